What follows belongs to an exercise in optimizing a design on an open flow for small area; a production flow would make more cautious choices. RTL that was checked went through simulation tests only; none was proved equivalent to the original. The runs stand in the order in which they began. Some may have run side by side, so a run need not build on the results above it, and the first need not be the original design. Some runs may be left out. An edit can pass the tests and still lose a function that they never use. Only the layout flow was run in runs 2 to 6, 13, 15, 16, 18, 20 and 23; the RTL was not checked for function there. The clock port is modelled as an ideal driver; clocking choices that lean on that would not hold on a real chip.

==> design.v <==
`timescale 1ns / 1ps
module uart (
    input clk,
    input reset,
    input start,
    input [7:0] tx_data,
    output tx,
    output tx_done,
    input rx,
    output [7:0] rx_data,
    output rx_done
);
    wire w_br_tick;
    baudrate_generator U_BAUDRATE_GEN (
        .clk(clk),
        .reset(reset),
        .br_tick(w_br_tick)
    );
    transmitter U_Trnasmitter (
        .clk(clk),
        .reset(reset),
        .br_tick(w_br_tick),
        .start(start),
        .tx_data(tx_data),
        .tx(tx),
        .tx_done(tx_done)
    );
    receiver U_Receiver (
        .clk(clk),
        .reset(reset),
        .br_tick(w_br_tick),
        .rx(rx),
        .rx_data(rx_data),
        .rx_done(rx_done)
    );
endmodule
module baudrate_generator (
    input  clk,
    input  reset,
    output br_tick
);
    reg [$clog2(100_000_000 / 9600 / 16) - 1:0] counter_reg, counter_next;
    reg tick_reg, tick_next;
    assign br_tick = tick_reg;
    always @(posedge clk, posedge reset) begin
        if (reset) begin
            counter_reg <= 0;
            tick_reg <= 1'b0;
        end else begin
            counter_reg <= counter_next;
            tick_reg <= tick_next;
        end
    end
    always @(*) begin
        counter_next = counter_reg;
            if(counter_reg == 100_000_000 / 9600 / 16 - 1) begin  
            counter_next = 0;
            tick_next = 1'b1;
        end else begin
            counter_next = counter_reg + 1;
            tick_next = 1'b0;
        end
    end
endmodule
module transmitter (
    input clk,
    input reset,
    input br_tick,
    input start,
    input [7:0] tx_data,
    output tx,
    output tx_done
);
    localparam IDLE = 0, START = 1, DATA = 2, STOP = 3;
    reg [1:0] state, state_next;
    reg tx_reg, tx_next;
    reg [7:0] data_tmp_reg, data_tmp_next;
    reg [3:0] br_cnt_reg, br_cnt_next;
    reg [2:0] data_bit_cnt_reg, data_bit_cnt_next;
    assign tx = tx_reg;
    assign tx_done = (state == STOP) && br_tick && (br_cnt_reg == 15);
    always @(posedge clk, posedge reset) begin
        if (reset) begin
            state            <= IDLE;
            tx_reg           <= 1'b1;
            br_cnt_reg       <= 0;
            data_bit_cnt_reg <= 0;
            data_tmp_reg     <= 0;
        end else begin
            state            <= state_next;
            tx_reg           <= tx_next;
            br_cnt_reg       <= br_cnt_next;
            data_bit_cnt_reg <= data_bit_cnt_next;
            data_tmp_reg     <= data_tmp_next;
        end
    end
    always @(*) begin
        state_next        = state;
        data_tmp_next     = data_tmp_reg;
        tx_next           = tx_reg;
        br_cnt_next       = br_cnt_reg;
        data_bit_cnt_next = data_bit_cnt_reg;
        case (state)
            IDLE: begin
                tx_next      = 1'b1;
                if (start) begin
                    state_next        = START;
                    data_tmp_next     = tx_data;
                    br_cnt_next       = 0;
                    data_bit_cnt_next = 0;
                end
            end
            START: begin
                tx_next = 1'b0;
                if (br_tick) begin
                    if (br_cnt_reg == 15) begin
                        state_next  = DATA;
                        br_cnt_next = 0;
                    end else begin
                        br_cnt_next = br_cnt_reg + 1;
                    end
                end
            end
            DATA: begin
                tx_next = data_tmp_reg[0];
                if (br_tick) begin
                    if (br_cnt_reg == 15) begin
                        if (data_bit_cnt_reg == 7) begin
                            state_next  = STOP;
                            br_cnt_next = 0;
                        end else begin
                            data_bit_cnt_next = data_bit_cnt_reg + 1;
                            data_tmp_next = {
                                1'b0, data_tmp_reg[7:1]
                            };   
                            br_cnt_next = 0;
                        end
                    end else begin
                        br_cnt_next = br_cnt_reg + 1;
                    end
                end
            end
            STOP: begin
                tx_next = 1'b1;
                if (br_tick) begin
                    if (br_cnt_reg == 15) begin 
                        state_next   = IDLE;
                    end else begin
                        br_cnt_next = br_cnt_reg + 1;
                    end
                end
            end
        endcase
    end
endmodule
module receiver (
    input clk,
    input reset,
    input br_tick,
    input rx,
    output [7:0] rx_data,
    output rx_done
);
    localparam IDLE = 0, START = 1, DATA = 2, STOP = 3;
    reg [1:0] state, state_next;
    reg [7:0] rx_data_reg, rx_data_next;
    reg rx_done_reg, rx_done_next;
    reg [3:0] br_cnt_reg, br_cnt_next; 
    reg [2:0] data_bit_cnt_reg, data_bit_cnt_next;
    assign rx_data = rx_data_reg;
    assign rx_done = rx_done_reg;
    always @(posedge clk, posedge reset) begin
        if (reset) begin
            state            <= IDLE;
            rx_data_reg      <= 0;
            rx_done_reg      <= 1'b0;
            br_cnt_reg       <= 0;
            data_bit_cnt_reg <= 0;
        end else begin
            state            <= state_next;
            rx_data_reg      <= rx_data_next;
            rx_done_reg      <= rx_done_next;
            br_cnt_reg       <= br_cnt_next;
            data_bit_cnt_reg <= data_bit_cnt_next;
        end
    end
    always @(*) begin
        state_next        = state;
        br_cnt_next       = br_cnt_reg;
        data_bit_cnt_next = data_bit_cnt_reg;
        rx_data_next      = rx_data_reg;
        rx_done_next      = rx_done_reg;
        case (state)
            IDLE: begin
                rx_done_next = 1'b0;
                if (rx == 1'b0) begin
                    br_cnt_next       = 0;
                    data_bit_cnt_next = 0;
                    rx_data_next      = 0;
                    state_next        = START;
                end
            end
            START: begin
                if (br_tick) begin
                    if (br_cnt_reg == 7) begin
                        br_cnt_next = 0;
                        state_next  = DATA;
                    end else begin
                        br_cnt_next = br_cnt_reg + 1;
                    end
                end
            end
            DATA: begin
                if (br_tick) begin
                    if (br_cnt_reg == 15) begin
                        br_cnt_next  = 0;
                        rx_data_next = {rx, rx_data_reg[7:1]};   
                        if (data_bit_cnt_reg == 7) begin
                            state_next  = STOP;
                            br_cnt_next = 0;
                        end else begin
                            data_bit_cnt_next = data_bit_cnt_reg + 1;
                        end
                    end else begin
                        br_cnt_next = br_cnt_reg + 1;
                    end
                end
            end
            STOP: begin
                if (br_tick) begin
                    if (br_cnt_reg == 15) begin
                        br_cnt_next  = 0;
                        rx_done_next = 1'b1;
                        state_next   = IDLE;
                    end else begin
                        br_cnt_next = br_cnt_reg + 1;
                    end
                end
            end
        endcase
    end
endmodule
`timescale 1ns / 1ps
module fifo #(
    parameter ADDR_WIDTH = 3,
    DATA_WIDTH = 8
) (
    input clk,
    input reset,
    input                   wr_en,
    output                  full,
    input  [DATA_WIDTH-1:0] wdata,
    input                   rd_en,
    output                  empty,
    output [DATA_WIDTH-1:0] rdata
);
    wire [ADDR_WIDTH-1:0] w_waddr, w_raddr;
    register_file #(
        .ADDR_WIDTH(ADDR_WIDTH),
        .DATA_WIDTH (DATA_WIDTH)   
    ) U_RegFile (
        .clk  (clk),
        .reset(reset),
        .wr_en(wr_en & ~full),
        .waddr(w_waddr),
        .wdata(wdata),
        .raddr(w_raddr),
        .rdata(rdata)
    );
    fifo_control_unit #(
        .ADDR_WIDTH(ADDR_WIDTH)
    ) U_FIFO_CU (
        .clk  (clk),
        .reset(reset),
        .wr_en(wr_en),
        .full (full),
        .waddr(w_waddr),
        .rd_en(rd_en),
        .empty(empty),
        .raddr(w_raddr)
    );
endmodule
module register_file #(
    parameter ADDR_WIDTH = 3,
    DATA_WIDTH = 8
) (
    input                  clk,
    input                  reset,
    input                  wr_en,
    input [ADDR_WIDTH-1:0] waddr,
    input [DATA_WIDTH-1:0] wdata,
    input [ADDR_WIDTH-1:0] raddr,
    output [DATA_WIDTH-1:0] rdata
);
    reg [DATA_WIDTH-1:0] mem[0:2**ADDR_WIDTH-1];
    integer i;
    always @(posedge clk, posedge reset) begin
        if (reset) begin
            for (i = 0; i < 2**ADDR_WIDTH; i = i + 1) mem[i] <= 0;
        end else begin
            if (wr_en) mem[waddr] <= wdata;
        end
    end
    assign rdata = mem[raddr];
endmodule
module fifo_control_unit #(
    parameter ADDR_WIDTH = 3
) (
    input clk,
    input reset,
    input                   wr_en,
    output                  full,
    output [ADDR_WIDTH-1:0] waddr,
    input rd_en,
    output empty,
    output [ADDR_WIDTH-1:0] raddr
);
    reg [ADDR_WIDTH-1:0] wr_ptr_reg, wr_ptr_next;
    reg [ADDR_WIDTH-1:0] rd_ptr_reg, rd_ptr_next;
    reg full_reg, full_next, empty_reg, empty_next;
    assign waddr = wr_ptr_reg;
    assign raddr = rd_ptr_reg;
    assign full  = full_reg;
    assign empty = empty_reg;
    always @(posedge clk, posedge reset) begin
        if (reset) begin
            wr_ptr_reg <= 0;
            rd_ptr_reg <= 0;
            full_reg   <= 1'b0;
            empty_reg  <= 1'b1;
        end else begin
            wr_ptr_reg <= wr_ptr_next;
            rd_ptr_reg <= rd_ptr_next;
            full_reg   <= full_next;
            empty_reg  <= empty_next;
        end
    end
    always @(*) begin
        wr_ptr_next = wr_ptr_reg;
        rd_ptr_next = rd_ptr_reg;
        full_next   = full_reg;
        empty_next  = empty_reg;
        case ({
            wr_en, rd_en
        })
            2'b01: begin   
                if (!empty_reg) begin
                    full_next   = 1'b0;
                    rd_ptr_next = rd_ptr_reg + 1;
                    if (rd_ptr_next == wr_ptr_reg) begin
                        empty_next = 1'b1;
                    end
                end
            end
            2'b10: begin   
                if (!full_reg) begin
                    empty_next  = 1'b0;
                    wr_ptr_next = wr_ptr_reg + 1;
                    if (wr_ptr_next == rd_ptr_reg) begin
                        full_next = 1'b1;
                    end
                end
            end
            2'b11: begin   
                if (empty_reg) begin   
                    empty_next  = 1'b0;
                    wr_ptr_next = wr_ptr_reg + 1;
                end else if (full_reg) begin   
                    full_next   = 1'b0;
                    rd_ptr_next = rd_ptr_reg + 1;
                end else begin   
                    wr_ptr_next = wr_ptr_reg + 1;
                    rd_ptr_next = rd_ptr_reg + 1;
                end
            end
        endcase
    end
endmodule
`timescale 1ns / 1ps
module uart_fifo (
    input clk,
    input reset,
    output tx,
    input tx_en,
    input [7:0] tx_data,
    output tx_full,
    input rx,
    input rx_en,
    output [7:0] rx_data,
    output rx_empty
);
    wire w_tx_fifo_empty, w_tx_done, w_rx_done;
    wire [7:0] w_tx_fifo_rdata, w_rx_data;
    uart U_UART (
        .clk(clk),
        .reset(reset),
        .tx(tx),
        .start(~w_tx_fifo_empty),
        .tx_data(w_tx_fifo_rdata),
        .tx_done(w_tx_done),
        .rx(rx),
        .rx_data(w_rx_data),
        .rx_done(w_rx_done)
    );
    fifo #(
        .ADDR_WIDTH(3),
        .DATA_WIDTH(8)
    ) U_Rx_Fifo (
        .clk  (clk),
        .reset(reset),
        .wr_en(w_rx_done),
        .full (),
        .wdata(w_rx_data),
        .rd_en (rx_en),
        .empty(rx_empty),
        .rdata(rx_data)
    );
    fifo #(
        .ADDR_WIDTH(3),
        .DATA_WIDTH(8)
    ) U_Tx_Fifo (
        .clk  (clk),
        .reset(reset),
        .wr_en(tx_en),
        .full (tx_full),
        .wdata(tx_data),
        .rd_en (w_tx_done),
        .empty(w_tx_fifo_empty),
        .rdata(w_tx_fifo_rdata)
    );
endmodule
==> run.sh <==
#!/bin/bash
# synth_recipe.tcl (not shown) runs the flow's synth.tcl, then flattens the netlist and writes it again
# the make line also repeats each setting of config.mk as NAME=value (left out here)
make -C /OpenROAD-flow-scripts/flow DESIGN_CONFIG=/design/flow/config.mk WORK_HOME=/design/flow/orfs CLKGATE_MAP_FILE= SYNTH_SCRIPT=/design/flow/synth_recipe.tcl finish
==> config.mk <==
export PLATFORM = sky130hd
export DESIGN_NAME = uart_fifo
export DESIGN_NICKNAME = uart_fifo
export VERILOG_FILES = /design/flow/design.v
export SDC_FILE = /design/flow/constraint.sdc
export NUM_CORES = 4
export LEC_CHECK = 0
export CAP_MARGIN = 20
export CORE_MARGIN = 2
export CORE_UTILIZATION = 40
export PLACE_DENSITY = 0.6
export SLEW_MARGIN = 20
==> constraint.sdc <==
create_clock -name core_clock -period 10.0 [get_ports {clk}]
set_input_delay 2.0000 -clock core_clock [delete_from_list [all_inputs] [get_ports {clk}]]
set_output_delay 2.0000 -clock core_clock [all_outputs]
set_load 0.01 [all_outputs]
==> flow_summary.yaml, run 1 <==
detailed_routing:
  drt_iter0_markers: 386
  post_drt_wl_per_cell_um: 18.2
  drc: 0
  antenna_left: 0
  first_pass_iters: 5
  vias_per_cell: 5.51
  routed-via-count: 5755
  wirelength_um: 19000
floorplanning:
  fp.dieW_um: 156
  coreArea_mm2: 0.0227
  io-pin-count: 24
  initial_core_util_pct: 40.8
  die_height_um: 156
  die_area_mm2: 0.0244
  rows: 55
timing:
  slew_headroom_pct: 36.4
  worst_pin_slew_ns: 0.954
  slew_viol_final: 0
  layout_setup_ws_ns: 4.82
  hold_viol: 0
  finalSetupTns_ns: 0
  fin_crit_sh_pct: 51.8
  max_freq_mhz: 193
  layout_min_cycle_time_ns: 5.18
  setup_violations: 0
  finalClockSkew_ns: 0.0149
  rsz0062_at_grt: "no"
synthesis:
  yosys.area.top_type_share_pct: 50.8
  ys_async_sr_fraction_pct: 100
  ys.flop_type: "dfrtp_1"
  ys_types: 65
  synth_edf_count: 0
  synth_area_mm2: 0.00926
  ys_warn_count: 6
  synth_cells: 736
  ys_seq_area_share_pct: 51.7
  post-synth-top-area-cell: "dfrtp_1"
  ys_ff_latch: 191
  yosys-top-cells-area: "dfrtp_1 (51%), mux2_2 (18%), ha_1 (5.8%)"
  synth_area_per_cell_um2: 12.6
global_routing:
  grt_pass1_wl_um: 31700
  grt_pass1_vias: 6066
  grt_usage_pct: 16.6
  grt_overflow_total: 0
  grt_max_degree: 108
  antenna_found_initial: 0
final_layout:
  area_delta_synth_final_pct: 11.5
  antenna_cells: 0
  seq_area_mm2: 0.00478
  multi_input_area_mm2: 0.00419
  drive_above_1_share_pct: 27.0
  finalNonFillerCells: 1044
  final_nets: 802
  num-fill-cells: 2033
placed_design:
  dp_cells: 1011
  dp_slack_ns: 5.30
  io_buffers: 23
  dp.final_hpwl_um: 13100
  gp_congestion: 0.816
critical_path:
  reg2reg_to: "U_UART.U_Trnasmitter.data_tmp_reg[4]"
  reg2reg_setup_slack_ns: 7.60
  startpoint_type: "flip-flop"
  arrival_ns: 3.18
  r2r_cells: 6
  timing.rr.start: "U_Tx_Fifo.U_FIFO_CU.rd_ptr_reg[1]"
  end_kind: "output port"
  path_class: "flip-flop to output port"
  cp.required_ns: 8.00
  startpoint: "U_Rx_Fifo.U_FIFO_CU.rd_ptr_reg[2]"
  endpoint: "rx_data[6]"
  crit_path_max_fanout: 19
clocking:
  numCtsBuffers: 17
  cts_resized: 0
  clock_sinks: 191
  clk_latency_ns: 0.44
  cts_hold_repair.buffers: 0
  clockBufferDepth: 2
  tritoncts: "built"
  cts.clk_slew.worst_paths_ns: 0.08
  postCtsSetupBuffers: 0
  h-tree-depth: 4
  clockRootBuffer: "clkbuf_16"
outcome:
  status: "timing/DRC/antenna clean"
min_path:
  min-delay-path-class: "flip-flop to flip-flop"
flow_run:
  maxCapViolCount: 0
==> how the worst min path moves through the flow <==
stage,depth (start not counted),slack (ns),startpoint,endpoint
finish,2,0.48,U_UART.U_Trnasmitter.data_tmp_reg[7],U_UART.U_Trnasmitter.data_tmp_reg[7]
global route,2,0.51,U_UART.U_Trnasmitter.data_tmp_reg[7],U_UART.U_Trnasmitter.data_tmp_reg[7]
CTS,2,0.48,U_UART.U_Trnasmitter.data_tmp_reg[7],U_UART.U_Trnasmitter.data_tmp_reg[7]
floorplan,2,0.44,U_UART.U_Trnasmitter.data_tmp_reg[7],U_UART.U_Trnasmitter.data_tmp_reg[7]
global placement,2,0.46,U_UART.U_Trnasmitter.data_tmp_reg[7],U_UART.U_Trnasmitter.data_tmp_reg[7]
detailed placement,2,0.47,U_UART.U_Trnasmitter.data_tmp_reg[7],U_UART.U_Trnasmitter.data_tmp_reg[7]
==> layer usage <==
layer	GRT usage, %	vias up	share of wire, %	wire length [um]
met5	0	-	0	0
li1	-	2727	-	-
met4	4.46	0	1.6	295
met2	28.7	86	50	9400
met1	21.0	2917	46	8720
met3	3.56	25	2.8	530
==> critical path, stage by stage (launching register included) <==
cell             delay (ns)
dfrtp_1                0.74
inv_1                  0.27
ha_1                   0.38
nor4_1                 0.29
nand2b_2               0.24
mux2_2                 0.29
clkdlybuf4s50_1        0.52
==> stage by stage <==
stage	utilization (%)	instance area (um2)	hold WS, ns
final	45.5	10300	0.476
after global routing	45.5	10300	0.508
after CTS	45.4	10300	0.484
after detailed placement	42.6	9680	0.468
after global placement	42.6	9680	0.457
after floorplan	-	9260	0.440
==> logic make-up after synthesis <==
kind of cell | synth area share, %
buffers and inverters | 3.11
multiplexers | 18.6
AND/OR/NAND/NOR | 8.63
AO/OA/AOI/OAI | 10.1
adder cells (fa/ha/maj) | 5.81
XOR/XNOR | 2.18
flip-flops | 51.7
==> layout make-up <==
class                   count  share of cell area, %
flip-flops and latches    191                   46.3
multi-input cells         483                   40.6
clock buffers              17                   4.12
well taps                 285                   3.45
repair buffers             25                   2.41
clock inverters            15                   2.05
inverters                  28                   1.07
==> synth_stat cells (3+ instances only) <==
library cell / n
a21oi_1: 9
a221o_1: 7
a221oi_1: 7
a222oi_1: 13
a22o_1: 5
a22oi_1: 12
a31oi_1: 9
a41oi_1: 6
and2_1: 3
and3_1: 9
buf_1: 4
buf_2: 14
buf_4: 8
clkbuf_1: 7
dfrtp_1: 188
dfstp_2: 3
ha_1: 43
inv_1: 27
mux2_2: 149
mux2i_1: 4
nand2_1: 48
nand3_1: 18
nand4_1: 7
nor2_1: 23
nor3_1: 6
nor3b_1: 3
nor3b_4: 3
o211ai_1: 3
o21ai_0: 26
o21ai_1: 4
xnor2_1: 17
xor2_1: 6
==> layout by cell type (no fill, tap or decap), types with 5 or more instances in the layout <==
cell             synthesis  routed
clkdlybuf4s50_1          0      23
o21ai_0                 26      26
a21oi_1                  9       9
a221o_1                  7       7
mux2_2                 149     149
and3_1                   9       9
nor2_1                  23      23
dfrtp_1                188     188
a221oi_1                 7       7
a22o_1                   5       5
inv_1                   27      26
nand2_1                 48      48
xor2_1                   6       6
clkinv_8                 0       8
nor3_1                   6       6
a22oi_1                 12      12
nand4_1                  7       7
xnor2_1                 17      17
nand3_1                 18      18
clkbuf_16                0      17
ha_1                    43      43
a31oi_1                  9       9
a222oi_1                13      13
a41oi_1                  6       6
Power of run 1 is not shown: the default activity estimate is doubtful for this run.
==> run 2, diff against run 1 <==
==> design.v (replaced) <==
`timescale 1ns / 1ps
module baud_gen (
    input  clk,
    input  reset,
    output tick
);
    reg [1:0] a;
    reg [2:0] b;
    reg [4:0] d;
    always @(posedge clk, posedge reset) begin
        if (reset) begin
            a <= 0;
            b <= 0;
            d <= 0;
        end else begin
            a <= {a[0], ~(a[1] | a[0])};
            b <= {b[1:0], ~(b[2] ^ b[1])};
            d <= {d[3:0], ~(d[4] ^ d[2])};
        end
    end
    assign tick = ~|{a, b, d};
endmodule
module transmitter (
    input        clk,
    input        reset,
    input        tick,
    input        start,
    input        bit_in,
    output [2:0] bitsel,
    output       tx,
    output       done
);
    reg [7:0] c;
    reg       tx_reg;
    wire [3:0] slot = c[7:4];
    wire idle = c[7] & c[5];
    wire data = (slot != 4'd0) & ~(c[7] & (c[4] | c[5]));
    assign bitsel = slot[2:0];
    assign tx     = tx_reg;
    assign done   = tick & c[7] & c[4] & (&c[3:0]);
    always @(posedge clk, posedge reset) begin
        if (reset) begin
            c      <= 8'b1010_0000;
            tx_reg <= 1'b1;
        end else begin
            if (idle) begin
                if (start) c <= 8'd0;
            end else if (tick) begin
                c <= c + 8'd1;
            end
            tx_reg <= data ? bit_in : (slot != 4'd0);
        end
    end
endmodule
module receiver (
    input        clk,
    input        reset,
    input        tick,
    input        rx,
    output [7:0] data,
    output       done
);
    reg [7:0] c;
    reg [7:0] sr;
    wire idle   = c[7] & c[5];
    wire sample = tick & ~idle & (c[7:4] != 4'd0) & ~(c[7] & c[4]) & (&c[3:0]);
    assign data = sr;
    assign done = idle & ~c[0];
    always @(posedge clk, posedge reset) begin
        if (reset) begin
            c <= 8'b1010_0001;
        end else begin
            if (idle) begin
                if (!rx) c <= 8'b0000_1000;
                else c <= 8'b1010_0001;
            end else if (tick) begin
                c <= c + 8'd1;
            end
        end
    end
    always @(posedge clk) begin
        if (sample) sr <= {rx, sr[7:1]};
    end
endmodule
`timescale 1ns / 1ps
module tx_fifo (
    input        clk,
    input        reset,
    input        push,
    input  [7:0] wdata,
    output       full,
    input        pop,
    output       nonempty,
    input  [2:0] bitsel,    
    output       bit_out
);
    reg [3:0] n;
    reg [63:0] mem;
    wire do_push = push & ~n[3];
    assign full     = n[3];
    assign nonempty = |n;
    always @(posedge clk, posedge reset) begin
        if (reset) n <= 0;
        else if (do_push & ~pop) n <= n + 4'd1;
        else if (pop & ~do_push) n <= n - 4'd1;
    end
    always @(posedge clk) begin
        if (do_push) mem <= {mem[55:0], wdata};
    end
    wire [63:0] perm;
    genvar i, j;
    generate
        for (i = 0; i < 8; i = i + 1) begin : g_e
            for (j = 0; j < 8; j = j + 1) begin : g_b
                assign perm[i*8+j] = mem[((i+7)%8)*8 + (j+7)%8];
            end
        end
    endgenerate
    assign bit_out = perm[{n[2:0], bitsel}];
endmodule
module rx_fifo (
    input        clk,
    input        reset,
    input        push,
    input  [7:0] wdata,
    input        pop,
    output       empty,
    output [7:0] rdata
);
    reg        e;
    reg  [2:0] s;
    reg [63:0] mem;
    wire full    = ~e & (s == 3'd0);
    wire do_push = push & ~full;
    wire do_pop  = pop & ~e;
    assign empty = e;
    always @(posedge clk, posedge reset) begin
        if (reset) begin
            e <= 1'b1;
            s <= 0;
        end else begin
            if (do_push & ~do_pop) begin
                e <= 1'b0;
                s <= s + 3'd1;
            end else if (do_pop & ~do_push) begin
                s <= s - 3'd1;
                if (s == 3'd1) e <= 1'b1;
            end
        end
    end
    always @(posedge clk) begin
        if (do_push) mem <= {mem[55:0], wdata};
    end
    wire [63:0] perm = {mem[55:0], mem[63:56]};
    assign rdata = perm[s*8 +: 8];
endmodule
`timescale 1ns / 1ps
module uart_fifo (
    input clk,
    input reset,
    output tx,
    input tx_en,
    input [7:0] tx_data,
    output tx_full,
    input rx,
    input rx_en,
    output [7:0] rx_data,
    output rx_empty
);
    wire       br_tick;
    wire       tx_start, tx_done, tx_bit, rx_done;
    wire [2:0] tx_bitsel;
    wire [7:0] rx_byte;
    baud_gen U_BAUD (
        .clk(clk), .reset(reset), .tick(br_tick)
    );
    tx_fifo U_TX_FIFO (
        .clk(clk), .reset(reset),
        .push(tx_en), .wdata(tx_data), .full(tx_full),
        .pop(tx_done), .nonempty(tx_start),
        .bitsel(tx_bitsel), .bit_out(tx_bit)
    );
    transmitter U_TX (
        .clk(clk), .reset(reset), .tick(br_tick),
        .start(tx_start), .bit_in(tx_bit), .bitsel(tx_bitsel),
        .tx(tx), .done(tx_done)
    );
    receiver U_RX (
        .clk(clk), .reset(reset), .tick(br_tick), .rx(rx),
        .data(rx_byte), .done(rx_done)
    );
    rx_fifo U_RX_FIFO (
        .clk(clk), .reset(reset),
        .push(rx_done), .wdata(rx_byte),
        .pop(rx_en), .empty(rx_empty), .rdata(rx_data)
    );
endmodule
==> run 2 against run 1 <==
Effect of this change:
- still clean on timing, DRC and antenna
- die area is 25% lower
- sequential cell count down 20
- critical path type unchanged
- worst setup slack better by 0.44 ns
- critical endpoint is now rx_data[4]
==> flow_summary.yaml, run 2 <==
detailed_routing:
  post_drt_wl_per_cell_um: 16.2
  wirelength_um: 10500
  drt_iter0_markers: 283
  drc: 0
  first_pass_iters: 4
  vias_per_cell: 5.06
  antenna_left: 0
  routed-via-count: 3290
timing:
  setup_violations: 0
  slew_viol_final: 0
  layout_min_cycle_time_ns: 4.73
  slew_headroom_pct: 40.0
  finalSetupTns_ns: 0
  rsz0062_at_grt: "no"
  hold_viol: 0
  fin_crit_sh_pct: 47.3
  max_freq_mhz: 211
  finalClockSkew_ns: 0.00830
  worst_pin_slew_ns: 0.900
synthesis:
  ys_ff_latch: 171
  ys_types: 51
  synth.cells.most_frequent: "edfxtp_1 (136), dfrtp_1 (28), mux4_2 (24)"
  synth_edf_count: 136
  ys.flop_type: "edfxtp_1"
  synth_cells: 381
  ys_warn_count: 5
  synth_area_mm2: 0.00691
  yosys-top-cells-area: "edfxtp_1 (59%), dfrtp_1 (10%), mux4_2 (7.8%)"
  yosysMostFrequentCell: "edfxtp_1"
  synth_area_per_cell_um2: 18.1
  ys_seq_area_share_pct: 71.9
  yosys.area.top_type_share_pct: 59.1
  ys_async_sr_fraction_pct: 20.5
  post-synth-top-area-cell: "edfxtp_1"
min_path:
  hold_path_startpoint: "U_BAUD.d[0]"
  hold_depth: 0
  min_to: "U_BAUD.d[1]"
  min-delay-path-class: "flip-flop to flip-flop"
clocking:
  tritoncts: "built"
  clockRootBuffer: "clkbuf_16"
  clk_latency_ns: 0.43
  cts_resized: 0
  h-tree-depth: 4
  cts.clk_slew.worst_paths_ns: 0.06
  postCtsSetupBuffers: 0
  clock_sinks: 171
  numCtsBuffers: 17
  clockBufferDepth: 2
  cts_hold_repair.buffers: 0
critical_path:
  cp_top_family: "buffers and inverters"
  worst-path-stages: 4
  startpoint_type: "flip-flop"
  arrival_ns: 2.73
  crit_path_max_fanout: 11
  slowest_stage: "dfrtp_1"
  end_kind: "output port"
  slowest_delay_ns: 0.69
  crit_chain: "buf_4 > mux4_2 > mux2_2 > clkdlybuf4s50_1"
  reg2reg_to: "U_TX_FIFO.n[3]"
  reg2reg_setup_slack_ns: 6.94
  cp.required_ns: 8.00
  timing.rr.start: "U_BAUD.b[1]"
  r2r_cells: 13
  path_class: "flip-flop to output port"
  worst-path-buf-inv: 2
floorplanning:
  fp.dieW_um: 135
  coreArea_mm2: 0.0171
  rows: 48
  die_height_um: 135
  io-pin-count: 24
  initial_core_util_pct: 40.4
  die_area_mm2: 0.0183
placed_design:
  io_buffers: 23
  dp_cells: 618
  dp.final_hpwl_um: 6430
  gp_congestion: 0.750
final_layout:
  antenna_cells: 0
  area_delta_synth_final_pct: 15.6
  multi_input_area_mm2: 0.00180
  num-fill-cells: 1457
  final_cell_mix: "edfxtp_1 (136), dfrtp_1 (28), mux4_2 (24)"
  seq_area_mm2: 0.00497
  finalNonFillerCells: 650
  final_common_cell: "edfxtp_1"
  final_nets: 437
  drive_above_1_share_pct: 19.3
global_routing:
  grt_pass1_vias: 3440
  grt_pass1_wl_um: 17500
  grt_overflow_total: 0
  grt_max_degree: 65
  antenna_found_initial: 0
  grt_usage_pct: 12.8
flow_run:
  maxCapViolCount: 0
outcome:
  status: "timing/DRC/antenna clean"
[run 2: cell type report]
class                           instances  area share (%)
Clock buffer                           17            5.33
Clock inverter                         15            2.35
Inverter                               11           0.517
Multi-Input combinational cell        182            22.6
Sequential cell                       171            62.3
Tap cell                              225            3.53
Timing Repair Buffer                   29            3.45
[run 2: cells by family (layout without fill, tap and decap cells)]
family	after synthesis	after routing	share of synthesized area, %
XOR/XNOR	12	12	1.52
buffers and inverters	28	72	2.26
AND/OR/NAND/NOR	68	68	5.45
adder cells (fa/ha/maj)	12	12	2.28
flip-flops	171	171	71.9
AO/OA/AOI/OAI	43	43	3.80
multiplexers	47	47	12.7
[run 2: worst max-delay path by stage]
stage / start / endpoint / slack, ns
finish: U_RX_FIFO.s[0] / rx_data[4] / 5.27
global placement: U_RX_FIFO.s[0] / rx_data[4] / 5.70
global route: U_RX_FIFO.s[0] / rx_data[4] / 5.07
detailed placement: U_RX_FIFO.s[0] / rx_data[5] / 5.68
CTS: U_RX_FIFO.s[0] / rx_data[5] / 5.20
floorplan: U_RX_FIFO.s[1] / U_RX_FIFO.s[2] / 2.88
[run 2: routing by layer]
metal / vias up / share of wire, % / global-route usage [%]
met1: 1659 / 47 / 16.8
li1: 1566 / - / -
met5: - / 0 / 0
met4: 0 / 2.2 / 6.94
met3: 19 / 3.0 / 3.59
met2: 46 / 48 / 19.6
[run 2: metrics by stage]
step                      area (um2)  utilization (%)  setup slack [ns]  hold WS (ns)
after floorplan                 6910                -              2.88         0.354
after global placement          7370             43.0              5.70         0.360
after detailed placement        7370             43.0              5.68         0.366
after CTS                       7980             46.6              5.20         0.380
after global routing            7980             46.6              5.07         0.389
final                           7980             46.6              5.27         0.375
Power of run 2 is not shown: the default activity estimate is doubtful for this run.
==> run 3, diff against run 2 <==
--- a/design.v
+++ b/design.v
@@ -94,29 +94,34 @@
     input  [2:0] bitsel,    
     output       bit_out
 );
-    reg [3:0] n;
-    reg [63:0] mem;
-    wire do_push = push & ~n[3];
-    assign full     = n[3];
-    assign nonempty = |n;
+    reg  [7:0] v;
+    reg [63:0] mem;           
+    wire [7:0] hole;          
+    wire [7:0] mv = hole | {8{pop}};
+    assign hole[0] = ~v[0];
+    genvar i;
+    generate
+        for (i = 1; i < 8; i = i + 1) begin : g_hole
+            assign hole[i] = hole[i-1] | ~v[i];
+        end
+    endgenerate
+    assign full     = ~hole[7];
+    assign nonempty = |v;
+    wire [8:0] v_in   = {push & hole[7], v};
+    wire [71:0] m_in  = {wdata, mem};
     always @(posedge clk, posedge reset) begin
-        if (reset) n <= 0;
-        else if (do_push & ~pop) n <= n + 4'd1;
-        else if (pop & ~do_push) n <= n - 4'd1;
+        if (reset) v <= 0;
+        else v <= (mv & v_in[8:1]) | (~mv & v);
     end
-    always @(posedge clk) begin
-        if (do_push) mem <= {mem[55:0], wdata};
-    end
-    wire [63:0] perm;
-    genvar i, j;
     generate
-        for (i = 0; i < 8; i = i + 1) begin : g_e
-            for (j = 0; j < 8; j = j + 1) begin : g_b
-                assign perm[i*8+j] = mem[((i+7)%8)*8 + (j+7)%8];
+        for (i = 0; i < 8; i = i + 1) begin : g_slot
+            always @(posedge clk) begin
+                if (mv[i]) mem[8*i +: 8] <= m_in[8*(i+1) +: 8];
             end
         end
     endgenerate
-    assign bit_out = perm[{n[2:0], bitsel}];
+    wire [7:0] head_rot = {mem[6:0], mem[7]};
+    assign bit_out = head_rot[bitsel];
 endmodule
 module rx_fifo (
     input        clk,
@@ -127,32 +132,27 @@
     output       empty,
     output [7:0] rdata
 );
-    reg        e;
-    reg  [2:0] s;
+    reg  [3:0] n;
     reg [63:0] mem;
-    wire full    = ~e & (s == 3'd0);
+    wire full    = n[3];
     wire do_push = push & ~full;
-    wire do_pop  = pop & ~e;
-    assign empty = e;
+    wire do_pop  = pop & (n != 4'd0);
+    assign empty = (n == 4'd0);
+    assign rdata = mem[7:0];
     always @(posedge clk, posedge reset) begin
-        if (reset) begin
-            e <= 1'b1;
-            s <= 0;
-        end else begin
-            if (do_push & ~do_pop) begin
-                e <= 1'b0;
-                s <= s + 3'd1;
-            end else if (do_pop & ~do_push) begin
-                s <= s - 3'd1;
-                if (s == 3'd1) e <= 1'b1;
+        if (reset) n <= 0;
+        else if (do_push & ~do_pop) n <= n + 4'd1;
+        else if (do_pop & ~do_push) n <= n - 4'd1;
+    end
+    wire [71:0] m_in = {wdata, mem};
+    genvar i;
+    generate
+        for (i = 0; i < 8; i = i + 1) begin : g_slot
+            always @(posedge clk) begin
+                if (do_pop || n <= i) mem[8*i +: 8] <= m_in[8*(i+1) +: 8];
             end
         end
-    end
-    always @(posedge clk) begin
-        if (do_push) mem <= {mem[55:0], wdata};
-    end
-    wire [63:0] perm = {mem[55:0], mem[63:56]};
-    assign rdata = perm[s*8 +: 8];
+    endgenerate
 endmodule
 `timescale 1ns / 1ps
 module uart_fifo (
==> flow/run.sh (new file) <==
#!/bin/bash
# The standard layout, with a lighter clock tree (small clock buffers, no
# dummy loads) and the smallest buffer on the ports.
set -euo pipefail
export CTS_ARGS="-sink_clustering_enable -repair_clock_nets -dont_use_dummy_load -buf_list sky130_fd_sc_hd__clkbuf_8"
export BUFFER_PORTS_ARGS="-buffer_cell sky130_fd_sc_hd__buf_1"
bash standard.sh finish > standard.log 2>&1
==> standard.sh (new file) <==
#!/bin/bash
# synth_recipe.tcl (not shown) runs the flow's synth.tcl, then flattens the netlist and writes it again
# the make line also repeats each setting of config.mk as NAME=value (left out here)
make -C /OpenROAD-flow-scripts/flow DESIGN_CONFIG=/design/flow/config.mk WORK_HOME=/design/flow/orfs CLKGATE_MAP_FILE= SYNTH_SCRIPT=/design/flow/synth_recipe.tcl "${@:-finish}"
removed: run.sh
==> run 3 against run 2 <==
Effect of this change:
- still clean on timing, DRC and antenna
- register-to-register slack gained 0.57 ns
- wire length decreased by 27%
- non-clock buffer count fell by 5
- sequential share of layout area rose by 14 points
- cell count is 15% lower
- core utilization decreased by 2.7 points
- die area fell by 10%
- largest cell class unchanged
==> flow_summary.yaml, run 3 <==
synthesis:
  synth.cells.most_frequent: "edfxtp_1 (136), dfrtp_1 (33), nand2_1 (16)"
  ys_types: 49
  yosys.area.top_type_share_pct: 66.2
  ys_warn_count: 5
  synth_area_per_cell_um2: 18.1
  synth_edf_count: 136
  synth_area_mm2: 0.00617
  yosys-top-cells-area: "edfxtp_1 (66%), dfrtp_1 (13%), dfstp_2 (2.6%)"
  ys_ff_latch: 175
  ys_async_sr_fraction_pct: 22.3
  ys_seq_area_share_pct: 82.1
  synth_cells: 340
  ys.flop_type: "edfxtp_1"
  post-synth-top-area-cell: "edfxtp_1"
  yosysMostFrequentCell: "edfxtp_1"
global_routing:
  grt_max_degree: 40
  grt_util_met2_pct: 15.4
  grt_busiest_layer: "met2"
  use_met3_pct: 3.92
  antenna_found_initial: 0
  use_met1_pct: 13.1
  grt_usage_pct: 10.2
  grt_pass1_vias: 2679
  grt_overflow_total: 0
  grt_pass1_wl_um: 12800
flow_run:
  maxCapViolCount: 0
critical_path:
  arrival_ns: 1.86
  reg2reg_setup_slack_ns: 7.51
  end_kind: "output port"
  r2r_cells: 6
  cp.required_ns: 8.00
  crit_path_max_fanout: 7
  path_class: "flip-flop to output port"
  startpoint_type: "flip-flop"
clocking:
  postCtsSetupBuffers: 0
  clockRootBuffer: "clkbuf_8"
  tritoncts: "built"
  h-tree-depth: 4
  clockBufferDepth: 2
  cts_resized: 0
  numCtsBuffers: 17
  clk_latency_ns: 0.42
  clock_sinks: 175
  cts_hold_repair.buffers: 0
  cts.clk_slew.worst_paths_ns: 0.07
placed_design:
  dp.final_hpwl_um: 5250
  gp_congestion: 0.790
  io_buffers: 23
  postPlaceCellArea_mm2: 0.00641
  dp_cells: 537
timing:
  max_freq_mhz: 259
  slew_headroom_pct: 45.6
  rsz0062_at_grt: "no"
  finalClockSkew_ns: 0.0225
  worst_pin_slew_ns: 0.814
  hold_viol: 0
  layout_min_cycle_time_ns: 3.86
  slew_viol_final: 0
  setup_violations: 0
  finalSetupTns_ns: 0
  fin_crit_sh_pct: 38.6
final_layout:
  design_area_mm2: 0.00665
  final_nets: 389
  area_delta_synth_final_pct: 7.79
  postLayoutCoreUtil_pct: 43.9
  final_common_cell: "edfxtp_1"
  antenna_cells: 0
  num-fill-cells: 1311
  finalNonFillerCells: 554
  final_cell_mix: "edfxtp_1 (136), dfrtp_1 (33), buf_1 (23)"
  drive_above_1_share_pct: 10.1
floorplanning:
  rows: 45
  initial_core_util_pct: 40.7
  fp.dieW_um: 128
  die_area_mm2: 0.0164
  coreArea_mm2: 0.0151
  die_height_um: 128
  io-pin-count: 24
min_path:
  min-delay-path-class: "flip-flop to flip-flop"
  hold_depth: 0
detailed_routing:
  drc: 0
  drt_iter0_markers: 178
  post_drt_wl_per_cell_um: 13.8
  first_pass_iters: 4
  vias_per_cell: 4.94
  antenna_left: 0
  wirelength_um: 7650
  routed-via-count: 2736
outcome:
  status: "timing/DRC/antenna clean"
-- run 3: final cells by class --
class                      count  area, um2  share of cell area [%]
multi-input combinational    139        980                    14.7
sequential                   175       5070                    76.2
clock buffer                  17        234                    3.52
inverter                      11       41.3                   0.621
timing repair buffer          24       93.8                    1.41
tap                          188        235                    3.54
-- run 3: cells by family (layout without fill, tap and decap cells) --
logic type,count (synthesis),count (layout),share of synthesized area [%]
AOI/OAI and AO/OA,44,44,4.76
xor gates and xnor gates,9,9,1.28
adders and majority gates,8,8,1.62
buffers and inverters,26,52,2.09
DFF,175,175,82.1
muxes,6,6,1.20
and+or+nand+nor,72,72,6.93
-- run 3: per-layer routing --
metal  routed length [um]  part of all wire (%)
met1                 3630                    47
met2                 3650                    48
met3                  287                   3.7
met4                   90                   1.2
met5                    0                     0
-- run 3: per-stage QoR --
stage	hold WS, ns	setup slack (ns)
after CTS	0.379	6.13
final	0.377	6.14
after floorplan	0.354	6.74
after global placement	0.359	6.61
after global routing	0.394	6.00
after detailed placement	0.363	6.55
-- run 3: final timing paths --
kind	start	to
worst max-delay path	flip-flop	tx_full
worst min-delay path	U_BAUD.b[1]	U_BAUD.b[2]
worst max register to register	U_BAUD.b[1]	U_TX_FIFO.mem[11]
worst min register to register	U_BAUD.b[1]	U_BAUD.b[2]
max in group asynchronous	reset	U_RX.c[5]
min in group asynchronous	reset	U_RX_FIFO.n[3]
-- run 3: worst max-delay path: stages (launching register included) --
cell,delay [ns]
dfrtp_1,0.42
and3_1,0.32
and4_1,0.32
and3_1,0.23
buf_1,0.16
Power of run 3 is not shown: the default activity estimate is doubtful for this run.
==> run 4, diff against run 3 <==
==> flow/run.sh (replaced) <==
#!/bin/bash
# The standard layout, with a lighter clock tree (small clock buffers, no
# dummy loads) and the smallest buffer on the ports.
set -euo pipefail
export CTS_ARGS="-sink_clustering_enable -repair_clock_nets -dont_use_dummy_load -buf_list sky130_fd_sc_hd__clkbuf_8 -sink_clustering_size 30"
export BUFFER_PORTS_ARGS="-buffer_cell sky130_fd_sc_hd__buf_1"
export REMOVE_ABC_BUFFERS=1
bash standard.sh finish > standard.log 2>&1
==> run 4 against run 3 <==
Effect of this change:
- fmax is 1.2% lower
- global-route usage is essentially flat
- via count decreased by 0.69%
- first-iteration DRC count fell by 6.2%
- synthesized cell count stayed put
- final area unchanged
- area after synthesis stayed put
- critical path type unchanged
==> flow_summary.yaml, run 4 <==
critical_path:
  path_class: "flip-flop to output port"
  worst-path-buf-inv: 1
  crit_top_cell: "and3_1"
  end_kind: "output port"
  cp.required_ns: 8.00
  arrival_ns: 1.91
  timing.rr.start: "U_BAUD.b[1]"
  crit_path_max_fanout: 7
  crit_chain: "and3_1 > and4_1 > and3_1 > buf_1"
  cp_top_family: "simple AND/OR/NAND/NOR gates"
  slowest_stage: "dfrtp_1"
  startpoint_type: "flip-flop"
  reg2reg_setup_slack_ns: 7.47
  slowest_delay_ns: 0.43
timing:
  rsz0062_at_grt: "no"
  layout_min_cycle_time_ns: 3.91
  finalSetupTns_ns: 0
  max_freq_mhz: 256
  slew_headroom_pct: 49.9
  finalClockSkew_ns: 0.0255
  fin_crit_sh_pct: 39.1
  setup_violations: 0
  slew_viol_final: 0
  hold_viol: 0
  worst_pin_slew_ns: 0.748
detailed_routing:
  antenna_left: 0
  first_pass_iters: 4
  routed-via-count: 2717
  vias_per_cell: 4.90
  routed.top_layer: "met4"
  wirelength_um: 7560
  wl_met1_um: 3450
  routed-wl-met3_um: 331
  post_drt_wl_per_cell_um: 13.6
  wl_met2_um: 3590
  drc: 0
  drt_iter0_markers: 167
floorplanning:
  die_area_mm2: 0.0164
  rows: 45
  fp.dieW_um: 128
  io-pin-count: 24
  initial_core_util_pct: 40.7
  coreArea_mm2: 0.0151
  die_height_um: 128
outcome:
  status: "timing/DRC/antenna clean"
clocking:
  tritoncts: "built"
  cts_hold_repair.buffers: 0
  numCtsBuffers: 17
  h-tree-depth: 4
  cts.clk_slew.worst_paths_ns: 0.08
  clockRootBuffer: "clkbuf_8"
  clock_sinks: 175
  cts_resized: 0
  postCtsSetupBuffers: 0
  clk_latency_ns: 0.45
  clockBufferDepth: 2
final_layout:
  final_cell_mix: "edfxtp_1 (136), dfrtp_1 (33), buf_1 (23)"
  area_delta_synth_final_pct: 7.79
  final_nets: 389
  antenna_cells: 0
  drive_above_1_share_pct: 10.1
  final_common_cell: "edfxtp_1"
synthesis:
  yosysMostFrequentCell: "edfxtp_1"
  ys_warn_count: 5
  ys_ff_latch: 175
  synth_area_mm2: 0.00617
  post-synth-top-area-cell: "edfxtp_1"
  synth_area_per_cell_um2: 18.1
  ys_seq_area_share_pct: 82.1
  yosys-top-cells-area: "edfxtp_1 (66%), dfrtp_1 (13%), dfstp_2 (2.6%)"
  yosys.area.top_type_share_pct: 66.2
  synth_cells: 340
  ys_types: 49
  synth.cells.most_frequent: "edfxtp_1 (136), dfrtp_1 (33), nand2_1 (16)"
  ys.flop_type: "edfxtp_1"
  ys_async_sr_fraction_pct: 22.3
  synth_edf_count: 136
min_path:
  hold_path_startpoint: "U_BAUD.d[3]"
  min-delay-path-class: "flip-flop to flip-flop"
global_routing:
  grt_usage_pct: 10.3
  grt_max_degree: 40
  grt_pass1_wl_um: 12700
  grt_overflow_total: 0
  antenna_found_initial: 0
  grt_pass1_vias: 2732
placed_design:
  dp.final_hpwl_um: 5090
  io_buffers: 23
  gp_congestion: 0.783
flow_run:
  maxCapViolCount: 0
run 4: cell counts after synthesis:
Identical to the previous run, type by type.
run 4: path summary, 6_finish.rpt:
path / cells after the start / endpoint
max reg2reg: 6 / U_TX_FIFO.mem[53]
min in group asynchronous: 3 / U_BAUD.d[4]
min reg2reg: 0 / U_BAUD.d[4]
min: 0 / U_BAUD.d[4]
max: 4 / tx_full
max in group asynchronous: 3 / U_TX.c[7]
run 4: stage by stage:
step	utilization (%)	setup WS [ns]	cells	instance area [um2]	hold WS, ns
after floorplan	-	6.83	325	6080	0.354
after global placement	42.3	6.60	537	6410	0.359
after detailed placement	42.3	6.49	537	6410	0.367
after CTS	43.9	6.06	554	6650	0.388
after global routing	43.9	5.99	554	6650	0.397
final	43.9	6.09	554	6650	0.382
run 4: cell families (layout without fill, tap and decap cells):
group,Yosys count,count (layout),share of synthesized area [%]
fa+ha+maj,8,8,1.62
compound gates,44,44,4.76
flops,175,175,82.1
xor+xnor,9,9,1.28
mux,6,6,1.20
buf+inv,26,52,2.09
simple gates,72,72,6.93
run 4: area by class of cell:
cell class                      instances  area, um2
Inverter                               11       41.3
Sequential cell                       175       5070
Timing Repair Buffer                   24       93.8
Multi-Input combinational cell        139        980
Clock buffer                           17        234
Fill cell                            1307       8490
Tap cell                              188        235
run 4: layer usage:
layer,GRT usage (%),vias up
li1,-,1328
met5,0,-
met3,4.05,17
met1,12.2,1312
met2,15.8,60
met4,6.08,0
Power of run 4 is not shown: the default activity estimate is doubtful for this run.
==> run 5, diff against run 4 <==
==> flow/run.sh (replaced) <==
#!/bin/bash
# The standard layout, with a lighter clock tree (small clock buffers, no
# dummy loads) and the smallest buffer on the ports.
set -euo pipefail
export CTS_ARGS="-sink_clustering_enable -repair_clock_nets -dont_use_dummy_load -buf_list sky130_fd_sc_hd__clkbuf_16 -sink_clustering_size 45"
export BUFFER_PORTS_ARGS="-buffer_cell sky130_fd_sc_hd__buf_1"
export REMOVE_ABC_BUFFERS=1
bash standard.sh finish > standard.log 2>&1
==> run 5 against run 4 <==
Effect of this change:
- still clean on timing, DRC and antenna
- cell count stayed put
- area after synthesis stayed put
- sequential cell count stayed put
==> flow_summary.yaml, run 5 <==
critical_path:
  path_class: "flip-flop to output port"
  worst-path-buf-inv: 1
  crit_path_max_fanout: 7
  timing.rr.start: "U_BAUD.b[1]"
  slowest_stage: "dfrtp_1"
  reg2reg_to: "U_TX_FIFO.mem[53]"
  slowest_delay_ns: 0.42
  crit_top_cell: "and3_1"
  startpoint_type: "flip-flop"
  r2r_cells: 6
  crit_chain: "and3_1 > and4_1 > and3_1 > buf_1"
  reg2reg_setup_slack_ns: 7.48
  end_kind: "output port"
  cp_top_family: "simple AND/OR/NAND/NOR gates"
  arrival_ns: 1.88
  cp.required_ns: 8.00
timing:
  setup_violations: 0
  layout_setup_ws_ns: 6.12
  rsz0062_at_grt: "no"
  layout_min_cycle_time_ns: 3.88
  finalClockSkew_ns: 0.0171
  max_freq_mhz: 258
  slew_viol_final: 0
  hold_viol: 0
  worst_pin_slew_ns: 0.755
  slew_headroom_pct: 49.6
  finalSetupTns_ns: 0
  fin_crit_sh_pct: 38.8
floorplanning:
  die_area_mm2: 0.0164
  fp.dieW_um: 128
  io-pin-count: 24
  initial_core_util_pct: 40.7
  die_height_um: 128
  rows: 45
  coreArea_mm2: 0.0151
clocking:
  clk_latency_ns: 0.42
  cts.clk_slew.worst_paths_ns: 0.05
  clockBufferDepth: 2
  clockRootBuffer: "clkbuf_16"
  tritoncts: "built"
  postCtsSetupBuffers: 0
  h-tree-depth: 4
  cts_hold_repair.buffers: 0
  cts_resized: 0
  numCtsBuffers: 17
  clock_sinks: 175
outcome:
  status: "timing/DRC/antenna clean"
global_routing:
  grt_overflow_total: 0
  grt_max_degree: 40
  grt_pass1_wl_um: 12900
  grt_pass1_vias: 2754
  grt_usage_pct: 10.4
  antenna_found_initial: 0
synthesis:
  ys_warn_count: 5
  ys.flop_type: "edfxtp_1"
  ys_types: 49
  synth.cells.most_frequent: "edfxtp_1 (136), dfrtp_1 (33), nand2_1 (16)"
  synth_cells: 340
  post-synth-top-area-cell: "edfxtp_1"
  ys_ff_latch: 175
  ys_async_sr_fraction_pct: 22.3
  synth_area_per_cell_um2: 18.1
  synth_area_mm2: 0.00617
  synth_edf_count: 136
  yosys-top-cells-area: "edfxtp_1 (66%), dfrtp_1 (13%), dfstp_2 (2.6%)"
  yosys.area.top_type_share_pct: 66.2
  ys_seq_area_share_pct: 82.1
  yosysMostFrequentCell: "edfxtp_1"
min_path:
  hold_depth: 0
  hold_path_startpoint: "U_BAUD.b[1]"
  min-delay-path-class: "flip-flop to flip-flop"
  min_to: "U_BAUD.b[2]"
placed_design:
  dp.final_hpwl_um: 5090
  gp_congestion: 0.783
  io_buffers: 23
  dp_slack_ns: 6.49
detailed_routing:
  first_pass_iters: 4
  drc: 0
  drt_iter0_markers: 181
  routed-via-count: 2737
  antenna_left: 0
  wirelength_um: 7600
  vias_per_cell: 4.94
  post_drt_wl_per_cell_um: 13.7
final_layout:
  antenna_cells: 0
  final_common_cell: "edfxtp_1"
  drive_above_1_share_pct: 10.1
  area_delta_synth_final_pct: 10.9
  final_cell_mix: "edfxtp_1 (136), dfrtp_1 (33), buf_1 (23)"
  final_nets: 389
  num-fill-cells: 1280
flow_run:
  maxCapViolCount: 0
==> run 5: changes by cell type in the layout (fill, tap and decap cells not counted) <==
| cell | previous run | this run |
|---|---|---|
| clkbuf_8 | 17 | 0 |
| clkbuf_16 | 0 | 17 |
==> run 5: final cells by class <==
class	instances	area, um2	area share (%)
inverter	11	41.3	0.603
clock buffer	17	425	6.22
multi-input combinational	139	980	14.3
timing repair buffer	24	93.8	1.37
sequential	175	5070	74.1
tap	188	235	3.44
==> run 5: cell families after synthesis <==
kind of cell               after synthesis  share of synthesized area (%)
adders and majority gates                8                           1.62
AOI/OAI and AO/OA                       44                           4.76
muxes                                    6                           1.20
DFF                                    175                           82.1
buffers and inverters                   26                           2.09
and+or+nand+nor                         72                           6.93
xor gates and xnor gates                 9                           1.28
==> run 5: worst max-delay path by stage <==
stage                     endpoint  slack [ns]  startpoint  cells past startpoint
finish                     tx_full        6.12   flip-flop                      4
CTS                        tx_full        6.10   flip-flop                      4
global placement    U_RX_FIFO.n[3]        6.60       rx_en                      6
detailed placement  U_RX_FIFO.n[3]        6.49       rx_en                      6
global route               tx_full        6.03   flip-flop                      4
floorplan                  tx_full        6.83   flip-flop                      3
==> run 5: layer usage <==
layer	track usage (%)	up-vias	part of all wire [%]
met4	6.66	0	3.2
met5	0	-	0
met3	3.67	18	3.9
met2	15.9	58	47
li1	-	1335	-
met1	12.5	1326	46
==> run 5: per-stage QoR <==
stage / std cells / utilization (%) / area, um2 / hold WS, ns
5_1_grt: 554 / 45.2 / 6840 / 0.393
3_3_place_gp: 537 / 42.3 / 6410 / 0.359
6_report: 554 / 45.2 / 6840 / 0.380
3_5_place_dp: 537 / 42.3 / 6410 / 0.367
4_1_cts: 554 / 45.1 / 6840 / 0.385
2_1_floorplan: 325 / - / 6080 / 0.354
Power of run 5 is not shown: the default activity estimate is doubtful for this run.
==> run 6, diff against run 5 <==
==> flow/run.sh (replaced) <==
#!/bin/bash
# The standard layout, with a lighter clock tree (small clock buffers, no
# dummy loads) and the smallest buffer on the ports.
set -euo pipefail
export CTS_ARGS='-sink_clustering_enable -repair_clock_nets -dont_use_dummy_load -buf_list {sky130_fd_sc_hd__clkbuf_4 sky130_fd_sc_hd__clkbuf_8}'
export BUFFER_PORTS_ARGS="-buffer_cell sky130_fd_sc_hd__buf_1"
bash standard.sh finish > standard.log 2>&1
--- a/config.mk
+++ b/config.mk
@@ -7,6 +7,6 @@
 export LEC_CHECK = 0
 export CAP_MARGIN = 20
 export CORE_MARGIN = 2
-export CORE_UTILIZATION = 40
-export PLACE_DENSITY = 0.6
+export CORE_UTILIZATION = 60
+export PLACE_DENSITY = 0.7
 export SLEW_MARGIN = 20
==> run 6 against run 5 <==
Effect of this change:
- still clean on timing, DRC and antenna
- area after synthesis stayed put
- largest cell class unchanged
- sequential cell count stayed put
- count of clock-buffer cells in the layout stayed put
==> flow_summary.yaml, run 6 <==
outcome:
  status: "timing/DRC/antenna clean"
final_layout:
  num-fill-cells: 719
  final_nets: 389
  design_area_mm2: 0.00659
  drive_above_1_share_pct: 10.1
  finalNonFillerCells: 502
  final_common_cell: "edfxtp_1"
  final_cell_mix: "edfxtp_1 (136), dfrtp_1 (33), buf_1 (23)"
  area_delta_synth_final_pct: 6.73
  antenna_cells: 0
floorplanning:
  die_height_um: 105
  fp.dieW_um: 105
  io-pin-count: 24
  coreArea_mm2: 0.0101
  initial_core_util_pct: 60.9
  die_area_mm2: 0.0111
  rows: 37
synthesis:
  post-synth-top-area-cell: "edfxtp_1"
  ys.flop_type: "edfxtp_1"
  ys_seq_area_share_pct: 82.1
  synth_edf_count: 136
  yosys-top-cells-area: "edfxtp_1 (66%), dfrtp_1 (13%), dfstp_2 (2.6%)"
  synth_cells: 340
  synth_area_per_cell_um2: 18.1
  ys_types: 49
  synth.cells.most_frequent: "edfxtp_1 (136), dfrtp_1 (33), nand2_1 (16)"
  synth_area_mm2: 0.00617
  ys_ff_latch: 175
  yosys.area.top_type_share_pct: 66.2
  ys_async_sr_fraction_pct: 22.3
  ys_warn_count: 5
  yosysMostFrequentCell: "edfxtp_1"
flow_run:
  maxCapViolCount: 0
global_routing:
  antenna_found_initial: 0
  grt_usage_pct: 16.0
  use_met1_pct: 21.6
  grt_util_met2_pct: 22.6
  grt_pass1_wl_um: 13100
  grt_busiest_layer: "met2"
  grt_max_degree: 40
  use_met3_pct: 6.49
  grt_overflow_total: 0
  grt_pass1_vias: 2656
clocking:
  clk_latency_ns: 0.44
  clockBufferDepth: 2
  cts_hold_repair.buffers: 0
  clock_sinks: 175
  tritoncts: "built"
  numCtsBuffers: 17
  cts_resized: 0
  postCtsSetupBuffers: 0
  cts.clk_slew.worst_paths_ns: 0.07
  h-tree-depth: 4
  clockRootBuffer: "clkbuf_8"
timing:
  layout_min_cycle_time_ns: 3.94
  finalClockSkew_ns: 0.0146
  fin_crit_sh_pct: 39.4
  slew_viol_final: 0
  finalSetupTns_ns: 0
  worst_pin_slew_ns: 0.865
  setup_violations: 0
  max_freq_mhz: 254
  rsz0062_at_grt: "no"
  slew_headroom_pct: 42.1
  hold_viol: 0
min_path:
  min_to: "U_BAUD.b[2]"
  hold_path_startpoint: "U_BAUD.b[1]"
  hold_depth: 0
  min-delay-path-class: "flip-flop to flip-flop"
critical_path:
  arrival_ns: 1.94
  cp.required_ns: 8.00
  reg2reg_to: "U_TX_FIFO.mem[55]"
  crit_path_max_fanout: 7
  reg2reg_setup_slack_ns: 7.42
  startpoint_type: "flip-flop"
  path_class: "flip-flop to output port"
  r2r_cells: 6
  timing.rr.start: "U_BAUD.b[1]"
  end_kind: "output port"
detailed_routing:
  routed-via-count: 2772
  antenna_left: 0
  drc: 0
  first_pass_iters: 4
  wirelength_um: 7640
  drt_iter0_markers: 177
  post_drt_wl_per_cell_um: 15.2
  vias_per_cell: 5.52
placed_design:
  dp_cells: 485
  dp.final_hpwl_um: 5150
  gp_congestion: 0.806
  io_buffers: 23
  postPlaceCellArea_mm2: 0.00635
run 6: cell counts after synthesis:
Identical to the previous run, type by type.
run 6: cell families after synthesis:
group	synth area share (%)
adders and majority gates	1.62
xor gates and xnor gates	1.28
muxes	1.20
and+or+nand+nor	6.93
buffers and inverters	2.09
AOI/OAI and AO/OA	4.76
DFF	82.1
run 6: metal layers:
| metal | vias up | wire, um |
|---|---|---|
| met4 | 0 | 153 |
| li1 | 1331 | - |
| met1 | 1366 | 3510 |
| met3 | 16 | 335 |
| met2 | 59 | 3640 |
| met5 | - | 0 |
run 6: final cells by class:
cell class	count	area, um2	share of cell area, %
sequential	175	5070	76.9
multi-input combinational	139	980	14.9
clock buffer	17	234	3.55
tap	136	170	2.58
timing repair buffer	24	93.8	1.42
inverter	11	41.3	0.627
run 6: how the worst max path moves through the flow:
stage               from             end
3_3_place_gp   flip-flop         tx_full
2_1_floorplan  flip-flop         tx_full
4_1_cts        flip-flop         tx_full
6_report       flip-flop         tx_full
3_5_place_dp       rx_en  U_RX_FIFO.n[3]
5_1_grt        flip-flop         tx_full
run 6: through the flow:
stage | setup WS [ns] | utilization, % | hold WS [ns]
after global routing | 5.91 | 65.0 | 0.405
after global placement | 6.62 | 62.6 | 0.356
after floorplan | 6.74 | - | 0.354
after CTS | 6.05 | 64.9 | 0.397
final | 6.06 | 65.0 | 0.394
after detailed placement | 6.52 | 62.6 | 0.371
run 6: critical path, cell delays in order, from the launching register on:
cell	delay [ns]
dfrtp_1	0.45
and3_1	0.31
and4_1	0.33
and3_1	0.23
buf_1	0.19
Power of run 6 is not shown: the default activity estimate is doubtful for this run.
==> run 7, diff against run 6 <==
--- a/design.v
+++ b/design.v
@@ -33,22 +33,23 @@
     reg [7:0] c;
     reg       tx_reg;
     wire [3:0] slot = c[7:4];
-    wire idle = c[7] & c[5];
-    wire data = (slot != 4'd0) & ~(c[7] & (c[4] | c[5]));
+    wire idle = ~(c[7] | c[6]);
+    wire stop = &slot;
+    wire start_bit = ~c[7] & c[6] & c[5] & ~c[4];
     assign bitsel = slot[2:0];
     assign tx     = tx_reg;
-    assign done   = tick & c[7] & c[4] & (&c[3:0]);
+    assign done   = tick & (&c);
     always @(posedge clk, posedge reset) begin
         if (reset) begin
-            c      <= 8'b1010_0000;
+            c      <= 8'd0;
             tx_reg <= 1'b1;
         end else begin
             if (idle) begin
-                if (start) c <= 8'd0;
+                if (start) c[6:5] <= 2'b11;
             end else if (tick) begin
                 c <= c + 8'd1;
             end
-            tx_reg <= data ? bit_in : (slot != 4'd0);
+            tx_reg <= idle | stop | (~start_bit & bit_in);
         end
     end
 endmodule
@@ -96,31 +97,30 @@
 );
     reg  [7:0] v;
     reg [63:0] mem;           
-    wire [7:0] hole;          
-    wire [7:0] mv = hole | {8{pop}};
-    assign hole[0] = ~v[0];
+    wire [7:0] keep;
+    assign keep[0] = v[0] & ~pop;
     genvar i;
     generate
-        for (i = 1; i < 8; i = i + 1) begin : g_hole
-            assign hole[i] = hole[i-1] | ~v[i];
+        for (i = 1; i < 8; i = i + 1) begin : g_keep
+            assign keep[i] = keep[i-1] & v[i];
         end
     endgenerate
-    assign full     = ~hole[7];
+    assign full     = &v;
     assign nonempty = |v;
-    wire [8:0] v_in   = {push & hole[7], v};
-    wire [71:0] m_in  = {wdata, mem};
+    wire [8:0]  v_in = {push & ~full, v};
+    wire [71:0] m_in = {wdata, mem};
     always @(posedge clk, posedge reset) begin
         if (reset) v <= 0;
-        else v <= (mv & v_in[8:1]) | (~mv & v);
+        else v <= v_in[8:1] | keep;
     end
     generate
         for (i = 0; i < 8; i = i + 1) begin : g_slot
             always @(posedge clk) begin
-                if (mv[i]) mem[8*i +: 8] <= m_in[8*(i+1) +: 8];
+                if (!keep[i]) mem[8*i +: 8] <= m_in[8*(i+1) +: 8];
             end
         end
     endgenerate
-    wire [7:0] head_rot = {mem[6:0], mem[7]};
+    wire [7:0] head_rot = {mem[0], mem[7:1]};
     assign bit_out = head_rot[bitsel];
 endmodule
 module rx_fifo (
==> flow/run.sh (replaced) <==
#!/bin/bash
# The standard layout, with a lighter clock tree (small clock buffers, no
# dummy loads) and the smallest buffer on the ports.
set -euo pipefail
export CTS_ARGS="-sink_clustering_enable -repair_clock_nets -dont_use_dummy_load -buf_list sky130_fd_sc_hd__clkbuf_8"
export BUFFER_PORTS_ARGS="-buffer_cell sky130_fd_sc_hd__buf_1"
bash standard.sh finish > standard.log 2>&1
--- a/config.mk
+++ b/config.mk
@@ -7,6 +7,6 @@
 export LEC_CHECK = 0
 export CAP_MARGIN = 20
 export CORE_MARGIN = 2
-export CORE_UTILIZATION = 60
-export PLACE_DENSITY = 0.7
+export CORE_UTILIZATION = 40
+export PLACE_DENSITY = 0.6
 export SLEW_MARGIN = 20
==> run 7 against run 6 <==
Effect of this change:
- hold slack worse by 0.0087 ns
- synthesized cell count down 4.1%
- first-iteration DRC count down 41%
- via count down 6.0%
- sequential share of layout area down 0.57 points
- clock skew up 0.017 ns
- area after synthesis down 0.47%
- die area up 47%
- critical endpoint unchanged
- largest cell class unchanged
==> flow_summary.yaml, run 7 <==
outcome:
  status: "timing/DRC/antenna clean"
global_routing:
  antenna_found_initial: 0
  grt_pass1_wl_um: 12500
  grt_usage_pct: 10.1
  grt_overflow_total: 0
  grt_pass1_vias: 2638
  grt_max_degree: 40
final_layout:
  num-fill-cells: 1300
  final_cell_mix: "edfxtp_1 (136), dfrtp_1 (35), buf_1 (23)"
  area_delta_synth_final_pct: 7.99
  final_nets: 379
  final_common_cell: "edfxtp_1"
  antenna_cells: 0
  drive_above_1_share_pct: 11.5
  seq_area_mm2: 0.00506
  multi_input_area_um2: 963
floorplanning:
  coreArea_mm2: 0.0151
  initial_core_util_pct: 40.7
  die_area_mm2: 0.0164
  io-pin-count: 24
  rows: 45
  die_height_um: 128
  fp.dieW_um: 128
synthesis:
  synth_area_mm2: 0.00614
  ys.flop_type: "edfxtp_1"
  yosys-top-cells-area: "edfxtp_1 (66%), dfrtp_1 (14%), ha_1 (1.8%)"
  ys_types: 45
  synth_edf_count: 136
  synth_cells: 326
  synth.cells.most_frequent: "edfxtp_1 (136), dfrtp_1 (35), nand2_1 (13)"
  ys_async_sr_fraction_pct: 22.3
  yosysMostFrequentCell: "edfxtp_1"
  ys_ff_latch: 175
  ys_warn_count: 5
  post-synth-top-area-cell: "edfxtp_1"
  ys_seq_area_share_pct: 82.5
  synth_area_per_cell_um2: 18.8
  yosys.area.top_type_share_pct: 66.5
critical_path:
  cp.required_ns: 8.00
  end_kind: "output port"
  reg2reg_to: "U_RX.sr[3]"
  startpoint_type: "flip-flop"
  r2r_cells: 5
  crit_path_max_fanout: 6
  arrival_ns: 1.87
  timing.rr.start: "U_BAUD.b[1]"
  reg2reg_setup_slack_ns: 7.36
  path_class: "flip-flop to output port"
min_path:
  hold_depth: 0
  min-delay-path-class: "flip-flop to flip-flop"
  min_to: "U_BAUD.b[2]"
  hold_path_startpoint: "U_BAUD.b[1]"
timing:
  slew_viol_final: 0
  hold_viol: 0
  layout_min_cycle_time_ns: 3.87
  setup_violations: 0
  finalSetupTns_ns: 0
  fin_crit_sh_pct: 38.7
  whs_ns: 0.385
  finalClockSkew_ns: 0.0321
  slew_headroom_pct: 31.2
  worst_pin_slew_ns: 1.02
  max_freq_mhz: 258
  rsz0062_at_grt: "no"
placed_design:
  dp.final_hpwl_um: 4940
  io_buffers: 23
  gp_congestion: 0.770
clocking:
  h-tree-depth: 4
  clk_latency_ns: 0.45
  cts.clk_slew.worst_paths_ns: 0.07
  tritoncts: "built"
  cts_hold_repair.buffers: 0
  clockRootBuffer: "clkbuf_8"
  cts_resized: 0
  numCtsBuffers: 17
  clockBufferDepth: 2
  clock_sinks: 175
  postCtsSetupBuffers: 0
detailed_routing:
  drc: 0
  antenna_left: 0
  routed-via-count: 2605
  vias_per_cell: 4.80
  drt_iter0_markers: 105
  first_pass_iters: 5
  post_drt_wl_per_cell_um: 13.5
  wirelength_um: 7310
flow_run:
  maxCapViolCount: 0
-- run 7: cell types whose count changed after synthesis, moves of 3 or more --
cell and change:
o21ai_0 -3, xnor2_1 +5, a21o_1 -3, a21oi_1 -4
clkbuf_1 -3, nand2_1 -3
-- run 7: stage by stage --
stage	std cells	worst slack (ns)	util (%)	area, um2
2_1_floorplan	326	6.82	-	6140
3_3_place_gp	526	6.59	42.3	6390
3_5_place_dp	526	6.52	42.3	6390
4_1_cts	543	6.09	43.9	6620
5_1_grt	543	5.95	44.0	6630
6_report	543	6.13	44.0	6630
-- run 7: final cells by class --
type                            count  share of cell area, %
Sequential cell                   175                   76.4
Multi-Input combinational cell    128                   14.5
Tap cell                          188                   3.55
Clock buffer                       17                   3.53
Timing Repair Buffer               24                   1.41
Inverter                           11                  0.623
-- run 7: layer usage --
metal,vias to the layer above,track usage (%),wire length [um]
met2,50,15.2,3480
met4,0,5.82,184
met3,16,4.01,291
li1,1279,-,-
met5,-,0,0
met1,1260,12.5,3360
-- run 7: cells by family (layout without fill, tap and decap cells) --
kind of cell	Yosys count	count (layout)	share of synthesized area [%]
simple gates	68	68	6.95
buf+inv	23	52	2.02
compound gates	30	30	3.34
xor+xnor	14	14	2.00
fa+ha+maj	9	9	1.83
flops	175	175	82.5
mux	7	7	1.41
-- run 7: worst max-delay path by stage --
stage / end / cells past startpoint / startpoint / slack, ns
finish: tx_full / 4 / U_TX_FIFO.v[0] / 6.13
global route: tx_full / 4 / U_TX_FIFO.v[0] / 5.95
CTS: tx_full / 4 / U_TX_FIFO.v[0] / 6.09
detailed placement: U_RX_FIFO.n[3] / 6 / rx_en / 6.52
global placement: U_RX_FIFO.n[3] / 6 / rx_en / 6.59
floorplan: U_RX_FIFO.n[3] / 5 / rx_en / 6.82
-- run 7: worst max-delay path, stage by stage (launching register included) --
cell,delay (ns)
dfrtp_1,0.43
and3_1,0.30
and4_1,0.31
and3_1,0.24
buf_1,0.17
Power of run 7 is not shown: the default activity estimate is doubtful for this run.
==> run 8, diff against run 7 <==
==> flow/run.sh (replaced) <==
#!/bin/bash
# The standard layout, with these changes:
#  - the ports get the smallest buffer (buf_1);
#  - the clock tree uses clkbuf_8 and no dummy loads, and then each clock
#    buffer is made as small as a 110 ps flip-flop clock-pin slew target (on
#    placement parasitics) allows, before CTS's timing repair (flow/post_cts.tcl).
# Each tool's output is in the ORFS logs under orfs/logs; make's in standard.log.
set -euo pipefail
F=$(cd "$(dirname "$0")" && pwd)
export CTS_ARGS="-sink_clustering_enable -repair_clock_nets -dont_use_dummy_load -buf_list sky130_fd_sc_hd__clkbuf_8"
export BUFFER_PORTS_ARGS="-buffer_cell sky130_fd_sc_hd__buf_1"
export SKIP_CTS_REPAIR_TIMING=1
export POST_CTS_TCL=$F/post_cts.tcl
bash standard.sh finish > standard.log 2>&1
==> flow/post_cts.tcl (new file) <==
# Run after clock_tree_synthesis (with SKIP_CTS_REPAIR_TIMING=1): make the clock
# tree's buffers as small as the flip-flop clock-pin slew target allows, then
# repair timing (setup and hold) and legalize, as cts.tcl would have.
proc ct_worst_sink_slew {} {
  set worst 0
  foreach pin [get_pins -hierarchical */CLK] {
    set s [get_property $pin slew_max]
    if {$s > $worst} { set worst $s }
  }
  return $worst
}

proc ct_worst_buf_slew { bufs } {
  set worst 0
  foreach inst $bufs {
    set s [get_property [get_pins [get_full_name $inst]/X] slew_max]
    if {$s > $worst} { set worst $s }
  }
  return $worst
}

proc ct_downsize { sink_target buf_target sizes } {
  estimate_parasitics -placement
  set leaves {}; set upper {}
  foreach inst [get_cells *] {
    if {![string match sky130_fd_sc_hd__clkbuf_* [get_property $inst ref_name]]} { continue }
    set drives_ff 0
    foreach p [get_pins -of_objects [get_nets -of_objects [get_pins [get_full_name $inst]/X]]] {
      if {[get_property $p direction] eq "input" && [get_property $p lib_pin_name] eq "CLK"} { set drives_ff 1; break }
    }
    if {$drives_ff} { lappend leaves $inst } else { lappend upper $inst }
  }
  set all [concat $leaves $upper]
  puts "ct_downsize: [llength $leaves] leaf and [llength $upper] upper clock buffers, worst clock pin slew [ct_worst_sink_slew]"
  foreach inst $all {
    set orig [get_property $inst ref_name]
    set cur $orig
    foreach m $sizes {
      if {[get_property [get_lib_cells */$m] area] >= [get_property [get_lib_cells */$cur] area]} { continue }
      replace_cell $inst $m
      estimate_parasitics -placement
      if {[ct_worst_sink_slew] > $sink_target || [ct_worst_buf_slew $all] > $buf_target} {
        replace_cell $inst $cur
        estimate_parasitics -placement
        break
      }
      set cur $m
    }
    if {$cur ne $orig} { puts "ct_downsize: [get_full_name $inst] $orig -> $cur" }
  }
  puts "ct_downsize: worst clock pin slew [ct_worst_sink_slew], worst clock buffer slew [ct_worst_buf_slew $all]"
}

ct_downsize 0.110 0.150 {sky130_fd_sc_hd__clkbuf_4 sky130_fd_sc_hd__clkbuf_2 sky130_fd_sc_hd__clkbuf_1}
estimate_parasitics -placement
repair_timing_helper
detailed_placement
check_placement -verbose
--- a/config.mk
+++ b/config.mk
@@ -7,6 +7,6 @@
 export LEC_CHECK = 0
 export CAP_MARGIN = 20
 export CORE_MARGIN = 2
-export CORE_UTILIZATION = 40
-export PLACE_DENSITY = 0.6
+export CORE_UTILIZATION = 70
+export PLACE_DENSITY = 0.8
 export SLEW_MARGIN = 20
==> run 8 against run 7 <==
Effect of this change:
- sequential share of layout area up 1.2 points
- via count increased by 3.1%
- register-to-register slack got worse by 0.25 ns
- final area decreased by 1.6%
- first-iteration DRC count up 55%
- wire length grew 3.2%
- critical endpoint unchanged
==> flow_summary.yaml, run 8 <==
min_path:
  min_to: "U_BAUD.a[1]"
  hold_path_startpoint: "U_BAUD.a[0]"
  min-delay-path-class: "flip-flop to flip-flop"
  hold_depth: 0
timing:
  layout_min_cycle_time_ns: 3.88
  finalSetupTns_ns: 0
  hold_viol: 0
  layout_setup_ws_ns: 6.12
  finalClockSkew_ns: 0.0326
  max_freq_mhz: 258
  slew_headroom_pct: 30.6
  setup_violations: 0
  worst_pin_slew_ns: 1.03
  rsz0062_at_grt: "no"
  fin_crit_sh_pct: 38.8
  slew_viol_final: 0
synthesis:
  ys_async_sr_fraction_pct: 22.3
  ys_types: 45
  synth_area_mm2: 0.00614
  synth.cells.most_frequent: "edfxtp_1 (136), dfrtp_1 (35), nand2_1 (13)"
  yosysMostFrequentCell: "edfxtp_1"
  synth_cells: 326
  ys_ff_latch: 175
  synth_edf_count: 136
  ys_warn_count: 5
  yosys.area.top_type_share_pct: 66.5
  post-synth-top-area-cell: "edfxtp_1"
  yosys-top-cells-area: "edfxtp_1 (66%), dfrtp_1 (14%), ha_1 (1.8%)"
  synth_area_per_cell_um2: 18.8
  ys.flop_type: "edfxtp_1"
  ys_seq_area_share_pct: 82.5
critical_path:
  worst-path-stages: 4
  timing.rr.start: "U_BAUD.b[1]"
  slowest_delay_ns: 0.43
  cp.required_ns: 8.00
  startpoint_type: "flip-flop"
  path_class: "flip-flop to output port"
  crit_top_cell: "and3_1"
  r2r_cells: 5
  reg2reg_setup_slack_ns: 7.11
  reg2reg_to: "U_RX.sr[5]"
  crit_chain: "and3_1 > and4_1 > and3_1 > buf_1"
  slowest_stage: "dfrtp_1"
  crit_path_max_fanout: 6
  end_kind: "output port"
  arrival_ns: 1.88
  worst-path-buf-inv: 1
  cp_top_family: "simple AND/OR/NAND/NOR gates"
floorplanning:
  io-pin-count: 24
  initial_core_util_pct: 71.5
  die_height_um: 97.7
  fp.dieW_um: 97.7
  coreArea_mm2: 0.00859
  rows: 34
  die_area_mm2: 0.00954
clocking:
  cts.clk_slew.worst_paths_ns: 0.06
  clock_sinks: 175
  clk_latency_ns: 0.43
  tritoncts: "built"
detailed_routing:
  wirelength_um: 7550
  drt_iter0_markers: 163
  post_drt_wl_per_cell_um: 16.3
  vias_per_cell: 5.79
  drc: 0
  routed-via-count: 2686
  first_pass_iters: 5
  antenna_left: 0
placed_design:
  gp_congestion: 0.782
  io_buffers: 23
  postPlaceCellArea_mm2: 0.00629
  dp_slack_ns: 6.53
  dp.final_hpwl_um: 5140
final_layout:
  seq_area_mm2: 0.00506
  design_area_mm2: 0.00653
  drive_above_1_share_pct: 11.2
  final_common_cell: "edfxtp_1"
  final_cell_mix: "edfxtp_1 (136), dfrtp_1 (35), buf_1 (23)"
  antenna_cells: 0
  num-fill-cells: 476
  multi_input_area_um2: 953
  area_delta_synth_final_pct: 6.27
  final_nets: 380
  postLayoutCoreUtil_pct: 76.0
global_routing:
  antenna_found_initial: 0
  grt_overflow_total: 0
  grt_pass1_wl_um: 12600
  grt_max_degree: 40
  grt_pass1_vias: 2690
  grt_usage_pct: 17.5
outcome:
  status: "timing/DRC/antenna clean"
flow_run:
  maxCapViolCount: 0
run 8: worst max path at each step:
stage / from / slack, ns / endpoint
final: U_TX_FIFO.v[0] / 6.12 / tx_full
after detailed placement: rx_en / 6.53 / U_RX_FIFO.n[3]
after floorplan: rx_en / 6.82 / U_RX_FIFO.n[3]
after global placement: rx_en / 6.58 / U_RX_FIFO.n[3]
after global routing: U_TX_FIFO.v[0] / 6.00 / tx_full
run 8: area by class of cell:
type                       count  share of cell area, %
sequential                   175                   77.6
inverter                      11                  0.633
tap                          108                   2.07
clock buffer                  17                   3.58
multi-input combinational    128                   14.6
timing repair buffer          25                   1.51
run 8: metal layers:
metal	GRT usage, %	share of wire [%]
met5	0	0
met4	7.91	1.4
met1	24.3	45
met3	4.32	3.7
met2	27.0	50
run 8: per-stage QoR:
step	cells	hold WS [ns]
after floorplan	326	0.346
after global placement	446	0.352
after detailed placement	446	0.376
after global routing	464	0.381
final	464	0.366
run 8: cells by family (layout without fill, tap and decap cells):
kind of cell / after synthesis / in the layout / synth area share [%]
buffers and inverters: 23 / 53 / 2.02
AOI/OAI and AO/OA: 30 / 30 / 3.34
muxes: 7 / 7 / 1.41
and+or+nand+nor: 68 / 68 / 6.95
adders and majority gates: 9 / 9 / 1.83
DFF: 175 / 175 / 82.5
xor gates and xnor gates: 14 / 14 / 2.00
run 8: worst register-to-register path, cell delays in order (launching register included):
cell	delay [ns]
dfrtp_1	0.38
inv_1	0.06
ha_1	0.16
or3b_2	0.55
or4_4	0.55
nor3_1	0.81
Power of run 8 is not shown: the default activity estimate is doubtful for this run.
==> run 9, diff against run 8 <==
--- a/design.v
+++ b/design.v
@@ -2,7 +2,8 @@
 module baud_gen (
     input  clk,
     input  reset,
-    output tick
+    output tick,
+    output tick_d     
 );
     reg [1:0] a;
     reg [2:0] b;
@@ -18,38 +19,37 @@
             d <= {d[3:0], ~(d[4] ^ d[2])};
         end
     end
-    assign tick = ~|{a, b, d};
+    assign tick   = ~|{a, b, d};
+    assign tick_d = ~|{a[1], b[2:1], d[4:1]} & a[0] & b[0] & d[0];
 endmodule
 module transmitter (
     input        clk,
     input        reset,
     input        tick,
-    input        start,
+    input        tick_d,
+    input        started,
     input        bit_in,
     output [2:0] bitsel,
     output       tx,
     output       done
 );
     reg [7:0] c;
-    reg       tx_reg;
     wire [3:0] slot = c[7:4];
     wire idle = ~(c[7] | c[6]);
     wire stop = &slot;
     wire start_bit = ~c[7] & c[6] & c[5] & ~c[4];
     assign bitsel = slot[2:0];
-    assign tx     = tx_reg;
+    assign tx     = idle | stop | (~start_bit & bit_in);
     assign done   = tick & (&c);
     always @(posedge clk, posedge reset) begin
         if (reset) begin
-            c      <= 8'd0;
-            tx_reg <= 1'b1;
+            c <= 8'd0;
         end else begin
             if (idle) begin
-                if (start) c[6:5] <= 2'b11;
-            end else if (tick) begin
+                if (started) c[6:5] <= 2'b11;
+            end else if (tick_d) begin
                 c <= c + 8'd1;
             end
-            tx_reg <= idle | stop | (~start_bit & bit_in);
         end
     end
 endmodule
@@ -91,7 +91,7 @@
     input  [7:0] wdata,
     output       full,
     input        pop,
-    output       nonempty,
+    output       started,   
     input  [2:0] bitsel,    
     output       bit_out
 );
@@ -106,7 +106,7 @@
         end
     endgenerate
     assign full     = &v;
-    assign nonempty = |v;
+    assign started  = |v[6:0];
     wire [8:0]  v_in = {push & ~full, v};
     wire [71:0] m_in = {wdata, mem};
     always @(posedge clk, posedge reset) begin
@@ -167,22 +167,22 @@
     output [7:0] rx_data,
     output rx_empty
 );
-    wire       br_tick;
+    wire       br_tick, br_tick_d;
     wire       tx_start, tx_done, tx_bit, rx_done;
     wire [2:0] tx_bitsel;
     wire [7:0] rx_byte;
     baud_gen U_BAUD (
-        .clk(clk), .reset(reset), .tick(br_tick)
+        .clk(clk), .reset(reset), .tick(br_tick), .tick_d(br_tick_d)
     );
     tx_fifo U_TX_FIFO (
         .clk(clk), .reset(reset),
         .push(tx_en), .wdata(tx_data), .full(tx_full),
-        .pop(tx_done), .nonempty(tx_start),
+        .pop(tx_done), .started(tx_start),
         .bitsel(tx_bitsel), .bit_out(tx_bit)
     );
     transmitter U_TX (
-        .clk(clk), .reset(reset), .tick(br_tick),
-        .start(tx_start), .bit_in(tx_bit), .bitsel(tx_bitsel),
+        .clk(clk), .reset(reset), .tick(br_tick), .tick_d(br_tick_d),
+        .started(tx_start), .bit_in(tx_bit), .bitsel(tx_bitsel),
         .tx(tx), .done(tx_done)
     );
     receiver U_RX (
--- a/flow/post_cts.tcl
+++ b/flow/post_cts.tcl
@@ -31,6 +31,8 @@
     if {$drives_ff} { lappend leaves $inst } else { lappend upper $inst }
   }
   set all [concat $leaves $upper]
+  set b0 [ct_worst_buf_slew $all]
+  if {$b0 > $buf_target} { set buf_target $b0 }
   puts "ct_downsize: [llength $leaves] leaf and [llength $upper] upper clock buffers, worst clock pin slew [ct_worst_sink_slew]"
   foreach inst $all {
     set orig [get_property $inst ref_name]
==> run 9 against run 8 <==
Effect of this change:
- worst setup slack improved by 0.014 ns
- via count decreased by 0.26%
- hold slack better by 0.017 ns
- still clean on timing, DRC and antenna
- clock skew increased by 0.018 ns
==> flow_summary.yaml, run 9 <==
clocking:
  tritoncts: "built"
  clock_sinks: 174
  clk_latency_ns: 0.41
  cts.clk_slew.worst_paths_ns: 0.11
synthesis:
  ys_warn_count: 5
  synth_compound_area_share_pct: 3.31
  ys_types: 44
  ys_seq_area_share_pct: 82.4
  yosys.area.top_type_share_pct: 66.7
  post-synth-top-area-cell: "edfxtp_1"
  synth_area_mm2: 0.00612
  yosys.area_share.simple_pct: 6.63
  ys_ff_latch: 174
  synth.cells.most_frequent: "edfxtp_1 (136), dfrtp_1 (35), nand2_1 (12)"
  post_synth_xor_area_fraction_pct: 2.00
  synth_cells: 331
  yosys-top-cells-area: "edfxtp_1 (67%), dfrtp_1 (14%), ha_1 (1.8%)"
  yosysMostFrequentCell: "edfxtp_1"
  synth_top_family_by_area: "simple AND/OR/NAND/NOR gates"
  yosys.area_share.adder_pct: 1.84
  muxShareOfSynthArea_pct: 1.41
  synth_edf_count: 136
  synth_area_per_cell_um2: 18.5
  ys_async_sr_fraction_pct: 21.8
  ys.flop_type: "edfxtp_1"
timing:
  setup_violations: 0
  worst_pin_slew_ns: 1.04
  finalSetupTns_ns: 0
  fin_crit_sh_pct: 38.6
  hold_viol: 0
  slew_viol_final: 0
  finalClockSkew_ns: 0.0502
  layout_min_cycle_time_ns: 3.86
  rsz0062_at_grt: "no"
  slew_headroom_pct: 30.0
  max_freq_mhz: 259
global_routing:
  grt_pass1_vias: 2634
  grt_overflow_total: 0
  grt_pass1_wl_um: 12600
  grt_usage_pct: 17.8
  grt_max_degree: 39
  antenna_found_initial: 0
critical_path:
  crit_chain: "and3_1 > and3_1 > and2_1 > buf_1"
  end_kind: "output port"
  startpoint_type: "flip-flop"
  slowest_delay_ns: 0.45
  path_class: "flip-flop to output port"
  worst-path-buf-inv: 1
  slowest_stage: "dfrtp_1"
  crit_path_max_fanout: 8
  cp_top_family: "simple AND/OR/NAND/NOR gates"
  reg2reg_setup_slack_ns: 7.23
  arrival_ns: 1.86
  crit_top_cell: "and3_1"
  cp.required_ns: 8.00
final_layout:
  drive_above_1_share_pct: 9.55
  num-fill-cells: 490
  final_cell_mix: "edfxtp_1 (136), dfrtp_1 (35), buf_1 (23)"
  antenna_cells: 0
  final_common_cell: "edfxtp_1"
  final_nets: 380
  area_delta_synth_final_pct: 4.99
floorplanning:
  initial_core_util_pct: 71.2
  io-pin-count: 24
  fp.dieW_um: 97.5
  coreArea_mm2: 0.00859
  die_height_um: 97.5
  die_area_mm2: 0.00950
  rows: 34
detailed_routing:
  antenna_left: 0
  wl_met2_um: 3800
  post_drt_wl_per_cell_um: 16.4
  routed.top_layer: "met4"
  drc: 0
  routed-via-count: 2679
  first_pass_iters: 5
  wirelength_um: 7630
  vias_per_cell: 5.77
  wl_met1_um: 3290
  routed-wl-met3_um: 432
  drt_iter0_markers: 120
placed_design:
  dp.final_hpwl_um: 5220
  io_buffers: 23
  gp_congestion: 0.870
min_path:
  min-delay-path-class: "flip-flop to flip-flop"
flow_run:
  maxCapViolCount: 0
outcome:
  status: "timing/DRC/antenna clean"
-- run 9: metal layers --
metal  global-route usage [%]  vias up
li1                         -     1278
met2                     27.7       76
met4                     7.05        0
met3                     5.83       12
met5                        0        -
met1                     23.8     1313
-- run 9: worst paths after layout --
check / from / end / cells after the start
min in group asynchronous: reset / U_RX.c[4] / 3
setup / recovery: U_TX_FIFO.v[1] / tx_full / 4
setup reg to reg: U_BAUD.b[1] / U_TX_FIFO.mem[53] / 6
max in group asynchronous: reset / U_RX.c[0] / 3
hold / removal: U_RX_FIFO.mem[21] / U_RX_FIFO.mem[13] / 0
hold reg to reg: U_RX_FIFO.mem[21] / U_RX_FIFO.mem[13] / 0
-- run 9: per-stage QoR --
step / setup slack (ns) / hold WS [ns] / cell area, um2 / std cells / util [%]
finish: 6.14 / 0.383 / 6420 / 464 / 74.8
global route: 6.00 / 0.396 / 6420 / 464 / 74.8
detailed placement: 6.52 / 0.365 / 6240 / 447 / 72.6
global placement: 6.62 / 0.356 / 6240 / 447 / 72.6
floorplan: 6.81 / 0.354 / 6120 / 331 / -
-- run 9: cell type report --
class                      count  area (um2)  area share (%)
sequential                   174        5040            78.4
multi-input combinational    130         940            14.6
clock buffer                  17         175            2.73
tap                          108         135            2.10
timing repair buffer          24        93.8            1.46
inverter                      11        41.3           0.643
-- run 9: kinds of logic (layout without fill, tap and decap cells) --
logic type      after synthesis  after routing
compound gates               29             29
xor+xnor                     14             14
fa+ha+maj                     9              9
buf+inv                      27             52
flops                       174            174
mux                           7              7
simple gates                 71             71
Power of run 9 is not shown: the default activity estimate is doubtful for this run.
==> run 10, diff against run 9 <==
--- a/flow/post_cts.tcl
+++ b/flow/post_cts.tcl
@@ -53,6 +53,39 @@
   puts "ct_downsize: worst clock pin slew [ct_worst_sink_slew], worst clock buffer slew [ct_worst_buf_slew $all]"
 }
 
+# Give every other cell the smallest drive of its kind (name stem _N) that keeps
+# the worst setup slack above a margin and adds no slew or capacitance
+# violation.
+proc cell_downsize { slack_margin } {
+  estimate_parasitics -placement
+  set n 0; set saved 0
+  foreach inst [get_cells *] {
+    set m [get_property $inst ref_name]
+    if {![regexp {^(sky130_fd_sc_hd__[a-z0-9]+)_([0-9]+)$} $m -> stem drive]} { continue }
+    if {[string match *clk* $stem] || [string match *df* $stem] || [string match *tap* $stem]} { continue }
+    if {[get_property $inst is_buffer] && [string match input* [get_full_name $inst]]} { continue }
+    set a0 [get_property [get_lib_cells */$m] area]
+    set cur $m
+    foreach d {0 1 2} {
+      set cand ${stem}_$d
+      if {$cand eq $cur || [llength [get_lib_cells -quiet */$cand]] == 0} { continue }
+      if {[get_property [get_lib_cells */$cand] area] >= [get_property [get_lib_cells */$cur] area]} { continue }
+      replace_cell $inst $cand
+      estimate_parasitics -placement
+      if {[sta::worst_slack_cmd max] < $slack_margin * 1e-9 || [sta::max_slew_violation_count] > 0 || [sta::max_capacitance_violation_count] > 0} {
+        replace_cell $inst $cur
+        estimate_parasitics -placement
+      } else {
+        set cur $cand
+        break
+      }
+    }
+    if {$cur ne $m} { incr n; set saved [expr {$saved + $a0 - [get_property [get_lib_cells */$cur] area]}] }
+  }
+  puts "cell_downsize: $n cells made smaller, [format %.2f $saved] um2 saved"
+}
+
+cell_downsize 2.0
 ct_downsize 0.110 0.150 {sky130_fd_sc_hd__clkbuf_4 sky130_fd_sc_hd__clkbuf_2 sky130_fd_sc_hd__clkbuf_1}
 estimate_parasitics -placement
 repair_timing_helper
==> run 10 against run 9 <==
Effect of this change:
- still clean on timing, DRC and antenna
- die area is the same
- worst setup slack lost 0.0019 ns
- fmax is essentially flat
- register-to-register slack lost 0.50 ns
- hold slack lost 0.025 ns
- non-clock buffer count is the same
- critical path type unchanged
- highest routed layer unchanged
==> flow_summary.yaml, run 10 <==
timing:
  slew_viol_final: 0
  layout_min_cycle_time_ns: 3.86
  finalClockSkew_ns: 0.0512
  finalSetupTns_ns: 0
  worst_pin_slew_ns: 1.04
  fin_crit_sh_pct: 38.6
  setup_violations: 0
  rsz0062_at_grt: "no"
  hold_viol: 0
  slew_headroom_pct: 29.9
  max_freq_mhz: 259
synthesis:
  synth_cells: 331
  yosys.area_share.simple_pct: 6.63
  yosys-top-cells-area: "edfxtp_1 (67%), dfrtp_1 (14%), ha_1 (1.8%)"
  yosys.area_share.adder_pct: 1.84
  muxShareOfSynthArea_pct: 1.41
  ys_types: 44
  ys.flop_type: "edfxtp_1"
  post_synth_xor_area_fraction_pct: 2.00
  synth_area_mm2: 0.00612
  yosys.area.top_type_share_pct: 66.7
  ys_async_sr_fraction_pct: 21.8
  ys_seq_area_share_pct: 82.4
  synth.cells.most_frequent: "edfxtp_1 (136), dfrtp_1 (35), nand2_1 (12)"
  ys_warn_count: 5
  synth_area_per_cell_um2: 18.5
  synth_compound_area_share_pct: 3.31
  post-synth-top-area-cell: "edfxtp_1"
  yosysMostFrequentCell: "edfxtp_1"
  synth_edf_count: 136
  ys_ff_latch: 174
  synth_top_family_by_area: "simple AND/OR/NAND/NOR gates"
floorplanning:
  initial_core_util_pct: 71.2
  io-pin-count: 24
  rows: 34
  die_height_um: 97.5
  die_area_mm2: 0.00950
  coreArea_mm2: 0.00859
  fp.dieW_um: 97.5
global_routing:
  grt_overflow_total: 0
  use_met1_pct: 23.8
  antenna_found_initial: 0
  grt_busiest_layer: "met2"
  grt_max_degree: 39
  grt_pass1_wl_um: 12600
  grt_util_met2_pct: 27.6
  grt_usage_pct: 17.8
  use_met3_pct: 5.83
  grt_pass1_vias: 2632
critical_path:
  arrival_ns: 1.86
  reg2reg_setup_slack_ns: 6.73
  end_kind: "output port"
  slowest_stage: "dfrtp_1"
  slowest_delay_ns: 0.45
  path_class: "flip-flop to output port"
  crit_path_max_fanout: 8
  crit_chain: "and3_1 > and3_1 > and2_1 > buf_1"
  cp_top_family: "simple AND/OR/NAND/NOR gates"
  r2r_cells: 4
  crit_top_cell: "and3_1"
  startpoint_type: "flip-flop"
  cp.required_ns: 8.00
  worst-path-buf-inv: 1
  worst-path-stages: 4
detailed_routing:
  drt_iter0_markers: 153
  vias_per_cell: 5.77
  wirelength_um: 7660
  drc: 0
  post_drt_wl_per_cell_um: 16.5
  antenna_left: 0
  routed-via-count: 2679
  first_pass_iters: 4
placed_design:
  io_buffers: 23
  postPlaceCellArea_mm2: 0.00624
  gp_congestion: 0.870
  dp.final_hpwl_um: 5220
clocking:
  clk_latency_ns: 0.41
  clock_sinks: 174
  cts.clk_slew.worst_paths_ns: 0.11
  tritoncts: "built"
final_layout:
  final_common_cell: "edfxtp_1"
  multi_input_area_um2: 907
  design_area_mm2: 0.00639
  final_nets: 380
  drive_above_1_share_pct: 8.71
  num-fill-cells: 496
  final_cell_mix: "edfxtp_1 (136), dfrtp_1 (35), buf_1 (23)"
  area_delta_synth_final_pct: 4.42
  antenna_cells: 0
  seq_area_mm2: 0.00504
  postLayoutCoreUtil_pct: 74.3
min_path:
  min-delay-path-class: "flip-flop to flip-flop"
  hold_depth: 0
flow_run:
  maxCapViolCount: 0
outcome:
  status: "timing/DRC/antenna clean"
-- run 10: final cells by class --
type	instances	share of cell area [%]
Sequential cell	174	78.9
Multi-Input combinational cell	130	14.2
Clock buffer	17	2.74
Tap cell	108	2.12
Timing Repair Buffer	24	1.43
Inverter	11	0.646
-- run 10: per-stage QoR --
stage               std cells  setup WS, ns  hold WS, ns
floorplan                 331          6.81        0.354
global placement          447          6.62        0.356
detailed placement        447          6.52        0.365
global route              464          6.00        0.370
finish                    464          6.14        0.358
-- run 10: final timing paths --
kind,startpoint,end
min in group asynchronous,reset,U_RX.c[4]
max in group asynchronous,reset,U_BAUD.d[1]
max,U_TX_FIFO.v[1],tx_full
min,U_BAUD.d[1],U_BAUD.d[2]
min reg2reg,U_BAUD.d[1],U_BAUD.d[2]
max reg2reg,U_BAUD.d[2],U_TX_FIFO.mem[53]
-- run 10: worst register-to-register path, stage by stage (launching register included) --
cell and delay [ns]:
dfrtp_1 0.41, nor4_1 0.88, nand3_1 0.47, or3_1 0.73, nand4_1 0.44
-- run 10: routing by layer --
| metal | up-vias | wire length, um |
|---|---|---|
| li1 | 1278 | - |
| met1 | 1317 | 3280 |
| met2 | 80 | 3870 |
| met3 | 4 | 462 |
| met4 | 0 | 53 |
| met5 | - | 0 |
-- run 10: logic make-up (layout without fill, tap and decap cells) --
kind of cell,Yosys count,count (layout)
AND/OR/NAND/NOR,71,71
AO/OA/AOI/OAI,29,29
adder cells (fa/ha/maj),9,9
multiplexers,7,7
flip-flops,174,174
XOR/XNOR,14,14
buffers and inverters,27,52
Power of run 10 is not shown: the default activity estimate is doubtful for this run.
==> run 11, diff against run 10 <==
==> flow/run.sh (replaced) <==
#!/bin/bash
# The standard layout (standard.sh, unchanged synthesis), with these changes:
#  - the ports get the smallest buffer (buf_1);
#  - the clock tree is built by flow/pre_cts.tcl instead of TritonCTS (which
#    is then given no net to work on): the flip-flops are split by recursive
#    bisection of their placement into groups of at most 11, each driven by a
#    clkbuf_4 at its centroid, all driven by one clkbuf_16 fed by the clock port;
#  - after that, flow/post_cts.tcl gives each logic cell the smallest drive of
#    its kind that keeps timing, makes each clock buffer as small as a 110 ps
#    flip-flop clock-pin slew target (on placement parasitics) allows, and then
#    runs CTS's usual timing repair.
# Each tool's output is in the ORFS logs under orfs/logs; make's in standard.log.
set -euo pipefail
F=$(cd "$(dirname "$0")" && pwd)
export PRE_CTS_TCL=$F/pre_cts.tcl
export CTS_ARGS="-clk_nets clk -dont_use_dummy_load -buf_list sky130_fd_sc_hd__clkbuf_8"
export BUFFER_PORTS_ARGS="-buffer_cell sky130_fd_sc_hd__buf_1"
export SKIP_CTS_REPAIR_TIMING=1
export POST_CTS_TCL=$F/post_cts.tcl
bash standard.sh finish > standard.log 2>&1
--- a/flow/post_cts.tcl
+++ b/flow/post_cts.tcl
@@ -1,4 +1,4 @@
-# Run after clock_tree_synthesis (with SKIP_CTS_REPAIR_TIMING=1): make the clock
+# Run after CTS (with SKIP_CTS_REPAIR_TIMING=1): make the clock
 # tree's buffers as small as the flip-flop clock-pin slew target allows, then
 # repair timing (setup and hold) and legalize, as cts.tcl would have.
 proc ct_worst_sink_slew {} {
==> flow/pre_cts.tcl (new file) <==
# A hand-built two-level clock tree: the clock port drives one root buffer,
# which drives one leaf buffer per group of flip-flops. The groups come from
# recursive bisection of the placed flip-flops (split along the longer side,
# sizes kept in proportion), so they are compact and of even size; each leaf
# buffer is placed at its group's centroid and the root at the centroid of the
# leaves.
proc ct_split { sinks k } {
  if {$k <= 1} { return [list $sinks] }
  set xs {}; set ys {}
  foreach s $sinks { lappend xs [lindex $s 1]; lappend ys [lindex $s 2] }
  set xs [lsort -real $xs]; set ys [lsort -real $ys]
  set w [expr {[lindex $xs end] - [lindex $xs 0]}]
  set h [expr {[lindex $ys end] - [lindex $ys 0]}]
  set idx [expr {$w >= $h ? 1 : 2}]
  set sorted [lsort -real -index $idx $sinks]
  set k1 [expr {$k / 2}]
  set n1 [expr {int(round(double([llength $sinks]) * $k1 / $k))}]
  return [concat [ct_split [lrange $sorted 0 [expr {$n1 - 1}]] $k1] \
                 [ct_split [lrange $sorted $n1 end] [expr {$k - $k1}]]]
}

proc build_clock_tree { ngroups root_master leaf_master } {
  set block [ord::get_db_block]
  set clk_net [$block findNet clk]
  set sinks {}
  foreach it [$clk_net getITerms] {
    set inst [$it getInst]
    set bb [$inst getBBox]
    lappend sinks [list $it [expr {([$bb xMin] + [$bb xMax]) / 2}] [expr {([$bb yMin] + [$bb yMax]) / 2}]]
  }
  set groups [ct_split $sinks $ngroups]
  set rm [[ord::get_db] findMaster $root_master]
  set lm [[ord::get_db] findMaster $leaf_master]
  set root [odb::dbInst_create $block $rm clkroot_buf]
  set rnet [odb::dbNet_create $block clknet_root]
  $rnet setSigType CLOCK
  set sizes {}
  set rx 0.0; set ry 0.0
  set k 0
  foreach g $groups {
    set gx 0.0; set gy 0.0
    foreach s $g { set gx [expr {$gx + [lindex $s 1]}]; set gy [expr {$gy + [lindex $s 2]}] }
    set gx [expr {int($gx / [llength $g])}]; set gy [expr {int($gy / [llength $g])}]
    set rx [expr {$rx + $gx}]; set ry [expr {$ry + $gy}]
    set b [odb::dbInst_create $block $lm clkleaf_buf_$k]
    $b setLocation $gx $gy
    $b setPlacementStatus PLACED
    set net [odb::dbNet_create $block clknet_leaf_$k]
    $net setSigType CLOCK
    [$b findITerm A] connect $rnet
    [$b findITerm X] connect $net
    foreach s $g {
      set it [lindex $s 0]
      $it disconnect
      $it connect $net
    }
    lappend sizes [llength $g]
    incr k
  }
  $root setLocation [expr {int($rx / $k)}] [expr {int($ry / $k)}]
  $root setPlacementStatus PLACED
  [$root findITerm A] connect $clk_net
  [$root findITerm X] connect $rnet
  $clk_net setSigType CLOCK
  puts "build_clock_tree: [llength $sinks] sinks in $k groups of $sizes"
}

# Groups of at most 11 flip-flops, one clkbuf_4 each, under one clkbuf_16.
set ct_n [llength [[[ord::get_db_block] findNet clk] getITerms]]
build_clock_tree [expr {($ct_n + 10) / 11}] sky130_fd_sc_hd__clkbuf_16 sky130_fd_sc_hd__clkbuf_4
set_propagated_clock [all_clocks]
==> run 11 against run 10 <==
Effect of this change:
- global-route usage shrank 1.6 points
- core utilization is 0.35 points lower
- sequential cell count unchanged
- still clean on timing, DRC and antenna
- clock skew is 0.036 ns lower
==> flow_summary.yaml, run 11 <==
outcome:
  status: "timing/DRC/antenna clean"
timing:
  max_freq_mhz: 261
  rsz0062_at_grt: "no"
  layout_setup_ws_ns: 6.17
  layout_min_cycle_time_ns: 3.83
  setup_violations: 0
  slew_headroom_pct: 28.9
  worst_pin_slew_ns: 1.06
  finalClockSkew_ns: 0.0152
  hold_viol: 0
  fin_crit_sh_pct: 38.3
  slew_viol_final: 0
  finalSetupTns_ns: 0
critical_path:
  r2r_cells: 4
  path_class: "flip-flop to output port"
  cp_top_family: "simple AND/OR/NAND/NOR gates"
  startpoint_type: "flip-flop"
  arrival_ns: 1.83
  crit_path_max_fanout: 8
  crit_top_cell: "and3_1"
  reg2reg_to: "U_TX_FIFO.mem[50]"
  worst-path-buf-inv: 1
  timing.rr.start: "U_BAUD.d[2]"
  slowest_stage: "dfrtp_1"
  reg2reg_setup_slack_ns: 6.72
  end_kind: "output port"
  crit_chain: "and3_1 > and3_1 > and2_1 > buf_1"
  slowest_delay_ns: 0.45
  cp.required_ns: 8.00
global_routing:
  grt_util_met2_pct: 27.3
  use_met3_pct: 2.01
  use_met1_pct: 23.9
  grt_overflow_total: 0
  grt_busiest_layer: "met2"
  grt_pass1_wl_um: 12600
  grt_pass1_vias: 2661
  grt_usage_pct: 16.2
  grt_max_degree: 39
  antenna_found_initial: 0
synthesis:
  synth.cells.most_frequent: "edfxtp_1 (136), dfrtp_1 (35), nand2_1 (12)"
  yosys-top-cells-area: "edfxtp_1 (67%), dfrtp_1 (14%), ha_1 (1.8%)"
  ys_ff_latch: 174
  synth_cells: 331
  ys_types: 44
  ys_warn_count: 5
  synth_edf_count: 136
  yosys.area.top_type_share_pct: 66.7
  synth_area_mm2: 0.00612
  yosysMostFrequentCell: "edfxtp_1"
  synth_area_per_cell_um2: 18.5
  ys_seq_area_share_pct: 82.4
  ys_async_sr_fraction_pct: 21.8
  ys.flop_type: "edfxtp_1"
  post-synth-top-area-cell: "edfxtp_1"
floorplanning:
  initial_core_util_pct: 71.2
  coreArea_mm2: 0.00859
  io-pin-count: 24
  die_height_um: 97.5
  die_area_mm2: 0.00950
  rows: 34
  fp.dieW_um: 97.5
min_path:
  hold_depth: 0
  min_to: "U_BAUD.b[2]"
  hold_path_startpoint: "U_BAUD.b[1]"
  min-delay-path-class: "flip-flop to flip-flop"
detailed_routing:
  first_pass_iters: 4
  wirelength_um: 7660
  post_drt_wl_per_cell_um: 16.5
  drt_iter0_markers: 153
  vias_per_cell: 5.73
  drc: 0
  routed-via-count: 2658
  antenna_left: 0
final_layout:
  antenna_cells: 0
  final_common_cell: "edfxtp_1"
  postLayoutCoreUtil_pct: 74.0
  final_nets: 380
  area_delta_synth_final_pct: 3.93
  num-fill-cells: 507
  final_cell_mix: "edfxtp_1 (136), dfrtp_1 (35), buf_1 (23)"
  drive_above_1_share_pct: 8.71
placed_design:
  io_buffers: 23
  dp.final_hpwl_um: 5220
  gp_congestion: 0.870
  dp_slack_ns: 6.52
flow_run:
  maxCapViolCount: 0
clocking:
  cts.clk_slew.worst_paths_ns: 0.11
  clk_latency_ns: 0.36
==> run 11: changes by cell type in the layout (fill, tap and decap cells not counted) <==
cell and delta:
clkbuf_16 +1, clkbuf_8 -8, clkbuf_2 -1, clkbuf_4 +8
==> run 11: metal layers <==
| metal | vias up | part of all wire [%] |
|---|---|---|
| met3 | 14 | 5.5 |
| li1 | 1279 | - |
| met2 | 79 | 49 |
| met1 | 1286 | 44 |
| met5 | - | 0 |
| met4 | 0 | 1.5 |
==> run 11: logic make-up (layout without fill, tap and decap cells) <==
logic type | after synthesis | after routing | share of synthesized area (%)
flops | 174 | 174 | 82.4
simple gates | 71 | 71 | 6.63
compound gates | 29 | 29 | 3.31
buf+inv | 27 | 52 | 2.45
xor+xnor | 14 | 14 | 2.00
fa+ha+maj | 9 | 9 | 1.84
mux | 7 | 7 | 1.41
==> run 11: cell type report <==
class                      count  area (um2)  area share [%]
sequential                   174        5040            79.2
tap                          108         135            2.13
buffer                        17         145            2.28
timing repair buffer          24        91.3            1.44
multi-input combinational    130         907            14.3
inverter                      11        41.3           0.649
==> run 11: metrics by stage <==
step	instances	hold WS [ns]	area, um2
finish	464	0.386	6360
global route	464	0.396	6360
detailed placement	447	0.365	6240
global placement	447	0.356	6240
floorplan	331	0.354	6120
==> run 11: worst max path at each step <==
| stage | startpoint | end | slack [ns] | cells past startpoint |
|---|---|---|---|---|
| 2_1_floorplan | U_TX_FIFO.v[0] | tx_full | 6.81 | 4 |
| 3_3_place_gp | rx_en | U_RX_FIFO.n[3] | 6.62 | 6 |
| 3_5_place_dp | rx_en | U_RX_FIFO.n[3] | 6.52 | 6 |
| 5_1_grt | U_TX_FIFO.v[0] | tx_full | 6.05 | 4 |
| 6_report | U_TX_FIFO.v[0] | tx_full | 6.17 | 4 |
Power of run 11 is not shown: the default activity estimate is doubtful for this run.
==> run 12, diff against run 11 <==
--- a/config.mk
+++ b/config.mk
@@ -7,6 +7,6 @@
 export LEC_CHECK = 0
 export CAP_MARGIN = 20
 export CORE_MARGIN = 2
-export CORE_UTILIZATION = 70
-export PLACE_DENSITY = 0.8
+export CORE_UTILIZATION = 85
+export PLACE_DENSITY = 0.92
 export SLEW_MARGIN = 20
==> run 12 against run 11 <==
Effect of this change:
- the run now fails in clock tree synthesis
- area after synthesis did not move
- synthesized cell count did not move
==> flow_summary.yaml, run 12 <==
placed_design:
  dp_slack_ns: 6.30
  gp_congestion: 0.785
  dp.final_hpwl_um: 7590
  io_buffers: 23
synthesis:
  synth_compound_area_share_pct: 3.31
  synth_cells: 331
  synth.cells.most_frequent: "edfxtp_1 (136), dfrtp_1 (35), nand2_1 (12)"
  post-synth-top-area-cell: "edfxtp_1"
  synth_top_family_by_area: "simple AND/OR/NAND/NOR gates"
  ys_warn_count: 5
  muxShareOfSynthArea_pct: 1.41
  ys_async_sr_fraction_pct: 21.8
  yosys-top-cells-area: "edfxtp_1 (67%), dfrtp_1 (14%), ha_1 (1.8%)"
  yosys.area.top_type_share_pct: 66.7
  synth_area_mm2: 0.00612
  ys_seq_area_share_pct: 82.4
  yosysMostFrequentCell: "edfxtp_1"
  synth_area_per_cell_um2: 18.5
  ys_ff_latch: 174
  synth_edf_count: 136
  yosys.area_share.simple_pct: 6.63
  ys.flop_type: "edfxtp_1"
  yosys.area_share.adder_pct: 1.84
  post_synth_xor_area_fraction_pct: 2.00
  ys_types: 44
floorplanning:
  rows: 30
  io-pin-count: 24
  die_height_um: 88.8
  fp.dieW_um: 88.8
  initial_core_util_pct: 89.1
outcome:
  status: "aborted with a tool error"
  error: "[ERROR DPL-0033] detailed placement checks failed during check placement."
  stop_stage: "clock tree synthesis"
run 12: kinds of logic after synthesis:
family	after synthesis
adder cells (fa/ha/maj)	9
multiplexers	7
AO/OA/AOI/OAI	29
buffers and inverters	27
XOR/XNOR	14
AND/OR/NAND/NOR	71
flip-flops	174
run 12: worst min-delay path by stage:
stage / endpoint / slack [ns]
floorplan: U_BAUD.b[2] / 0.35
global placement: U_BAUD.b[2] / 0.36
detailed placement: U_BAUD.b[2] / 0.37
run 12: metrics by stage:
| stage | instances | cell area (um2) |
|---|---|---|
| 3_5_place_dp | 435 | 6230 |
| 2_1_floorplan | 331 | 6120 |
| 3_3_place_gp | 435 | 6220 |
==> run 13, diff against run 12 <==
--- a/design.v
+++ b/design.v
@@ -63,21 +63,23 @@
 );
     reg [7:0] c;
     reg [7:0] sr;
-    wire idle   = c[7] & c[5];
-    wire sample = tick & ~idle & (c[7:4] != 4'd0) & ~(c[7] & c[4]) & (&c[3:0]);
+    wire idle   = ~(c[7] | c[6]);
+    wire sample = tick & (&c[3:0]) & ((c[7] & ~(&c[6:4])) | (~c[7] & (&c[6:4])));
+    wire go     = idle & ~rx;
+    wire [7:0] carry;
+    assign carry[0] = tick & ~idle;
+    genvar i;
+    generate
+        for (i = 1; i < 8; i = i + 1) begin : g_carry
+            assign carry[i] = carry[i-1] & c[i-1];
+        end
+    endgenerate
+    wire [7:0] flip = carry | {1'b0, go, go, 1'b0, go, 2'b00, idle & (rx ^ c[0])};
     assign data = sr;
     assign done = idle & ~c[0];
     always @(posedge clk, posedge reset) begin
-        if (reset) begin
-            c <= 8'b1010_0001;
-        end else begin
-            if (idle) begin
-                if (!rx) c <= 8'b0000_1000;
-                else c <= 8'b1010_0001;
-            end else if (tick) begin
-                c <= c + 8'd1;
-            end
-        end
+        if (reset) c <= 8'd1;
+        else c <= c ^ flip;
     end
     always @(posedge clk) begin
         if (sample) sr <= {rx, sr[7:1]};
--- a/config.mk
+++ b/config.mk
@@ -7,6 +7,6 @@
 export LEC_CHECK = 0
 export CAP_MARGIN = 20
 export CORE_MARGIN = 2
-export CORE_UTILIZATION = 85
-export PLACE_DENSITY = 0.92
+export CORE_UTILIZATION = 70
+export PLACE_DENSITY = 0.8
 export SLEW_MARGIN = 20
==> run 13 against run 12 <==
Effect of this change:
- the run now finishes clean
- synthesized cell count fell by 5.1%
- area after synthesis fell by 2.3%
==> flow_summary.yaml, run 13 <==
placed_design:
  dp_cells: 430
  gp_congestion: 0.851
  dp.final_hpwl_um: 4760
  postPlaceCellArea_mm2: 0.00612
  io_buffers: 23
min_path:
  min-delay-path-class: "flip-flop to flip-flop"
  hold_path_startpoint: "U_BAUD.d[1]"
synthesis:
  synth_area_mm2: 0.00598
  ys_seq_area_share_pct: 84.2
  ys_async_sr_fraction_pct: 21.8
  ys_ff_latch: 174
  synth_cells: 314
  yosys.area_share.adder_pct: 2.30
  yosysMostFrequentCell: "edfxtp_1"
  yosys.area_share.simple_pct: 5.50
  synth.cells.most_frequent: "edfxtp_1 (136), dfrtp_1 (37), nor2_1 (13)"
  synth_area_per_cell_um2: 19.0
  post_synth_xor_area_fraction_pct: 2.05
  ys_warn_count: 5
  muxShareOfSynthArea_pct: 1.28
  post-synth-top-area-cell: "edfxtp_1"
  yosys.area.top_type_share_pct: 68.3
  synth_edf_count: 136
  ys_types: 38
  ys.flop_type: "edfxtp_1"
  synth_compound_area_share_pct: 2.51
  yosys-top-cells-area: "edfxtp_1 (68%), dfrtp_1 (15%), ha_1 (2.3%)"
  synth_top_family_by_area: "simple AND/OR/NAND/NOR gates"
timing:
  layout_min_cycle_time_ns: 3.88
  fin_crit_sh_pct: 38.8
  finalSetupTns_ns: 0
  rsz0062_at_grt: "no"
  whs_ns: 0.405
  setup_violations: 0
  slew_viol_final: 0
  hold_viol: 0
  finalClockSkew_ns: 0.0167
  max_freq_mhz: 258
  slew_headroom_pct: 28.5
  worst_pin_slew_ns: 1.06
critical_path:
  startpoint: "U_TX_FIFO.v[0]"
  arrival_ns: 1.88
  crit_top_cell: "and4_1"
  cp.required_ns: 8.00
  end_kind: "output port"
  timing.rr.start: "U_BAUD.b[1]"
  crit_path_max_fanout: 7
  slowest_delay_ns: 0.41
  path_class: "flip-flop to output port"
  cp_top_family: "simple AND/OR/NAND/NOR gates"
  startpoint_type: "flip-flop"
  crit_chain: "and2_1 > and4_1 > and4_1 > buf_1"
  reg2reg_setup_slack_ns: 6.76
  worst-path-buf-inv: 1
  slowest_stage: "dfrtp_1"
global_routing:
  antenna_found_initial: 0
  grt_usage_pct: 15.7
  grt_pass1_vias: 2446
  grt_overflow_total: 0
  grt_max_degree: 39
  grt_pass1_wl_um: 11300
final_layout:
  drive_above_1_share_pct: 8.48
  area_delta_synth_final_pct: 4.88
  design_area_mm2: 0.00627
  antenna_cells: 0
  finalNonFillerCells: 447
  final_common_cell: "edfxtp_1"
  final_nets: 368
  final_cell_mix: "edfxtp_1 (136), dfrtp_1 (37), buf_1 (23)"
detailed_routing:
  drc: 0
  antenna_left: 0
  post_drt_wl_per_cell_um: 15.6
  routed-via-count: 2506
  vias_per_cell: 5.61
  first_pass_iters: 4
  wirelength_um: 6970
  drt_iter0_markers: 95
outcome:
  status: "timing/DRC/antenna clean"
floorplanning:
  rows: 33
  die_area_mm2: 0.00930
  fp.dieW_um: 96.4
  initial_core_util_pct: 72.4
  coreArea_mm2: 0.00826
  die_height_um: 96.4
  io-pin-count: 24
clocking:
  clk_latency_ns: 0.37
  cts.clk_slew.worst_paths_ns: 0.10
flow_run:
  maxCapViolCount: 0
## run 13: cell families (layout without fill, tap and decap cells)
kind of cell	after synthesis	after routing
AOI/OAI and AO/OA	22	22
xor gates and xnor gates	14	14
adders and majority gates	11	11
buffers and inverters	24	52
DFF	174	174
muxes	6	6
and+or+nand+nor	63	63
## run 13: stage by stage
step,utilization [%],worst slack (ns)
2_1_floorplan,-,6.65
5_1_grt,75.9,5.99
3_5_place_dp,74.1,6.57
3_3_place_gp,74.1,6.64
6_report,75.9,6.12
## run 13: path summary, 6_finish.rpt
path,endpoint,cells past startpoint
min in group asynchronous,U_RX.c[6],3
min reg2reg,U_BAUD.d[2],0
max,tx_full,4
min,U_BAUD.d[2],0
max reg2reg,U_TX_FIFO.mem[26],6
max in group asynchronous,U_TX.c[2],3
## run 13: per-layer routing
layer	up-vias	global-route usage, %	share of wire, %
met2	50	27.1	49
met3	21	2.09	4.3
met1	1212	21.6	44
met5	-	0	0
met4	0	3.87	3.1
li1	1223	-	-
## run 13: area by class of cell
class / instances / area, um2
flip-flops and latches: 174 / 5040
fillers: 461 / 1990
multi-input cells: 116 / 826
plain buffers: 17 / 145
well taps: 105 / 131
repair buffers: 24 / 91.3
inverters: 11 / 41.3
Power of run 13 is not shown: the default activity estimate is doubtful for this run.
==> run 14, diff against run 13 <==
--- a/design.v
+++ b/design.v
@@ -141,13 +141,23 @@
     wire do_pop  = pop & (n != 4'd0);
     assign empty = (n == 4'd0);
     assign rdata = mem[7:0];
+    wire up = do_push & ~do_pop;
+    wire dn = do_pop & ~do_push;
+    wire [3:0] ones, zeros;
+    assign ones[0] = up;
+    assign zeros[0] = dn;
+    genvar i;
+    generate
+        for (i = 1; i < 4; i = i + 1) begin : g_cnt
+            assign ones[i]  = ones[i-1] & n[i-1];
+            assign zeros[i] = zeros[i-1] & ~n[i-1];
+        end
+    endgenerate
     always @(posedge clk, posedge reset) begin
         if (reset) n <= 0;
-        else if (do_push & ~do_pop) n <= n + 4'd1;
-        else if (do_pop & ~do_push) n <= n - 4'd1;
+        else n <= n ^ (ones | zeros);
     end
     wire [71:0] m_in = {wdata, mem};
-    genvar i;
     generate
         for (i = 0; i < 8; i = i + 1) begin : g_slot
             always @(posedge clk) begin
==> run 14 against run 13 <==
Effect of this change:
- sequential share of layout area grew 0.35 points
- core utilization shrank 0.33 points
- sequential cell count is the same
- critical path depth is the same
- hold slack lost 0.012 ns
- cell count shrank 0.45%
- clock skew shrank 0.0032 ns
- worst setup slack gained 0.017 ns
==> flow_summary.yaml, run 14 <==
outcome:
  status: "timing/DRC/antenna clean"
placed_design:
  io_buffers: 23
  gp_congestion: 0.724
  dp.final_hpwl_um: 5050
final_layout:
  area_delta_synth_final_pct: 4.37
  drive_above_1_share_pct: 9.12
  final_cell_mix: "edfxtp_1 (136), dfrtp_1 (37), buf_1 (23)"
  antenna_cells: 0
  final_nets: 362
  final_common_cell: "edfxtp_1"
timing:
  layout_min_cycle_time_ns: 3.87
  setup_violations: 0
  finalSetupTns_ns: 0
  finalClockSkew_ns: 0.0134
  worst_pin_slew_ns: 1.02
  slew_viol_final: 0
  slew_headroom_pct: 31.3
  hold_viol: 0
  fin_crit_sh_pct: 38.7
  rsz0062_at_grt: "no"
  max_freq_mhz: 259
clocking:
  cts.clk_slew.worst_paths_ns: 0.11
  clk_latency_ns: 0.37
critical_path:
  arrival_ns: 1.87
  path_class: "flip-flop to output port"
  startpoint_type: "flip-flop"
  crit_path_max_fanout: 7
  end_kind: "output port"
  cp.required_ns: 8.00
floorplanning:
  fp.dieW_um: 96.4
  initial_core_util_pct: 72.4
  io-pin-count: 24
  die_area_mm2: 0.00930
  coreArea_mm2: 0.00826
  rows: 33
  die_height_um: 96.4
synthesis:
  yosys.area_share.simple_pct: 6.17
  post-synth-top-area-cell: "edfxtp_1"
  yosys.area_share.adder_pct: 1.46
  synth.cells.most_frequent: "edfxtp_1 (136), dfrtp_1 (37), nand2_1 (14)"
  synth_area_per_cell_um2: 19.1
  post_synth_xor_area_fraction_pct: 2.20
  ys_types: 42
  ys_warn_count: 5
  yosys-top-cells-area: "edfxtp_1 (68%), dfrtp_1 (15%), xnor2_1 (1.6%)"
  synth_top_family_by_area: "simple AND/OR/NAND/NOR gates"
  synth_compound_area_share_pct: 2.55
  ys_seq_area_share_pct: 84.2
  ys.flop_type: "edfxtp_1"
  synth_area_mm2: 0.00598
  ys_async_sr_fraction_pct: 21.8
  muxShareOfSynthArea_pct: 1.44
  synth_cells: 314
  yosysMostFrequentCell: "edfxtp_1"
  ys_ff_latch: 174
  synth_edf_count: 136
  yosys.area.top_type_share_pct: 68.3
global_routing:
  grt_max_degree: 39
  grt_pass1_vias: 2462
  antenna_found_initial: 0
  grt_overflow_total: 0
  grt_usage_pct: 16.4
  grt_pass1_wl_um: 11700
detailed_routing:
  drt_iter0_markers: 145
  first_pass_iters: 4
  wirelength_um: 7270
  post_drt_wl_per_cell_um: 16.3
  antenna_left: 0
  drc: 0
  vias_per_cell: 5.67
  routed-via-count: 2524
flow_run:
  maxCapViolCount: 0
min_path:
  min-delay-path-class: "flip-flop to flip-flop"
run 14: cell count changes after synthesis, moves of 3 or more:
cell,delta
and3_1,+5
ha_1,-4
inv_1,-3
nand2_1,+3
nor2_1,-3
xnor2_1,+4
xor2_1,-3
run 14: worst paths after layout:
check | startpoint | end | slack [ns] | depth (start not counted)
hold / removal | U_BAUD.b[1] | U_BAUD.b[2] | 0.39 | 0
setup / recovery | U_TX_FIFO.v[0] | tx_full | 6.13 | 4
hold reg to reg | U_BAUD.b[1] | U_BAUD.b[2] | 0.39 | 0
max in group asynchronous | reset | U_TX.c[2] | 7.62 | 3
min in group asynchronous | reset | U_RX.c[1] | 1.84 | 3
setup reg to reg | U_BAUD.d[2] | U_TX_FIFO.mem[54] | 6.93 | 4
run 14: through the flow:
| step | worst slack (ns) | instances | area (um2) | utilization, % | hold slack (ns) |
|---|---|---|---|---|---|
| after floorplan | 6.75 | 314 | 5980 | - | 0.354 |
| after detailed placement | 6.54 | 428 | 6120 | 74.1 | 0.374 |
| after global routing | 6.00 | 445 | 6240 | 75.6 | 0.402 |
| after global placement | 6.65 | 428 | 6120 | 74.1 | 0.357 |
| final | 6.13 | 445 | 6240 | 75.6 | 0.394 |
run 14: kinds of logic after synthesis:
family	count (synthesis)
DFF	174
and+or+nand+nor	66
buffers and inverters	23
AOI/OAI and AO/OA	22
xor gates and xnor gates	15
muxes	7
adders and majority gates	7
run 14: routing by layer:
| metal | vias up | share of wire, % | track usage [%] |
|---|---|---|---|
| met5 | - | 0 | 0 |
| met3 | 15 | 5.4 | 2.40 |
| met4 | 0 | 2.6 | 4.34 |
| met2 | 56 | 49 | 27.4 |
| met1 | 1236 | 43 | 23.3 |
| li1 | 1217 | - | - |
run 14: area by class of cell:
cell class,instances,area (um2)
plain buffers,17,145
well taps,105,131
repair buffers,24,91.3
multi-input cells,117,810
fillers,482,2010
flip-flops and latches,174,5040
inverters,8,30.0
run 14: critical path, cell delays in order, from the launching register on:
cell,delay [ns]
dfrtp_1,0.44
and3_1,0.28
and3_1,0.32
and4_1,0.29
buf_1,0.17
Power of run 14 is not shown: the default activity estimate is doubtful for this run.
==> run 15, diff against run 14 <==
--- a/design.v
+++ b/design.v
@@ -134,34 +134,40 @@
     output       empty,
     output [7:0] rdata
 );
-    reg  [3:0] n;
+    reg        e;
+    reg  [2:0] t;
     reg [63:0] mem;
-    wire full    = n[3];
+    wire full    = ~e & (&t);
     wire do_push = push & ~full;
-    wire do_pop  = pop & (n != 4'd0);
-    assign empty = (n == 4'd0);
+    wire do_pop  = pop & ~e;
+    assign empty = e;
     assign rdata = mem[7:0];
-    wire up = do_push & ~do_pop;
-    wire dn = do_pop & ~do_push;
-    wire [3:0] ones, zeros;
+    wire up = do_push & ~do_pop & ~e;
+    wire dn = do_pop & ~do_push & (t != 3'd0);
+    wire [2:0] ones, zeros;
     assign ones[0] = up;
     assign zeros[0] = dn;
     genvar i;
     generate
-        for (i = 1; i < 4; i = i + 1) begin : g_cnt
-            assign ones[i]  = ones[i-1] & n[i-1];
-            assign zeros[i] = zeros[i-1] & ~n[i-1];
-        end
-    endgenerate
-    always @(posedge clk, posedge reset) begin
-        if (reset) n <= 0;
-        else n <= n ^ (ones | zeros);
+        for (i = 1; i < 3; i = i + 1) begin : g_cnt
+            assign ones[i]  = ones[i-1] & t[i-1];
+            assign zeros[i] = zeros[i-1] & ~t[i-1];
+        end
+    endgenerate
+    always @(posedge clk, posedge reset) begin
+        if (reset) begin
+            e <= 1'b1;
+            t <= 3'd0;
+        end else begin
+            t <= t ^ (ones | zeros);
+            if (e ? do_push : (do_pop & ~do_push & (t == 3'd0))) e <= ~e;
+        end
     end
     wire [71:0] m_in = {wdata, mem};
     generate
         for (i = 0; i < 8; i = i + 1) begin : g_slot
             always @(posedge clk) begin
-                if (do_pop || n <= i) mem[8*i +: 8] <= m_in[8*(i+1) +: 8];
+                if (do_pop || e || t < i) mem[8*i +: 8] <= m_in[8*(i+1) +: 8];
             end
         end
     endgenerate
==> run 15 against run 14 <==
Effect of this change:
- global-route usage increased by 0.098 points
- final area unchanged
- core utilization decreased by 0.38 points
- cell count increased by 0.45%
- still clean
- first-iteration DRC count increased by 2.1%
- sequential share of layout area about the same
- critical path depth unchanged
- hold slack got worse by 0.017 ns
==> flow_summary.yaml, run 15 <==
synthesis:
  synth.cells.most_frequent: "edfxtp_1 (136), dfrtp_1 (36), nand2_1 (16)"
  yosys.area.top_type_share_pct: 67.7
  synth_area_mm2: 0.00603
  ys_seq_area_share_pct: 83.5
  ys_async_sr_fraction_pct: 21.8
  post-synth-top-area-cell: "edfxtp_1"
  ys_types: 50
  synth_edf_count: 136
  yosysMostFrequentCell: "edfxtp_1"
  ys_warn_count: 5
  yosys-top-cells-area: "edfxtp_1 (68%), dfrtp_1 (15%), ha_1 (1.0%)"
  synth_cells: 318
  synth_area_per_cell_um2: 19.0
  ys_ff_latch: 174
  ys.flop_type: "edfxtp_1"
global_routing:
  grt_usage_pct: 16.5
  grt_max_degree: 39
  grt_pass1_vias: 2646
  antenna_found_initial: 0
  grt_overflow_total: 0
  grt_pass1_wl_um: 12800
floorplanning:
  coreArea_mm2: 0.00830
  rows: 33
  die_area_mm2: 0.00937
  die_height_um: 96.8
  io-pin-count: 24
  initial_core_util_pct: 72.7
  fp.dieW_um: 96.8
critical_path:
  slowest_stage: "mux4_2"
  slowest_delay_ns: 0.54
  arrival_ns: 1.85
  worst-path-buf-inv: 1
  end_kind: "output port"
  path_class: "flip-flop to output port"
  crit_chain: "mux4_2 > nor3b_1 > a41oi_1 > buf_1"
  startpoint_type: "flip-flop"
  crit_path_max_fanout: 9
  cp_top_family: "multiplexers"
  cp.required_ns: 8.00
timing:
  setup_violations: 0
  slew_headroom_pct: 31.9
  hold_viol: 0
  fin_crit_sh_pct: 38.5
  rsz0062_at_grt: "no"
  worst_pin_slew_ns: 1.01
  finalSetupTns_ns: 0
  finalClockSkew_ns: 0.0178
  slew_viol_final: 0
  max_freq_mhz: 260
  layout_min_cycle_time_ns: 3.85
final_layout:
  antenna_cells: 0
  num-fill-cells: 486
  drive_above_1_share_pct: 7.60
  postLayoutCoreUtil_pct: 75.2
  design_area_mm2: 0.00624
  area_delta_synth_final_pct: 3.55
  final_common_cell: "edfxtp_1"
  final_nets: 362
  final_cell_mix: "edfxtp_1 (136), dfrtp_1 (36), buf_1 (23)"
detailed_routing:
  routed-via-count: 2625
  drt_iter0_markers: 148
  drc: 0
  wirelength_um: 7420
  first_pass_iters: 4
  antenna_left: 0
  post_drt_wl_per_cell_um: 16.6
  vias_per_cell: 5.87
placed_design:
  postPlaceCellArea_mm2: 0.00616
  gp_congestion: 0.749
  io_buffers: 23
  dp.final_hpwl_um: 4920
min_path:
  min-delay-path-class: "flip-flop to flip-flop"
outcome:
  status: "timing/DRC/antenna clean"
clocking:
  clk_latency_ns: 0.37
  cts.clk_slew.worst_paths_ns: 0.12
flow_run:
  maxCapViolCount: 0
## run 15: layout make-up
class	instances	area [um2]	share of cell area, %
Buffer	17	145	2.32
Inverter	6	22.5	0.361
Multi-Input combinational cell	121	816	13.1
Sequential cell	174	5040	80.7
Tap cell	105	131	2.10
Timing Repair Buffer	24	91.3	1.46
## run 15: per-layer routing
metal  track usage, %  up-vias  part of all wire, %
met5                0        -                    0
met4             4.33        0                  2.7
met3             2.31       18                  5.3
met2             27.4       73                   49
met1             23.6     1292                   43
li1                 -     1242                    -
## run 15: path summary, 6_finish.rpt
| kind | slack [ns] | endpoint | start | cells after the start |
|---|---|---|---|---|
| worst max-delay path | 6.15 | tx | U_TX.c[4] | 4 |
| worst min-delay path | 0.38 | U_BAUD.d[4] | U_BAUD.d[3] | 0 |
| worst max register to register | 6.84 | U_RX.c[7] | U_BAUD.b[1] | 11 |
| worst min register to register | 0.38 | U_BAUD.d[4] | U_BAUD.d[3] | 0 |
| max in group asynchronous | 7.61 | U_TX.c[5] | reset | 3 |
| min in group asynchronous | 1.84 | U_RX.c[2] | reset | 3 |
## run 15: cells by family after synthesis
family                   Yosys count  share of synthesized area, %
AO/OA/AOI/OAI                     34                          4.38
XOR/XNOR                          11                          1.60
adder cells (fa/ha/maj)            5                          1.04
buffers and inverters             23                          1.95
flip-flops                       174                          83.5
multiplexers                       4                         0.996
AND/OR/NAND/NOR                   67                          6.50
## run 15: stage by stage
step	cells	setup slack (ns)	hold WS, ns
floorplan	318	6.64	0.346
global placement	430	6.44	0.349
detailed placement	430	6.30	0.359
global route	447	6.03	0.405
finish	447	6.15	0.377
Power of run 15 is not shown: the default activity estimate is doubtful for this run.
==> run 16, diff against run 15 <==
--- a/flow/run.sh
+++ b/flow/run.sh
@@ -1,5 +1,7 @@
 #!/bin/bash
 # The standard layout (standard.sh, unchanged synthesis), with these changes:
+#  - at the end of floorplan, flow/post_floorplan.tcl re-maps the synthesized
+#    logic for area with OpenROAD's restructure (registers untouched);
 #  - the ports get the smallest buffer (buf_1);
 #  - the clock tree is built by flow/pre_cts.tcl instead of TritonCTS (which
 #    is then given no net to work on): the flip-flops are split by recursive
@@ -12,6 +14,7 @@
 # Each tool's output is in the ORFS logs under orfs/logs; make's in standard.log.
 set -euo pipefail
 F=$(cd "$(dirname "$0")" && pwd)
+export POST_FLOORPLAN_TCL=$F/post_floorplan.tcl
 export PRE_CTS_TCL=$F/pre_cts.tcl
 export CTS_ARGS="-clk_nets clk -dont_use_dummy_load -buf_list sky130_fd_sc_hd__clkbuf_8"
 export BUFFER_PORTS_ARGS="-buffer_cell sky130_fd_sc_hd__buf_1"
==> flow/filter_lib.py (new file) <==
#!/usr/bin/env python3
"""Copy a liberty file without the cells whose names match the given patterns
(the platform's don't-use cells), for restructure to map with."""
import fnmatch, re, sys

src, dst, pats = sys.argv[1], sys.argv[2], sys.argv[3].split()
out = []
skip = 0  # brace depth inside a skipped cell, 0 when not skipping
with open(src) as f:
    for line in f:
        if skip:
            skip += line.count('{') - line.count('}')
            continue
        m = re.match(r'\s*cell\s*\(\s*"?([\w$]+)"?\s*\)\s*\{', line)
        if m and any(fnmatch.fnmatch(m.group(1), p) for p in pats):
            skip = line.count('{') - line.count('}')
            continue
        out.append(line)
with open(dst, 'w') as f:
    f.writelines(out)
==> flow/post_floorplan.tcl (new file) <==
# Run at the end of floorplan: re-map the synthesized logic for area with
# OpenROAD's restructure (ABC), from a copy of the library without the
# platform's don't-use cells. Registers are not touched.
set rmp_dir $::env(RESULTS_DIR)/rmp
file mkdir $rmp_dir
set rmp_lib $rmp_dir/restructure.lib
exec python3 [file dirname [info script]]/filter_lib.py \
  $::env(PLATFORM_DIR)/lib/sky130_fd_sc_hd__tt_025C_1v80.lib $rmp_lib $::env(DONT_USE_CELLS)
log_cmd restructure -target area -liberty_file $rmp_lib \
  -tielo_port sky130_fd_sc_hd__conb_1/LO -tiehi_port sky130_fd_sc_hd__conb_1/HI \
  -work_dir $rmp_dir
==> run 16 against run 15 <==
Effect of this change:
- core utilization is 0.92 points lower
- global-route usage fell by 0.82 points
- first-iteration DRC count is 12% higher
- critical path type is now flip-flop to flip-flop
==> flow_summary.yaml, run 16 <==
min_path:
  min-delay-path-class: "flip-flop to flip-flop"
final_layout:
  final_cell_mix: "edfxtp_1 (136), dfrtp_1 (36), clkinv_1 (34)"
  finalNonFillerCells: 465
  drive_above_1_share_pct: 6.11
  final_nets: 375
  postLayoutCoreUtil_pct: 74.3
  antenna_cells: 0
  final_common_cell: "edfxtp_1"
  area_delta_synth_final_pct: 2.28
timing:
  worst_pin_slew_ns: 0.890
  finalSetupTns_ns: 0
  max_freq_mhz: 252
  slew_headroom_pct: 40.1
  rsz0062_at_grt: "no"
  finalClockSkew_ns: 0.0158
  layout_setup_ws_ns: 6.03
  hold_viol: 0
  fin_crit_sh_pct: 39.7
  layout_min_cycle_time_ns: 3.97
  slew_viol_final: 0
  setup_violations: 0
floorplanning:
  io-pin-count: 24
  fp.dieW_um: 96.8
  initial_core_util_pct: 72.7
  die_height_um: 96.8
  rows: 33
  die_area_mm2: 0.00937
  coreArea_mm2: 0.00830
critical_path:
  path_class: "flip-flop to flip-flop"
  crit_chain: "or4_1 > nor4_1 > nand4_1 > nor4_1 > or3_1 > or2_0 > or3_1"
  arrival_ns: 4.01
  end_kind: "flip-flop"
  slowest_delay_ns: 0.73
  startpoint_type: "flip-flop"
  crit_path_max_fanout: 11
  cp.required_ns: 10.04
  slowest_stage: "nor4_1"
synthesis:
  yosys.area.top_type_share_pct: 67.7
  synth_area_mm2: 0.00603
  ys_ff_latch: 174
  yosys-top-cells-area: "edfxtp_1 (68%), dfrtp_1 (15%), ha_1 (1.0%)"
  ys_seq_area_share_pct: 83.5
  ys_warn_count: 5
  synth_edf_count: 136
  ys.flop_type: "edfxtp_1"
  yosysMostFrequentCell: "edfxtp_1"
  synth.cells.most_frequent: "edfxtp_1 (136), dfrtp_1 (36), nand2_1 (16)"
  synth_area_per_cell_um2: 19.0
  ys_async_sr_fraction_pct: 21.8
  synth_cells: 318
  ys_types: 50
  post-synth-top-area-cell: "edfxtp_1"
placed_design:
  gp_congestion: 0.746
  io_buffers: 23
  dp_cells: 447
  dp_slack_ns: 6.11
  dp.final_hpwl_um: 4850
flow_run:
  maxCapViolCount: 0
global_routing:
  grt_overflow_total: 0
  grt_pass1_vias: 2678
  grt_usage_pct: 15.6
  grt_max_degree: 39
  antenna_found_initial: 0
  grt_pass1_wl_um: 12100
detailed_routing:
  first_pass_iters: 7
  wirelength_um: 7210
  routed-via-count: 2602
  post_drt_wl_per_cell_um: 15.5
  drt_iter0_markers: 166
  vias_per_cell: 5.60
  drc: 0
  antenna_left: 0
clocking:
  cts.clk_slew.worst_paths_ns: 0.11
  clk_latency_ns: 0.37
outcome:
  status: "timing/DRC/antenna clean"
==> run 16: worst paths after layout <==
path | from | end | slack [ns] | cells past startpoint
hold reg to reg | U_BAUD.d[0] | U_BAUD.d[1] | 0.40 | 0
setup reg to reg | U_BAUD.d[2] | U_TX_FIFO.mem[32] | 6.03 | 7
hold / removal | U_BAUD.d[0] | U_BAUD.d[1] | 0.40 | 0
max in group asynchronous | reset | U_TX.c[0] | 7.64 | 3
min in group asynchronous | reset | U_TX_FIFO.v[4] | 1.84 | 3
setup / recovery | U_BAUD.d[2] | U_TX_FIFO.mem[32] | 6.03 | 7
==> run 16: cells by family (layout without fill, tap and decap cells) <==
kind of cell,after synthesis,after routing,share of synthesized area [%]
DFF,174,174,83.5
AOI/OAI and AO/OA,34,39,4.38
adders and majority gates,5,0,1.04
muxes,4,0,0.996
and+or+nand+nor,67,66,6.50
buffers and inverters,23,77,1.95
xor gates and xnor gates,11,4,1.60
==> run 16: per-stage QoR <==
stage                     area, um2  hold WS [ns]
after floorplan                6030         0.346
after global placement         6020         0.368
after detailed placement       6020         0.370
after global routing           6170         0.421
final                          6170         0.401
==> run 16: per-layer routing <==
metal  global-route usage, %  share of wire (%)
met2                    26.2                 49
met3                    2.82                7.6
met4                    3.03                1.3
met5                       0                  0
met1                    22.3                 42
==> run 16: area by class of cell <==
class	instances	area [um2]
Sequential cell	174	5040
Fill cell	478	2130
Multi-Input combinational cell	109	626
Buffer	17	145
Tap cell	105	131
Inverter	34	128
Timing Repair Buffer	26	100
==> run 16: worst max-delay path, delay by kind of cell, from the launching register on <==
kind | cells | cell delay (ns)
and+or+nand+nor | 7 | 3.21
DFF | 1 | 0.42
Power of run 16 is not shown: the default activity estimate is doubtful for this run.
==> run 17, diff against run 16 <==
--- a/design.v
+++ b/design.v
@@ -134,40 +134,34 @@
     output       empty,
     output [7:0] rdata
 );
-    reg        e;
-    reg  [2:0] t;
+    reg  [3:0] n;
     reg [63:0] mem;
-    wire full    = ~e & (&t);
+    wire full    = n[3];
     wire do_push = push & ~full;
-    wire do_pop  = pop & ~e;
-    assign empty = e;
+    wire do_pop  = pop & (n != 4'd0);
+    assign empty = (n == 4'd0);
     assign rdata = mem[7:0];
-    wire up = do_push & ~do_pop & ~e;
-    wire dn = do_pop & ~do_push & (t != 3'd0);
-    wire [2:0] ones, zeros;
+    wire up = do_push & ~do_pop;
+    wire dn = do_pop & ~do_push;
+    wire [3:0] ones, zeros;
     assign ones[0] = up;
     assign zeros[0] = dn;
     genvar i;
     generate
-        for (i = 1; i < 3; i = i + 1) begin : g_cnt
-            assign ones[i]  = ones[i-1] & t[i-1];
-            assign zeros[i] = zeros[i-1] & ~t[i-1];
-        end
-    endgenerate
-    always @(posedge clk, posedge reset) begin
-        if (reset) begin
-            e <= 1'b1;
-            t <= 3'd0;
-        end else begin
-            t <= t ^ (ones | zeros);
-            if (e ? do_push : (do_pop & ~do_push & (t == 3'd0))) e <= ~e;
-        end
+        for (i = 1; i < 4; i = i + 1) begin : g_cnt
+            assign ones[i]  = ones[i-1] & n[i-1];
+            assign zeros[i] = zeros[i-1] & ~n[i-1];
+        end
+    endgenerate
+    always @(posedge clk, posedge reset) begin
+        if (reset) n <= 0;
+        else n <= n ^ (ones | zeros);
     end
     wire [71:0] m_in = {wdata, mem};
     generate
         for (i = 0; i < 8; i = i + 1) begin : g_slot
             always @(posedge clk) begin
-                if (do_pop || e || t < i) mem[8*i +: 8] <= m_in[8*(i+1) +: 8];
+                if (do_pop || n <= i) mem[8*i +: 8] <= m_in[8*(i+1) +: 8];
             end
         end
     endgenerate
==> run 17 against run 16 <==
Effect of this change:
- global-route usage is 0.12 points higher
- synthesized cell count is 1.3% lower
- register-to-register slack better by 0.67 ns
- critical path type is now flip-flop to output port
==> flow_summary.yaml, run 17 <==
synthesis:
  yosys.area.top_type_share_pct: 68.3
  synth_cells: 314
  ys_warn_count: 5
  ys_async_sr_fraction_pct: 21.8
  yosys-top-cells-area: "edfxtp_1 (68%), dfrtp_1 (15%), xnor2_1 (1.6%)"
  ys.flop_type: "edfxtp_1"
  yosysMostFrequentCell: "edfxtp_1"
  ys_seq_area_share_pct: 84.2
  post-synth-top-area-cell: "edfxtp_1"
  ys_types: 42
  synth_area_mm2: 0.00598
  synth_area_per_cell_um2: 19.1
  ys_ff_latch: 174
  synth.cells.most_frequent: "edfxtp_1 (136), dfrtp_1 (37), nand2_1 (14)"
  synth_edf_count: 136
global_routing:
  grt_pass1_vias: 2400
  antenna_found_initial: 0
  grt_overflow_total: 0
  grt_max_degree: 39
  grt_usage_pct: 15.8
  grt_pass1_wl_um: 11300
critical_path:
  reg2reg_setup_slack_ns: 6.70
  startpoint_type: "flip-flop"
  worst-path-buf-inv: 2
  end_kind: "output port"
  worst-path-stages: 5
  timing.rr.start: "U_BAUD.b[1]"
  r2r_cells: 8
  slowest_stage: "dfrtp_1"
  path_class: "flip-flop to output port"
  cp_top_family: "compound AO/OA/AOI/OAI gates"
  reg2reg_to: "U_TX_FIFO.mem[18]"
  crit_chain: "clkinv_1 > a221oi_1 > nor2_1 > o32a_1 > buf_1"
  slowest_delay_ns: 0.48
  crit_path_max_fanout: 8
  arrival_ns: 1.74
  cp.required_ns: 8.00
final_layout:
  drive_above_1_share_pct: 5.83
  antenna_cells: 0
  final_common_cell: "edfxtp_1"
  final_cell_mix: "edfxtp_1 (136), dfrtp_1 (37), clkinv_1 (34)"
  final_nets: 375
  area_delta_synth_final_pct: 2.93
flow_run:
  maxCapViolCount: 0
clocking:
  cts.clk_slew.worst_paths_ns: 0.11
  clk_latency_ns: 0.37
detailed_routing:
  drt_iter0_markers: 109
  first_pass_iters: 4
  antenna_left: 0
  vias_per_cell: 5.59
  wirelength_um: 6970
  post_drt_wl_per_cell_um: 15.0
  routed-via-count: 2598
  drc: 0
floorplanning:
  die_height_um: 96.4
  fp.dieW_um: 96.4
  io-pin-count: 24
  coreArea_mm2: 0.00826
  initial_core_util_pct: 72.4
  die_area_mm2: 0.00930
  rows: 33
timing:
  rsz0062_at_grt: "no"
  hold_viol: 0
  setup_violations: 0
  slew_viol_final: 0
  fin_crit_sh_pct: 37.4
  finalClockSkew_ns: 0.0197
  max_freq_mhz: 268
  finalSetupTns_ns: 0
  slew_headroom_pct: 28.3
  worst_pin_slew_ns: 1.07
  layout_min_cycle_time_ns: 3.74
min_path:
  hold_depth: 0
  hold_path_startpoint: "U_BAUD.d[1]"
  min_to: "U_BAUD.d[2]"
  min-delay-path-class: "flip-flop to flip-flop"
outcome:
  status: "timing/DRC/antenna clean"
placed_design:
  dp.final_hpwl_um: 4760
  io_buffers: 23
  gp_congestion: 0.752
==> run 17: logic make-up after synthesis <==
family,share of synthesized area [%]
muxes,1.44
xor gates and xnor gates,2.20
AOI/OAI and AO/OA,2.55
adders and majority gates,1.46
buffers and inverters,1.99
DFF,84.2
and+or+nand+nor,6.17
==> run 17: worst max path at each step <==
| stage | start | endpoint | slack (ns) |
|---|---|---|---|
| finish | U_TX.c[5] | tx | 6.26 |
| global route | U_TX.c[5] | tx | 6.08 |
| detailed placement | U_TX.c[5] | tx | 6.65 |
| global placement | U_TX.c[5] | tx | 6.73 |
| floorplan | U_TX_FIFO.v[0] | tx_full | 6.75 |
==> run 17: layer usage <==
metal,share of wire (%),GRT usage [%],vias up,routed length (um)
li1,-,-,1262,-
met1,43,23.3,1255,2980
met2,49,26.1,67,3420
met3,6.4,2.02,14,443
met4,1.8,3.52,0,129
met5,0,0,-,0
==> run 17: per-stage QoR <==
stage / utilization [%] / hold slack (ns) / instance area [um2] / instances / worst slack [ns]
2_1_floorplan: - / 0.354 / 5980 / 314 / 6.75
3_3_place_gp: 72.6 / 0.352 / 6000 / 447 / 6.73
3_5_place_dp: 72.6 / 0.363 / 6000 / 447 / 6.65
5_1_grt: 74.6 / 0.411 / 6160 / 465 / 6.08
6_report: 74.6 / 0.377 / 6160 / 465 / 6.26
==> run 17: area by class of cell <==
type                            count  area [um2]
Tap cell                          105         131
Fill cell                         496        2100
Multi-Input combinational cell    110         621
Sequential cell                   174        5040
Buffer                             17         145
Inverter                           34         128
Timing Repair Buffer               25        96.3
Power of run 17 is not shown: the default activity estimate is doubtful for this run.
==> run 18, diff against run 17 <==
--- a/design.v
+++ b/design.v
@@ -41,16 +41,18 @@
     assign bitsel = slot[2:0];
     assign tx     = idle | stop | (~start_bit & bit_in);
     assign done   = tick & (&c);
-    always @(posedge clk, posedge reset) begin
-        if (reset) begin
-            c <= 8'd0;
-        end else begin
-            if (idle) begin
-                if (started) c[6:5] <= 2'b11;
-            end else if (tick_d) begin
-                c <= c + 8'd1;
-            end
-        end
+    wire go = idle & started;
+    wire [7:0] carry;
+    assign carry[0] = tick_d & ~idle;
+    genvar i;
+    generate
+        for (i = 1; i < 8; i = i + 1) begin : g_carry
+            assign carry[i] = carry[i-1] & c[i-1];
+        end
+    endgenerate
+    always @(posedge clk, posedge reset) begin
+        if (reset) c <= 8'd0;
+        else c <= c ^ (carry | {1'b0, go, go, 5'b0});
     end
 endmodule
 module receiver (
@@ -134,34 +136,40 @@
     output       empty,
     output [7:0] rdata
 );
-    reg  [3:0] n;
+    reg        e;
+    reg  [2:0] t;
     reg [63:0] mem;
-    wire full    = n[3];
+    wire full    = ~e & (&t);
     wire do_push = push & ~full;
-    wire do_pop  = pop & (n != 4'd0);
-    assign empty = (n == 4'd0);
+    wire do_pop  = pop & ~e;
+    assign empty = e;
     assign rdata = mem[7:0];
-    wire up = do_push & ~do_pop;
-    wire dn = do_pop & ~do_push;
-    wire [3:0] ones, zeros;
+    wire up = do_push & ~do_pop & ~e;
+    wire dn = do_pop & ~do_push & (t != 3'd0);
+    wire [2:0] ones, zeros;
     assign ones[0] = up;
     assign zeros[0] = dn;
     genvar i;
     generate
-        for (i = 1; i < 4; i = i + 1) begin : g_cnt
-            assign ones[i]  = ones[i-1] & n[i-1];
-            assign zeros[i] = zeros[i-1] & ~n[i-1];
-        end
-    endgenerate
-    always @(posedge clk, posedge reset) begin
-        if (reset) n <= 0;
-        else n <= n ^ (ones | zeros);
+        for (i = 1; i < 3; i = i + 1) begin : g_cnt
+            assign ones[i]  = ones[i-1] & t[i-1];
+            assign zeros[i] = zeros[i-1] & ~t[i-1];
+        end
+    endgenerate
+    always @(posedge clk, posedge reset) begin
+        if (reset) begin
+            e <= 1'b1;
+            t <= 3'd0;
+        end else begin
+            t <= t ^ (ones | zeros);
+            if (e ? do_push : (do_pop & ~do_push & (t == 3'd0))) e <= ~e;
+        end
     end
     wire [71:0] m_in = {wdata, mem};
     generate
         for (i = 0; i < 8; i = i + 1) begin : g_slot
             always @(posedge clk) begin
-                if (do_pop || n <= i) mem[8*i +: 8] <= m_in[8*(i+1) +: 8];
+                if (do_pop || e || t < i) mem[8*i +: 8] <= m_in[8*(i+1) +: 8];
             end
         end
     endgenerate
==> run 18 against run 17 <==
Effect of this change:
- still clean
- area after synthesis down 0.42%
- wire length rose by 8.3%
- first-iteration DRC count grew 39%
- sequential share of layout area fell by 0.26 points
- worst setup slack got worse by 0.071 ns
- global-route usage up 1.5 points
- sequential cell count unchanged
- cell count did not move
- critical path depth did not move
- via count is 2.7% higher
- hold slack better by 0.027 ns
- register-to-register slack worse by 0.32 ns
==> flow_summary.yaml, run 18 <==
global_routing:
  grt_util_met2_pct: 30.2
  use_met1_pct: 23.5
  grt_usage_pct: 17.3
  grt_max_degree: 39
  grt_busiest_layer: "met2"
  grt_pass1_wl_um: 12300
  grt_overflow_total: 0
  antenna_found_initial: 0
  use_met3_pct: 2.74
  grt_pass1_vias: 2619
final_layout:
  antenna_cells: 0
  num-fill-cells: 479
  final_cell_mix: "edfxtp_1 (136), dfrtp_1 (36), clkinv_1 (31)"
  area_delta_synth_final_pct: 3.72
  final_nets: 375
  drive_above_1_share_pct: 6.11
  final_common_cell: "edfxtp_1"
floorplanning:
  die_area_mm2: 0.00926
  io-pin-count: 24
  fp.dieW_um: 96.3
  rows: 33
  die_height_um: 96.3
  coreArea_mm2: 0.00822
  initial_core_util_pct: 72.5
timing:
  whs_ns: 0.404
  layout_setup_ws_ns: 6.19
  slew_headroom_pct: 35.7
  layout_min_cycle_time_ns: 3.81
  rsz0062_at_grt: "no"
  finalSetupTns_ns: 0
  fin_crit_sh_pct: 38.1
  finalClockSkew_ns: 0.0155
  setup_violations: 0
  worst_pin_slew_ns: 0.954
  slew_viol_final: 0
  max_freq_mhz: 263
  hold_viol: 0
critical_path:
  reg2reg_setup_slack_ns: 6.38
  slowest_stage: "dfrtp_1"
  endpoint: "tx"
  end_kind: "output port"
  slowest_delay_ns: 0.48
  arrival_ns: 1.81
  startpoint: "U_TX.c[5]"
  reg2reg_to: "U_TX_FIFO.mem[50]"
  timing.rr.start: "U_BAUD.a[1]"
  r2r_cells: 7
  crit_path_max_fanout: 7
  cp.required_ns: 8.00
  path_class: "flip-flop to output port"
  startpoint_type: "flip-flop"
  crit_chain: "clkinv_1 > a221oi_1 > nor2_1 > o32a_1 > buf_1"
synthesis:
  yosys.area.top_type_share_pct: 68.6
  yosysMostFrequentCell: "edfxtp_1"
  ys.flop_type: "edfxtp_1"
  ys_async_sr_fraction_pct: 21.8
  ys_ff_latch: 174
  yosys-top-cells-area: "edfxtp_1 (69%), dfrtp_1 (15%), ha_1 (1.9%)"
  ys_warn_count: 5
  synth.cells.most_frequent: "edfxtp_1 (136), dfrtp_1 (36), nand2_1 (10), nor2_1 (10), ha_1 (9)"
  synth_edf_count: 136
  ys_types: 48
  synth_cells: 307
  post-synth-top-area-cell: "edfxtp_1"
  synth_area_per_cell_um2: 19.4
  synth_area_mm2: 0.00596
  ys_seq_area_share_pct: 84.6
clocking:
  clk_latency_ns: 0.37
  cts.clk_slew.worst_paths_ns: 0.10
detailed_routing:
  routed-via-count: 2669
  drc: 0
  post_drt_wl_per_cell_um: 16.2
  wirelength_um: 7550
  antenna_left: 0
  first_pass_iters: 4
  drt_iter0_markers: 152
  vias_per_cell: 5.74
flow_run:
  maxCapViolCount: 0
placed_design:
  dp.final_hpwl_um: 5130
  dp_slack_ns: 6.20
  gp_congestion: 0.792
  io_buffers: 23
min_path:
  min-delay-path-class: "flip-flop to flip-flop"
outcome:
  status: "timing/DRC/antenna clean"
[run 18: cell types whose count changed after synthesis, moves of 2 or more]
cell      previous run  this run
xnor2_1             11         4
nand2_1             14        10
and3_1               6         3
mux2i_1              3         0
o31ai_1              1         4
a21oi_1              4         6
buf_2                2         0
ha_1                 7         9
nand2b_1             3         1
nand4_1              2         4
or2_2                3         1
or4_1                0         2
or4_4                2         0
[run 18: final cells by class]
| class | count | area [um2] | share of cell area (%) |
|---|---|---|---|
| well taps | 105 | 131 | 2.13 |
| plain buffers | 17 | 145 | 2.35 |
| repair buffers | 24 | 91.3 | 1.48 |
| flip-flops and latches | 174 | 5040 | 81.5 |
| inverters | 31 | 116 | 1.88 |
| multi-input cells | 114 | 657 | 10.6 |
[run 18: logic make-up (layout without fill, tap and decap cells)]
group / after synthesis / in the layout / synth area share, %
AOI/OAI and AO/OA: 32 / 46 / 3.74
xor gates and xnor gates: 7 / 2 / 1.03
adders and majority gates: 9 / 0 / 1.89
buffers and inverters: 24 / 72 / 2.35
DFF: 174 / 174 / 84.6
muxes: 3 / 0 / 0.756
and+or+nand+nor: 58 / 66 / 5.67
[run 18: per-layer routing]
metal	vias to the layer above	share of wire (%)
met5	-	0
met4	0	2.3
met3	14	4.9
met2	74	50
met1	1307	43
li1	1274	-
[run 18: stage by stage]
step	instances	util, %	cell area, um2
floorplan	307	-	5960
global placement	448	73.3	6030
detailed placement	448	73.3	6030
global route	465	75.2	6180
finish	465	75.2	6180
[run 18: how the worst min path moves through the flow]
stage | from | end | slack (ns) | cells past startpoint
floorplan | U_BAUD.b[1] | U_BAUD.b[2] | 0.35 | 0
global placement | U_BAUD.d[3] | U_BAUD.d[4] | 0.35 | 0
detailed placement | U_BAUD.d[3] | U_BAUD.d[4] | 0.37 | 0
global route | U_BAUD.d[1] | U_BAUD.d[2] | 0.42 | 0
finish | U_BAUD.d[3] | U_BAUD.d[4] | 0.40 | 0
[run 18: worst max-delay path, delay by kind of cell (launching register included)]
kind	cells	cell delay, ns
AOI/OAI and AO/OA	2	0.61
buffers and inverters	2	0.29
DFF	1	0.48
and+or+nand+nor	1	0.07
Power of run 18 is not shown: the default activity estimate is doubtful for this run.
==> run 19, diff against run 18 <==
==> design.v: back to that of run 14 <==
==> flow/run.sh (replaced) <==
#!/bin/bash
# The standard layout (standard.sh, unchanged synthesis), with these changes:
#  - at the end of floorplan, flow/post_floorplan.tcl re-maps the synthesized
#    logic for area with OpenROAD's restructure (registers untouched);
#  - the ports get the smallest buffer (buf_1);
#  - the clock tree is hand-built (flow/ct_lib.tcl) instead of by TritonCTS:
#    the flip-flops are split by recursive bisection of their placement into
#    groups of at most 22, each driven by an inv_8 at its centroid, all driven
#    by one inv_12 fed by the clock port (two inversions, so the flip-flops see
#    the clock's own polarity). flow/pre_cts.tcl first puts in a buffer tree of
#    the same shape so that CTS finds no clock net to work on; flow/post_cts.tcl
#    then replaces it with the inverters (after CTS's repair_clock_inverters);
#  - flow/post_cts.tcl then also gives each logic cell the smallest drive of
#    its kind that keeps timing, makes each clock-tree inverter as small as a 110 ps
#    flip-flop clock-pin slew target (on placement parasitics) allows, and then
#    runs CTS's usual timing repair.
# Each tool's output is in the ORFS logs under orfs/logs; make's in standard.log.
set -euo pipefail
F=$(cd "$(dirname "$0")" && pwd)
export POST_FLOORPLAN_TCL=$F/post_floorplan.tcl
export PRE_CTS_TCL=$F/pre_cts.tcl
export CTS_ARGS="-clk_nets clk -dont_use_dummy_load -buf_list sky130_fd_sc_hd__clkbuf_8"
export BUFFER_PORTS_ARGS="-buffer_cell sky130_fd_sc_hd__buf_1"
export SKIP_CTS_REPAIR_TIMING=1
export POST_CTS_TCL=$F/post_cts.tcl
bash standard.sh finish > standard.log 2>&1
==> flow/ct_lib.tcl (new file) <==
# A hand-built two-level clock tree: the clock port drives one root inverter,
# which drives one leaf inverter per group of flip-flops, so the flip-flops get
# the clock inverted twice, that is with its own polarity. The groups come from
# recursive bisection of the placed flip-flops (split along the longer side,
# sizes kept in proportion), so they are compact and of even size; each leaf
# inverter is placed at its group's centroid and the root at the centroid of the
# leaves.
proc ct_split { sinks k } {
  if {$k <= 1} { return [list $sinks] }
  set xs {}; set ys {}
  foreach s $sinks { lappend xs [lindex $s 1]; lappend ys [lindex $s 2] }
  set xs [lsort -real $xs]; set ys [lsort -real $ys]
  set w [expr {[lindex $xs end] - [lindex $xs 0]}]
  set h [expr {[lindex $ys end] - [lindex $ys 0]}]
  set idx [expr {$w >= $h ? 1 : 2}]
  set sorted [lsort -real -index $idx $sinks]
  set k1 [expr {$k / 2}]
  set n1 [expr {int(round(double([llength $sinks]) * $k1 / $k))}]
  return [concat [ct_split [lrange $sorted 0 [expr {$n1 - 1}]] $k1] \
                 [ct_split [lrange $sorted $n1 end] [expr {$k - $k1}]]]
}

proc ct_out { inst } {
  foreach it [$inst getITerms] {
    if {[$it isOutputSignal]} { return $it }
  }
}

proc build_clock_tree { ngroups root_master leaf_master } {
  set block [ord::get_db_block]
  set clk_net [$block findNet clk]
  set sinks {}
  foreach it [$clk_net getITerms] {
    set inst [$it getInst]
    set bb [$inst getBBox]
    lappend sinks [list $it [expr {([$bb xMin] + [$bb xMax]) / 2}] [expr {([$bb yMin] + [$bb yMax]) / 2}]]
  }
  set groups [ct_split $sinks $ngroups]
  set rm [[ord::get_db] findMaster $root_master]
  set lm [[ord::get_db] findMaster $leaf_master]
  set root [odb::dbInst_create $block $rm clkroot_buf]
  set rnet [odb::dbNet_create $block clknet_root]
  $rnet setSigType CLOCK
  set sizes {}
  set rx 0.0; set ry 0.0
  set k 0
  foreach g $groups {
    set gx 0.0; set gy 0.0
    foreach s $g { set gx [expr {$gx + [lindex $s 1]}]; set gy [expr {$gy + [lindex $s 2]}] }
    set gx [expr {int($gx / [llength $g])}]; set gy [expr {int($gy / [llength $g])}]
    set rx [expr {$rx + $gx}]; set ry [expr {$ry + $gy}]
    set b [odb::dbInst_create $block $lm clkleaf_buf_$k]
    $b setLocation $gx $gy
    $b setPlacementStatus PLACED
    set net [odb::dbNet_create $block clknet_leaf_$k]
    $net setSigType CLOCK
    [$b findITerm A] connect $rnet
    [ct_out $b] connect $net
    foreach s $g {
      set it [lindex $s 0]
      $it disconnect
      $it connect $net
    }
    lappend sizes [llength $g]
    incr k
  }
  $root setLocation [expr {int($rx / $k)}] [expr {int($ry / $k)}]
  $root setPlacementStatus PLACED
  [$root findITerm A] connect $clk_net
  [ct_out $root] connect $rnet
  $clk_net setSigType CLOCK
  puts "build_clock_tree: [llength $sinks] sinks in $k groups of $sizes"
}


# Take the tree build_clock_tree made out again: the flip-flops go back on the
# clock net and the tree's cells and nets are deleted.
proc remove_clock_tree {} {
  set block [ord::get_db_block]
  set clk_net [$block findNet clk]
  foreach net [$block getNets] {
    set name [$net getName]
    if {![string match clknet_leaf_* $name]} { continue }
    foreach it [$net getITerms] {
      set inst [$it getInst]
      if {[string match clkleaf_buf_* [$inst getName]]} { continue }
      $it disconnect
      $it connect $clk_net
    }
  }
  foreach inst [$block getInsts] {
    set name [$inst getName]
    if {[string match clkleaf_buf_* $name] || $name eq "clkroot_buf"} { odb::dbInst_destroy $inst }
  }
  foreach net [$block getNets] {
    set name [$net getName]
    if {[string match clknet_leaf_* $name] || $name eq "clknet_root"} { odb::dbNet_destroy $net }
  }
}
--- a/flow/post_cts.tcl
+++ b/flow/post_cts.tcl
@@ -1,6 +1,7 @@
-# Run after CTS (with SKIP_CTS_REPAIR_TIMING=1): make the clock
-# tree's buffers as small as the flip-flop clock-pin slew target allows, then
-# repair timing (setup and hold) and legalize, as cts.tcl would have.
+# Run after CTS (with SKIP_CTS_REPAIR_TIMING=1): give logic cells their smallest
+# drive that keeps timing, make the clock-tree cells (flow/pre_cts.tcl) as small
+# as the flip-flop clock-pin slew target allows, then repair timing (setup and
+# hold) and legalize, as cts.tcl would have.
 proc ct_worst_sink_slew {} {
   set worst 0
   foreach pin [get_pins -hierarchical */CLK] {
@@ -13,7 +14,7 @@
 proc ct_worst_buf_slew { bufs } {
   set worst 0
   foreach inst $bufs {
-    set s [get_property [get_pins [get_full_name $inst]/X] slew_max]
+    set s [get_property [get_pins -of_objects $inst -filter "direction == output"] slew_max]
     if {$s > $worst} { set worst $s }
   }
   return $worst
@@ -23,9 +24,9 @@
   estimate_parasitics -placement
   set leaves {}; set upper {}
   foreach inst [get_cells *] {
-    if {![string match sky130_fd_sc_hd__clkbuf_* [get_property $inst ref_name]]} { continue }
+    if {![string match clkleaf_buf_* [get_full_name $inst]] && [get_full_name $inst] ne "clkroot_buf"} { continue }
     set drives_ff 0
-    foreach p [get_pins -of_objects [get_nets -of_objects [get_pins [get_full_name $inst]/X]]] {
+    foreach p [get_pins -of_objects [get_nets -of_objects [get_pins -of_objects $inst -filter "direction == output"]]] {
       if {[get_property $p direction] eq "input" && [get_property $p lib_pin_name] eq "CLK"} { set drives_ff 1; break }
     }
     if {$drives_ff} { lappend leaves $inst } else { lappend upper $inst }
@@ -37,7 +38,9 @@
   foreach inst $all {
     set orig [get_property $inst ref_name]
     set cur $orig
+    regexp {^(sky130_fd_sc_hd__[a-z0-9]+)_[0-9]+$} $orig -> stem
     foreach m $sizes {
+      if {![string match ${stem}_* $m]} { continue }
       if {[get_property [get_lib_cells */$m] area] >= [get_property [get_lib_cells */$cur] area]} { continue }
       replace_cell $inst $m
       estimate_parasitics -placement
@@ -63,6 +66,7 @@
     set m [get_property $inst ref_name]
     if {![regexp {^(sky130_fd_sc_hd__[a-z0-9]+)_([0-9]+)$} $m -> stem drive]} { continue }
     if {[string match *clk* $stem] || [string match *df* $stem] || [string match *tap* $stem]} { continue }
+    if {[string match clk* [get_full_name $inst]]} { continue }
     if {[get_property $inst is_buffer] && [string match input* [get_full_name $inst]]} { continue }
     set a0 [get_property [get_lib_cells */$m] area]
     set cur $m
@@ -85,8 +89,19 @@
   puts "cell_downsize: $n cells made smaller, [format %.2f $saved] um2 saved"
 }
 
+# The tree of inverters: groups of at most 22 flip-flops, one inv_8 each,
+# under one inv_12 (two inversions, so the flip-flops see the clock's own
+# polarity). It is built here, after CTS's repair_clock_inverters, which would
+# otherwise give every flip-flop an inverter of its own.
+source [file dirname [info script]]/ct_lib.tcl
+remove_clock_tree
+set ct_n [llength [[[ord::get_db_block] findNet clk] getITerms]]
+build_clock_tree [expr {($ct_n + 21) / 22}] sky130_fd_sc_hd__inv_12 sky130_fd_sc_hd__inv_8
+detailed_placement
+estimate_parasitics -placement
+
 cell_downsize 2.0
-ct_downsize 0.110 0.150 {sky130_fd_sc_hd__clkbuf_4 sky130_fd_sc_hd__clkbuf_2 sky130_fd_sc_hd__clkbuf_1}
+ct_downsize 0.110 0.150 {sky130_fd_sc_hd__inv_8 sky130_fd_sc_hd__inv_6 sky130_fd_sc_hd__inv_4 sky130_fd_sc_hd__inv_2}
 estimate_parasitics -placement
 repair_timing_helper
 detailed_placement
==> flow/pre_cts.tcl (replaced) <==
# Before CTS: a clock tree of buffers (flow/ct_lib.tcl), only to keep TritonCTS
# and repair_clock_inverters away from the clock; post_cts.tcl replaces it.
source [file dirname [info script]]/ct_lib.tcl
set ct_n [llength [[[ord::get_db_block] findNet clk] getITerms]]
build_clock_tree [expr {($ct_n + 21) / 22}] sky130_fd_sc_hd__clkbuf_16 sky130_fd_sc_hd__clkbuf_8
set_propagated_clock [all_clocks]
==> run 19 against run 18 <==
Effect of this change:
- critical path depth unchanged
- via count down 4.5%
- die area up 0.40%
- fmax up 7.3%
- area after synthesis up 0.42%
- first-iteration DRC count down 5.9%
- global-route usage down 1.7 points
==> flow_summary.yaml, run 19 <==
outcome:
  status: "timing/DRC/antenna clean"
timing:
  slew_headroom_pct: 29.4
  setup_violations: 0
  finalClockSkew_ns: 0.00792
  max_freq_mhz: 282
  slew_viol_final: 0
  rsz0062_at_grt: "no"
  layout_min_cycle_time_ns: 3.55
  fin_crit_sh_pct: 35.5
  hold_viol: 0
  layout_setup_ws_ns: 6.45
  worst_pin_slew_ns: 1.05
  finalSetupTns_ns: 0
synthesis:
  yosys-top-cells-area: "edfxtp_1 (68%), dfrtp_1 (15%), xnor2_1 (1.6%)"
  ys.flop_type: "edfxtp_1"
  synth_edf_count: 136
  ys_seq_area_share_pct: 84.2
  yosys.area.top_type_share_pct: 68.3
  post-synth-top-area-cell: "edfxtp_1"
  yosysMostFrequentCell: "edfxtp_1"
  ys_warn_count: 5
  ys_ff_latch: 174
  ys_async_sr_fraction_pct: 21.8
  synth.cells.most_frequent: "edfxtp_1 (136), dfrtp_1 (37), nand2_1 (14)"
  synth_area_mm2: 0.00598
  synth_area_per_cell_um2: 19.1
  synth_cells: 314
  ys_types: 42
detailed_routing:
  post_drt_wl_per_cell_um: 15.0
  first_pass_iters: 4
  routed-via-count: 2550
  vias_per_cell: 5.58
  drt_iter0_markers: 143
  drc: 0
  antenna_left: 0
  wirelength_um: 6860
min_path:
  min-delay-path-class: "flip-flop to flip-flop"
final_layout:
  final_nets: 367
  final_cell_mix: "edfxtp_1 (136), dfrtp_1 (37), clkinv_1 (34)"
  design_area_mm2: 0.00612
  drive_above_1_share_pct: 3.69
  antenna_cells: 0
  finalNonFillerCells: 457
  final_common_cell: "edfxtp_1"
  area_delta_synth_final_pct: 2.28
  num-fill-cells: 507
global_routing:
  grt_usage_pct: 15.6
  grt_overflow_total: 0
  grt_pass1_vias: 2330
  grt_pass1_wl_um: 11200
  grt_max_degree: 39
  antenna_found_initial: 0
critical_path:
  path_class: "flip-flop to output port"
  end_kind: "output port"
  cp.required_ns: 8.00
  crit_path_max_fanout: 8
  startpoint_type: "flip-flop"
  arrival_ns: 1.55
floorplanning:
  die_height_um: 96.4
  die_area_mm2: 0.00930
  io-pin-count: 24
  initial_core_util_pct: 72.4
  fp.dieW_um: 96.4
  coreArea_mm2: 0.00826
  rows: 33
clocking:
  clk_latency_ns: 0.18
  cts.clk_slew.worst_paths_ns: 0.10
placed_design:
  gp_congestion: 0.752
  dp_slack_ns: 6.65
  postPlaceCellArea_mm2: 0.00600
  io_buffers: 23
  dp_cells: 447
  dp.final_hpwl_um: 4760
flow_run:
  maxCapViolCount: 0
## run 19: changes by cell type in the layout (fill, tap and decap cells not counted), moves of 3 or more
| cell | delta |
|---|---|
| clkbuf_4 | -16 |
| clkinv_1 | +3 |
| inv_8 | +8 |
| nand2_1 | +3 |
| nand3_1 | -5 |
| nor2_1 | +6 |
| nor3_1 | -3 |
| o21a_1 | -4 |
## run 19: cells by family (layout without fill, tap and decap cells)
family                     after synthesis  after routing  share of synthesized area, %
AOI/OAI and AO/OA                       22             37                          2.55
xor gates and xnor gates                15              4                          2.20
adders and majority gates                7              0                          1.46
buffers and inverters                   23             68                          1.99
DFF                                    174            174                          84.2
muxes                                    7              0                          1.44
and+or+nand+nor                         66             69                          6.17
## run 19: final timing paths
check	cells past startpoint	start	end	slack [ns]
worst max-delay path	5	U_TX.c[5]	tx	6.45
worst min-delay path	0	U_BAUD.d[1]	U_BAUD.d[2]	0.38
worst max register to register	8	U_BAUD.b[1]	U_TX_FIFO.mem[18]	6.67
worst min register to register	0	U_BAUD.d[1]	U_BAUD.d[2]	0.38
max in group asynchronous	3	reset	U_RX_FIFO.n[2]	7.43
min in group asynchronous	3	reset	U_RX.c[3]	2.04
## run 19: metrics by stage
stage	util [%]	hold slack, ns
finish	74.1	0.384
global route	74.1	0.396
detailed placement	72.6	0.363
global placement	72.6	0.352
floorplan	-	0.354
## run 19: worst max-delay path, cell delays in order (launching register included)
cell and delay [ns]:
dfrtp_1 0.48, clkinv_1 0.12, a221oi_1 0.28, nor2_1 0.08, o32a_1 0.28, buf_1 0.13
## run 19: cell type report
cell class              count  area (um2)  area share (%)
inverters                  43         234            3.82
multi-input cells         110         621            10.1
repair buffers             25        96.3            1.57
well taps                 105         131            2.15
flip-flops and latches    174        5040            82.3
## run 19: per-layer routing
metal  global-route usage [%]  up-vias  wire [um]
met4                     2.70        0        118
li1                         -     1246          -
met1                     23.8     1241       3040
met5                        0        -          0
met2                     26.0       53       3410
met3                     1.32       10        289
Power of run 19 is not shown: the default activity estimate is doubtful for this run.
==> run 20, diff against run 19 <==
==> design.v: back to that of run 18 <==
==> run 20 against run 19 <==
Effect of this change:
- area after synthesis is 0.42% lower
- final area increased by 0.35%
- synthesized cell count fell by 2.2%
- sequential cell count unchanged
- critical endpoint is now U_RX_FIFO.mem[44]
- global-route usage is 0.85 points higher
- hold slack better by 0.018 ns
- clock skew hardly changed
- sequential share of layout area is 0.26 points lower
- fmax shrank 3.2%
- cell count unchanged
- core utilization grew 0.63 points
==> flow_summary.yaml, run 20 <==
flow_run:
  maxCapViolCount: 0
final_layout:
  final_cell_mix: "edfxtp_1 (136), dfrtp_1 (36), clkinv_1 (31)"
  area_delta_synth_final_pct: 3.07
  final_nets: 367
  final_common_cell: "edfxtp_1"
  antenna_cells: 0
  postLayoutCoreUtil_pct: 74.7
  drive_above_1_share_pct: 3.98
detailed_routing:
  routed.top_layer: "met4"
  wl_met2_um: 3700
  routed-wl-met3_um: 252
  post_drt_wl_per_cell_um: 15.9
  first_pass_iters: 4
  antenna_left: 0
  wirelength_um: 7280
  wl_met1_um: 3220
  drc: 0
  drt_iter0_markers: 152
  routed-via-count: 2607
  vias_per_cell: 5.70
synthesis:
  synth_cells: 307
  ys_async_sr_fraction_pct: 21.8
  yosysMostFrequentCell: "edfxtp_1"
  ys_warn_count: 5
  synth_area_per_cell_um2: 19.4
  yosys.area.top_type_share_pct: 68.6
  synth_area_mm2: 0.00596
  synth_edf_count: 136
  ys_seq_area_share_pct: 84.6
  ys_types: 48
  post-synth-top-area-cell: "edfxtp_1"
  ys.flop_type: "edfxtp_1"
  yosys-top-cells-area: "edfxtp_1 (69%), dfrtp_1 (15%), ha_1 (1.9%)"
  synth.cells.most_frequent: "edfxtp_1 (136), dfrtp_1 (36), nand2_1 (10), nor2_1 (10), ha_1 (9)"
  ys_ff_latch: 174
timing:
  fin_crit_sh_pct: 36.7
  rsz0062_at_grt: "no"
  layout_min_cycle_time_ns: 3.67
  slew_headroom_pct: 36.9
  setup_violations: 0
  finalSetupTns_ns: 0
  finalClockSkew_ns: 0.00786
  hold_viol: 0
  max_freq_mhz: 273
  worst_pin_slew_ns: 0.936
  slew_viol_final: 0
global_routing:
  grt_pass1_wl_um: 11800
  grt_pass1_vias: 2544
  grt_max_degree: 39
  grt_usage_pct: 16.5
  antenna_found_initial: 0
  grt_overflow_total: 0
floorplanning:
  die_height_um: 96.3
  fp.dieW_um: 96.3
  rows: 33
  io-pin-count: 24
  die_area_mm2: 0.00926
  coreArea_mm2: 0.00822
  initial_core_util_pct: 72.5
placed_design:
  gp_congestion: 0.792
  io_buffers: 23
  dp.final_hpwl_um: 5130
critical_path:
  reg2reg_setup_slack_ns: 6.40
  reg2reg_to: "U_TX_FIFO.mem[53]"
  r2r_cells: 7
  timing.rr.start: "U_BAUD.a[1]"
  startpoint_type: "input port"
  arrival_ns: 3.48
  path_class: "input port to flip-flop"
  end_kind: "flip-flop"
  crit_path_max_fanout: 9
  cp.required_ns: 9.82
clocking:
  clk_latency_ns: 0.18
  cts.clk_slew.worst_paths_ns: 0.10
min_path:
  min-delay-path-class: "flip-flop to flip-flop"
  hold_path_startpoint: "U_BAUD.d[3]"
  hold_depth: 0
  min_to: "U_BAUD.d[4]"
outcome:
  status: "timing/DRC/antenna clean"
==> run 20: cell count changes in the layout (fill, tap and decap cells not counted), moves of 2 or more <==
cell | before | now
a31oi_1 | 0 | 2
nand4_1 | 6 | 4
clkinv_1 | 34 | 31
nand3_1 | 2 | 7
o21a_1 | 2 | 6
nor2_1 | 25 | 19
nor3_1 | 6 | 9
o22ai_1 | 3 | 1
nand2_1 | 15 | 12
==> run 20: worst max path at each step <==
| stage | slack (ns) | cells after the start | endpoint | from |
|---|---|---|---|---|
| after global placement | 6.33 | 5 | U_RX_FIFO.mem[40] | rx_en |
| after detailed placement | 6.20 | 5 | U_RX_FIFO.mem[43] | rx_en |
| after global routing | 6.00 | 7 | U_TX_FIFO.mem[52] | U_BAUD.a[1] |
| after floorplan | 6.64 | 4 | U_RX_FIFO.mem[40] | rx_en |
| final | 6.33 | 5 | U_RX_FIFO.mem[44] | rx_en |
==> run 20: stage by stage <==
stage	setup WS, ns	area, um2	std cells	hold WS [ns]
floorplan	6.64	5960	307	0.354
global placement	6.33	6030	448	0.348
detailed placement	6.20	6030	448	0.372
global route	6.00	6140	457	0.423
finish	6.33	6140	457	0.402
==> run 20: metal layers <==
| metal | up-vias | global-route usage, % |
|---|---|---|
| li1 | 1257 | - |
| met1 | 1286 | 23.3 |
| met2 | 54 | 29.2 |
| met3 | 10 | 1.41 |
| met4 | 0 | 2.50 |
| met5 | - | 0 |
==> run 20: kinds of logic (layout without fill, tap and decap cells) <==
| kind of cell | after synthesis | count (layout) | share of synthesized area (%) |
|---|---|---|---|
| AND/OR/NAND/NOR | 58 | 66 | 5.67 |
| buffers and inverters | 24 | 64 | 2.35 |
| flip-flops | 174 | 174 | 84.6 |
| adder cells (fa/ha/maj) | 9 | 0 | 1.89 |
| multiplexers | 3 | 0 | 0.756 |
| XOR/XNOR | 7 | 2 | 1.03 |
| AO/OA/AOI/OAI | 32 | 46 | 3.74 |
==> run 20: critical path, cell delays in order <==
cell and delay [ns]:
buf_1 0.12, nor2_1 0.28, clkinv_1 0.39, nor2_1 0.29, o21ai_0 0.39
==> run 20: cell type report <==
type	instances	area [um2]
Inverter	40	223
Fill cell	489	2080
Multi-Input combinational cell	114	657
Timing Repair Buffer	24	91.3
Tap cell	105	131
Sequential cell	174	5040
Power of run 20 is not shown: the default activity estimate is doubtful for this run.
==> run 21, diff against run 20 <==
==> design.v: back to that of run 14 <==
--- a/flow/post_cts.tcl
+++ b/flow/post_cts.tcl
@@ -101,7 +101,7 @@
 estimate_parasitics -placement
 
 cell_downsize 2.0
-ct_downsize 0.110 0.150 {sky130_fd_sc_hd__inv_8 sky130_fd_sc_hd__inv_6 sky130_fd_sc_hd__inv_4 sky130_fd_sc_hd__inv_2}
+ct_downsize 0.120 0.150 {sky130_fd_sc_hd__inv_8 sky130_fd_sc_hd__inv_6 sky130_fd_sc_hd__inv_4 sky130_fd_sc_hd__inv_2}
 estimate_parasitics -placement
 repair_timing_helper
 detailed_placement
--- a/config.mk
+++ b/config.mk
@@ -5,8 +5,8 @@
 export SDC_FILE = /design/flow/constraint.sdc
 export NUM_CORES = 4
 export LEC_CHECK = 0
-export CAP_MARGIN = 20
+export CAP_MARGIN = 0
 export CORE_MARGIN = 2
 export CORE_UTILIZATION = 70
 export PLACE_DENSITY = 0.8
-export SLEW_MARGIN = 20
+export SLEW_MARGIN = 0
==> run 21 against run 20 <==
Effect of this change:
- global-route usage fell by 0.85 points
- first-iteration DRC count down 30%
- wire length shrank 5.4%
- highest routed layer unchanged
- still clean
- final area shrank 0.63%
- via count fell by 2.3%
==> flow_summary.yaml, run 21 <==
synthesis:
  synth.cells.most_frequent: "edfxtp_1 (136), dfrtp_1 (37), nand2_1 (14)"
  yosysMostFrequentCell: "edfxtp_1"
  ys_ff_latch: 174
  ys_async_sr_fraction_pct: 21.8
  ys_seq_area_share_pct: 84.2
  post-synth-top-area-cell: "edfxtp_1"
  synth_cells: 314
  synth_edf_count: 136
  ys.flop_type: "edfxtp_1"
  yosys-top-cells-area: "edfxtp_1 (68%), dfrtp_1 (15%), xnor2_1 (1.6%)"
  yosys.area.top_type_share_pct: 68.3
  synth_area_per_cell_um2: 19.1
  synth_area_mm2: 0.00598
  ys_types: 42
  ys_warn_count: 5
global_routing:
  grt_max_degree: 39
  grt_pass1_wl_um: 11200
  grt_pass1_vias: 2330
  grt_usage_pct: 15.6
  grt_overflow_total: 0
  antenna_found_initial: 0
detailed_routing:
  drt_iter0_markers: 107
  routed-via-count: 2548
  vias_per_cell: 5.59
  drc: 0
  post_drt_wl_per_cell_um: 15.1
  wirelength_um: 6880
  first_pass_iters: 4
  antenna_left: 0
final_layout:
  antenna_cells: 0
  final_nets: 366
  final_cell_mix: "edfxtp_1 (136), dfrtp_1 (37), clkinv_1 (34)"
  final_common_cell: "edfxtp_1"
  design_area_mm2: 0.00610
  drive_above_1_share_pct: 3.42
  area_delta_synth_final_pct: 1.99
timing:
  slew_viol_final: 0
  finalClockSkew_ns: 0.00835
  worst_pin_slew_ns: 1.07
  setup_violations: 0
  finalSetupTns_ns: 0
  layout_min_cycle_time_ns: 3.55
  fin_crit_sh_pct: 35.5
  max_freq_mhz: 281
  slew_headroom_pct: 28.4
  rsz0062_at_grt: "no"
  hold_viol: 0
floorplanning:
  die_area_mm2: 0.00930
  io-pin-count: 24
  initial_core_util_pct: 72.4
  rows: 33
  die_height_um: 96.4
  fp.dieW_um: 96.4
  coreArea_mm2: 0.00826
critical_path:
  crit_chain: "clkinv_1 > a221oi_1 > nor2_1 > o32a_1 > buf_1"
  slowest_stage: "dfrtp_1"
  r2r_cells: 8
  timing.rr.start: "U_BAUD.d[2]"
  end_kind: "output port"
  startpoint_type: "flip-flop"
  slowest_delay_ns: 0.48
  reg2reg_setup_slack_ns: 6.72
  crit_path_max_fanout: 8
  arrival_ns: 1.55
  cp.required_ns: 8.00
  path_class: "flip-flop to output port"
  reg2reg_to: "U_TX_FIFO.mem[18]"
min_path:
  hold_depth: 0
  hold_path_startpoint: "U_BAUD.d[1]"
  min-delay-path-class: "flip-flop to flip-flop"
  min_to: "U_BAUD.d[2]"
placed_design:
  gp_congestion: 0.752
  dp.final_hpwl_um: 4760
  postPlaceCellArea_mm2: 0.00600
  io_buffers: 23
clocking:
  cts.clk_slew.worst_paths_ns: 0.10
  clk_latency_ns: 0.18
flow_run:
  maxCapViolCount: 0
outcome:
  status: "timing/DRC/antenna clean"
## run 21: cell types whose count changed in the layout (fill, tap and decap cells not counted), moves of 2 or more
| cell | previous run | this run |
|---|---|---|
| o22ai_1 | 1 | 3 |
| nor2_1 | 19 | 25 |
| nor3_1 | 9 | 6 |
| a31oi_1 | 2 | 0 |
| o21ai_1 | 2 | 0 |
| nand3_1 | 7 | 2 |
| clkinv_1 | 31 | 34 |
| nand2_1 | 12 | 15 |
| o21a_1 | 6 | 2 |
| nand4_1 | 4 | 6 |
## run 21: worst max path at each step
stage                               from       to  slack (ns)  cells past startpoint
after floorplan           U_TX_FIFO.v[0]  tx_full        6.75                      4
after global placement         U_TX.c[5]       tx        6.73                      5
final                          U_TX.c[5]       tx        6.45                      5
after detailed placement       U_TX.c[5]       tx        6.65                      5
after global routing           U_TX.c[5]       tx        6.27                      5
## run 21: layout make-up
type | instances | area (um2)
Fill cell | 512 | 2160
Inverter | 43 | 234
Tap cell | 105 | 131
Sequential cell | 174 | 5040
Multi-Input combinational cell | 110 | 608
Timing Repair Buffer | 24 | 91.3
## run 21: kinds of logic after synthesis
group	Yosys count	synth area share [%]
buf+inv	23	1.99
simple gates	66	6.17
flops	174	84.2
xor+xnor	15	2.20
compound gates	22	2.55
fa+ha+maj	7	1.46
mux	7	1.44
## run 21: stage by stage
| stage | cells | setup slack (ns) | hold WS (ns) | util (%) |
|---|---|---|---|---|
| 2_1_floorplan | 314 | 6.75 | 0.354 | - |
| 5_1_grt | 456 | 6.27 | 0.396 | 73.9 |
| 3_3_place_gp | 447 | 6.73 | 0.352 | 72.6 |
| 6_report | 456 | 6.45 | 0.381 | 73.9 |
| 3_5_place_dp | 447 | 6.65 | 0.363 | 72.6 |
## run 21: metal layers
| metal | GRT usage (%) | wire (um) |
|---|---|---|
| met3 | 1.32 | 289 |
| met2 | 26.0 | 3380 |
| met4 | 2.70 | 136 |
| met5 | 0 | 0 |
| met1 | 23.8 | 3080 |
## run 21: critical path, delay by kind of cell (launching register included)
| family | cells | cell delay, ns |
|---|---|---|
| AOI/OAI and AO/OA | 2 | 0.56 |
| DFF | 1 | 0.48 |
| buffers and inverters | 2 | 0.25 |
| and+or+nand+nor | 1 | 0.08 |
Power of run 21 is not shown: the default activity estimate is doubtful for this run.
==> run 22, diff against run 21 <==
--- a/flow/post_cts.tcl
+++ b/flow/post_cts.tcl
@@ -101,7 +101,7 @@
 estimate_parasitics -placement
 
 cell_downsize 2.0
-ct_downsize 0.120 0.150 {sky130_fd_sc_hd__inv_8 sky130_fd_sc_hd__inv_6 sky130_fd_sc_hd__inv_4 sky130_fd_sc_hd__inv_2}
+ct_downsize 0.110 0.150 {sky130_fd_sc_hd__inv_8 sky130_fd_sc_hd__inv_6 sky130_fd_sc_hd__inv_4 sky130_fd_sc_hd__inv_2}
 estimate_parasitics -placement
 repair_timing_helper
 detailed_placement
==> run 22 against run 21 <==
Effect of this change:
- core utilization did not move
- area after synthesis unchanged
- wire length stayed put
- die area unchanged
- fmax unchanged
- sequential share of layout area is the same
- via count stayed put
- critical endpoint unchanged
==> flow_summary.yaml, run 22 <==
min_path:
  min-delay-path-class: "flip-flop to flip-flop"
synthesis:
  yosys.area_share.adder_pct: 1.46
  synth_area_mm2: 0.00598
  post_synth_xor_area_fraction_pct: 2.20
  ys_warn_count: 5
  synth_top_family_by_area: "simple AND/OR/NAND/NOR gates"
  muxShareOfSynthArea_pct: 1.44
  yosysMostFrequentCell: "edfxtp_1"
  synth_area_per_cell_um2: 19.1
  yosys.area_share.simple_pct: 6.17
  post-synth-top-area-cell: "edfxtp_1"
  ys_seq_area_share_pct: 84.2
  synth_cells: 314
  ys_ff_latch: 174
  yosys-top-cells-area: "edfxtp_1 (68%), dfrtp_1 (15%), xnor2_1 (1.6%)"
  synth.cells.most_frequent: "edfxtp_1 (136), dfrtp_1 (37), nand2_1 (14)"
  synth_edf_count: 136
  synth_compound_area_share_pct: 2.55
  ys_async_sr_fraction_pct: 21.8
  ys.flop_type: "edfxtp_1"
  yosys.area.top_type_share_pct: 68.3
  ys_types: 42
critical_path:
  endpoint: "tx"
  timing.rr.start: "U_BAUD.d[2]"
  startpoint_type: "flip-flop"
  reg2reg_to: "U_TX_FIFO.mem[18]"
  cp.required_ns: 8.00
  path_class: "flip-flop to output port"
  crit_path_max_fanout: 8
  startpoint: "U_TX.c[5]"
  reg2reg_setup_slack_ns: 6.72
  arrival_ns: 1.55
  r2r_cells: 8
  end_kind: "output port"
global_routing:
  grt_pass1_wl_um: 11200
  grt_pass1_vias: 2330
  grt_usage_pct: 15.6
  grt_overflow_total: 0
  grt_max_degree: 39
  antenna_found_initial: 0
detailed_routing:
  routed-via-count: 2548
  post_drt_wl_per_cell_um: 15.1
  drc: 0
  first_pass_iters: 4
  drt_iter0_markers: 107
  antenna_left: 0
  vias_per_cell: 5.59
  wirelength_um: 6880
placed_design:
  dp.final_hpwl_um: 4760
  gp_congestion: 0.752
  io_buffers: 23
flow_run:
  maxCapViolCount: 0
timing:
  layout_min_cycle_time_ns: 3.55
  finalClockSkew_ns: 0.00835
  worst_pin_slew_ns: 1.07
  finalSetupTns_ns: 0
  max_freq_mhz: 281
  setup_violations: 0
  fin_crit_sh_pct: 35.5
  slew_headroom_pct: 28.4
  slew_viol_final: 0
  hold_viol: 0
  rsz0062_at_grt: "no"
floorplanning:
  rows: 33
  initial_core_util_pct: 72.4
  fp.dieW_um: 96.4
  io-pin-count: 24
  die_height_um: 96.4
  coreArea_mm2: 0.00826
  die_area_mm2: 0.00930
final_layout:
  drive_above_1_share_pct: 3.42
  antenna_cells: 0
  final_cell_mix: "edfxtp_1 (136), dfrtp_1 (37), clkinv_1 (34)"
  final_nets: 366
  final_common_cell: "edfxtp_1"
  area_delta_synth_final_pct: 1.99
clocking:
  clk_latency_ns: 0.18
  cts.clk_slew.worst_paths_ns: 0.10
outcome:
  status: "timing/DRC/antenna clean"
==> run 22: area by class of cell <==
type                    count  area [um2]
fillers                   512        2160
multi-input cells         110         608
well taps                 105         131
repair buffers             24        91.3
inverters                  43         234
flip-flops and latches    174        5040
==> run 22: how the worst min path moves through the flow <==
stage	start	to	slack, ns	cells after the start
global placement	U_BAUD.d[1]	U_BAUD.d[2]	0.35	0
finish	U_BAUD.d[1]	U_BAUD.d[2]	0.38	0
floorplan	U_BAUD.b[1]	U_BAUD.b[2]	0.35	0
detailed placement	U_BAUD.d[1]	U_BAUD.d[2]	0.36	0
global route	U_BAUD.d[1]	U_BAUD.d[2]	0.40	0
==> run 22: per-layer routing <==
metal	part of all wire, %	global-route usage [%]	wire length, um
met1	45	23.8	3080
met2	49	26.0	3380
met3	4.2	1.32	289
met4	2.0	2.70	136
met5	0	0	0
==> run 22: through the flow <==
step	worst slack (ns)	hold slack [ns]	instances	area (um2)	util, %
after global placement	6.73	0.352	447	6000	72.6
after floorplan	6.75	0.354	314	5980	-
after global routing	6.27	0.396	456	6100	73.9
final	6.45	0.381	456	6100	73.9
after detailed placement	6.65	0.363	447	6000	72.6
==> run 22: cell families (layout without fill, tap and decap cells) <==
group,Yosys count,in the layout
XOR/XNOR,15,4
AND/OR/NAND/NOR,66,69
flip-flops,174,174
buffers and inverters,23,67
AO/OA/AOI/OAI,22,37
adder cells (fa/ha/maj),7,0
multiplexers,7,0
==> run 22: critical path: stages, from the launching register on <==
cell      delay (ns)
dfrtp_1         0.48
clkinv_1        0.12
a221oi_1        0.28
nor2_1          0.08
o32a_1          0.28
buf_1           0.13
Power of run 22 is not shown: the default activity estimate is doubtful for this run.
==> run 23, diff against run 22 <==
--- a/design.v
+++ b/design.v
@@ -134,34 +134,40 @@
     output       empty,
     output [7:0] rdata
 );
-    reg  [3:0] n;
+    reg        e;
+    reg  [2:0] t;
     reg [63:0] mem;
-    wire full    = n[3];
+    wire full    = ~e & (&t);
     wire do_push = push & ~full;
-    wire do_pop  = pop & (n != 4'd0);
-    assign empty = (n == 4'd0);
+    wire do_pop  = pop & ~e;
+    assign empty = e;
     assign rdata = mem[7:0];
-    wire up = do_push & ~do_pop;
-    wire dn = do_pop & ~do_push;
-    wire [3:0] ones, zeros;
+    wire up = do_push & ~do_pop & ~e;
+    wire dn = do_pop & ~do_push & (t != 3'd0);
+    wire [2:0] ones, zeros;
     assign ones[0] = up;
     assign zeros[0] = dn;
     genvar i;
     generate
-        for (i = 1; i < 4; i = i + 1) begin : g_cnt
-            assign ones[i]  = ones[i-1] & n[i-1];
-            assign zeros[i] = zeros[i-1] & ~n[i-1];
-        end
-    endgenerate
-    always @(posedge clk, posedge reset) begin
-        if (reset) n <= 0;
-        else n <= n ^ (ones | zeros);
+        for (i = 1; i < 3; i = i + 1) begin : g_cnt
+            assign ones[i]  = ones[i-1] & t[i-1];
+            assign zeros[i] = zeros[i-1] & ~t[i-1];
+        end
+    endgenerate
+    always @(posedge clk, posedge reset) begin
+        if (reset) begin
+            e <= 1'b1;
+            t <= 3'd0;
+        end else begin
+            t <= t ^ (ones | zeros);
+            if (e ? do_push : (do_pop & ~do_push & (t == 3'd0))) e <= ~e;
+        end
     end
     wire [71:0] m_in = {wdata, mem};
     generate
         for (i = 0; i < 8; i = i + 1) begin : g_slot
             always @(posedge clk) begin
-                if (do_pop || n <= i) mem[8*i +: 8] <= m_in[8*(i+1) +: 8];
+                if (do_pop || e || t < i) mem[8*i +: 8] <= m_in[8*(i+1) +: 8];
             end
         end
     endgenerate
==> run 23 against run 22 <==
Effect of this change:
- still clean
- global-route usage down 0.64 points
- core utilization down 0.16 points
- fmax down 11%
- critical path depth up 2
- first-iteration DRC count up 71%
- worst setup slack worse by 0.42 ns
- synthesized cell count up 1.3%
- cell count unchanged
- register-to-register slack worse by 0.70 ns
- area after synthesis up 0.79%
- via count up 1.3%
==> flow_summary.yaml, run 23 <==
synthesis:
  ys_async_sr_fraction_pct: 21.8
  synth.cells.most_frequent: "edfxtp_1 (136), dfrtp_1 (36), nand2_1 (16)"
  synth_top_family_by_area: "simple AND/OR/NAND/NOR gates"
  muxShareOfSynthArea_pct: 0.996
  yosysMostFrequentCell: "edfxtp_1"
  synth_cells: 318
  synth_area_mm2: 0.00603
  ys_warn_count: 5
  synth_compound_area_share_pct: 4.38
  yosys.area.top_type_share_pct: 67.7
  yosys-top-cells-area: "edfxtp_1 (68%), dfrtp_1 (15%), ha_1 (1.0%)"
  ys_types: 50
  yosys.area_share.adder_pct: 1.04
  post-synth-top-area-cell: "edfxtp_1"
  post_synth_xor_area_fraction_pct: 1.60
  yosys.area_share.simple_pct: 6.50
  synth_edf_count: 136
  ys.flop_type: "edfxtp_1"
  ys_seq_area_share_pct: 83.5
  synth_area_per_cell_um2: 19.0
  ys_ff_latch: 174
floorplanning:
  fp.dieW_um: 96.8
  die_area_mm2: 0.00937
  io-pin-count: 24
  coreArea_mm2: 0.00830
  die_height_um: 96.8
  initial_core_util_pct: 72.7
  rows: 33
critical_path:
  crit_path_max_fanout: 11
  end_kind: "flip-flop"
  path_class: "flip-flop to flip-flop"
  cp_top_family: "simple AND/OR/NAND/NOR gates"
  arrival_ns: 3.83
  worst-path-buf-inv: 0
  startpoint_type: "flip-flop"
  slowest_stage: "nor4_1"
  reg2reg_setup_slack_ns: 6.02
  crit_chain: "or4_1 > nor4_1 > nand4_1 > nor4_1 > or3_1 > or2_0 > or3_1"
  slowest_delay_ns: 0.71
  cp.required_ns: 9.85
final_layout:
  area_delta_synth_final_pct: 1.47
  design_area_mm2: 0.00612
  drive_above_1_share_pct: 3.42
  final_common_cell: "edfxtp_1"
  final_cell_mix: "edfxtp_1 (136), dfrtp_1 (36), clkinv_1 (34)"
  finalNonFillerCells: 456
  final_nets: 366
  antenna_cells: 0
  num-fill-cells: 475
timing:
  worst_pin_slew_ns: 1.21
  fin_crit_sh_pct: 39.8
  max_freq_mhz: 251
  finalSetupTns_ns: 0
  layout_min_cycle_time_ns: 3.98
  setup_violations: 0
  rsz0062_at_grt: "no"
  hold_viol: 0
  slew_headroom_pct: 18.6
  slew_viol_final: 0
  finalClockSkew_ns: 0.0114
detailed_routing:
  drc: 0
  wirelength_um: 6930
  first_pass_iters: 4
  drt_iter0_markers: 183
  post_drt_wl_per_cell_um: 15.2
  routed-via-count: 2582
  antenna_left: 0
  vias_per_cell: 5.66
clocking:
  clk_latency_ns: 0.18
  cts.clk_slew.worst_paths_ns: 0.10
min_path:
  min-delay-path-class: "flip-flop to flip-flop"
placed_design:
  postPlaceCellArea_mm2: 0.00602
  dp.final_hpwl_um: 4850
  dp_cells: 447
  io_buffers: 23
  gp_congestion: 0.746
global_routing:
  grt_usage_pct: 15.0
  grt_pass1_vias: 2565
  grt_overflow_total: 0
  antenna_found_initial: 0
  grt_max_degree: 39
  grt_pass1_wl_um: 11700
outcome:
  status: "timing/DRC/antenna clean"
flow_run:
  maxCapViolCount: 0
## run 23: cell count changes after synthesis, moves of 3 or more
| cell | change |
|---|---|
| mux2i_1 | -3 |
| a31o_1 | +3 |
| xnor2_1 | -4 |
| clkbuf_1 | +3 |
| a31o_2 | -3 |
## run 23: path summary, 6_finish.rpt
path / endpoint / cells after the start / start
max: U_TX_FIFO.mem[37] / 7 / U_BAUD.d[2]
min reg2reg: U_BAUD.d[1] / 0 / U_BAUD.d[0]
max in group asynchronous: U_TX.c[4] / 3 / reset
max reg2reg: U_TX_FIFO.mem[37] / 7 / U_BAUD.d[2]
min in group asynchronous: U_RX.c[4] / 3 / reset
min: U_BAUD.d[1] / 0 / U_BAUD.d[0]
## run 23: per-stage QoR
step                setup slack, ns  hold slack, ns  utilization, %
floorplan                      6.64           0.346               -
global placement               6.33           0.368            72.5
detailed placement             6.11           0.370            72.5
global route                   5.78           0.409            73.7
finish                         6.02           0.396            73.7
## run 23: cell families after synthesis
logic type | Yosys count
AOI/OAI and AO/OA | 34
xor gates and xnor gates | 11
adders and majority gates | 5
buffers and inverters | 23
DFF | 174
muxes | 4
and+or+nand+nor | 67
## run 23: routing by layer
layer	global-route usage, %	vias up	share of wire [%]
met5	0	-	0
met4	2.06	0	1.8
met3	1.81	14	4.7
met2	25.4	65	48
met1	22.2	1251	45
li1	-	1252	-
## run 23: worst reg2reg max path, stage by stage (launching register included)
cell and delay, ns:
dfrtp_1 0.41, or4_1 0.52, nor4_1 0.32, nand4_1 0.26
nor4_1 0.71, or3_1 0.46, or2_0 0.57, or3_1 0.41
## run 23: final cells by class
| cell class | count | area (um2) | share of cell area, % |
|---|---|---|---|
| Sequential cell | 174 | 5040 | 82.3 |
| Multi-Input combinational cell | 109 | 621 | 10.1 |
| Inverter | 43 | 234 | 3.82 |
| Tap cell | 105 | 131 | 2.15 |
| Timing Repair Buffer | 25 | 95.1 | 1.55 |
Power of run 23 is not shown: the default activity estimate is doubtful for this run.
==> run 24, diff against run 23 <==
--- a/design.v
+++ b/design.v
@@ -134,40 +134,34 @@
     output       empty,
     output [7:0] rdata
 );
-    reg        e;
-    reg  [2:0] t;
+    reg  [3:0] n;
     reg [63:0] mem;
-    wire full    = ~e & (&t);
+    wire full    = n[3];
     wire do_push = push & ~full;
-    wire do_pop  = pop & ~e;
-    assign empty = e;
+    wire do_pop  = pop & (n != 4'd0);
+    assign empty = (n == 4'd0);
     assign rdata = mem[7:0];
-    wire up = do_push & ~do_pop & ~e;
-    wire dn = do_pop & ~do_push & (t != 3'd0);
-    wire [2:0] ones, zeros;
+    wire up = do_push & ~do_pop;
+    wire dn = do_pop & ~do_push;
+    wire [3:0] ones, zeros;
     assign ones[0] = up;
     assign zeros[0] = dn;
     genvar i;
     generate
-        for (i = 1; i < 3; i = i + 1) begin : g_cnt
-            assign ones[i]  = ones[i-1] & t[i-1];
-            assign zeros[i] = zeros[i-1] & ~t[i-1];
-        end
-    endgenerate
-    always @(posedge clk, posedge reset) begin
-        if (reset) begin
-            e <= 1'b1;
-            t <= 3'd0;
-        end else begin
-            t <= t ^ (ones | zeros);
-            if (e ? do_push : (do_pop & ~do_push & (t == 3'd0))) e <= ~e;
-        end
+        for (i = 1; i < 4; i = i + 1) begin : g_cnt
+            assign ones[i]  = ones[i-1] & n[i-1];
+            assign zeros[i] = zeros[i-1] & ~n[i-1];
+        end
+    endgenerate
+    always @(posedge clk, posedge reset) begin
+        if (reset) n <= 0;
+        else n <= n ^ (ones | zeros);
     end
     wire [71:0] m_in = {wdata, mem};
     generate
         for (i = 0; i < 8; i = i + 1) begin : g_slot
             always @(posedge clk) begin
-                if (do_pop || e || t < i) mem[8*i +: 8] <= m_in[8*(i+1) +: 8];
+                if (do_pop || n <= i) mem[8*i +: 8] <= m_in[8*(i+1) +: 8];
             end
         end
     endgenerate
--- a/flow/run.sh
+++ b/flow/run.sh
@@ -5,13 +5,13 @@
 #  - the ports get the smallest buffer (buf_1);
 #  - the clock tree is hand-built (flow/ct_lib.tcl) instead of by TritonCTS:
 #    the flip-flops are split by recursive bisection of their placement into
-#    groups of at most 22, each driven by an inv_8 at its centroid, all driven
-#    by one inv_12 fed by the clock port (two inversions, so the flip-flops see
+#    groups of at most 25, each driven by an inv_8 at its centroid, all driven
+#    by one inv_8 fed by the clock port (two inversions, so the flip-flops see
 #    the clock's own polarity). flow/pre_cts.tcl first puts in a buffer tree of
 #    the same shape so that CTS finds no clock net to work on; flow/post_cts.tcl
 #    then replaces it with the inverters (after CTS's repair_clock_inverters);
 #  - flow/post_cts.tcl then also gives each logic cell the smallest drive of
-#    its kind that keeps timing, makes each clock-tree inverter as small as a 110 ps
+#    its kind that keeps timing, makes each clock-tree inverter as small as a 120 ps
 #    flip-flop clock-pin slew target (on placement parasitics) allows, and then
 #    runs CTS's usual timing repair.
 # Each tool's output is in the ORFS logs under orfs/logs; make's in standard.log.
--- a/flow/post_cts.tcl
+++ b/flow/post_cts.tcl
@@ -89,19 +89,19 @@
   puts "cell_downsize: $n cells made smaller, [format %.2f $saved] um2 saved"
 }
 
-# The tree of inverters: groups of at most 22 flip-flops, one inv_8 each,
-# under one inv_12 (two inversions, so the flip-flops see the clock's own
+# The tree of inverters: groups of at most 25 flip-flops, one inv_8 each,
+# under one inv_8 (two inversions, so the flip-flops see the clock's own
 # polarity). It is built here, after CTS's repair_clock_inverters, which would
 # otherwise give every flip-flop an inverter of its own.
 source [file dirname [info script]]/ct_lib.tcl
 remove_clock_tree
 set ct_n [llength [[[ord::get_db_block] findNet clk] getITerms]]
-build_clock_tree [expr {($ct_n + 21) / 22}] sky130_fd_sc_hd__inv_12 sky130_fd_sc_hd__inv_8
+build_clock_tree [expr {($ct_n + 24) / 25}] sky130_fd_sc_hd__inv_8 sky130_fd_sc_hd__inv_8
 detailed_placement
 estimate_parasitics -placement
 
 cell_downsize 2.0
-ct_downsize 0.110 0.150 {sky130_fd_sc_hd__inv_8 sky130_fd_sc_hd__inv_6 sky130_fd_sc_hd__inv_4 sky130_fd_sc_hd__inv_2}
+ct_downsize 0.120 0.150 {sky130_fd_sc_hd__inv_8 sky130_fd_sc_hd__inv_6 sky130_fd_sc_hd__inv_4 sky130_fd_sc_hd__inv_2}
 estimate_parasitics -placement
 repair_timing_helper
 detailed_placement
==> run 24 against run 23 <==
Effect of this change:
- critical path type is now flip-flop to output port
- area after synthesis decreased by 0.79%
- clock skew is 0.0023 ns lower
- first-iteration DRC count shrank 16%
- largest cell class unchanged
- critical path depth is 2 lower
- hold slack worse by 0.016 ns
- via count is 1.9% lower
- cell count decreased by 0.22%
- sequential cell count stayed put
- wire length fell by 1.0%
- synthesized cell count down 1.3%
- sequential share of layout area rose by 0.44 points
- critical endpoint is now tx
- core utilization about the same
==> flow_summary.yaml, run 24 <==
critical_path:
  arrival_ns: 1.58
  crit_path_max_fanout: 8
  reg2reg_setup_slack_ns: 6.70
  path_class: "flip-flop to output port"
  timing.rr.start: "U_BAUD.b[1]"
  startpoint_type: "flip-flop"
  endpoint: "tx"
  end_kind: "output port"
  startpoint: "U_TX.c[5]"
  r2r_cells: 8
  cp.required_ns: 8.00
  reg2reg_to: "U_TX_FIFO.mem[17]"
floorplanning:
  coreArea_mm2: 0.00826
  rows: 33
  die_height_um: 96.4
  initial_core_util_pct: 72.4
  io-pin-count: 24
  fp.dieW_um: 96.4
  die_area_mm2: 0.00930
synthesis:
  synth_edf_count: 136
  synth.cells.most_frequent: "edfxtp_1 (136), dfrtp_1 (37), nand2_1 (14)"
  synth_cells: 314
  yosys.area_share.simple_pct: 6.17
  post_synth_xor_area_fraction_pct: 2.20
  yosys.area_share.adder_pct: 1.46
  yosysMostFrequentCell: "edfxtp_1"
  yosys-top-cells-area: "edfxtp_1 (68%), dfrtp_1 (15%), xnor2_1 (1.6%)"
  ys_seq_area_share_pct: 84.2
  muxShareOfSynthArea_pct: 1.44
  synth_area_mm2: 0.00598
  ys_warn_count: 5
  synth_compound_area_share_pct: 2.55
  ys_ff_latch: 174
  synth_top_family_by_area: "simple AND/OR/NAND/NOR gates"
  ys_async_sr_fraction_pct: 21.8
  ys.flop_type: "edfxtp_1"
  post-synth-top-area-cell: "edfxtp_1"
  yosys.area.top_type_share_pct: 68.3
  synth_area_per_cell_um2: 19.1
  ys_types: 42
final_layout:
  final_cell_mix: "edfxtp_1 (136), dfrtp_1 (37), clkinv_1 (34)"
  finalNonFillerCells: 455
  design_area_mm2: 0.00608
  antenna_cells: 0
  area_delta_synth_final_pct: 1.72
  final_nets: 365
  final_common_cell: "edfxtp_1"
  drive_above_1_share_pct: 3.14
placed_design:
  io_buffers: 23
  dp_cells: 447
  postPlaceCellArea_mm2: 0.00600
  dp.final_hpwl_um: 4760
  gp_congestion: 0.752
timing:
  layout_min_cycle_time_ns: 3.58
  slew_viol_final: 0
  fin_crit_sh_pct: 35.8
  hold_viol: 0
  slew_headroom_pct: 28.8
  rsz0062_at_grt: "no"
  worst_pin_slew_ns: 1.06
  finalClockSkew_ns: 0.00906
  finalSetupTns_ns: 0
  setup_violations: 0
  max_freq_mhz: 279
clocking:
  cts.clk_slew.worst_paths_ns: 0.12
  clk_latency_ns: 0.21
global_routing:
  grt_pass1_vias: 2290
  grt_overflow_total: 0
  use_met1_pct: 23.9
  grt_usage_pct: 15.5
  grt_max_degree: 39
  grt_pass1_wl_um: 11100
  use_met3_pct: 1.63
  grt_busiest_layer: "met2"
  grt_util_met2_pct: 25.6
  antenna_found_initial: 0
detailed_routing:
  vias_per_cell: 5.56
  wirelength_um: 6860
  antenna_left: 0
  routed-via-count: 2532
  drt_iter0_markers: 153
  first_pass_iters: 4
  drc: 0
  post_drt_wl_per_cell_um: 15.1
min_path:
  hold_path_startpoint: "U_BAUD.d[1]"
  min-delay-path-class: "flip-flop to flip-flop"
flow_run:
  maxCapViolCount: 0
outcome:
  status: "timing/DRC/antenna clean"
-- run 24: through the flow --
step | utilization (%) | hold WS, ns | setup WS [ns]
after floorplan | - | 0.354 | 6.75
after global placement | 72.6 | 0.352 | 6.73
after detailed placement | 72.6 | 0.363 | 6.65
after global routing | 73.7 | 0.399 | 6.24
final | 73.7 | 0.380 | 6.42
-- run 24: kinds of logic (layout without fill, tap and decap cells) --
group / Yosys count / in the layout
muxes: 7 / 0
AOI/OAI and AO/OA: 22 / 37
buffers and inverters: 23 / 66
and+or+nand+nor: 66 / 69
DFF: 174 / 174
xor gates and xnor gates: 15 / 4
adders and majority gates: 7 / 0
-- run 24: worst min path at each step --
| stage | to | slack [ns] | cells past startpoint |
|---|---|---|---|
| 2_1_floorplan | U_BAUD.b[2] | 0.35 | 0 |
| 3_3_place_gp | U_BAUD.d[2] | 0.35 | 0 |
| 3_5_place_dp | U_BAUD.d[2] | 0.36 | 0 |
| 5_1_grt | U_BAUD.d[2] | 0.40 | 0 |
| 6_report | U_BAUD.d[2] | 0.38 | 0 |
-- run 24: routing by layer --
metal / vias to the layer above / part of all wire, %
met5: - / 0
met4: 0 / 0.95
met3: 5 / 3.4
met2: 43 / 50
met1: 1242 / 46
li1: 1242 / -
-- run 24: layout make-up --
type / count / area [um2]
repair buffers: 24 / 91.3
flip-flops and latches: 174 / 5040
well taps: 105 / 131
inverters: 42 / 218
fillers: 506 / 2170
multi-input cells: 110 / 608
-- run 24: critical path, stage by stage (launching register included) --
cell	delay [ns]
dfrtp_1	0.48
clkinv_1	0.12
a221oi_1	0.28
nor2_1	0.08
o32a_1	0.28
buf_1	0.13
Power of run 24 is not shown: the default activity estimate is doubtful for this run.
==> run 25, diff against run 24 <==
--- a/config.mk
+++ b/config.mk
@@ -7,6 +7,6 @@
 export LEC_CHECK = 0
 export CAP_MARGIN = 0
 export CORE_MARGIN = 2
-export CORE_UTILIZATION = 70
-export PLACE_DENSITY = 0.8
+export CORE_UTILIZATION = 77
+export PLACE_DENSITY = 0.86
 export SLEW_MARGIN = 0
==> run 25 against run 24 <==
Effect of this change:
- hold slack improved by 0.011 ns
- worst setup slack worse by 0.019 ns
- area after synthesis stayed put
- critical endpoint is now tx_full
- global-route usage up 2.6 points
- critical path depth stayed put
==> flow_summary.yaml, run 25 <==
critical_path:
  slowest_stage: "nor4_1"
  timing.rr.start: "U_BAUD.b[1]"
  cp.required_ns: 8.00
  worst-path-buf-inv: 2
  startpoint_type: "flip-flop"
  crit_chain: "clkinv_1 > nor2_1 > nand4_1 > nor4_1 > buf_1"
  slowest_delay_ns: 0.39
  r2r_cells: 8
  end_kind: "output port"
  cp_top_family: "simple AND/OR/NAND/NOR gates"
  path_class: "flip-flop to output port"
  reg2reg_setup_slack_ns: 6.75
  reg2reg_to: "U_TX_FIFO.mem[17]"
  arrival_ns: 1.60
  crit_path_max_fanout: 4
min_path:
  min_to: "U_BAUD.d[2]"
  min-delay-path-class: "flip-flop to flip-flop"
  hold_depth: 0
  hold_path_startpoint: "U_BAUD.d[1]"
global_routing:
  grt_usage_pct: 18.1
  grt_overflow_total: 0
  grt_pass1_wl_um: 12000
  grt_util_met2_pct: 31.9
  grt_pass1_vias: 2564
  use_met3_pct: 2.63
  use_met1_pct: 25.0
  antenna_found_initial: 0
  grt_busiest_layer: "met2"
  grt_max_degree: 39
floorplanning:
  die_height_um: 92.1
  rows: 32
  io-pin-count: 24
  fp.dieW_um: 92.1
  initial_core_util_pct: 78.6
  coreArea_mm2: 0.00761
  die_area_mm2: 0.00849
timing:
  fin_crit_sh_pct: 36.0
  hold_viol: 0
  worst_pin_slew_ns: 1.15
  slew_headroom_pct: 22.4
  max_freq_mhz: 278
  rsz0062_at_grt: "no"
  layout_min_cycle_time_ns: 3.60
  slew_viol_final: 0
  setup_violations: 0
  finalSetupTns_ns: 0
  finalClockSkew_ns: 0.00793
detailed_routing:
  antenna_left: 0
  first_pass_iters: 4
  wirelength_um: 7350
  post_drt_wl_per_cell_um: 16.3
  drt_iter0_markers: 121
  routed-via-count: 2596
  drc: 0
  vias_per_cell: 5.74
synthesis:
  ys_types: 42
  synth_edf_count: 136
  yosysMostFrequentCell: "edfxtp_1"
  synth_cells: 314
  ys_warn_count: 5
  ys_async_sr_fraction_pct: 21.8
  yosys-top-cells-area: "edfxtp_1 (68%), dfrtp_1 (15%), xnor2_1 (1.6%)"
  post-synth-top-area-cell: "edfxtp_1"
  synth_area_mm2: 0.00598
  ys_seq_area_share_pct: 84.2
  yosys.area.top_type_share_pct: 68.3
  ys_ff_latch: 174
  ys.flop_type: "edfxtp_1"
  synth.cells.most_frequent: "edfxtp_1 (136), dfrtp_1 (37), nand2_1 (14)"
  synth_area_per_cell_um2: 19.1
placed_design:
  gp_congestion: 0.776
  dp.final_hpwl_um: 5230
  io_buffers: 23
final_layout:
  multi_input_area_um2: 608
  area_delta_synth_final_pct: 1.65
  antenna_cells: 0
  final_cell_mix: "edfxtp_1 (136), dfrtp_1 (37), clkinv_1 (34)"
  drive_above_1_share_pct: 3.14
  num-fill-cells: 408
  final_nets: 365
  seq_area_mm2: 0.00504
  final_common_cell: "edfxtp_1"
outcome:
  status: "timing/DRC/antenna clean"
clocking:
  clk_latency_ns: 0.20
  cts.clk_slew.worst_paths_ns: 0.11
flow_run:
  maxCapViolCount: 0
run 25: final cells by class:
cell class                 instances  share of cell area, %
inverter                          42                   3.58
multi-input combinational        110                   10.0
sequential                       174                   82.8
tap                              102                   2.10
timing repair buffer              24                   1.50
run 25: worst register-to-register path, cell delays in order (launching register included):
cell and delay (ns):
dfrtp_1 0.42, clkinv_1 0.08, nand4_1 0.10, or4_1 0.43, nor4_1 0.32, clkinv_1 0.25
nor3_1 0.34, or3_1 0.42, or2_0 0.53
run 25: how the worst max path moves through the flow:
stage / start / end / slack (ns) / depth (start not counted)
final: U_TX_FIFO.v[0] / tx_full / 6.40 / 5
after global placement: U_TX.c[5] / tx / 6.74 / 5
after floorplan: U_TX_FIFO.v[0] / tx_full / 6.75 / 4
after detailed placement: U_TX.c[5] / tx / 6.67 / 5
after global routing: U_TX_FIFO.v[1] / tx_full / 6.16 / 5
run 25: kinds of logic (layout without fill, tap and decap cells):
logic type,Yosys count,in the layout,share of synthesized area (%)
and+or+nand+nor,66,69,6.17
AOI/OAI and AO/OA,22,37,2.55
DFF,174,174,84.2
xor gates and xnor gates,15,4,2.20
buffers and inverters,23,66,1.99
adders and majority gates,7,0,1.46
muxes,7,0,1.44
run 25: routing by layer:
layer | part of all wire, % | routed length, um
met4 | 1.9 | 137
met3 | 4.1 | 298
met1 | 44 | 3220
met2 | 50 | 3700
met5 | 0 | 0
run 25: metrics by stage:
stage | worst slack [ns] | area [um2] | utilization (%) | hold slack, ns | instances
after floorplan | 6.75 | 5980 | - | 0.354 | 314
after global placement | 6.74 | 5990 | 78.8 | 0.353 | 444
after detailed placement | 6.67 | 5990 | 78.8 | 0.369 | 444
after global routing | 6.16 | 6080 | 79.9 | 0.402 | 452
final | 6.40 | 6080 | 79.9 | 0.392 | 452
Power of run 25 is not shown: the default activity estimate is doubtful for this run.
==> run 26, diff against run 25 <==
--- a/flow/post_floorplan.tcl
+++ b/flow/post_floorplan.tcl
@@ -6,6 +6,9 @@
 set rmp_lib $rmp_dir/restructure.lib
 exec python3 [file dirname [info script]]/filter_lib.py \
   $::env(PLATFORM_DIR)/lib/sky130_fd_sc_hd__tt_025C_1v80.lib $rmp_lib $::env(DONT_USE_CELLS)
-log_cmd restructure -target area -liberty_file $rmp_lib \
-  -tielo_port sky130_fd_sc_hd__conb_1/LO -tiehi_port sky130_fd_sc_hd__conb_1/HI \
-  -work_dir $rmp_dir
+# Two passes: the second finds a little more.
+foreach pass {1 2} {
+  log_cmd restructure -target area -liberty_file $rmp_lib \
+    -tielo_port sky130_fd_sc_hd__conb_1/LO -tiehi_port sky130_fd_sc_hd__conb_1/HI \
+    -work_dir $rmp_dir
+}
==> run 26 against run 25 <==
Effect of this change:
- register-to-register slack worse by 0.17 ns
- critical path depth unchanged
- first-iteration DRC count up 79%
- area after synthesis unchanged
- via count up 1.8%
- highest routed layer unchanged
- wire length up 2.3%
- core utilization down 0.16 points
- fmax down 2.2%
- still clean
- sequential share of layout area up 0.17 points
- synthesized cell count unchanged
==> flow_summary.yaml, run 26 <==
outcome:
  status: "timing/DRC/antenna clean"
detailed_routing:
  antenna_left: 0
  vias_per_cell: 5.89
  drt_iter0_markers: 217
  routed-via-count: 2643
  wirelength_um: 7520
  drc: 0
  post_drt_wl_per_cell_um: 16.8
  first_pass_iters: 4
global_routing:
  grt_overflow_total: 0
  grt_pass1_vias: 2534
  grt_max_degree: 39
  grt_usage_pct: 18.5
  antenna_found_initial: 0
  grt_pass1_wl_um: 12300
synthesis:
  ys.flop_type: "edfxtp_1"
  ys_seq_area_share_pct: 84.2
  ys_ff_latch: 174
  post-synth-top-area-cell: "edfxtp_1"
  ys_types: 42
  ys_warn_count: 5
  synth_cells: 314
  ys_async_sr_fraction_pct: 21.8
  yosysMostFrequentCell: "edfxtp_1"
  synth_edf_count: 136
  synth_area_per_cell_um2: 19.1
  synth.cells.most_frequent: "edfxtp_1 (136), dfrtp_1 (37), nand2_1 (14)"
  yosys.area.top_type_share_pct: 68.3
  synth_area_mm2: 0.00598
  yosys-top-cells-area: "edfxtp_1 (68%), dfrtp_1 (15%), xnor2_1 (1.6%)"
timing:
  slew_viol_final: 0
  slew_headroom_pct: 15.9
  finalClockSkew_ns: 0.0136
  layout_min_cycle_time_ns: 3.68
  setup_violations: 0
  max_freq_mhz: 272
  hold_viol: 0
  finalSetupTns_ns: 0
  worst_pin_slew_ns: 1.25
  fin_crit_sh_pct: 36.8
  rsz0062_at_grt: "no"
floorplanning:
  io-pin-count: 24
  die_height_um: 92.1
  die_area_mm2: 0.00849
  initial_core_util_pct: 78.6
  coreArea_mm2: 0.00761
  fp.dieW_um: 92.1
  rows: 32
clocking:
  clk_latency_ns: 0.21
  cts.clk_slew.worst_paths_ns: 0.11
critical_path:
  path_class: "flip-flop to output port"
  cp.required_ns: 8.00
  reg2reg_to: "U_TX_FIFO.mem[44]"
  reg2reg_setup_slack_ns: 6.58
  r2r_cells: 6
  arrival_ns: 1.68
  crit_path_max_fanout: 4
  startpoint_type: "flip-flop"
  end_kind: "output port"
  timing.rr.start: "U_BAUD.b[2]"
final_layout:
  final_common_cell: "edfxtp_1"
  antenna_cells: 0
  drive_above_1_share_pct: 2.88
  area_delta_synth_final_pct: 1.44
  final_cell_mix: "edfxtp_1 (136), dfrtp_1 (37), clkinv_1 (31)"
  final_nets: 362
min_path:
  hold_depth: 0
  min_to: "U_BAUD.d[2]"
  hold_path_startpoint: "U_BAUD.d[1]"
  min-delay-path-class: "flip-flop to flip-flop"
placed_design:
  gp_congestion: 0.807
  dp.final_hpwl_um: 5200
  io_buffers: 23
flow_run:
  maxCapViolCount: 0
## run 26: cell types whose count changed in the layout (fill, tap and decap cells not counted), sizes merged, moves of 2 or more
cell | previous run | this run
o21ai | 10 | 12
clkinv | 34 | 31
nand4 | 6 | 3
a21oi | 8 | 5
o22ai | 3 | 1
nand3 | 2 | 4
## run 26: worst max-delay path: stages, from the launching register on
cell      delay (ns)
dfrtp_1         0.35
clkinv_1        0.12
nor2_1          0.15
nand4_1         0.17
nor4_1          0.48
buf_1           0.21
## run 26: routing by layer
layer | vias to the layer above | part of all wire [%] | track usage (%)
li1 | 1229 | - | -
met1 | 1296 | 42 | 26.7
met2 | 100 | 51 | 32.2
met3 | 18 | 4.8 | 1.56
met4 | 0 | 2.5 | 3.73
met5 | - | 0 | 0
## run 26: final cells by class
cell class / instances / area [um2]
tap: 102 / 128
multi-input combinational: 110 / 607
fill: 397 / 1540
sequential: 174 / 5040
timing repair buffer: 24 / 91.3
inverter: 39 / 206
## run 26: worst max path at each step
stage                        start              to  slack (ns)  cells after the start
detailed placement           rx_en  U_RX_FIFO.n[3]        6.60                      6
global route        U_TX_FIFO.v[1]         tx_full        6.23                      5
floorplan           U_TX_FIFO.v[0]         tx_full        6.75                      4
finish              U_TX_FIFO.v[1]         tx_full        6.32                      5
global placement             rx_en  U_RX_FIFO.n[3]        6.72                      6
## run 26: kinds of logic after synthesis
family          after synthesis  share of synthesized area, %
compound gates               22                          2.55
xor+xnor                     15                          2.20
simple gates                 66                          6.17
flops                       174                          84.2
buf+inv                      23                          1.99
fa+ha+maj                     7                          1.46
mux                           7                          1.44
## run 26: metrics by stage
step	instance area, um2	hold slack (ns)	util (%)	setup WS [ns]	cells
global placement	5980	0.357	78.6	6.72	441
global route	6070	0.409	79.8	6.23	449
finish	6070	0.395	79.8	6.32	449
detailed placement	5980	0.370	78.6	6.60	441
floorplan	5980	0.354	-	6.75	314
Power of run 26 is not shown: the default activity estimate is doubtful for this run.
==> run 27, diff against run 26 <==
--- a/flow/run.sh
+++ b/flow/run.sh
@@ -1,7 +1,8 @@
 #!/bin/bash
 # The standard layout (standard.sh, unchanged synthesis), with these changes:
 #  - at the end of floorplan, flow/post_floorplan.tcl re-maps the synthesized
-#    logic for area with OpenROAD's restructure (registers untouched);
+#    logic for area with two passes of OpenROAD's restructure (registers
+#    untouched);
 #  - the ports get the smallest buffer (buf_1);
 #  - the clock tree is hand-built (flow/ct_lib.tcl) instead of by TritonCTS:
 #    the flip-flops are split by recursive bisection of their placement into
==> run 27 against run 26 <==
Effect of this change:
- still clean
- register-to-register slack hardly changed
- global-route usage stayed put
- cell count stayed put
- sequential share of layout area stayed put
- critical path depth stayed put
- fmax stayed put
- via count stayed put
- critical path type unchanged
- critical endpoint unchanged
- highest routed layer unchanged
==> flow_summary.yaml, run 27 <==
final_layout:
  finalNonFillerCells: 449
  final_cell_mix: "edfxtp_1 (136), dfrtp_1 (37), clkinv_1 (31)"
  antenna_cells: 0
  final_nets: 362
  final_common_cell: "edfxtp_1"
  drive_above_1_share_pct: 2.88
  design_area_mm2: 0.00607
  area_delta_synth_final_pct: 1.44
detailed_routing:
  first_pass_iters: 4
  routed-via-count: 2643
  drc: 0
  wirelength_um: 7520
  post_drt_wl_per_cell_um: 16.8
  vias_per_cell: 5.89
  antenna_left: 0
  drt_iter0_markers: 217
floorplanning:
  rows: 32
  die_height_um: 92.1
  fp.dieW_um: 92.1
  initial_core_util_pct: 78.6
  die_area_mm2: 0.00849
  coreArea_mm2: 0.00761
  io-pin-count: 24
critical_path:
  crit_path_max_fanout: 4
  reg2reg_to: "U_TX_FIFO.mem[44]"
  cp.required_ns: 8.00
  timing.rr.start: "U_BAUD.b[2]"
  r2r_cells: 6
  reg2reg_setup_slack_ns: 6.58
  path_class: "flip-flop to output port"
  startpoint_type: "flip-flop"
  end_kind: "output port"
  arrival_ns: 1.68
synthesis:
  post-synth-top-area-cell: "edfxtp_1"
  synth_top_family_by_area: "simple AND/OR/NAND/NOR gates"
  ys_types: 42
  synth_area_mm2: 0.00598
  synth.cells.most_frequent: "edfxtp_1 (136), dfrtp_1 (37), nand2_1 (14)"
  yosys.area_share.simple_pct: 6.17
  muxShareOfSynthArea_pct: 1.44
  ys.flop_type: "edfxtp_1"
  post_synth_xor_area_fraction_pct: 2.20
  yosys.area.top_type_share_pct: 68.3
  ys_async_sr_fraction_pct: 21.8
  synth_edf_count: 136
  yosys-top-cells-area: "edfxtp_1 (68%), dfrtp_1 (15%), xnor2_1 (1.6%)"
  synth_compound_area_share_pct: 2.55
  synth_area_per_cell_um2: 19.1
  ys_ff_latch: 174
  yosys.area_share.adder_pct: 1.46
  synth_cells: 314
  ys_seq_area_share_pct: 84.2
  ys_warn_count: 5
  yosysMostFrequentCell: "edfxtp_1"
global_routing:
  grt_pass1_wl_um: 12300
  grt_max_degree: 39
  grt_overflow_total: 0
  grt_usage_pct: 18.5
  grt_pass1_vias: 2534
  antenna_found_initial: 0
timing:
  setup_violations: 0
  whs_ns: 0.395
  finalSetupTns_ns: 0
  worst_pin_slew_ns: 1.25
  fin_crit_sh_pct: 36.8
  slew_viol_final: 0
  layout_min_cycle_time_ns: 3.68
  max_freq_mhz: 272
  finalClockSkew_ns: 0.0136
  rsz0062_at_grt: "no"
  hold_viol: 0
  slew_headroom_pct: 15.9
placed_design:
  gp_congestion: 0.807
  postPlaceCellArea_mm2: 0.00598
  dp.final_hpwl_um: 5200
  io_buffers: 23
  dp_cells: 441
flow_run:
  maxCapViolCount: 0
outcome:
  status: "timing/DRC/antenna clean"
min_path:
  hold_path_startpoint: "U_BAUD.d[1]"
  min-delay-path-class: "flip-flop to flip-flop"
  min_to: "U_BAUD.d[2]"
  hold_depth: 0
clocking:
  clk_latency_ns: 0.21
  cts.clk_slew.worst_paths_ns: 0.11
-- run 27: per-layer routing --
layer  up-vias  part of all wire [%]  GRT usage [%]  wire length [um]
li1       1229                     -              -                 -
met1      1296                    42           26.7              3160
met2       100                    51           32.2              3820
met3        18                   4.8           1.56               359
met4         0                   2.5           3.73               187
met5         -                     0              0                 0
-- run 27: worst max-delay path: stages (launching register included) --
cell	delay, ns
dfrtp_1	0.35
clkinv_1	0.12
nor2_1	0.15
nand4_1	0.17
nor4_1	0.48
buf_1	0.21
-- run 27: final cells by class --
| type | count | area, um2 |
|---|---|---|
| Tap cell | 102 | 128 |
| Multi-Input combinational cell | 110 | 607 |
| Inverter | 39 | 206 |
| Sequential cell | 174 | 5040 |
| Fill cell | 397 | 1540 |
| Timing Repair Buffer | 24 | 91.3 |
-- run 27: worst max-delay path by stage --
stage | from | end | slack [ns] | cells past startpoint
3_3_place_gp | rx_en | U_RX_FIFO.n[3] | 6.72 | 6
2_1_floorplan | U_TX_FIFO.v[0] | tx_full | 6.75 | 4
6_report | U_TX_FIFO.v[1] | tx_full | 6.32 | 5
3_5_place_dp | rx_en | U_RX_FIFO.n[3] | 6.60 | 6
5_1_grt | U_TX_FIFO.v[1] | tx_full | 6.23 | 5
-- run 27: cells by family after synthesis --
group | count (synthesis)
buf+inv | 23
mux | 7
fa+ha+maj | 7
flops | 174
simple gates | 66
xor+xnor | 15
compound gates | 22
-- run 27: metrics by stage --
step                setup slack (ns)  util (%)
floorplan                       6.75         -
global placement                6.72      78.6
detailed placement              6.60      78.6
global route                    6.23      79.8
finish                          6.32      79.8
Power of run 27 is not shown: the default activity estimate is doubtful for this run.
==> run 28, diff against run 27 <==
--- a/flow/run.sh
+++ b/flow/run.sh
@@ -1,7 +1,7 @@
 #!/bin/bash
 # The standard layout (standard.sh, unchanged synthesis), with these changes:
 #  - at the end of floorplan, flow/post_floorplan.tcl re-maps the synthesized
-#    logic for area with two passes of OpenROAD's restructure (registers
+#    logic for area with three passes of OpenROAD's restructure (registers
 #    untouched);
 #  - the ports get the smallest buffer (buf_1);
 #  - the clock tree is hand-built (flow/ct_lib.tcl) instead of by TritonCTS:
--- a/flow/post_floorplan.tcl
+++ b/flow/post_floorplan.tcl
@@ -6,8 +6,8 @@
 set rmp_lib $rmp_dir/restructure.lib
 exec python3 [file dirname [info script]]/filter_lib.py \
   $::env(PLATFORM_DIR)/lib/sky130_fd_sc_hd__tt_025C_1v80.lib $rmp_lib $::env(DONT_USE_CELLS)
-# Two passes: the second finds a little more.
-foreach pass {1 2} {
+# Three passes: the later ones find a little more.
+foreach pass {1 2 3} {
   log_cmd restructure -target area -liberty_file $rmp_lib \
     -tielo_port sky130_fd_sc_hd__conb_1/LO -tiehi_port sky130_fd_sc_hd__conb_1/HI \
     -work_dir $rmp_dir
==> run 28 against run 27 <==
Effect of this change:
- still clean on timing, DRC and antenna
- first-iteration DRC count fell by 41%
- register-to-register slack got worse by 0.38 ns
- hold slack improved by 0.013 ns
- synthesized cell count did not move
- area after synthesis did not move
- sequential cell count did not move
- die area did not move
- critical endpoint is now U_TX_FIFO.mem[45]
- highest routed layer unchanged
==> flow_summary.yaml, run 28 <==
timing:
  finalClockSkew_ns: 0.0129
  setup_violations: 0
  layout_min_cycle_time_ns: 3.80
  worst_pin_slew_ns: 1.20
  finalSetupTns_ns: 0
  hold_viol: 0
  slew_headroom_pct: 19.4
  rsz0062_at_grt: "no"
  max_freq_mhz: 263
  slew_viol_final: 0
  fin_crit_sh_pct: 38.0
placed_design:
  dp.final_hpwl_um: 5000
  io_buffers: 23
  gp_congestion: 0.744
global_routing:
  antenna_found_initial: 0
  grt_pass1_wl_um: 11400
  grt_overflow_total: 0
  grt_pass1_vias: 2426
  grt_max_degree: 39
  grt_usage_pct: 16.9
synthesis:
  synth_edf_count: 136
  ys_seq_area_share_pct: 84.2
  ys_ff_latch: 174
  ys_warn_count: 5
  yosys-top-cells-area: "edfxtp_1 (68%), dfrtp_1 (15%), xnor2_1 (1.6%)"
  synth_cells: 314
  synth.cells.most_frequent: "edfxtp_1 (136), dfrtp_1 (37), nand2_1 (14)"
  ys_types: 42
  post-synth-top-area-cell: "edfxtp_1"
  ys.flop_type: "edfxtp_1"
  ys_async_sr_fraction_pct: 21.8
  yosysMostFrequentCell: "edfxtp_1"
  yosys.area.top_type_share_pct: 68.3
  synth_area_mm2: 0.00598
  synth_area_per_cell_um2: 19.1
critical_path:
  crit_chain: "or4_1 > nor4_1 > nand4_1 > nor4_1 > or2_0 > or2_0"
  slowest_stage: "nor4_1"
  slowest_delay_ns: 0.68
  end_kind: "flip-flop"
  crit_path_max_fanout: 11
  path_class: "flip-flop to flip-flop"
  startpoint_type: "flip-flop"
  cp.required_ns: 9.85
  arrival_ns: 3.65
final_layout:
  postLayoutCoreUtil_pct: 79.9
  final_cell_mix: "edfxtp_1 (136), dfrtp_1 (37), clkinv_1 (30)"
  antenna_cells: 0
  final_nets: 360
  area_delta_synth_final_pct: 1.57
  final_common_cell: "edfxtp_1"
  drive_above_1_share_pct: 3.19
floorplanning:
  fp.dieW_um: 92.1
  rows: 32
  coreArea_mm2: 0.00761
  io-pin-count: 24
  die_height_um: 92.1
  initial_core_util_pct: 78.6
  die_area_mm2: 0.00849
detailed_routing:
  post_drt_wl_per_cell_um: 15.5
  drc: 0
  drt_iter0_markers: 127
  first_pass_iters: 4
  wirelength_um: 6920
  antenna_left: 0
  routed-via-count: 2512
  vias_per_cell: 5.62
clocking:
  cts.clk_slew.worst_paths_ns: 0.11
  clk_latency_ns: 0.21
min_path:
  min-delay-path-class: "flip-flop to flip-flop"
outcome:
  status: "timing/DRC/antenna clean"
flow_run:
  maxCapViolCount: 0
[run 28: layout make-up]
| class | count | area, um2 |
|---|---|---|
| fillers | 408 | 1530 |
| multi-input cells | 109 | 618 |
| repair buffers | 24 | 91.3 |
| flip-flops and latches | 174 | 5040 |
| inverters | 38 | 203 |
| well taps | 102 | 128 |
[run 28: worst paths after layout]
path | endpoint | cells past startpoint | slack, ns | from
worst max-delay path | U_TX_FIFO.mem[45] | 6 | 6.20 | U_BAUD.d[2]
worst min-delay path | U_BAUD.d[2] | 0 | 0.41 | U_BAUD.d[1]
worst max register to register | U_TX_FIFO.mem[45] | 6 | 6.20 | U_BAUD.d[2]
worst min register to register | U_BAUD.d[2] | 0 | 0.41 | U_BAUD.d[1]
max in group asynchronous | U_RX_FIFO.n[3] | 3 | 7.50 | reset
min in group asynchronous | U_TX.c[2] | 3 | 1.99 | reset
[run 28: worst max-delay path: cells and delay by family (launching register included)]
kind / cells / cell delay [ns]
and+or+nand+nor: 6 / 3.02
DFF: 1 / 0.42
[run 28: through the flow]
step           hold WS [ns]  instances  area (um2)  setup WS [ns]
2_1_floorplan         0.354        314        5980           6.75
6_report              0.408        447        6080           6.20
3_5_place_dp          0.374        439        5990           6.13
5_1_grt               0.423        447        6080           5.97
3_3_place_gp          0.370        439        5990           6.28
[run 28: metal layers]
metal	global-route usage, %	part of all wire [%]	up-vias
li1	-	-	1208
met1	23.8	43	1236
met2	29.7	51	54
met3	1.64	3.8	14
met4	3.48	2.0	0
met5	0	0	-
[run 28: cells by family (layout without fill, tap and decap cells)]
group                    count (synthesis)  count (layout)  share of synthesized area, %
flip-flops                             174             174                          84.2
AND/OR/NAND/NOR                         66              69                          6.17
buffers and inverters                   23              62                          1.99
AO/OA/AOI/OAI                           22              33                          2.55
XOR/XNOR                                15               7                          2.20
adder cells (fa/ha/maj)                  7               0                          1.46
multiplexers                             7               0                          1.44
Power of run 28 is not shown: the default activity estimate is doubtful for this run.

[static timing again, ports no longer ideal]
In the flow no input, the clock included, has a driving cell. The finished layouts below were timed again as built, in two steps.
Step 1 (the two cells are an assumption about what drives the block):
set clk [get_ports {clk}]
set_driving_cell -lib_cell sky130_fd_sc_hd__clkbuf_16 $clk
set_driving_cell -lib_cell sky130_fd_sc_hd__buf_2 [delete_from_list [all_inputs] $clk]
Step 2 moves the port delays by t, midway between the first and last clock arrival at a register: inputs arrive t later, outputs are due t later. That takes back most of the time a late clock gives input paths.
a / b / c = no drivers / after step 1 / after step 2; a / b = the first two.
run | t (ns) | setup WS [ns] | worst setup path after step 2
run 1 | 0.479 | 4.824 / 4.781 / 5.260 | register to output
run 2 | 0.467 | 5.269 / 5.229 / 5.696 | register to output
run 3 | 0.447 | 6.137 / 6.100 / 6.500 | input to register
run 4 | 0.469 | 6.089 / 6.052 / 6.429 | input to register
run 5 | 0.450 | 6.121 / 6.082 / 6.433 | input to register
run 6 | 0.466 | 6.056 / 6.020 / 6.460 | input to register
run 7 | 0.465 | 6.128 / 6.092 / 6.525 | input to register
run 8 | 0.445 | 6.124 / 6.095 / 6.485 | input to register
run 9 | 0.422 | 6.138 / 6.104 / 6.500 | input to register
run 10 | 0.420 | 6.136 / 6.103 / 6.500 | input to register
run 11 | 0.395 | 6.173 / 6.137 / 6.480 | input to register
run 13 | 0.396 | 6.118 / 6.084 / 6.479 | register to output
run 14 | 0.398 | 6.134 / 6.100 / 6.498 | register to output
run 15 | 0.397 | 6.151 / 6.117 / 6.260 | input to register
run 16 | 0.397 | 6.029 / 6.029 / 6.029 | register to register
run 17 | 0.397 | 6.262 / 6.227 / 6.625 | register to output
run 18 | 0.403 | 6.191 / 6.153 / 6.106 | input to register
run 19 | 0.232 | 6.451 / 6.395 / 6.627 | register to output
run 20 | 0.237 | 6.334 / 6.322 / 6.120 | input to register
run 21 | 0.233 | 6.446 / 6.389 / 6.622 | register to output
run 22 | 0.233 | 6.446 / 6.389 / 6.622 | register to output
run 23 | 0.237 | 6.022 / 6.022 / 6.022 | register to register
run 24 | 0.248 | 6.421 / 6.373 / 6.621 | register to output
run 25 | 0.248 | 6.401 / 6.354 / 6.602 | register to output
run 26 | 0.250 | 6.320 / 6.272 / 6.522 | register to output
run 27 | 0.250 | 6.320 / 6.272 / 6.522 | register to output
run 28 | 0.251 | 6.196 / 6.196 / 6.111 | input to register
After both steps setup and hold are still met in every run listed. For run 20, which loses most, drivers alone change the setup slack by -0.012 ns; drivers and shift together by -0.214 ns.
